What follows belongs to an exercise in optimizing a design on an open flow for small area; a production flow would make more cautious choices.
Function was checked by simulation only, so behaviour that the tests miss may differ from the original.
Runs are listed by start time; runs that overlapped did not see each other's results, and the first one shown may already differ from the original design.
The series may have gaps, and a smaller design here may also do less where the tests do not look.

`flow/design.v`:
```
function [15:0] get_coef;
input [7:0] index;
case (index)
0: get_coef = 0;
1: get_coef = 0;
2: get_coef = 2;
3: get_coef = 10;
4: get_coef = 18;
5: get_coef = 18;
6: get_coef = -1;
7: get_coef = -39;
8: get_coef = -83;
9: get_coef = -108;
10: get_coef = -85;
11: get_coef = 0;
12: get_coef = 127;
13: get_coef = 249;
14: get_coef = 296;
15: get_coef = 216;
16: get_coef = -1;
17: get_coef = -295;
18: get_coef = -552;
19: get_coef = -635;
20: get_coef = -450;
21: get_coef = 0;
22: get_coef = 587;
23: get_coef = 1085;
24: get_coef = 1240;
25: get_coef = 877;
26: get_coef = -1;
27: get_coef = -1164;
28: get_coef = -2191;
29: get_coef = -2579;
30: get_coef = -1908;
31: get_coef = 0;
32: get_coef = 2973;
33: get_coef = 6502;
34: get_coef = 9846;
35: get_coef = 12241;
36: get_coef = 13110;
37: get_coef = 12241;
38: get_coef = 9846;
39: get_coef = 6502;
40: get_coef = 2973;
41: get_coef = 0;
42: get_coef = -1908;
43: get_coef = -2579;
44: get_coef = -2191;
45: get_coef = -1164;
46: get_coef = -1;
47: get_coef = 877;
48: get_coef = 1240;
49: get_coef = 1085;
50: get_coef = 587;
51: get_coef = 0;
52: get_coef = -450;
53: get_coef = -635;
54: get_coef = -552;
55: get_coef = -295;
56: get_coef = -1;
57: get_coef = 216;
58: get_coef = 296;
59: get_coef = 249;
60: get_coef = 127;
61: get_coef = 0;
62: get_coef = -85;
63: get_coef = -108;
64: get_coef = -83;
65: get_coef = -39;
66: get_coef = -1;
67: get_coef = 18;
68: get_coef = 18;
69: get_coef = 10;
70: get_coef = 2;
71: get_coef = 0;
72: get_coef = 0;
default: get_coef = 0;
endcase
endfunction
module fir_base
#(
	parameter DATA_BITS = 16,
	parameter COEF_BITS = 16,
	parameter EXTEND_BITS = 5,
	parameter OUT_BITS = DATA_BITS + COEF_BITS + EXTEND_BITS
)
(
	input							clk			,
	input							rst			,
	input							en			,
	input	signed [DATA_BITS-1:0]	data_in_A	,
	input	signed [DATA_BITS-1:0]	data_in_B	,
	input	signed [COEF_BITS-1:0]	coef		,
	output	reg						fir_busy	,	 
	output	signed 	[OUT_BITS-1:0]	data_out	,
	output	reg						output_vld	
);
reg signed [DATA_BITS + COEF_BITS - 1:0]	data_mult;
wire signed [DATA_BITS:0]	data_in ;
assign data_in = {data_in_A[DATA_BITS-1], data_in_A} + {data_in_B[DATA_BITS-1], data_in_B};
assign data_out = {{EXTEND_BITS{data_mult[DATA_BITS + COEF_BITS - 1]}},data_mult };
always @(posedge clk or posedge rst) begin
	if (rst) begin
		fir_busy	<=	1'b0;
		data_mult	<= 	0 ;
		output_vld	<=	1'b0;
	end
	else if (en) begin
		data_mult	<=	coef != 0 ? data_in * coef : 0;
		output_vld	<=	1'b1;
	end
	else begin
		data_mult	<=	'd0;
		output_vld	<=	1'b0;
	end
end
endmodule
module fir_inst
#(
	parameter DATA_BITS = 16,	 
	parameter COEF_BITS = 16,	 
	parameter EXTEND_BITS = 5,	 
	parameter FIR_ORDER = 72,	 
	parameter OUT_BITS = DATA_BITS + COEF_BITS + EXTEND_BITS	 
)
(
	input							clk				,
	input							rst				,
	input							data_in_vld		,
	input	signed	[DATA_BITS-1:0]	data_in 		,
	output	reg signed[OUT_BITS-1:0]data_out		,
	output	reg						data_out_vld	
);
 function [15:0] get_coef;
input [7:0] index;
case (index)
0: get_coef = 0;
1: get_coef = 0;
2: get_coef = 2;
3: get_coef = 10;
4: get_coef = 18;
5: get_coef = 18;
6: get_coef = -1;
7: get_coef = -39;
8: get_coef = -83;
9: get_coef = -108;
10: get_coef = -85;
11: get_coef = 0;
12: get_coef = 127;
13: get_coef = 249;
14: get_coef = 296;
15: get_coef = 216;
16: get_coef = -1;
17: get_coef = -295;
18: get_coef = -552;
19: get_coef = -635;
20: get_coef = -450;
21: get_coef = 0;
22: get_coef = 587;
23: get_coef = 1085;
24: get_coef = 1240;
25: get_coef = 877;
26: get_coef = -1;
27: get_coef = -1164;
28: get_coef = -2191;
29: get_coef = -2579;
30: get_coef = -1908;
31: get_coef = 0;
32: get_coef = 2973;
33: get_coef = 6502;
34: get_coef = 9846;
35: get_coef = 12241;
36: get_coef = 13110;
37: get_coef = 12241;
38: get_coef = 9846;
39: get_coef = 6502;
40: get_coef = 2973;
41: get_coef = 0;
42: get_coef = -1908;
43: get_coef = -2579;
44: get_coef = -2191;
45: get_coef = -1164;
46: get_coef = -1;
47: get_coef = 877;
48: get_coef = 1240;
49: get_coef = 1085;
50: get_coef = 587;
51: get_coef = 0;
52: get_coef = -450;
53: get_coef = -635;
54: get_coef = -552;
55: get_coef = -295;
56: get_coef = -1;
57: get_coef = 216;
58: get_coef = 296;
59: get_coef = 249;
60: get_coef = 127;
61: get_coef = 0;
62: get_coef = -85;
63: get_coef = -108;
64: get_coef = -83;
65: get_coef = -39;
66: get_coef = -1;
67: get_coef = 18;
68: get_coef = 18;
69: get_coef = 10;
70: get_coef = 2;
71: get_coef = 0;
72: get_coef = 0;
default: get_coef = 0;
endcase
endfunction
localparam FIR_HALF_ORDER = FIR_ORDER / 2;   
localparam FIR_ADD_ORDER_ONE = (FIR_HALF_ORDER + 3) / 4; 
localparam FIR_ADD_ORDER_TWO = (FIR_ADD_ORDER_ONE + 3) / 4;  
reg signed 	[DATA_BITS-1:0]	data_tmp [FIR_ORDER:0] ;
wire signed [OUT_BITS-1:0]	data_out_tmp [FIR_HALF_ORDER:0] ;
reg signed 	[OUT_BITS-1:0]	dat_out_reg  [FIR_HALF_ORDER+4:0] ; 	 
reg signed [OUT_BITS-1:0]	dat_out_A [FIR_ADD_ORDER_ONE+3:0] ;	 
reg signed [OUT_BITS-1:0]	dat_out_B [FIR_ADD_ORDER_TWO+3:0] ;	 
wire		[FIR_HALF_ORDER:0]	output_vld_tmp;
always @ (posedge clk) begin
	dat_out_reg[FIR_HALF_ORDER+1] = 0;
	dat_out_reg[FIR_HALF_ORDER+2] = 0;
	dat_out_reg[FIR_HALF_ORDER+3] = 0;
	dat_out_reg[FIR_HALF_ORDER+4] = 0;
	dat_out_A[FIR_ADD_ORDER_ONE] = 0;
	dat_out_A[FIR_ADD_ORDER_ONE+1] = 0;
	dat_out_A[FIR_ADD_ORDER_ONE+2] = 0;
	dat_out_A[FIR_ADD_ORDER_ONE+3] = 0;
	dat_out_B[FIR_ADD_ORDER_TWO] = 0;
	dat_out_B[FIR_ADD_ORDER_TWO + 1] = 0;
	dat_out_B[FIR_ADD_ORDER_TWO + 2] = 0;
	dat_out_B[FIR_ADD_ORDER_TWO + 3] = 0;
end
reg vld_tap, vld_reg, vld_A, vld_B;
always @(posedge clk or posedge rst) begin
	if (rst) begin
		vld_tap <= 1'b0;
		vld_reg <= 1'b0;
		vld_A <= 1'b0;
		vld_B <= 1'b0;
		data_out_vld <= 1'b0;
	end
	else begin
		vld_tap <= data_in_vld;
		vld_reg <= &output_vld_tmp[FIR_HALF_ORDER:1];
		vld_A <= vld_reg;
		vld_B <= vld_A;
		data_out_vld <= vld_B;
	end
end
always @(posedge clk or posedge rst) begin
	if (rst) begin
		data_out 	<=	0;
	end
	else if (vld_B) begin
		data_out 	<= dat_out_B[0] + dat_out_B[1] + dat_out_B[2] + dat_out_B[3];
	end
end
always @(posedge clk or posedge rst) begin
	if (rst) begin
		data_tmp[0] <=	0;
		data_tmp[FIR_HALF_ORDER] <= 0;
		data_tmp[FIR_ORDER] <= 0;
	end
	else if (data_in_vld) begin
		data_tmp[0] <=	data_in;
		data_tmp[FIR_HALF_ORDER] <= data_tmp[FIR_HALF_ORDER-1];
		data_tmp[FIR_ORDER]	<=	data_tmp[FIR_ORDER-1];
	end
end
always @(posedge clk or posedge rst) begin
	if (rst) begin
		dat_out_reg[FIR_HALF_ORDER] <= 0;
	end
	else if (output_vld_tmp[FIR_HALF_ORDER]) begin
		dat_out_reg[FIR_HALF_ORDER] <= data_out_tmp[FIR_HALF_ORDER];
	end
end
fir_base 
#(
	.DATA_BITS(DATA_BITS),
	.COEF_BITS(COEF_BITS),
	.EXTEND_BITS(EXTEND_BITS)
	)
fir_inst_FIR_HALF_ORDER(
	.clk		(clk),
	.rst		(rst),
	.en			(vld_tap),
	.data_in_A	(data_tmp[FIR_HALF_ORDER]),
	.data_in_B	(12'd0),
	.coef		(get_coef(FIR_HALF_ORDER)),
	.fir_busy	(),
	.data_out	(data_out_tmp[FIR_HALF_ORDER]),
	.output_vld	(output_vld_tmp[FIR_HALF_ORDER])
);
generate
	genvar j;
	for (j = 1; j < FIR_HALF_ORDER; j = j + 1)
	begin: fir_base
	always @(posedge clk or posedge rst) begin
	if (rst) begin
		data_tmp[j] <=	0;
		data_tmp[FIR_HALF_ORDER + j] <= 0;
	end
	else if (data_in_vld) begin
		data_tmp[j] <=	data_tmp[j-1];
		data_tmp[FIR_HALF_ORDER + j] <= data_tmp[FIR_HALF_ORDER+j-1];
	end
	end
	fir_base
	#(
	.DATA_BITS(DATA_BITS),
	.COEF_BITS(COEF_BITS),
	.EXTEND_BITS(EXTEND_BITS)
	)
	fir_inst_NORMAL
	(
		.clk		(clk),
		.rst		(rst),
		.en			(vld_tap),
		.data_in_A	(data_tmp[j]),
		.data_in_B	(data_tmp[FIR_ORDER-j]),
		.coef		(get_coef(j)),
		.fir_busy	(),
		.data_out	(data_out_tmp[j]),
		.output_vld	(output_vld_tmp[j])
	);
	always @(posedge clk or posedge rst) begin
		if (rst) begin
			dat_out_reg[j] <= 0;
		end
		else if (output_vld_tmp[j]) begin
			dat_out_reg[j] <= data_out_tmp[j];
		end
	end
	if (j <= FIR_ADD_ORDER_ONE)
	begin
		always @(posedge clk or posedge rst) begin
			if (rst) begin
				dat_out_A[j-1] <= 0;
			end
			else begin
				dat_out_A[j-1] <= dat_out_reg[4*j-3] + dat_out_reg[4*j-2] + dat_out_reg[4*j-1] + dat_out_reg[4*j];
			end
		end
	end
	if (j <= FIR_ADD_ORDER_TWO)
	begin
		always @(posedge clk or posedge rst) begin
			if (rst) begin
				dat_out_B[j-1] <= 0;
			end
			else begin
				dat_out_B[j-1] <= dat_out_A[4*j - 4] + dat_out_A[4*j- 3] + dat_out_A[4*j - 2] + dat_out_A[4*j - 1];
			end
		end
	end
end	
endgenerate
endmodule 
```
`flow/run.sh`:
```
#!/bin/bash
# synth_recipe.tcl (not shown) runs the flow's synth.tcl, then flattens the netlist and writes it again
# the make line also repeats each setting of config.mk as NAME=value (left out here)
make -C /OpenROAD-flow-scripts/flow DESIGN_CONFIG=/design/flow/config.mk WORK_HOME=/design/flow/orfs CLKGATE_MAP_FILE= SYNTH_SCRIPT=/design/flow/synth_recipe.tcl finish
```
`flow/config.mk`:
```
export PLATFORM = sky130hd
export DESIGN_NAME = fir_inst
export DESIGN_NICKNAME = fir_inst
export VERILOG_FILES = /design/flow/design.v
export SDC_FILE = /design/flow/constraint.sdc
export NUM_CORES = 4
export LEC_CHECK = 0
export CAP_MARGIN = 20
export CORE_MARGIN = 2
export CORE_UTILIZATION = 40
export SLEW_MARGIN = 20
```
`flow/constraint.sdc`:
```
create_clock -name core_clock -period 9.0 [get_ports {clk}]
set_input_delay 1.8000 -clock core_clock [delete_from_list [all_inputs] [get_ports {clk}]]
set_output_delay 1.8000 -clock core_clock [all_outputs]
set_load 0.01 [all_outputs]
```
==> results of run 1 <==
==> per-layer routing <==
metal  routed length [um]  global-route usage  vias to the layer above
met3                23770             0.02144                      682
li1                     -                   -                    72850
met1               294700              0.2899                    78650
met2               285600              0.3234                     2342
met4                16680             0.04807                        4
met5                   20                   0                        -
==> layout make-up <==
| cell class | instances | area, um^2 |
|---|---|---|
| clock inverters | 184 | 2743 |
| well taps | 8092 | 10120 |
| inverters | 2903 | 10910 |
| repair buffers | 202 | 2079 |
| fillers | 56850 | 341600 |
| flip-flops and latches | 3312 | 82890 |
| clock buffers | 489 | 10390 |
| diodes | 16 | 40.04 |
| multi-input cells | 14930 | 150400 |
==> Yosys cell counts, types with 199 or more instances <==
cell type / instances / area [um^2]
clkbuf_1: 368 / 1381
nand2_1: 654 / 2455
a21o_1: 461 / 3461
o21ai_0: 608 / 3043
inv_1: 2896 / 10870
nor2b_1: 200 / 1251
xor2_1: 472 / 4134
mux2_2: 1906 / 21460
nor2_1: 1160 / 4354
nand3_1: 230 / 1151
fa_1: 2122 / 42480
ha_1: 3006 / 37610
dfrtp_1: 3312 / 82880
xnor2_1: 864 / 7567
o21a_1: 199 / 1494
a21oi_1: 890 / 4454
and2_1: 222 / 1389
nor3_1: 310 / 1551
==> worst reg2reg max path, delay by kind of cell, from the launching register on <==
kind,cells,cell delay [ns]
compound gates,12,3.27
xor+xnor,1,0.47
buf+inv,1,0.07
simple gates,5,0.83
flops,1,0.40
fa+ha+maj,8,3.11
==> metrics by stage <==
step | instances | setup WS (ns) | utilization
final | 30130 | 0.6903 | 0.4411
after global routing | 30110 | 0.02063 | 0.4410
after CTS | 30110 | 0.6115 | 0.4410
after detailed placement | 29440 | 0.7151 | 0.4195
after global placement | 29440 | 0.6950 | 0.4195
after floorplan | 21540 | -38.92 | -
==> logic make-up after synthesis <==
group | after synthesis
fa+ha+maj | 5132
compound gates | 3133
flops | 3312
buf+inv | 3298
other cells | 2
simple gates | 3384
mux | 1937
xor+xnor | 1340
==> how the worst max path moves through the flow <==
stage	from	to	slack (ns)
after floorplan	rst	dat_out_A[0][10]	-38.92
after global placement	data_tmp[29][0]	fir_base[29].fir_inst_NORMAL.data_mult[26]	0.69
after detailed placement	data_tmp[29][0]	fir_base[29].fir_inst_NORMAL.data_mult[26]	0.72
after CTS	data_tmp[29][0]	fir_base[29].fir_inst_NORMAL.data_mult[26]	0.61
after global routing	data_tmp[29][0]	fir_base[29].fir_inst_NORMAL.data_mult[26]	0.02
final	data_tmp[29][0]	fir_base[29].fir_inst_NORMAL.data_mult[26]	0.69
==> notes.md, run 1 <==
area fraction in compound gates after synthesis=0.08373; Die Ht=787.7 um; CTS root buffer=clkbuf_16; CP delay by family, top=compound AO/OA/AOI/OAI gates; Top cell by count, worst path=fa_1; largest family of logic cells by synthesized area=adder cells; critical path endpoint category=flop; area delta synth->final=9.742%; CTS tree=yes; via density per instance=roughly 5; layout cells sized above 1=0.1296; DP Wirelength=499.4 mm; initial antenna violation count=57; Simple-Gate Fraction of Synth Area=0.06571; die area=0.6204 mm^2; pin count of the biggest net entering global routing=roughly 170; # rows=287; sequential fraction of the synthesis area=0.3374; crit path kind=reg -> reg; Core Region=slightly above 0.6 mm^2; Post CTS Setup Buffer Count=0; CP Launch Type=flop; all-layer global routing usage=0.2004; Crit path arrival time=between 9 and 10 ns; Setup-failing EPs final=0; Post-synth EDFFs=0; Hold Slack=about 0.33 ns; Reg2Reg Depth=27; I/O pins=between 50 and 60; Max Buffers Root-to-Sink=4; Crit. path cell count=27; CP Max Fanout=5; first-pass GRT wire length=between 900 and 1000 mm; setup tns final=0 ns; worst hold start=dat_out_A[8][29]; Most used DFF post-synth=dfrtp_1; post-place instance area=~0.26 mm^2; Final nets=26.86k; routed via count=about 150k; port bufs=56; Reg2Reg Setup Slack=~0.69 ns; crit share post-route=0.9233; Design Area, Final=about 0.27 mm^2; Critical Path RT=around 9.8 ns; FF+latch count, synth=3312; min Tclk post-route=approximately 8.3 ns; detailed router's first-iteration violation count=~9.6k; total CTS buffers=about 370; Cell Area, Synth=~0.25 mm^2; TritonRoute pass-1 iters=6; Mean Syn Cell Area=about 11 um^2; Slowest-stage cell, CP=fa_1; # resized after CTS=0; Worst-Margin Slew=1.201 ns; GRT Residual Overflow=0; Max Slew Vio Count=0; final hold violation count=0; clk slew on worst S/H paths=0.07 ns; Synth Instances=roughly 22k; worst path buffer plus inverter count=1; commonest non-fill, non-tap cell in the layout=dfrtp_1; gp weighted congestion=0.8919; H-tree levels=5; Max Cap Viol=0; vias in the first global route=160.8k; ys async rst share=1.000; Hold Crit Depth=0; Starting Density=0.4019; routed len/inst=roughly 20 um; Final ANT Viol Nets=0; Peak Freq=120.3 MHz; multiplexer share of the synthesized area=0.08864; RSZ-0062 raised after global routing=no; Yosys cell types=approximately 110; Post-Synth Adder-Cell Area=0.3262; Worst R2R End=fir_base[29].fir_inst_NORMAL.data_mult[26]; CP max stage delay=0.58 ns; status=timing/DRC/antenna clean; most frequent cells in the layout=dfrtp_1, ha_1, inv_1, fa_1, mux2_2; Yosys Warn Count=10; Hold/Removal Path Class=reg -> reg; Hold Buf Count CTS=0; Synth Area in XOR/XNOR=0.04790; Hold Path End=dat_out_B[2][29]; Post-Route WL=~620 mm; Die W=slightly below 800 um; worst r2r src=data_tmp[29][0]; max reg flops=1136; clock latency on the worst-skew pair=1.04 ns; DRC errors left=0; clk_skew=between 0.09 and 0.1 ns; Rel. slew slack=0.1992; CTS sink count=around 3.3k
Power of run 1 is left out: the tool's default activity adds up to more than one toggle a clock period on the data nets, which glitch-free logic cannot reach.
--- run 2: outline of the changes from run 1 ---
flow/design.v: 362 -> 7042 lines; modules unchanged: 0
  fir_fa: new, 10 lines
  fir_ha: new, 9 lines
  fir_inst: edited, 245 -> 6944 lines, shown in part
  removed: fir_base
==> module fir_fa as of run 2 <==
module fir_fa (
    input  a,
    input  b,
    input  c,
    output s,
    output co
);
assign s  = a ^ b ^ c;
assign co = (a & b) | (c & (a | b));
endmodule
==> module fir_ha as of run 2 <==
module fir_ha (
    input  a,
    input  b,
    output s,
    output co
);
assign s  = a ^ b;
assign co = a & b;
endmodule
==> module fir_inst, changes in run 2, first 77 of 7187 lines <==
@@ -1,245 +1,6944 @@
-module fir_inst
-#(
-	parameter DATA_BITS = 16,	 
-	parameter COEF_BITS = 16,	 
-	parameter EXTEND_BITS = 5,	 
-	parameter FIR_ORDER = 72,	 
-	parameter OUT_BITS = DATA_BITS + COEF_BITS + EXTEND_BITS	 
-)
-(
-	input							clk				,
-	input							rst				,
-	input							data_in_vld		,
-	input	signed	[DATA_BITS-1:0]	data_in 		,
-	output	reg signed[OUT_BITS-1:0]data_out		,
-	output	reg						data_out_vld	
+module fir_inst (
+    input                clk,
+    input                rst,
+    input                data_in_vld,
+    input  signed [15:0] data_in,
+    output wire signed [36:0] data_out,
+    output reg           data_out_vld
 );
- function [15:0] get_coef;
-input [7:0] index;
-case (index)
-0: get_coef = 0;
-1: get_coef = 0;
-2: get_coef = 2;
-3: get_coef = 10;
-4: get_coef = 18;
-5: get_coef = 18;
-6: get_coef = -1;
-7: get_coef = -39;
-8: get_coef = -83;
-9: get_coef = -108;
-10: get_coef = -85;
-11: get_coef = 0;
-12: get_coef = 127;
-13: get_coef = 249;
-14: get_coef = 296;
-15: get_coef = 216;
-16: get_coef = -1;
-17: get_coef = -295;
-18: get_coef = -552;
-19: get_coef = -635;
-20: get_coef = -450;
-21: get_coef = 0;
-22: get_coef = 587;
-23: get_coef = 1085;
-24: get_coef = 1240;
-25: get_coef = 877;
-26: get_coef = -1;
-27: get_coef = -1164;
-28: get_coef = -2191;
-29: get_coef = -2579;
-30: get_coef = -1908;
-31: get_coef = 0;
-32: get_coef = 2973;
-33: get_coef = 6502;
-34: get_coef = 9846;
-35: get_coef = 12241;
-36: get_coef = 13110;
-37: get_coef = 12241;
-38: get_coef = 9846;
-39: get_coef = 6502;
-40: get_coef = 2973;
-41: get_coef = 0;
-42: get_coef = -1908;
-43: get_coef = -2579;
-44: get_coef = -2191;
-45: get_coef = -1164;
-46: get_coef = -1;
-47: get_coef = 877;
-48: get_coef = 1240;
-49: get_coef = 1085;
--- a/flow/config.mk
+++ b/flow/config.mk
@@ -7,5 +7,7 @@
 export LEC_CHECK = 0
 export CAP_MARGIN = 20
 export CORE_MARGIN = 2
-export CORE_UTILIZATION = 40
+export CORE_UTILIZATION = 50
 export SLEW_MARGIN = 20
+export SYNTH_HIERARCHICAL = 1
+export SYNTH_MINIMUM_KEEP_SIZE = 0
==> run 2 against run 1 <==
  * Still clean on timing, DRC and antenna
  * Sequential cell count shrank 1988
  * Clock skew shrank 0.055 ns
  * Sequential share of layout area up 4.8 points
  * Synthesized area down 61%
  * Register-to-register slack got worse by 0.48 ns
  * Count of clock-buffer cells in the layout is 301 lower
  * Critical path depth fell by 11
==> notes.md, run 2 <==
Top reg by flops=x; count leader, synth=fa_1 (was dfrtp_1); die area=0.1964 mm^2 (was 0.6204 mm^2); pin count of the biggest net entering global routing=182 (was 173); gp weighted congestion=1.057 (was 0.8919); all-layer global routing usage=0.4370 (was 0.2004); CP max stage delay=0.62 ns (was 0.58 ns); Critical Path RT=9.70 ns (was 9.83 ns); Hold Buf Count CTS=0 (unchanged); DRC errors left=0 (unchanged); most frequent cells in the layout=fa_1, edfxtp_1, nand2_1, inv_1, buf_4 (was dfrtp_1, ha_1, inv_1, fa_1, mux2_2); worst hold start=r1_n2265 (was dat_out_A[8][29]); crit path kind=reg -> reg (unchanged); clk slew on worst S/H paths=0.06 ns (was 0.07 ns); post-synth top area share=0.5110 (was 0.3374); detailed router's first-iteration violation count=8132 (was 9610); I/O pins=57 (unchanged); Max Slew Vio Count=0 (unchanged); post-place setup slack=0.3005 ns (was 0.7151 ns); clk_skew=0.03537 ns (was 0.09036 ns); min Tclk post-route=8.793 ns (was 8.310 ns); CP delay by family, top=adder cells (was compound AO/OA/AOI/OAI gates); area delta synth->final=10.93% (was 9.742%); Worst R2R End=r1_n7375 (was fir_base[29].fir_inst_NORMAL.data_mult[26]); # resized after CTS=0 (unchanged); Reg2Reg Depth=16 (was 27); CP Max Fanout=12 (was 5); Yosys Warn Count=7 (was 10); Cell Area, Synth=0.09645 mm^2 (was 0.2457 mm^2); via density per instance=6.176 (was 5.129); commonest non-fill, non-tap cell in the layout=fa_1 (was dfrtp_1); Die Ht=443.2 um (was 787.7 um); Final nets=8672 (was 26.86k); critical path endpoint category=flop (unchanged); initial antenna violation count=20 (was 57); Hold Path End=r2_n2265 (was dat_out_B[2][29]); cell accounting for the most synthesized area=fa_1 (was dfrtp_1); H-tree levels=4 (was 5); Slowest-stage cell, CP=inv_1 (was fa_1); worst-path cell chain=nand2_1, inv_1, fa_1, fa_1, fa_1, fa_1, fa_1, fa_1, fa_1, fa_1, fa_1, fa_1, fa_1, fa_1, fa_1, fa_1; Crit path arrival time=9.50 ns (was 9.14 ns); Most used DFF post-synth=edfxtp_1 (was dfrtp_1); sequential fraction of the synthesis area=0.3948 (was 0.3374); vias in the first global route=58.93k (was 160.8k); Hold/Removal Path Class=reg -> reg (unchanged); # rows=161 (was 287); CTS root buffer=clkbuf_16 (unchanged); Final ANT Viol Nets=0 (unchanged); Mean Syn Cell Area=16.78 um^2 (was 11.41 um^2); RSZ-0062 raised after global routing=no (unchanged); Finished Core Util=0.5567 (was 0.4411); Post-synth EDFFs=1120 (was 0); worst r2r src=v[35] (was data_tmp[29][0]); setup slack after layout=0.2071 ns (was 0.6903 ns); final hold violation count=0 (unchanged); setup tns final=0 ns (unchanged); Max Buffers Root-to-Sink=3 (was 4); Reg2Reg Setup Slack=0.21 ns (was 0.69 ns); clock latency on the worst-skew pair=0.85 ns (was 1.04 ns); Max Cap Viol=0 (unchanged); Post CTS Setup Buffer Count=0 (unchanged); Hold Crit Depth=0 (unchanged); ys async rst share=0.05438 (was 1.000); Core Region=0.1922 mm^2 (was 0.6112 mm^2); FF+latch count, synth=1324 (was 3312); GRT Residual Overflow=0 (unchanged); port bufs=56 (unchanged); total CTS buffers=149 (was 368); layout cells sized above 1=0.09100 (was 0.1296); CTS tree=yes (unchanged); Yosys cell types=19 (was 112); Synth Instances=5748 (was 21.54k); CTS sink count=1324 (was 3312); Peak Freq=113.7 MHz (was 120.3 MHz); routed len/inst=47.66 um (was 20.60 um); Setup-failing EPs final=0 (unchanged); Starting Density=0.5019 (was 0.4019); Post-Route WL=417.0 mm (was 620.7 mm); worst path buffer plus inverter count=1 (unchanged); crit share post-route=0.9770 (was 0.9233); CP Launch Type=flop (unchanged); Top cell by count, worst path=fa_1 (unchanged); max reg flops=1120 (was 1136); status=timing/DRC/antenna clean (unchanged); Crit. path cell count=16 (was 27); Die W=443.2 um (was 787.7 um); Rel. slew slack=0.1651 (was 0.1992); Commonest cells post-synth=fa_1, edfxtp_1, nand2_1 (was dfrtp_1, ha_1, inv_1); TritonRoute pass-1 iters=5 (was 6); DP Wirelength=364.9 mm (was 499.4 mm); Worst-Margin Slew=1.239 ns (was 1.201 ns); first-pass GRT wire length=544.4 mm (was 971.8 mm); largest cells by area after synthesis=fa_1, edfxtp_1, nand2_1 (was dfrtp_1, fa_1, ha_1); routed via count=54.04k (was 154.5k)
==> run 2: changes by cell type after synthesis, sizes merged, moves of 1120 or more <==
cell,previous run,this run
dfrtp,3312,72
ha,3006,97
edfxtp,0,1120
mux2,1907,0
inv,2901,512
nor2,1160,0
==> run 2: how the worst max path moves through the flow <==
stage | startpoint | to
4_1_cts | v[35] | r1_n7699
3_3_place_gp | v[35] | r1_n7375
2_1_floorplan | v[26] | r1_n7699
6_report | v[35] | r1_n7375
3_5_place_dp | v[35] | r1_n7699
5_1_grt | v[35] | r1_n7699
==> run 2: final cells by class <==
cell class	count	area (um^2)
diodes	4	10.01
clock buffers	188	4038
clock inverters	89	1142
fillers	15170	85190
inverters	512	1924
multi-input cells	3741	55460
flip-flops and latches	1324	38080
well taps	2526	3161
repair buffers	366	3173
==> run 2: metal layers <==
layer,vias up,wire length (um),share of wire,GRT usage
met2,3817,189600,0.45,0.6587
li1,18860,-,-,-
met4,16,28090,0.067,0.2324
met1,30440,154600,0.37,0.5821
met5,-,129,0.00031,0
met3,902,44680,0.11,0.1252
==> run 2: modules after synthesis, one instance, submodules excluded <==
module | copies in the design | area [um^2] | flip-flops and latches
fir_fa | 2462 | 20.02 | 0
fir_inst | 1 | 46280 | 1324
fir_ha | 71 | 12.51 | 0
==> run 2: metrics by stage <==
stage | cell area (um^2) | cells | hold WS (ns)
6_report | 107000 | 8750 | 0.3254
5_1_grt | 107000 | 8746 | 0.3295
4_1_cts | 107000 | 8746 | 0.3252
3_5_place_dp | 101800 | 8469 | 0.3121
3_3_place_gp | 101800 | 8469 | 0.3112
2_1_floorplan | 96450 | 5748 | 0.3096
==> run 2: logic make-up (layout without fill, tap and decap cells) <==
kind of cell / count (synthesis) / after routing / synth area share
flops: 1324 / 1324 / 0.3948
compound gates: 142 / 142 / 0.009703
simple gates: 1035 / 1035 / 0.04116
other cells: 0 / 4 / 0
fa+ha+maj: 2564 / 2564 / 0.5242
buf+inv: 683 / 1155 / 0.03019
Power of run 2 is left out for the same reason.
## Run 3: large edit since run 2, in outline
flow/design.v: 7042 -> 6406 lines; modules unchanged: 2
  fir_inst: edited, 6944 -> 6308 lines, shown in part
==> module fir_inst, changes in run 3, first 50 of 12661 lines <==
@@ -3,7 +3,7 @@
     input                rst,
     input                data_in_vld,
     input  signed [15:0] data_in,
-    output wire signed [36:0] data_out,
+    output signed [36:0] data_out,
     output reg           data_out_vld
 );
 reg [1119:0] x;
@@ -18,6927 +18,6291 @@
 always @(posedge clk or posedge rst)
     if (rst) begin vld1 <= 1'b0; data_out_vld <= 1'b0; end
     else begin vld1 <= data_in_vld; data_out_vld <= vld1; end
-wire mt_1_0_n = ~(x[16] & m[1]);
-wire mt_1_1_n = ~(x[17] & m[1]);
-wire mt_1_2_n = ~(x[18] & m[1]);
-wire mt_1_3_n = ~(x[19] & m[1]);
-wire mt_1_4_n = ~(x[20] & m[1]);
-wire mt_1_5_n = ~(x[21] & m[1]);
-wire mt_1_6_n = ~(x[22] & m[1]);
-wire mt_1_7_n = ~(x[23] & m[1]);
-wire mt_1_8_n = ~(x[24] & m[1]);
-wire mt_1_9_n = ~(x[25] & m[1]);
-wire mt_1_10_n = ~(x[26] & m[1]);
-wire mt_1_11_n = ~(x[27] & m[1]);
-wire mt_1_12_n = ~(x[28] & m[1]);
-wire mt_1_13_n = ~(x[29] & m[1]);
-wire mt_1_14_n = ~(x[30] & m[1]);
-wire mt_1_15_n = ~(x[31] & m[1]);
-wire mt_69_0_n = ~(x[1104] & m[69]);
-wire mt_69_1_n = ~(x[1105] & m[69]);
-wire mt_69_2_n = ~(x[1106] & m[69]);
-wire mt_69_3_n = ~(x[1107] & m[69]);
-wire mt_69_4_n = ~(x[1108] & m[69]);
-wire mt_69_5_n = ~(x[1109] & m[69]);
-wire mt_69_6_n = ~(x[1110] & m[69]);
-wire mt_69_7_n = ~(x[1111] & m[69]);
-wire mt_69_8_n = ~(x[1112] & m[69]);
-wire mt_69_9_n = ~(x[1113] & m[69]);
-wire mt_69_10_n = ~(x[1114] & m[69]);
-wire mt_69_11_n = ~(x[1115] & m[69]);
-wire mt_69_12_n = ~(x[1116] & m[69]);
-wire mt_69_13_n = ~(x[1117] & m[69]);
-wire mt_69_14_n = ~(x[1118] & m[69]);
-wire mt_69_15_n = ~(x[1119] & m[69]);
+wire mt0_1_0_n = ~(x[16] & m[1]);
+wire mt0_1_1_n = ~(x[17] & m[1]);
+wire mt0_1_2_n = ~(x[18] & m[1]);
+wire mt0_1_3_n = ~(x[19] & m[1]);
+wire mt0_1_4_n = ~(x[20] & m[1]);
--- a/flow/config.mk
+++ b/flow/config.mk
@@ -8,6 +8,8 @@
 export CAP_MARGIN = 20
 export CORE_MARGIN = 2
 export CORE_UTILIZATION = 50
+export CTS_CLUSTER_DIAMETER = 60
+export CTS_CLUSTER_SIZE = 25
 export SLEW_MARGIN = 20
 export SYNTH_HIERARCHICAL = 1
 export SYNTH_MINIMUM_KEEP_SIZE = 0
==> run 3 against run 2 <==
  * Sequential share of layout area is 7.2 points higher
  * Worst hold slack better by 0.0028 ns
  * Critical path type unchanged
  * Core utilization is 0.65 points lower
  * Via count is 13% lower
  * Largest cell class unchanged
  * Critical path depth stayed put
  * Maximum frequency is 5.9% higher
  * Routed wire length is 23% lower
  * Die area is 6.6% lower
  * Synthesized area is 6.7% lower
  * Design area is 8.1% lower
  * First-iteration DRC count is 22% lower
  * Non-clock buffer count is 222 lower
==> notes.md, run 3 <==
ys async rst share=0.04724 (was 0.05438); Final nets=7578 (was 8672); min Tclk post-route=8.304 ns (was 8.793 ns); Commonest cells post-synth=fa_1, edfxtp_1, nand2_1 (unchanged); Die Ht=428.3 um (was 443.2 um); worst-path cell chain=nand2_1, ha_1, ha_1, fa_1, fa_1, fa_1, fa_1, fa_1, fa_1, fa_1, fa_1, fa_1, fa_1, fa_1, fa_1, fa_1 (was nand2_1, inv_1, fa_1, fa_1, fa_1, fa_1, fa_1, fa_1, fa_1, fa_1, fa_1, fa_1, fa_1, fa_1, fa_1, fa_1); CP Max Fanout=19 (was 12); commonest non-fill, non-tap cell in the layout=fa_1 (unchanged); Final ANT Viol Nets=0 (unchanged); largest cells by area after synthesis=fa_1, edfxtp_1, dfxtp_1 (was fa_1, edfxtp_1, nand2_1); Die W=428.3 um (was 443.2 um); routed len/inst=40.42 um (was 47.66 um); layout cells sized above 1=0.06040 (was 0.09100); worst hold start=r1_n4840 (was r1_n2265); Hold Buf Count CTS=0 (unchanged); DRC errors left=0 (unchanged); RSZ-0062 raised after global routing=no (unchanged); H-tree levels=4 (unchanged); count leader, synth=fa_1 (unchanged); Reg2Reg Setup Slack=0.70 ns (was 0.21 ns); Setup-failing EPs final=0 (unchanged); Top cell by count, worst path=fa_1 (unchanged); Hold Crit Depth=0 (unchanged); Design Area, Final=0.09829 mm^2 (was 0.1070 mm^2); worst path buffer plus inverter count=0 (was 1); CP Launch Type=flop (unchanged); # rows=155 (was 161); Post-synth EDFFs=1120 (unchanged); Crit path arrival time=9.01 ns (was 9.50 ns); status=timing/DRC/antenna clean (unchanged); post-synth top area share=0.4183 (was 0.5110); TritonRoute pass-1 iters=6 (was 5); Cell Area, Synth=0.09003 mm^2 (was 0.09645 mm^2); CP max stage delay=0.86 ns (was 0.62 ns); Post-Route WL=319.0 mm (was 417.0 mm); initial antenna violation count=7 (was 20); via density per instance=5.974 (was 6.176); clk slew on worst S/H paths=0.08 ns (was 0.06 ns); routed via count=47.15k (was 54.04k); vias in the first global route=50.18k (was 58.93k); Hold Path End=r2_n4840 (was r2_n2265); crit path kind=reg -> reg (unchanged); CTS root buffer=clkbuf_16 (unchanged); Peak Freq=120.4 MHz (was 113.7 MHz); most frequent cells in the layout=fa_1, edfxtp_1, nand2_1, dfxtp_1, inv_1 (was fa_1, edfxtp_1, nand2_1, inv_1, buf_4); Rel. slew slack=0.1210 (was 0.1651); cell accounting for the most synthesized area=fa_1 (unchanged); port bufs=56 (unchanged); Reg area=0.04208 mm^2 (was 0.03808 mm^2); Finished Core Util=0.5503 (was 0.5567); Mean Syn Cell Area=16.94 um^2 (was 16.78 um^2); Top reg by flops=x (unchanged); clock latency on the worst-skew pair=0.87 ns (was 0.85 ns); Critical Path RT=9.71 ns (was 9.70 ns); setup tns final=0 ns (unchanged); Most used DFF post-synth=edfxtp_1 (unchanged); total CTS buffers=131 (was 149); clk_skew=0.05122 ns (was 0.03537 ns); CTS tree=yes (unchanged); Worst-Margin Slew=1.319 ns (was 1.239 ns); CTS sink count=1524 (was 1324); # resized after CTS=0 (unchanged); Max Slew Vio Count=0 (unchanged); final hold violation count=0 (unchanged); Max Buffers Root-to-Sink=3 (unchanged); setup slack after layout=0.6956 ns (was 0.2071 ns); Core Region=0.1786 mm^2 (was 0.1922 mm^2); area of the multi-input gates=0.04613 mm^2 (was 0.05546 mm^2); worst r2r src=v[9] (was v[35]); Reg2Reg Depth=16 (unchanged); DP Wirelength=276.3 mm (was 364.9 mm); Yosys Warn Count=7 (unchanged); Post CTS Setup Buffer Count=0 (unchanged); die area=0.1835 mm^2 (was 0.1964 mm^2); Worst R2R End=r1_n5538 (was r1_n7375); Yosys cell types=45 (was 19); pin count of the biggest net entering global routing=196 (was 182); gp weighted congestion=1.025 (was 1.057); Starting Density=0.5040 (was 0.5019); Hold/Removal Path Class=reg -> reg (unchanged); detailed router's first-iteration violation count=6372 (was 8132); first-pass GRT wire length=427.2 mm (was 544.4 mm); FILL cells=14.10k (was 15.17k); FF+latch count, synth=1524 (was 1324); I/O pins=57 (unchanged); post-place instance area=0.09345 mm^2 (was 0.1018 mm^2); Slowest-stage cell, CP=dfrtp_1 (was inv_1); crit share post-route=0.9227 (was 0.9770); GRT Residual Overflow=0 (unchanged); CP delay by family, top=adder cells (unchanged); Synth Instances=5314 (was 5748); all-layer global routing usage=0.3565 (was 0.4370); sequential fraction of the synthesis area=0.4674 (was 0.3948); Max Cap Viol=0 (unchanged); max reg flops=1120 (unchanged); critical path endpoint category=flop (unchanged); area delta synth->final=9.176% (was 10.93%); post-place setup slack=0.8422 ns (was 0.3005 ns)
-- run 3: metrics by stage --
step	hold slack, ns	std cells
final	0.3282	7893
after global routing	0.3390	7885
after CTS	0.3360	7885
after detailed placement	0.3153	7641
after global placement	0.3162	7641
after floorplan	0.3096	5314
-- run 3: modules after synthesis (local to each module, per instance) --
| module | cells inside | area (um^2) | copies in the design | flip-flops and latches |
|---|---|---|---|---|
| fir_fa | 1 | 20.02 | 1881 | 0 |
| fir_inst | 3190 | 49330 | 1 | 1524 |
| fir_ha | 1 | 12.51 | 243 | 0 |
-- run 3: cells by family (layout without fill, tap and decap cells) --
group / count (synthesis) / in the layout / synth area share
xor gates and xnor gates: 17 / 17 / 0.001654
DFF: 1524 / 1524 / 0.4674
AOI/OAI and AO/OA: 142 / 142 / 0.01134
adders and majority gates: 2140 / 2140 / 0.4543
and+or+nand+nor: 1053 / 1053 / 0.04498
buffers and inverters: 438 / 654 / 0.02032
other: 0 / 8 / 0
-- run 3: layout make-up --
class / count / area share
repair buffers: 144 / 0.01324
diodes: 8 / 0.0002037
clock inverters: 105 / 0.01514
flip-flops and latches: 1524 / 0.4281
multi-input cells: 3352 / 0.4694
clock buffers: 139 / 0.03376
inverters: 266 / 0.01018
well taps: 2355 / 0.02998
-- run 3: worst max-delay path by stage --
stage               startpoint  endpoint  depth (start not counted)
floorplan                 v[9]  r1_n6130                         18
global placement          v[9]  r1_n5538                         16
detailed placement       v[33]  r1_n4153                         17
CTS                       v[9]  r1_n5538                         16
global route              v[9]  r1_n5538                         16
finish                    v[9]  r1_n5538                         16
-- run 3: metal layers --
| layer | up-vias | share of wire | track usage |
|---|---|---|---|
| met5 | - | 0 | 0 |
| met4 | 0 | 0.031 | 0.1007 |
| met3 | 406 | 0.12 | 0.1173 |
| met2 | 2669 | 0.43 | 0.5098 |
| met1 | 26520 | 0.41 | 0.5265 |
| li1 | 17560 | - | - |
Power of run 3 is left out for the same reason.
--- run 4: outline of the changes from run 3 ---
flow/design.v: 6406 -> 6330 lines; modules unchanged: 2
  fir_inst: edited, 6308 -> 6232 lines, shown in part
==> module fir_inst, changes in run 4, first 38 of 8667 lines <==
@@ -61,17 +61,17 @@
 wire n14, n15;
 fir_fa un13 (.a(mt0_1_4_n), .b(mt0_69_4_n), .c(n12), .s(n14), .co(n15));
 wire n17, n18;
-fir_fa un16 (.a(mt0_1_5_n), .b(mt0_69_5_n), .c(n15), .s(n17), .co(n18));
+fir_ha un16 (.a(mt0_1_5_n), .b(mt0_69_5_n), .s(n17), .co(n18));
 wire n20, n21;
 fir_fa un19 (.a(mt0_1_6_n), .b(mt0_69_6_n), .c(n18), .s(n20), .co(n21));
 wire n23, n24;
 fir_fa un22 (.a(mt0_1_7_n), .b(mt0_69_7_n), .c(n21), .s(n23), .co(n24));
 wire n26, n27;
-fir_ha un25 (.a(mt0_1_8_n), .b(mt0_69_8_n), .s(n26), .co(n27));
+fir_fa un25 (.a(mt0_1_8_n), .b(mt0_69_8_n), .c(n24), .s(n26), .co(n27));
 wire n29, n30;
 fir_fa un28 (.a(mt0_1_9_n), .b(mt0_69_9_n), .c(n27), .s(n29), .co(n30));
 wire n32, n33;
-fir_fa un31 (.a(mt0_1_10_n), .b(mt0_69_10_n), .c(n30), .s(n32), .co(n33));
+fir_ha un31 (.a(mt0_1_10_n), .b(mt0_69_10_n), .s(n32), .co(n33));
 wire n35, n36;
 fir_fa un34 (.a(mt0_1_11_n), .b(mt0_69_11_n), .c(n33), .s(n35), .co(n36));
 wire n38, n39;
@@ -127,17 +127,17 @@
 wire n64, n65;
 fir_fa un63 (.a(mt0_2_4_n), .b(mt0_68_4_n), .c(n62), .s(n64), .co(n65));
 wire n67, n68;
-fir_fa un66 (.a(mt0_2_5_n), .b(mt0_68_5_n), .c(n65), .s(n67), .co(n68));
+fir_ha un66 (.a(mt0_2_5_n), .b(mt0_68_5_n), .s(n67), .co(n68));
 wire n70, n71;
 fir_fa un69 (.a(mt0_2_6_n), .b(mt0_68_6_n), .c(n68), .s(n70), .co(n71));
 wire n73, n74;
 fir_fa un72 (.a(mt0_2_7_n), .b(mt0_68_7_n), .c(n71), .s(n73), .co(n74));
 wire n76, n77;
-fir_ha un75 (.a(mt0_2_8_n), .b(mt0_68_8_n), .s(n76), .co(n77));
+fir_fa un75 (.a(mt0_2_8_n), .b(mt0_68_8_n), .c(n74), .s(n76), .co(n77));
 wire n79, n80;
 fir_fa un78 (.a(mt0_2_9_n), .b(mt0_68_9_n), .c(n77), .s(n79), .co(n80));
 wire n82, n83;
-fir_fa un81 (.a(mt0_2_10_n), .b(mt0_68_10_n), .c(n80), .s(n82), .co(n83));
--- a/flow/config.mk
+++ b/flow/config.mk
@@ -8,8 +8,8 @@
 export CAP_MARGIN = 20
 export CORE_MARGIN = 2
 export CORE_UTILIZATION = 50
-export CTS_CLUSTER_DIAMETER = 60
-export CTS_CLUSTER_SIZE = 25
+export CTS_CLUSTER_DIAMETER = 70
+export CTS_CLUSTER_SIZE = 30
 export SLEW_MARGIN = 20
 export SYNTH_HIERARCHICAL = 1
 export SYNTH_MINIMUM_KEEP_SIZE = 0
==> run 4 against run 3 <==
  * Sequential share of layout area decreased by 0.40 points
  * Synthesized cell count is 1.5% lower
  * Worst setup slack got worse by 0.084 ns
  * Critical path type unchanged
  * Largest cell class unchanged
  * Via count is 1.3% lower
  * Routed wire length grew 0.37%
  * Die area shrank 0.92%
  * Sequential cell count decreased by 55
  * First-iteration DRC count is 3.1% higher
==> notes.md, run 4 <==
status=timing/DRC/antenna clean (unchanged); Max Slew Vio Count=0 (unchanged); GRT Residual Overflow=0 (unchanged); CTS tree=yes (unchanged); Top reg by flops=x (unchanged); port bufs=56 (unchanged); Synth Instances=5236 (was 5314); count leader, synth=fa_1 (unchanged); FF+latch count, synth=1469 (was 1524); Die Ht=426.3 um (was 428.3 um); area of the multi-input gates=0.04671 mm^2 (was 0.04613 mm^2); via density per instance=5.995 (was 5.974); gp weighted congestion=1.053 (was 1.025); Simple-Gate Fraction of Synth Area=0.04565 (was 0.04498); # resized after CTS=0 (unchanged); DP Wirelength=277.3 mm (was 276.3 mm); crit share post-route=0.9320 (was 0.9227); Crit path arrival time=9.06 ns (was 9.01 ns); CP Launch Type=flop (unchanged); all-layer global routing usage=0.3612 (was 0.3565); Critical Path RT=9.67 ns (was 9.71 ns); ys async rst share=0.04901 (was 0.04724); clk_skew=0.04220 ns (was 0.05122 ns); Hold Buf Count CTS=0 (unchanged); initial antenna violation count=16 (was 7); # rows=155 (unchanged); Max Buffers Root-to-Sink=3 (unchanged); area fraction in compound gates after synthesis=0.01155 (was 0.01134); FILL cells=14.11k (was 14.10k); Core Region=0.1778 mm^2 (was 0.1786 mm^2); Yosys Warn Count=7 (unchanged); largest family of logic cells by synthesized area=adder cells (unchanged); sequential fraction of the synthesis area=0.4595 (was 0.4674); detailed router's first-iteration violation count=6569 (was 6372); Commonest cells post-synth=fa_1, edfxtp_1, nand2_1 (unchanged); Post CTS Setup Buffer Count=0 (unchanged); commonest non-fill, non-tap cell in the layout=fa_1 (unchanged); Starting Density=0.5015 (was 0.5040); TritonRoute pass-1 iters=5 (was 6); largest cells by area after synthesis=fa_1, edfxtp_1, dfxtp_1 (unchanged); clock latency on the worst-skew pair=0.80 ns (was 0.87 ns); area delta synth->final=8.336% (was 9.176%); Hold/Removal Path Class=reg -> reg (unchanged); routed via count=46.56k (was 47.15k); clk slew on worst S/H paths=0.09 ns (was 0.08 ns); first-pass GRT wire length=424.9 mm (was 427.2 mm); final hold violation count=0 (unchanged); RSZ-0062 raised after global routing=no (unchanged); Peak Freq=119.2 MHz (was 120.4 MHz); CP Max Fanout=19 (unchanged); setup tns final=0 ns (unchanged); CTS sink count=1469 (was 1524); Cell Area, Synth=0.08919 mm^2 (was 0.09003 mm^2); max reg flops=1120 (unchanged); Rel. slew slack=0.1472 (was 0.1210); Final ANT Viol Nets=0 (unchanged); Post-Synth Adder-Cell Area=0.4646 (was 0.4543); CTS root buffer=clkbuf_16 (unchanged); Finished Core Util=0.5433 (was 0.5503); die area=0.1818 mm^2 (was 0.1835 mm^2); critical path endpoint category=flop (unchanged); min Tclk post-route=8.388 ns (was 8.304 ns); vias in the first global route=48.97k (was 50.18k); Worst-Margin Slew=1.279 ns (was 1.319 ns); I/O pins=57 (unchanged); pin count of the biggest net entering global routing=183 (was 196); H-tree levels=3 (was 4); multiplexer share of the synthesized area=0.0001122 (was 0); total CTS buffers=104 (was 131); crit path kind=reg -> reg (unchanged); most frequent cells in the layout=fa_1, edfxtp_1, nand2_1, ha_1, dfxtp_1 (was fa_1, edfxtp_1, nand2_1, dfxtp_1, inv_1); Synth Area in XOR/XNOR=0.001768 (was 0.001654); Most used DFF post-synth=edfxtp_1 (unchanged); Reg area=0.04098 mm^2 (was 0.04208 mm^2); layout cells sized above 1=0.05235 (was 0.06040); Max Cap Viol=0 (unchanged); Die W=426.3 um (was 428.3 um); Setup-failing EPs final=0 (unchanged); Mean Syn Cell Area=17.03 um^2 (was 16.94 um^2); cell accounting for the most synthesized area=fa_1 (unchanged); Post-Route WL=320.2 mm (was 319.0 mm); routed len/inst=41.24 um (was 40.42 um); DRC errors left=0 (unchanged); Yosys cell types=44 (was 45); Post-synth EDFFs=1120 (unchanged); Final nets=7523 (was 7578); post-synth top area share=0.4200 (was 0.4183)
run 4: logic make-up (layout without fill, tap and decap cells):
logic type	Yosys count	after routing
other	0	4
XOR/XNOR	18	18
AO/OA/AOI/OAI	142	142
AND/OR/NAND/NOR	1053	1053
buffers and inverters	364	534
multiplexers	1	1
adder cells (fa/ha/maj)	2189	2189
flip-flops	1469	1469
run 4: Yosys stat by module (local to each module, per instance):
module | times used | cell area, um^2 | cells inside
fir_fa | 1871 | 20.02 | 1
fir_inst | 1 | 47940 | 3062
fir_ha | 303 | 12.51 | 1
run 4: final timing paths:
path	from	end	slack [ns]	depth (start not counted)
setup / recovery	v[22]	r1_n4477	0.61	15
hold / removal	r1_n4971	r2_n4971	0.33	0
setup reg to reg	v[22]	r1_n4477	0.61	15
hold reg to reg	r1_n4971	r2_n4971	0.33	0
max in group asynchronous	rst	v[11]	6.01	4
min in group asynchronous	rst	data_out_vld	1.50	3
run 4: critical path, cell delays in order (launching register included):
cell and delay [ns]:
dfrtp_1 0.92, nand2_1 0.14, ha_1 0.26, fa_1 0.40
fa_1 0.41, fa_1 0.41, fa_1 1.06, fa_1 0.73
fa_1 0.52, fa_1 0.47, fa_1 0.46, fa_1 0.53
fa_1 0.44, fa_1 0.53, fa_1 0.57, fa_1 0.40
run 4: final cells by class:
class,count,area share
antenna,4,0.0001036
multi-input combinational,3403,0.4834
timing repair buffer,144,0.01373
tap,2355,0.03050
clock inverter,71,0.01102
clock buffer,126,0.02963
inverter,193,0.007511
sequential,1469,0.4241
run 4: layer usage:
layer	vias up	global-route usage	share of wire
li1	17380	-	-
met1	26220	0.5444	0.42
met4	8	0.1171	0.037
met2	2541	0.5180	0.43
met5	-	0	0.00017
met3	405	0.09160	0.10
run 4: stage by stage:
| step | worst slack [ns] | std cells | hold slack, ns | cell area [um^2] |
|---|---|---|---|---|
| after floorplan | 1.570 | 5236 | 0.3096 | 89190 |
| after global placement | 0.7452 | 7564 | 0.3110 | 92680 |
| after detailed placement | 0.7198 | 7564 | 0.3121 | 92680 |
| after CTS | 0.7230 | 7761 | 0.3327 | 96610 |
| after global routing | 0.5805 | 7761 | 0.3448 | 96610 |
| final | 0.6118 | 7765 | 0.3319 | 96620 |
Power of run 4 is left out for the same reason.
## Run 5: large edit since run 4, in outline
flow/design.v: 6330 -> 6293 lines; modules unchanged: 2
  fir_inst: edited, 6232 -> 6195 lines, shown in part
==> module fir_inst as of run 5, first 52 of 6195 lines <==
module fir_inst (
    input                clk,
    input                rst,
    input                data_in_vld,
    input  signed [15:0] data_in,
    output signed [36:0] data_out,
    output reg           data_out_vld
);
reg [1119:0] x;
always @(posedge clk)
    if (data_in_vld) x <= {x[1103:0], data_in};
reg [69:0] v;
always @(posedge clk or posedge rst)
    if (rst) v <= 70'd0;
    else v <= v | ({v[68:0], 1'b1} & {70{data_in_vld}});
wire [69:0] m = v;
reg vld1;
always @(posedge clk or posedge rst)
    if (rst) begin vld1 <= 1'b0; data_out_vld <= 1'b0; end
    else begin vld1 <= data_in_vld; data_out_vld <= vld1; end
wire mt0_1_0_n = ~(x[16] & m[1]);
wire mt0_1_1_n = ~(x[17] & m[1]);
wire mt0_1_2_n = ~(x[18] & m[1]);
wire mt0_1_3_n = ~(x[19] & m[1]);
wire mt0_1_4_n = ~(x[20] & m[1]);
wire mt0_1_5_n = ~(x[21] & m[1]);
wire mt0_1_6_n = ~(x[22] & m[1]);
wire mt0_1_7_n = ~(x[23] & m[1]);
wire mt0_1_8_n = ~(x[24] & m[1]);
wire mt0_1_9_n = ~(x[25] & m[1]);
wire mt0_1_10_n = ~(x[26] & m[1]);
wire mt0_1_11_n = ~(x[27] & m[1]);
wire mt0_1_12_n = ~(x[28] & m[1]);
wire mt0_1_13_n = ~(x[29] & m[1]);
wire mt0_1_14_n = ~(x[30] & m[1]);
wire mt0_1_15_n = ~(x[31] & m[1]);
wire mt0_69_0_n = ~(x[1104] & m[69]);
wire mt0_69_1_n = ~(x[1105] & m[69]);
wire mt0_69_2_n = ~(x[1106] & m[69]);
wire mt0_69_3_n = ~(x[1107] & m[69]);
wire mt0_69_4_n = ~(x[1108] & m[69]);
wire mt0_69_5_n = ~(x[1109] & m[69]);
wire mt0_69_6_n = ~(x[1110] & m[69]);
wire mt0_69_7_n = ~(x[1111] & m[69]);
wire mt0_69_8_n = ~(x[1112] & m[69]);
wire mt0_69_9_n = ~(x[1113] & m[69]);
wire mt0_69_10_n = ~(x[1114] & m[69]);
wire mt0_69_11_n = ~(x[1115] & m[69]);
wire mt0_69_12_n = ~(x[1116] & m[69]);
wire mt0_69_13_n = ~(x[1117] & m[69]);
wire mt0_69_14_n = ~(x[1118] & m[69]);
wire mt0_69_15_n = ~(x[1119] & m[69]);
removed: flow/run.sh
==> flow/flow/run.sh (new file) <==
#!/bin/bash
# The standard layout (standard.sh: standard synthesis, floorplan,
# placement, CTS, routing), with one change: clock tree synthesis does not
# insert dummy loads (the leaf clusters are balanced well enough without
# them).  Everything else, including the synthesis, is the standard flow.
set -euo pipefail
export CTS_ARGS="-sink_clustering_enable -repair_clock_nets -dont_use_dummy_load -sink_clustering_size 30 -sink_clustering_max_diameter 70"
bash standard.sh > standard_flow.log 2>&1
==> flow/standard.sh (new file) <==
#!/bin/bash
# synth_recipe.tcl (not shown) runs the flow's synth.tcl, then flattens the netlist and writes it again
# the make line also repeats each setting of config.mk as NAME=value (left out here)
make -C /OpenROAD-flow-scripts/flow DESIGN_CONFIG=/design/flow/config.mk WORK_HOME=/design/flow/orfs CLKGATE_MAP_FILE= SYNTH_SCRIPT=/design/flow/synth_recipe.tcl "${@:-finish}"
==> run 5 against run 4 <==
  * Worst setup slack improved by 0.012 ns
  * Design area is 1.9% lower
  * Core utilization shrank 0.56 points
  * Via count about the same
  * Worst hold slack got worse by 0.031 ns
  * Routed wire length grew 2.5%
  * Critical endpoint is now r1_n4392
  * Largest cell class unchanged
  * Highest routed layer unchanged
==> notes.md, run 5 <==
Worst-Margin Slew=1.239 ns (was 1.279 ns); post-synth top area share=0.4225 (was 0.4200); CP delay by family, top=adder cells (unchanged); critical path endpoint category=flop (unchanged); Yosys Warn Count=7 (unchanged); final hold violation count=0 (unchanged); layout cells sized above 1=0.03932 (was 0.05235); clock latency on the worst-skew pair=0.79 ns (was 0.80 ns); CTS sink count=1458 (was 1469); CP max stage delay=1.10 ns (was 1.06 ns); # rows=154 (was 155); routed via count=46.60k (was 46.56k); Reg area=0.04076 mm^2 (was 0.04098 mm^2); largest cells by area after synthesis=fa_1, edfxtp_1, dfxtp_1 (unchanged); Rel. slew slack=0.1740 (was 0.1472); via density per instance=6.105 (was 5.995); DP Wirelength=287.4 mm (was 277.3 mm); ys async rst share=0.04938 (was 0.04901); all-layer global routing usage=0.3719 (was 0.3612); Max Buffers Root-to-Sink=3 (unchanged); cell accounting for the most synthesized area=fa_1 (unchanged); Hold/Removal Path Class=reg -> reg (unchanged); largest family of logic cells by synthesized area=adder cells (unchanged); Die W=425.4 um (was 426.3 um); commonest non-fill, non-tap cell in the layout=fa_1 (unchanged); initial antenna violation count=15 (was 16); Top reg by flops=x (unchanged); Final ANT Viol Nets=0 (unchanged); routed len/inst=43.02 um (was 41.24 um); Crit path arrival time=9.02 ns (was 9.06 ns); Post-Route WL=328.3 mm (was 320.2 mm); Mean Syn Cell Area=17.05 um^2 (was 17.03 um^2); CP Launch Type=flop (unchanged); multiplexer share of the synthesized area=0 (was 0.0001122); total CTS buffers=100 (was 104); Synth Area in XOR/XNOR=0.001874 (was 0.001768); area delta synth->final=6.773% (was 8.336%); status=timing/DRC/antenna clean (unchanged); Peak Freq=119.4 MHz (was 119.2 MHz); Starting Density=0.5036 (was 0.5015); Die Ht=425.4 um (was 426.3 um); Simple-Gate Fraction of Synth Area=0.04565 (about the same); crit share post-route=0.9307 (was 0.9320); Post-Synth Adder-Cell Area=0.4655 (was 0.4646); Yosys cell types=34 (was 44); min Tclk post-route=8.376 ns (was 8.388 ns); Core Region=0.1763 mm^2 (was 0.1778 mm^2); FILL cells=14.08k (was 14.11k); port bufs=56 (unchanged); RSZ-0062 raised after global routing=no (unchanged); worst path buffer plus inverter count=0 (unchanged); die area=0.1810 mm^2 (was 0.1818 mm^2); Hold Buf Count CTS=0 (unchanged); area fraction in compound gates after synthesis=0.01081 (was 0.01155); Setup-failing EPs final=0 (unchanged); first-pass GRT wire length=432.4 mm (was 424.9 mm); area of the multi-input gates=0.04651 mm^2 (was 0.04671 mm^2); Commonest cells post-synth=fa_1, edfxtp_1, nand2_1 (unchanged); Max Slew Vio Count=0 (unchanged); Cell Area, Synth=0.08880 mm^2 (was 0.08919 mm^2); Critical Path RT=9.64 ns (was 9.67 ns); FF+latch count, synth=1458 (was 1469); most frequent cells in the layout=fa_1, edfxtp_1, nand2_1, ha_1, dfxtp_1 (unchanged); DRC errors left=0 (unchanged); Slowest-stage cell, CP=fa_1 (unchanged); pin count of the biggest net entering global routing=160 (was 183); sequential fraction of the synthesis area=0.4590 (was 0.4595); crit path kind=reg -> reg (unchanged); I/O pins=57 (unchanged); CP Max Fanout=19 (unchanged); clk_skew=0.09819 ns (was 0.04220 ns); CTS root buffer=clkbuf_16 (unchanged); TritonRoute pass-1 iters=5 (unchanged); Top cell by count, worst path=fa_1 (unchanged); Final nets=7490 (was 7523); gp weighted congestion=1.040 (was 1.053); Synth Instances=5207 (was 5236); Post-synth EDFFs=1120 (unchanged); max reg flops=1120 (unchanged); setup tns final=0 ns (unchanged); Max Cap Viol=0 (unchanged); worst-path cell chain=nand2_1, ha_1, fa_1, fa_1, fa_1, fa_1, fa_1, fa_1, fa_1, fa_1, fa_1, fa_1, fa_1, fa_1, fa_1 (unchanged); # resized after CTS=0 (unchanged); CTS tree=yes (unchanged); Post CTS Setup Buffer Count=0 (unchanged); Most used DFF post-synth=edfxtp_1 (unchanged); vias in the first global route=48.65k (was 48.97k); clk slew on worst S/H paths=0.10 ns (was 0.09 ns); count leader, synth=fa_1 (unchanged); H-tree levels=3 (unchanged); detailed router's first-iteration violation count=6905 (was 6569); GRT Residual Overflow=0 (unchanged)
## run 5: cell types whose count changed after synthesis, sizes merged, moves of 4 or more
cell    before   now
ha         318   305
buf         81    77
dfxtp      277   266
nand4        4     0
inv        193   198
clkbuf      90    94
nand2     1016  1022
## run 5: through the flow
stage / worst slack (ns) / hold WS, ns / util / area, um^2 / cells
global placement: 0.7049 / 0.3138 / 0.5235 / 92300 / 7530
finish: 0.6241 / 0.3013 / 0.5378 / 94810 / 7633
detailed placement: 0.6594 / 0.3121 / 0.5235 / 92300 / 7530
CTS: 0.6708 / 0.3062 / 0.5377 / 94800 / 7630
floorplan: 1.589 / 0.3096 / - / 88800 / 5207
global route: 0.5299 / 0.3195 / 0.5377 / 94800 / 7630
## run 5: final cells by class
cell class                 instances  share of cell area
clock buffer                     100             0.02639
multi-input combinational       3380              0.4906
antenna                            3          0.00007918
sequential                      1458              0.4299
timing repair buffer             154             0.01429
inverter                         198            0.007865
tap                             2340             0.03088
## run 5: per-layer routing
layer	GRT usage	routed length (um)	vias up
li1	-	-	17130
met1	0.5663	139100	26350
met2	0.5277	141000	2696
met3	0.09839	36530	412
met4	0.1134	11450	10
met5	0	227	-
## run 5: cell families (layout without fill, tap and decap cells)
family,count (synthesis),count (layout)
AOI/OAI and AO/OA,132,132
adders and majority gates,2179,2179
other,0,3
DFF,1458,1458
xor gates and xnor gates,19,19
and+or+nand+nor,1050,1050
buffers and inverters,369,452
## run 5: path summary, 6_finish.rpt
check                              start        to  slack [ns]  cells past startpoint
worst max-delay path               v[31]  r1_n4392        0.62                     15
worst min-delay path            r1_n4879  r2_n4879        0.30                      0
worst max register to register     v[31]  r1_n4392        0.62                     15
worst min register to register  r1_n4879  r2_n4879        0.30                      0
max in group asynchronous            rst     v[14]        6.06                      3
min in group asynchronous            rst      vld1        1.43                      2
## run 5: per-module statistics from Yosys, one instance, submodules excluded
| module | area (um^2) | times used |
|---|---|---|
| fir_fa | 20.02 | 1874 |
| fir_ha | 12.51 | 291 |
| fir_inst | 47640 | 1 |
Power of run 5 is left out for the same reason.
==> run 6: too many edits to list; what changed since run 5 <==
flow/design.v: 6293 -> 6268 lines; modules unchanged: 2
  fir_inst: edited, 6195 -> 6170 lines, shown in part
==> module fir_inst, changes in run 6, first 51 of 11476 lines <==
@@ -7,6189 +7,6164 @@
     output reg           data_out_vld
 );
 reg [1119:0] x;
+wire [1119:0] xd;
+assign xd[15:0] = data_in & {16{~rst}};
+genvar g;
+generate for (g = 1; g < 70; g = g + 1) begin : gt
+    if (g % 2) begin : godd
+        assign xd[16*g+15:16*g] = ~(x[16*g-1:16*g-16] & {16{~rst}});
+    end else begin : geven
+        assign xd[16*g+15:16*g] = ~(x[16*g-1:16*g-16] | {16{rst}});
+    end
+end endgenerate
 always @(posedge clk)
-    if (data_in_vld) x <= {x[1103:0], data_in};
-reg [69:0] v;
-always @(posedge clk or posedge rst)
-    if (rst) v <= 70'd0;
-    else v <= v | ({v[68:0], 1'b1} & {70{data_in_vld}});
-wire [69:0] m = v;
+    if (data_in_vld | rst) x <= xd;
 reg vld1;
 always @(posedge clk or posedge rst)
     if (rst) begin vld1 <= 1'b0; data_out_vld <= 1'b0; end
     else begin vld1 <= data_in_vld; data_out_vld <= vld1; end
-wire mt0_1_0_n = ~(x[16] & m[1]);
-wire mt0_1_1_n = ~(x[17] & m[1]);
-wire mt0_1_2_n = ~(x[18] & m[1]);
-wire mt0_1_3_n = ~(x[19] & m[1]);
-wire mt0_1_4_n = ~(x[20] & m[1]);
-wire mt0_1_5_n = ~(x[21] & m[1]);
-wire mt0_1_6_n = ~(x[22] & m[1]);
-wire mt0_1_7_n = ~(x[23] & m[1]);
-wire mt0_1_8_n = ~(x[24] & m[1]);
-wire mt0_1_9_n = ~(x[25] & m[1]);
-wire mt0_1_10_n = ~(x[26] & m[1]);
-wire mt0_1_11_n = ~(x[27] & m[1]);
-wire mt0_1_12_n = ~(x[28] & m[1]);
-wire mt0_1_13_n = ~(x[29] & m[1]);
-wire mt0_1_14_n = ~(x[30] & m[1]);
-wire mt0_1_15_n = ~(x[31] & m[1]);
-wire mt0_69_0_n = ~(x[1104] & m[69]);
-wire mt0_69_1_n = ~(x[1105] & m[69]);
-wire mt0_69_2_n = ~(x[1106] & m[69]);
-wire mt0_69_3_n = ~(x[1107] & m[69]);
-wire mt0_69_4_n = ~(x[1108] & m[69]);
-wire mt0_69_5_n = ~(x[1109] & m[69]);
-wire mt0_69_6_n = ~(x[1110] & m[69]);
-wire mt0_69_7_n = ~(x[1111] & m[69]);
-wire mt0_69_8_n = ~(x[1112] & m[69]);
==> run 6 against run 5 <==
  * Synthesized cell count is 0.29% higher
  * Critical path depth is 3 higher
  * Worst hold slack better by 0.026 ns
==> notes.md, run 6 <==
status=timing/DRC/antenna clean (unchanged); Hold/Removal Path Class=reg -> reg (unchanged); Starting Density=0.5026 (was 0.5036); commonest non-fill, non-tap cell in the layout=fa_1 (unchanged); Hold Buf Count CTS=0 (unchanged); FF+latch count, synth=1372 (was 1458); Final ANT Viol Nets=0 (unchanged); TritonRoute pass-1 iters=6 (was 5); initial antenna violation count=10 (was 15); # resized after CTS=0 (unchanged); Top reg by flops=x (unchanged); worst-path cell chain=ha_1, fa_1, fa_1, fa_1, inv_1, fa_1, fa_1, fa_1, inv_1, fa_1, fa_1, fa_1, fa_1, fa_1, fa_1, fa_1, fa_1, fa_1 (was nand2_1, ha_1, fa_1, fa_1, fa_1, fa_1, fa_1, fa_1, fa_1, fa_1, fa_1, fa_1, fa_1, fa_1, fa_1); port bufs=56 (unchanged); Final nets=7404 (was 7490); Crit path arrival time=9.14 ns (was 9.02 ns); Yosys Warn Count=7 (unchanged); final hold violation count=0 (unchanged); number of placed instances, taps included=7455 (was 7530); Max Cap Viol=0 (unchanged); Hold Crit Depth=0 (unchanged); Max Slew Vio Count=0 (unchanged); Worst-Margin Slew=1.406 ns (was 1.239 ns); H-tree levels=3 (unchanged); clock latency on the worst-skew pair=0.82 ns (was 0.79 ns); DP Wirelength=238.5 mm (was 287.4 mm); total CTS buffers=99 (was 100); most frequent cells in the layout=fa_1, edfxtp_1, nand2_1, nor2_1, ha_1 (was fa_1, edfxtp_1, nand2_1, ha_1, dfxtp_1); count leader, synth=fa_1 (unchanged); die area=0.1756 mm^2 (was 0.1810 mm^2); CTS root buffer=clkbuf_16 (unchanged); CP Max Fanout=2 (was 19); Setup-failing EPs final=0 (unchanged); FILL cells=13.91k (was 14.08k); Peak Freq=117.7 MHz (was 119.4 MHz); detailed router's first-iteration violation count=6220 (was 6905); routed via count=44.24k (was 46.60k); vias in the first global route=46.85k (was 48.65k); post-place setup slack=0.6165 ns (was 0.6594 ns); all-layer global routing usage=0.3282 (was 0.3719); DRC errors left=0 (unchanged); Design Area, Final=0.09157 mm^2 (was 0.09481 mm^2); Critical Path RT=9.64 ns (about the same); cell accounting for the most synthesized area=fa_1 (unchanged); first-pass GRT wire length=379.4 mm (was 432.4 mm); pin count of the biggest net entering global routing=203 (was 160); clk_skew=0.1238 ns (was 0.09819 ns); Crit. path cell count=18 (was 15); Die W=419.0 um (was 425.4 um); CTS tree=yes (unchanged); Die Ht=419.0 um (was 425.4 um); Top cell by count, worst path=fa_1 (unchanged); CP Launch Type=flop (unchanged); I/O pins=57 (unchanged); CP delay by family, top=adder cells (unchanged); Mean Syn Cell Area=16.49 um^2 (was 17.05 um^2); Synth Instances=5222 (was 5207); max reg flops=1120 (unchanged); sequential fraction of the synthesis area=0.4492 (was 0.4590); via density per instance=5.854 (was 6.105); min Tclk post-route=8.498 ns (was 8.376 ns); # rows=152 (was 154); post-synth top area share=0.4205 (was 0.4225); RSZ-0062 raised after global routing=no (unchanged); Post-synth EDFFs=1120 (unchanged); layout cells sized above 1=0.02650 (was 0.03932); Finished Core Util=0.5344 (was 0.5378); Post-Route WL=281.3 mm (was 328.3 mm); Post CTS Setup Buffer Count=0 (unchanged); ys async rst share=0.001458 (was 0.04938); CP max stage delay=0.74 ns (was 1.10 ns); Commonest cells post-synth=fa_1, edfxtp_1, nand2_1 (unchanged); Reg2Reg Depth=18 (was 15); Core Region=0.1714 mm^2 (was 0.1763 mm^2); setup slack after layout=0.5015 ns (was 0.6241 ns); crit path kind=reg -> reg (unchanged); Rel. slew slack=0.06236 (was 0.1740); Max Buffers Root-to-Sink=3 (unchanged); GRT Residual Overflow=0 (unchanged); post-place instance area=0.08906 mm^2 (was 0.09230 mm^2); largest cells by area after synthesis=fa_1, edfxtp_1, dfxtp_1 (unchanged); crit share post-route=0.9443 (was 0.9307); area delta synth->final=6.325% (was 6.773%); gp weighted congestion=1.087 (was 1.040); clk slew on worst S/H paths=0.10 ns (about the same); Yosys cell types=33 (was 34); fin cells=7558 (was 7633); CTS sink count=1372 (was 1458); Most used DFF post-synth=edfxtp_1 (unchanged); worst path buffer plus inverter count=2 (was 0); critical path endpoint category=flop (unchanged); routed len/inst=37.22 um (was 43.02 um); Slowest-stage cell, CP=fa_1 (unchanged); Cell Area, Synth=0.08613 mm^2 (was 0.08880 mm^2)
[run 6: cell types whose count changed after synthesis, sizes merged, moves of 19 or more]
| cell | before | now |
|---|---|---|
| buf | 77 | 145 |
| o21ai | 0 | 27 |
| a21oi | 33 | 0 |
| ha | 305 | 329 |
| a41oi | 26 | 0 |
| a21o | 69 | 30 |
| dfrtp | 72 | 2 |
| nor2b | 1 | 20 |
| fa | 1874 | 1809 |
| clkbuf | 94 | 16 |
| nor2 | 11 | 546 |
| nand2 | 1022 | 567 |
| inv | 198 | 316 |
[run 6: per-stage QoR]
stage / hold slack (ns) / setup TNS [ns]
global route: 0.3416 / 0
floorplan: 0.3096 / -1671.61
CTS: 0.3265 / 0
finish: 0.3277 / 0
detailed placement: 0.3121 / 0
global placement: 0.3116 / 0
[run 6: area by class of cell]
class                      count  area, um^2  share of cell area
multi-input combinational   3373       45380              0.4955
clock buffer                  99        2477             0.02705
tap                         2310        2890             0.03156
sequential                  1372       38690              0.4225
timing repair buffer          85       940.9             0.01027
antenna                        3       7.507          0.00008198
inverter                     316        1194             0.01303
[run 6: cells by family after synthesis]
logic type / Yosys count / share of synthesized area
buffers and inverters: 477 / 0.02397
and+or+nand+nor: 1153 / 0.05165
DFF: 1372 / 0.4492
xor gates and xnor gates: 21 / 0.002136
adders and majority gates: 2139 / 0.4684
AOI/OAI and AO/OA: 60 / 0.004649
[run 6: modules after synthesis (local to each module, per instance)]
module	cells	area [um^2]	copies in the design
fir_ha	1	12.51	314
fir_fa	1	20.02	1809
fir_inst	3099	45980	1
[run 6: final timing paths]
check / to / slack (ns) / startpoint
setup / recovery: r1_n7217 / 0.50 / x[448]
hold / removal: r2_n7646 / 0.33 / r1_n7646
setup reg to reg: r1_n7217 / 0.50 / x[448]
hold reg to reg: r2_n7646 / 0.33 / r1_n7646
max in group asynchronous: vld1 / 7.17 / rst
min in group asynchronous: data_out_vld / 1.35 / rst
[run 6: layer usage]
metal / wire length (um) / global-route usage
met2: 115000 / 0.4396
met1: 122500 / 0.5051
met3: 34920 / 0.1183
met5: 20 / 0
met4: 8853 / 0.09080
Power of run 6 is left out for the same reason.
==> run 7: too many edits to list; what changed since run 6 <==
flow/design.v: 6268 -> 6153 lines; modules unchanged: 2
  fir_inst: edited, 6170 -> 6055 lines, shown in part
==> module fir_inst as of run 7, first 67 of 6055 lines <==
module fir_inst (
    input                clk,
    input                rst,
    input                data_in_vld,
    input  signed [15:0] data_in,
    output signed [36:0] data_out,
    output reg           data_out_vld
);
reg [1119:0] x;
wire [1119:0] xd;
assign xd[15:0] = data_in & {16{~rst}};
genvar g;
generate for (g = 1; g < 70; g = g + 1) begin : gt
    if (g % 2) begin : godd
        assign xd[16*g+15:16*g] = ~(x[16*g-1:16*g-16] & {16{~rst}});
    end else begin : geven
        assign xd[16*g+15:16*g] = ~(x[16*g-1:16*g-16] | {16{rst}});
    end
end endgenerate
always @(posedge clk)
    if (data_in_vld | rst) x <= xd;
reg vld1;
always @(posedge clk or posedge rst)
    if (rst) begin vld1 <= 1'b0; data_out_vld <= 1'b0; end
    else begin vld1 <= data_in_vld; data_out_vld <= vld1; end
wire tp0_1_0 = x[16];
wire tp0_1_1 = x[17];
wire tp0_1_2 = x[18];
wire tp0_1_3 = x[19];
wire tp0_1_4 = x[20];
wire tp0_1_5 = x[21];
wire tp0_1_6 = x[22];
wire tp0_1_7 = x[23];
wire tp0_1_8 = x[24];
wire tp0_1_9 = x[25];
wire tp0_1_10 = x[26];
wire tp0_1_11 = x[27];
wire tp0_1_12 = x[28];
wire tp0_1_13 = x[29];
wire tp0_1_14 = x[30];
wire tp0_1_15 = x[31];
wire tp0_69_0 = x[1104];
wire tp0_69_1 = x[1105];
wire tp0_69_2 = x[1106];
wire tp0_69_3 = x[1107];
wire tp0_69_4 = x[1108];
wire tp0_69_5 = x[1109];
wire tp0_69_6 = x[1110];
wire tp0_69_7 = x[1111];
wire tp0_69_8 = x[1112];
wire tp0_69_9 = x[1113];
wire tp0_69_10 = x[1114];
wire tp0_69_11 = x[1115];
wire tp0_69_12 = x[1116];
wire tp0_69_13 = x[1117];
wire tp0_69_14 = x[1118];
wire tp0_69_15 = x[1119];
wire n1 = ~tp0_1_15;
wire n2 = ~tp0_69_15;
wire tp0_2_0 = x[32];
wire tp0_2_1 = x[33];
wire tp0_2_2 = x[34];
wire tp0_2_3 = x[35];
wire tp0_2_4 = x[36];
wire tp0_2_5 = x[37];
wire tp0_2_6 = x[38];
wire tp0_2_7 = x[39];
==> run 7 against run 6 <==
  * Sequential cell count is 6 higher
  * First-iteration DRC count is 6.3% higher
  * Synthesized area is 0.98% lower
  * Core utilization is 0.094 points higher
  * Routed wire length is 6.7% higher
  * Via count is 0.56% higher
==> notes.md, run 7 <==
Peak Freq=113.3 MHz (was 117.7 MHz); CTS sink count=1378 (was 1372); Simple-Gate Fraction of Synth Area=0.05267 (was 0.05165); Synth Instances=5176 (was 5222); commonest non-fill, non-tap cell in the layout=fa_1 (unchanged); Hold/Removal Path Class=reg -> reg (unchanged); DP Wirelength=256.6 mm (was 238.5 mm); Die W=417.0 um (was 419.0 um); Post-synth EDFFs=1120 (unchanged); Hold Slack=0.2893 ns (was 0.3277 ns); Final ANT Viol Nets=0 (unchanged); DRC errors left=0 (unchanged); Mean Syn Cell Area=16.48 um^2 (was 16.49 um^2); Slowest-stage cell, CP=fa_1 (unchanged); Hold Crit Depth=0 (unchanged); status=timing/DRC/antenna clean (unchanged); Worst-Margin Slew=1.300 ns (was 1.406 ns); vias in the first global route=46.39k (was 46.85k); Top reg by flops=x (unchanged); crit share post-route=0.9803 (was 0.9443); routed len/inst=40.36 um (was 37.22 um); count leader, synth=fa_1 (unchanged); port bufs=56 (unchanged); Synth Area in XOR/XNOR=0.001951 (was 0.002136); Max Slew Vio Count=0 (unchanged); Critical Path RT=9.64 ns (about the same); layout cells sized above 1=0.03011 (was 0.02650); RSZ-0062 raised after global routing=no (unchanged); Rel. slew slack=0.1277 (was 0.06236); Yosys Warn Count=7 (unchanged); worst-path cell chain=ha_1, inv_1, fa_1, fa_1, fa_1, fa_1, fa_1, fa_1, fa_1, fa_1, fa_1, fa_1, fa_1, fa_1, fa_1, fa_1, inv_1, ha_1, inv_1 (was ha_1, fa_1, fa_1, fa_1, inv_1, fa_1, fa_1, fa_1, inv_1, fa_1, fa_1, fa_1, fa_1, fa_1, fa_1, fa_1, fa_1, fa_1); post-synth top area share=0.4235 (was 0.4205); Post-Route WL=300.1 mm (was 281.3 mm); gp weighted congestion=1.043 (was 1.087); min Tclk post-route=8.823 ns (was 8.498 ns); Starting Density=0.5032 (was 0.5026); detailed router's first-iteration violation count=6612 (was 6220); Post-Synth Adder-Cell Area=0.4618 (was 0.4684); sequential fraction of the synthesis area=0.4551 (was 0.4492); Commonest cells post-synth=fa_1, edfxtp_1, nand2_1 (unchanged); Most used DFF post-synth=edfxtp_1 (unchanged); die area=0.1739 mm^2 (was 0.1756 mm^2); Cell Area, Synth=0.08528 mm^2 (was 0.08613 mm^2); GRT Residual Overflow=0 (unchanged); # rows=151 (was 152); Hold Buf Count CTS=0 (unchanged); critical path endpoint category=flop (unchanged); Crit path arrival time=9.46 ns (was 9.14 ns); clk_skew=0.09804 ns (was 0.1238 ns); Top cell by count, worst path=fa_1 (unchanged); initial antenna violation count=18 (was 10); post-place instance area=0.08829 mm^2 (was 0.08906 mm^2); CP Launch Type=flop (unchanged); TritonRoute pass-1 iters=7 (was 6); CP max stage delay=0.83 ns (was 0.74 ns); Final nets=7300 (was 7404); Setup-failing EPs final=0 (unchanged); worst path buffer plus inverter count=3 (was 2); total CTS buffers=97 (was 99); crit path kind=reg -> reg (unchanged); clk slew on worst S/H paths=0.11 ns (was 0.10 ns); Core Region=0.1695 mm^2 (was 0.1714 mm^2); all-layer global routing usage=0.3521 (was 0.3282); CTS tree=yes (unchanged); H-tree levels=3 (unchanged); CP delay by family, top=adder cells (unchanged); Max Cap Viol=0 (unchanged); via density per instance=5.983 (was 5.854); first-pass GRT wire length=398.6 mm (was 379.4 mm); area fraction in compound gates after synthesis=0.002993 (was 0.004649); clock latency on the worst-skew pair=0.80 ns (was 0.82 ns); Yosys cell types=33 (unchanged); CTS root buffer=clkbuf_16 (unchanged); max reg flops=1120 (unchanged); FF+latch count, synth=1378 (was 1372); Post CTS Setup Buffer Count=0 (unchanged); pin count of the biggest net entering global routing=187 (was 203); largest family of logic cells by synthesized area=adder cells (unchanged); ys async rst share=0.001451 (was 0.001458); Max Buffers Root-to-Sink=3 (unchanged); cell accounting for the most synthesized area=fa_1 (unchanged); # resized after CTS=0 (unchanged); CP Max Fanout=3 (was 2); most frequent cells in the layout=fa_1, edfxtp_1, nand2_1, nor2_1, inv_1 (was fa_1, edfxtp_1, nand2_1, nor2_1, ha_1); largest cells by area after synthesis=fa_1, edfxtp_1, dfxtp_1 (unchanged); routed via count=44.49k (was 44.24k); final hold violation count=0 (unchanged); area delta synth->final=6.388% (was 6.325%); Design Area, Final=0.09073 mm^2 (was 0.09157 mm^2); Reg2Reg Depth=19 (was 18); Die Ht=417.0 um (was 419.0 um); Crit. path cell count=19 (was 18); I/O pins=57 (unchanged); multiplexer share of the synthesized area=0 (unchanged)
run 7: per-layer routing:
metal,routed length [um],track usage
met1,133300,0.5630
met2,121500,0.4662
met3,37380,0.1161
met4,7763,0.08039
met5,128,0
run 7: through the flow:
| stage | TNS, ns | setup WS (ns) | instances | utilization |
|---|---|---|---|---|
| after global placement | 0 | 0.3455 | 7335 | 0.5209 |
| after floorplan | -1671.61 | -1.493 | 5176 | - |
| final | 0 | 0.1771 | 7436 | 0.5353 |
| after detailed placement | 0 | 0.3542 | 7335 | 0.5210 |
| after CTS | 0 | 0.2847 | 7432 | 0.5353 |
| after global routing | 0 | 0.1659 | 7434 | 0.5353 |
run 7: final cells by class:
type / instances / area (um^2)
well taps: 2218 / 2775
flip-flops and latches: 1378 / 38810
multi-input cells: 3275 / 44300
clock buffers: 97 / 2427
diodes: 4 / 10.01
inverters: 362 / 1366
fillers: 13770 / 78750
repair buffers: 102 / 1036
run 7: worst register-to-register path, delay by kind of cell, from the launching register on:
kind	cells	cell delay (ns)
adder cells (fa/ha/maj)	16	8.01
flip-flops	1	0.43
buffers and inverters	3	0.24
run 7: kinds of logic after synthesis:
family,after synthesis
AOI/OAI and AO/OA,37
xor gates and xnor gates,19
adders and majority gates,2065
buffers and inverters,523
DFF,1378
and+or+nand+nor,1154
run 7: Yosys stat by module, one instance, submodules excluded:
module | copies in the design | cells inside
fir_inst | 1 | 3129
fir_fa | 1804 | 1
fir_ha | 243 | 1
run 7: final timing paths:
check                               end  slack (ns)      from
max reg2reg                    r1_n8027        0.18    x[624]
max in group asynchronous          vld1        7.19       rst
min in group asynchronous  data_out_vld        1.37       rst
max                            r1_n8027        0.18    x[624]
min                            r2_n7956        0.29  r1_n7956
min reg2reg                    r2_n7956        0.29  r1_n7956
Power of run 7 is left out for the same reason.
==> run 8, diff against run 7 <==
--- a/flow/design.v
+++ b/flow/design.v
@@ -4955,6 +4955,16 @@
 fir_fa un9230 (.a(n9228), .b(n9200), .c(n9203), .s(n9231), .co(n9232));
 wire n9252, n9253;
 fir_fa un9251 (.a(n920), .b(n9229), .c(n9232), .s(n9252), .co(n9253));
+wire r1_tp0_35_13 = ~x[589];
+wire r1_tp0_35_14 = ~x[590];
+wire r1_tp0_35_15 = ~x[591];
+wire r1_n927 = x[591];
+wire r1_n6173 = x[585];
+wire r1_n6174 = x[586];
+wire r1_n6175 = x[587];
+wire r1_n6176 = x[588];
+wire r1_n6177 = x[589];
+wire r1_n6178 = x[590];
 reg r1_n212;
 reg r1_n215;
 reg r1_n218;
@@ -4964,10 +4974,6 @@
 reg r1_n776;
 reg r1_n924;
 reg r1_n926;
-reg r1_tp0_35_13;
-reg r1_tp0_35_14;
-reg r1_tp0_35_15;
-reg r1_n927;
 reg r1_n1220;
 reg r1_n1223;
 reg r1_n1226;
@@ -5051,12 +5057,6 @@
 reg r1_n5981;
 reg r1_n6162;
 reg r1_n6163;
-reg r1_n6173;
-reg r1_n6174;
-reg r1_n6175;
-reg r1_n6176;
-reg r1_n6177;
-reg r1_n6178;
 reg r1_n6273;
 reg r1_n6276;
 reg r1_n6277;
@@ -5181,10 +5181,6 @@
     r1_n776 <= n776;
     r1_n924 <= n924;
     r1_n926 <= n926;
-    r1_tp0_35_13 <= tp0_35_13;
-    r1_tp0_35_14 <= tp0_35_14;
-    r1_tp0_35_15 <= tp0_35_15;
-    r1_n927 <= n927;
     r1_n1220 <= n1220;
     r1_n1223 <= n1223;
     r1_n1226 <= n1226;
@@ -5268,12 +5264,6 @@
     r1_n5981 <= n5981;
     r1_n6162 <= n6162;
     r1_n6163 <= n6163;
-    r1_n6173 <= n6173;
-    r1_n6174 <= n6174;
-    r1_n6175 <= n6175;
-    r1_n6176 <= n6176;
-    r1_n6177 <= n6177;
-    r1_n6178 <= n6178;
     r1_n6273 <= n6273;
     r1_n6276 <= n6276;
     r1_n6277 <= n6277;
--- a/flow/config.mk
+++ b/flow/config.mk
@@ -7,9 +7,10 @@
 export LEC_CHECK = 0
 export CAP_MARGIN = 20
 export CORE_MARGIN = 2
-export CORE_UTILIZATION = 50
+export CORE_UTILIZATION = 62
 export CTS_CLUSTER_DIAMETER = 70
 export CTS_CLUSTER_SIZE = 30
+export PLACE_DENSITY = 0.7
 export SLEW_MARGIN = 20
 export SYNTH_HIERARCHICAL = 1
 export SYNTH_MINIMUM_KEEP_SIZE = 0
==> run 8 against run 7 <==
  * Non-clock buffer count is 8 lower
  * Worst hold slack better by 0.0076 ns
  * Core utilization is 13 points higher
  * Design area is 1.0% lower
  * Die area is 19% lower
  * Critical path depth is 1 lower
  * Cell count is 6.2% lower
==> notes.md, run 8 <==
die area=0.1402 mm^2 (was 0.1739 mm^2); status=timing/DRC/antenna clean (unchanged); all-layer global routing usage=0.4149 (was 0.3521); GRT Residual Overflow=0 (unchanged); Post-synth EDFFs=1120 (unchanged); Hold/Removal Path Class=reg -> reg (unchanged); Final nets=7272 (was 7300); Crit. path cell count=18 (was 19); Reg2Reg Depth=18 (was 19); Die W=374.4 um (was 417.0 um); DRC errors left=0 (unchanged); Hold Buf Count CTS=0 (unchanged); Worst R2R End=r1_n8027 (unchanged); Crit path arrival time=9.36 ns (was 9.46 ns); commonest non-fill, non-tap cell in the layout=fa_1 (unchanged); worst r2r src=x[544] (was x[624]); CP delay by family, top=adder cells (unchanged); Top cell by count, worst path=fa_1 (unchanged); crit share post-route=0.9722 (was 0.9803); clk slew on worst S/H paths=0.09 ns (was 0.11 ns); Commonest cells post-synth=fa_1, edfxtp_1, nand2_1 (unchanged); total CTS buffers=91 (was 97); detailed router's first-iteration violation count=7074 (was 6612); routed len/inst=40.47 um (was 40.36 um); post-synth top area share=0.4246 (was 0.4235); Worst-Margin Slew=1.369 ns (was 1.300 ns); Core Region=0.1358 mm^2 (was 0.1695 mm^2); Max Cap Viol=0 (unchanged); Die Ht=374.4 um (was 417.0 um); Hold Slack=0.2969 ns (was 0.2893 ns); Peak Freq=114.3 MHz (was 113.3 MHz); Hold Crit Depth=0 (unchanged); critical path endpoint category=flop (unchanged); Max Buffers Root-to-Sink=3 (unchanged); worst path buffer plus inverter count=2 (was 3); Mean Syn Cell Area=16.48 um^2 (about the same); initial antenna violation count=11 (was 18); Yosys Warn Count=7 (unchanged); gp weighted congestion=1.092 (was 1.043); sequential fraction of the synthesis area=0.4539 (was 0.4551); TritonRoute pass-1 iters=6 (was 7); Max Slew Vio Count=0 (unchanged); Critical Path RT=9.61 ns (was 9.64 ns); Starting Density=0.6264 (was 0.5032); final hold violation count=0 (unchanged); Setup-failing EPs final=0 (unchanged); Finished Core Util=0.6611 (was 0.5353); worst hold start=r1_n7956 (unchanged); CP max stage delay=1.01 ns (was 0.83 ns); largest cells by area after synthesis=fa_1, edfxtp_1, dfxtp_1 (unchanged); pin count of the biggest net entering global routing=214 (was 187); max reg flops=1120 (unchanged); Most used DFF post-synth=edfxtp_1 (unchanged); Top reg by flops=x (unchanged); CTS tree=yes (unchanged); Post-Route WL=282.2 mm (was 300.1 mm); # resized after CTS=0 (unchanged); DP Wirelength=242.8 mm (was 256.6 mm); clock latency on the worst-skew pair=0.77 ns (was 0.80 ns); CTS sink count=1368 (was 1378); ys async rst share=0.001462 (was 0.001451); Reg2Reg Setup Slack=0.25 ns (was 0.18 ns); worst-path cell chain=ha_1, fa_1, fa_1, fa_1, fa_1, fa_1, fa_1, fa_1, fa_1, fa_1, fa_1, fa_1, fa_1, fa_1, fa_1, inv_1, ha_1, inv_1 (was ha_1, inv_1, fa_1, fa_1, fa_1, fa_1, fa_1, fa_1, fa_1, fa_1, fa_1, fa_1, fa_1, fa_1, fa_1, fa_1, inv_1, ha_1, inv_1); H-tree levels=3 (unchanged); Hold Path End=r2_n7956 (unchanged); Yosys cell types=34 (was 33); I/O pins=57 (unchanged); Synth Instances=5162 (was 5176); cell accounting for the most synthesized area=fa_1 (unchanged); FF+latch count, synth=1368 (was 1378); count leader, synth=fa_1 (unchanged); # rows=135 (was 151); Rel. slew slack=0.08728 (was 0.1277); CTS root buffer=clkbuf_16 (unchanged); CP Launch Type=flop (unchanged); min Tclk post-route=8.750 ns (was 8.823 ns); crit path kind=reg -> reg (unchanged); most frequent cells in the layout=fa_1, edfxtp_1, nand2_1, nor2_1, inv_1 (unchanged); clk_skew=0.1103 ns (was 0.09804 ns); area delta synth->final=5.547% (was 6.388%); FILL cells=9346 (was 13.77k); layout cells sized above 1=0.02757 (was 0.03011); Cell Area, Synth=0.08506 mm^2 (was 0.08528 mm^2); CP Max Fanout=3 (unchanged); RSZ-0062 raised after global routing=no (unchanged); port bufs=56 (unchanged); Final ANT Viol Nets=0 (unchanged); vias in the first global route=46.81k (was 46.39k); routed via count=44.88k (was 44.49k); Post CTS Setup Buffer Count=0 (unchanged); first-pass GRT wire length=381.3 mm (was 398.6 mm); Slowest-stage cell, CP=fa_1 (unchanged); via density per instance=6.437 (was 5.983)
-- run 8: changes by cell type after synthesis --
cell	before	now
dfxtp_1	256	246
inv_1	360	357
a21o_1	18	17
maj3_1	0	1
o21ai_0	15	14
-- run 8: final cells by class --
class	instances	area (um^2)	area share
antenna	5	12.51	0.0001394
clock buffer	91	2277	0.02536
inverter	359	1355	0.01509
multi-input combinational	3274	44300	0.4934
sequential	1368	38610	0.4300
tap	1781	2228	0.02482
timing repair buffer	94	1001	0.01115
-- run 8: modules after synthesis (local to each module, per instance) --
module / cells / cell area (um^2) / flip-flops and latches / times used
fir_fa: 1 / 20.02 / 0 / 1804
fir_ha: 1 / 12.51 / 0 / 243
fir_inst: 3115 / 45910 / 1368 / 1
-- run 8: worst reg2reg max path, stage by stage (launching register included) --
cell and delay [ns]:
edfxtp_1 0.41, ha_1 0.23, fa_1 0.39, fa_1 0.41, fa_1 1.01, fa_1 0.62
fa_1 0.48, fa_1 0.44, fa_1 0.76, fa_1 0.53, fa_1 0.55, fa_1 0.49
fa_1 0.47, fa_1 0.55, fa_1 0.44, fa_1 0.49, inv_1 0.04, ha_1 0.26
inv_1 0.03
-- run 8: stage by stage --
stage	setup WS [ns]	setup TNS, ns	std cells	cell area [um^2]
floorplan	-1.493	-1671.61	5162	85090
detailed placement	0.4008	0	6876	87490
global route	0.1116	0	6967	89770
CTS	0.3505	0	6967	89770
finish	0.2505	0	6972	89780
global placement	0.4074	0	6876	87490
-- run 8: worst max-delay path by stage --
| stage | slack [ns] | endpoint | start |
|---|---|---|---|
| final | 0.25 | r1_n8027 | x[544] |
| after global routing | 0.11 | r1_n8027 | x[544] |
| after CTS | 0.35 | r1_n8027 | x[544] |
| after detailed placement | 0.40 | r1_n8027 | x[544] |
| after global placement | 0.41 | r1_n8027 | x[576] |
| after floorplan | -1.49 | x[0] | rst |
-- run 8: cells by family after synthesis --
group | Yosys count | share of synthesized area
flops | 1368 | 0.4539
xor+xnor | 19 | 0.001956
simple gates | 1154 | 0.05281
compound gates | 35 | 0.002853
buf+inv | 520 | 0.02546
fa+ha+maj | 2066 | 0.4631
-- run 8: routing by layer --
metal,part of all wire,up-vias,global-route usage,wire (um)
met5,0.00018,-,0,50
met4,0.032,8,0.1097,9045
met3,0.17,399,0.1908,46640
met2,0.41,3246,0.5500,115300
met1,0.39,24710,0.6270,111100
li1,-,16520,-,-
Power of run 8 is left out for the same reason.
==> run 9, diff against run 8 <==
==> flow/flow/run.sh (replaced) <==
#!/bin/bash
# The standard layout (standard.sh: standard synthesis, floorplan,
# placement, CTS, routing), with two changes:
#  - clock tree synthesis does not insert dummy loads (the leaf clusters are
#    balanced well enough without them);
#  - the buffer that placement puts on every input and output port is the
#    platform's smallest plain buffer (buf_1) instead of the delay cell that
#    buffer_ports picks by default.
# Everything else, including the synthesis, is the standard flow.
set -euo pipefail
export CTS_ARGS="-sink_clustering_enable -repair_clock_nets -dont_use_dummy_load -sink_clustering_size 30 -sink_clustering_max_diameter 70"
export BUFFER_PORTS_ARGS="-buffer_cell sky130_fd_sc_hd__buf_1"
bash standard.sh > standard_flow.log 2>&1
==> run 9 against run 8 <==
  * Critical path depth grew 1
  * Worst setup slack worse by 0.16 ns
  * Maximum frequency fell by 1.7%
  * Global-route usage up 0.83 points
  * Cell count barely moved
  * Worst hold slack better by 0.0035 ns
  * Die area is the same
  * First-iteration DRC count increased by 4.8%
  * Clock skew up 0.0048 ns
  * Core utilization fell by 0.30 points
  * Critical path type unchanged
  * Critical endpoint unchanged
==> notes.md, run 9 <==
Yosys cell types=34 (unchanged); Reg2Reg Setup Slack=0.1 ns (was 0.25 ns); Critical path origin=x[496] (was x[544]); Post-synth EDFFs=1120 (unchanged); Crit. path cell count=19 (was 18); area delta synth->final=5.072% (was 5.547%); min Tclk post-route=8.905 ns (was 8.750 ns); CP Launch Type=flop (unchanged); most frequent cells in the layout=fa_1, edfxtp_1, nand2_1, nor2_1, inv_1 (unchanged); vias in the first global route=47.51k (was 46.81k); total CTS buffers=89 (was 91); Slowest-stage cell, CP=fa_1 (unchanged); post-synth top area share=0.4246 (unchanged); CTS sink count=1368 (unchanged); worst-path cell chain=ha_1, fa_1, fa_1, fa_1, fa_1, fa_1, fa_1, fa_1, ha_1, fa_1, ha_1, fa_1, fa_1, fa_1, fa_1, fa_1, inv_1, ha_1, inv_1 (was ha_1, fa_1, fa_1, fa_1, fa_1, fa_1, fa_1, fa_1, fa_1, fa_1, fa_1, fa_1, fa_1, fa_1, fa_1, inv_1, ha_1, inv_1); Starting Density=0.6264 (unchanged); Hold Buf Count CTS=0 (unchanged); commonest non-fill, non-tap cell in the layout=fa_1 (unchanged); number of placed instances, taps included=6878 (was 6876); cell accounting for the most synthesized area=fa_1 (unchanged); Yosys Warn Count=7 (unchanged); Critical Path RT=9.60 ns (was 9.61 ns); Hold/Removal Path Class=reg -> reg (unchanged); Core Region=0.1358 mm^2 (unchanged); worst r2r src=x[496] (was x[544]); via density per instance=6.507 (was 6.437); port bufs=56 (unchanged); DRC errors left=0 (unchanged); Max Slew Vio Count=0 (unchanged); Final nets=7273 (was 7272); post-place instance area=0.08713 mm^2 (was 0.08749 mm^2); count leader, synth=fa_1 (unchanged); Hold Slack=0.3004 ns (was 0.2969 ns); crit path kind=reg -> reg (unchanged); # resized after CTS=0 (unchanged); FILL cells=9335 (was 9346); Post-Route WL=287.3 mm (was 282.2 mm); Final ANT Viol Nets=0 (unchanged); Reg2Reg Depth=19 (was 18); GRT Residual Overflow=0 (unchanged); Synth Instances=5162 (unchanged); CTS root buffer=clkbuf_16 (unchanged); crit share post-route=0.9894 (was 0.9722); initial antenna violation count=19 (was 11); Top reg by flops=x (unchanged); Rel. slew slack=0.1589 (was 0.08728); Mean Syn Cell Area=16.48 um^2 (unchanged); status=timing/DRC/antenna clean (unchanged); all-layer global routing usage=0.4232 (was 0.4149); CP Max Fanout=3 (unchanged); routed via count=45.38k (was 44.88k); Max Cap Viol=0 (unchanged); detailed router's first-iteration violation count=7413 (was 7074); final hold violation count=0 (unchanged); clock latency on the worst-skew pair=0.76 ns (was 0.77 ns); largest cells by area after synthesis=fa_1, edfxtp_1, dfxtp_1 (unchanged); Top cell by count, worst path=fa_1 (unchanged); setup tns final=0 ns (unchanged); clk slew on worst S/H paths=0.10 ns (was 0.09 ns); layout cells sized above 1=0.02776 (was 0.02757); I/O pins=57 (unchanged); # rows=135 (unchanged); CP max stage delay=0.82 ns (was 1.01 ns); routed len/inst=41.20 um (was 40.47 um); Worst R2R End=r1_n8027 (unchanged); FF+latch count, synth=1368 (unchanged); worst path buffer plus inverter count=2 (unchanged); Post CTS Setup Buffer Count=0 (unchanged); RSZ-0062 raised after global routing=no (unchanged); TritonRoute pass-1 iters=6 (unchanged); Die W=374.4 um (unchanged); max reg flops=1120 (unchanged); gp weighted congestion=1.073 (was 1.092); H-tree levels=3 (unchanged); DP Wirelength=247.3 mm (was 242.8 mm); sequential fraction of the synthesis area=0.4539 (unchanged); Crit path arrival time=9.50 ns (was 9.36 ns); Worst-Margin Slew=1.249 ns (was 1.369 ns); pin count of the biggest net entering global routing=186 (was 214); first-pass GRT wire length=388.4 mm (was 381.3 mm); CTS tree=yes (unchanged); critical path endpoint category=flop (unchanged); clk_skew=0.1152 ns (was 0.1103 ns); Die Ht=374.4 um (unchanged); Design Area, Final=0.08938 mm^2 (was 0.08978 mm^2); Setup-failing EPs final=0 (unchanged); Peak Freq=112.3 MHz (was 114.3 MHz); ys async rst share=0.001462 (unchanged); Cell Area, Synth=0.08506 mm^2 (unchanged); Most used DFF post-synth=edfxtp_1 (unchanged); Max Buffers Root-to-Sink=3 (unchanged); CP delay by family, top=adder cells (unchanged); crit path capture=r1_n8027 (unchanged); fin cells=6974 (was 6972); die area=0.1402 mm^2 (unchanged); Commonest cells post-synth=fa_1, edfxtp_1, nand2_1 (unchanged)
-- run 9: final cells by class --
cell class,instances,area [um^2],area share
Clock buffer,89,2227,0.02492
Antenna cell,6,15.01,0.0001680
Multi-Input combinational cell,3274,44300,0.4957
Timing Repair Buffer,97,644.4,0.007209
Sequential cell,1368,38610,0.4320
Inverter,359,1355,0.01516
Tap cell,1781,2228,0.02493
-- run 9: through the flow --
stage	util	worst slack (ns)
after global routing	0.6580	0.1145
final	0.6581	0.09504
after floorplan	-	-1.493
after detailed placement	0.6416	0.3774
after CTS	0.6580	0.2565
after global placement	0.6416	0.3852
-- run 9: modules after synthesis (local to each module, per instance) --
module | cells inside | flops+latches | cell area (um^2)
fir_inst | 3115 | 1368 | 45910
fir_fa | 1 | 0 | 20.02
fir_ha | 1 | 0 | 12.51
-- run 9: worst min-delay path by stage --
stage,end,slack (ns),depth (start not counted),start
2_1_floorplan,r2_n7576,0.31,0,r1_n7576
3_3_place_gp,r2_n7611,0.31,0,r1_n7611
3_5_place_dp,r2_n7655,0.31,0,r1_n7655
4_1_cts,r2_n7706,0.30,0,r1_n7706
5_1_grt,r2_n7706,0.30,0,r1_n7706
6_report,r2_n7706,0.30,0,r1_n7706
-- run 9: layer usage --
metal | part of all wire | track usage | vias up
li1 | - | - | 16520
met1 | 0.39 | 0.6410 | 24860
met2 | 0.41 | 0.5596 | 3530
met3 | 0.17 | 0.1915 | 461
met4 | 0.035 | 0.1163 | 16
met5 | 0.00044 | 0 | -
-- run 9: cell families (layout without fill, tap and decap cells) --
family | count (synthesis) | in the layout | synth area share
fa+ha+maj | 2066 | 2066 | 0.4631
flops | 1368 | 1368 | 0.4539
simple gates | 1154 | 1154 | 0.05281
buf+inv | 520 | 545 | 0.02546
compound gates | 35 | 35 | 0.002853
xor+xnor | 19 | 19 | 0.001956
other cells | 0 | 6 | 0
Power of run 9 is left out for the same reason.
==> run 10, diff against run 9 <==
--- a/flow/config.mk
+++ b/flow/config.mk
@@ -7,10 +7,10 @@
 export LEC_CHECK = 0
 export CAP_MARGIN = 20
 export CORE_MARGIN = 2
-export CORE_UTILIZATION = 62
+export CORE_UTILIZATION = 68
 export CTS_CLUSTER_DIAMETER = 70
 export CTS_CLUSTER_SIZE = 30
-export PLACE_DENSITY = 0.7
+export PLACE_DENSITY = 0.76
 export SLEW_MARGIN = 20
 export SYNTH_HIERARCHICAL = 1
 export SYNTH_MINIMUM_KEEP_SIZE = 0
==> run 10 against run 9 <==
  * Still clean on timing, DRC and antenna
  * Synthesized area unchanged
  * Sequential cell count unchanged
  * Non-clock buffer count down 12
  * Critical path depth unchanged
  * Routed wire length down 3.8%
  * Worst hold slack worse by 0.0033 ns
  * Synthesized cell count unchanged
  * Critical path type unchanged
==> notes.md, run 10 <==
all-layer global routing usage=0.4485 (was 0.4232); crit path kind=reg -> reg (unchanged); clock latency on the worst-skew pair=0.78 ns (was 0.76 ns); Yosys cell types=34 (unchanged); Starting Density=0.6862 (was 0.6264); CTS tree=yes (unchanged); clk slew on worst S/H paths=0.10 ns (about the same); commonest non-fill, non-tap cell in the layout=fa_1 (unchanged); min Tclk post-route=8.808 ns (was 8.905 ns); Final ANT Viol Nets=0 (unchanged); Post-Route WL=276.5 mm (was 287.3 mm); Cell Area, Synth=0.08506 mm^2 (unchanged); largest cells by area after synthesis=fa_1, edfxtp_1, dfxtp_1 (unchanged); routed via count=45.34k (was 45.38k); Synth Instances=5162 (unchanged); Die W=357.7 um (was 374.4 um); area delta synth->final=4.679% (was 5.072%); Max Buffers Root-to-Sink=3 (unchanged); FILL cells=7739 (was 9335); crit share post-route=0.9786 (was 0.9894); TritonRoute pass-1 iters=8 (was 6); Crit path arrival time=9.38 ns (was 9.50 ns); port bufs=56 (unchanged); ys async rst share=0.001462 (unchanged); Max Cap Viol=0 (unchanged); layout cells sized above 1=0.02513 (was 0.02776); sequential fraction of the synthesis area=0.4539 (unchanged); I/O pins=57 (unchanged); CP Launch Type=flop (unchanged); Die Ht=357.7 um (was 374.4 um); post-synth top area share=0.4246 (unchanged); Most used DFF post-synth=edfxtp_1 (unchanged); Post CTS Setup Buffer Count=0 (unchanged); Worst-Margin Slew=1.163 ns (was 1.249 ns); Yosys Warn Count=7 (unchanged); Mean Syn Cell Area=16.48 um^2 (unchanged); count leader, synth=fa_1 (unchanged); Commonest cells post-synth=fa_1, edfxtp_1, nand2_1 (unchanged); Post-synth EDFFs=1120 (unchanged); FF+latch count, synth=1368 (unchanged); DRC errors left=0 (unchanged); Critical Path RT=9.57 ns (was 9.60 ns); first-pass GRT wire length=373.0 mm (was 388.4 mm); detailed router's first-iteration violation count=8046 (was 7413); gp weighted congestion=1.121 (was 1.073); # rows=129 (was 135); vias in the first global route=47.41k (was 47.51k); CTS sink count=1368 (unchanged); most frequent cells in the layout=fa_1, edfxtp_1, nand2_1, nor2_1, inv_1 (unchanged); Hold Buf Count CTS=0 (unchanged); Max Slew Vio Count=0 (unchanged); Rel. slew slack=0.2250 (was 0.1589); GRT Residual Overflow=0 (unchanged); via density per instance=6.654 (was 6.507); max reg flops=1120 (unchanged); cell accounting for the most synthesized area=fa_1 (unchanged); Design Area, Final=0.08904 mm^2 (was 0.08938 mm^2); post-place instance area=0.08685 mm^2 (was 0.08713 mm^2); final hold violation count=0 (unchanged); Final nets=7259 (was 7273); DP Wirelength=234.6 mm (was 247.3 mm); Hold/Removal Path Class=reg -> reg (unchanged); critical path endpoint category=flop (unchanged); Top reg by flops=x (unchanged); total CTS buffers=87 (was 89); initial antenna violation count=10 (was 19); RSZ-0062 raised after global routing=no (unchanged); H-tree levels=3 (unchanged); Setup-failing EPs final=0 (unchanged); Peak Freq=113.5 MHz (was 112.3 MHz); pin count of the biggest net entering global routing=193 (was 186); clk_skew=0.09339 ns (was 0.1152 ns); status=timing/DRC/antenna clean (unchanged); # resized after CTS=0 (unchanged); Core Region=0.1240 mm^2 (was 0.1358 mm^2); die area=0.1279 mm^2 (was 0.1402 mm^2); CTS root buffer=clkbuf_16 (unchanged); CP Max Fanout=3 (unchanged); routed len/inst=40.58 um (was 41.20 um)
[run 10: cell count changes in the layout (fill, tap and decap cells not counted), sizes merged]
cell,change
diode,-3
buf,-11
clkbuf,-3
[run 10: per-module statistics from Yosys (local to each module, per instance)]
module / cells / area, um^2 / flops+latches
fir_ha: 1 / 12.51 / 0
fir_inst: 3115 / 45910 / 1368
fir_fa: 1 / 20.02 / 0
[run 10: logic make-up (layout without fill, tap and decap cells)]
kind of cell	after synthesis	in the layout	synth area share
buf+inv	520	531	0.02546
xor+xnor	19	19	0.001956
other cells	0	3	0
compound gates	35	35	0.002853
fa+ha+maj	2066	2066	0.4631
simple gates	1154	1154	0.05281
flops	1368	1368	0.4539
[run 10: cell type report]
type,count,area (um^2),share of cell area
Multi-Input combinational cell,3274,44300,0.4975
Clock buffer,87,2177,0.02445
Sequential cell,1368,38610,0.4336
Inverter,359,1355,0.01522
Tap cell,1637,2048,0.02300
Timing Repair Buffer,85,548.0,0.006155
Antenna cell,3,7.507,0.00008431
[run 10: critical path: stages, from the launching register on]
cell,delay (ns)
edfxtp_1,0.40
ha_1,0.51
fa_1,0.48
fa_1,0.40
fa_1,0.51
fa_1,0.45
fa_1,0.43
fa_1,0.43
fa_1,0.75
ha_1,0.37
fa_1,0.47
ha_1,0.30
fa_1,0.75
fa_1,0.53
fa_1,0.58
fa_1,0.43
fa_1,0.49
inv_1,0.04
ha_1,0.27
inv_1,0.04
[run 10: worst paths after layout]
kind	slack, ns	endpoint	startpoint	cells after the start
setup / recovery	0.19	r1_n8027	x[496]	19
hold / removal	0.30	r2_n7611	r1_n7611	0
setup reg to reg	0.19	r1_n8027	x[496]	19
hold reg to reg	0.30	r2_n7611	r1_n7611	0
max in group asynchronous	6.83	data_out_vld	rst	2
min in group asynchronous	1.68	vld1	rst	2
[run 10: through the flow]
stage,instances,setup WS [ns],utilization,TNS [ns],hold WS [ns]
5_1_grt,6810,0.1499,0.7183,0,0.2948
3_3_place_gp,6723,0.3567,0.7007,0,0.3107
2_1_floorplan,5162,-1.493,-,-1671.61,0.3096
4_1_cts,6810,0.2815,0.7182,0,0.2974
6_report,6813,0.1925,0.7183,0,0.2971
3_5_place_dp,6723,0.3598,0.7007,0,0.3121
[run 10: layer usage]
| metal | routed length, um | vias to the layer above | GRT usage |
|---|---|---|---|
| met5 | 87 | - | 0 |
| met4 | 11550 | 12 | 0.1428 |
| met3 | 52130 | 536 | 0.2421 |
| met2 | 111900 | 3928 | 0.5886 |
| met1 | 100800 | 24380 | 0.6527 |
| li1 | - | 16480 | - |
Power of run 10 is left out for the same reason.
==> run 11, diff against run 10 <==
--- a/flow/design.v
+++ b/flow/design.v
@@ -2270,8 +2270,6 @@
 fir_fa un2662 (.a(n2655), .b(n2660), .c(n2658), .s(n2663), .co(n2664));
 wire n2666, n2667;
 fir_fa un2665 (.a(n2433), .b(n2448), .c(n1856), .s(n2666), .co(n2667));
-wire n2669, n2670;
-fir_fa un2668 (.a(n2661), .b(n2666), .c(n2664), .s(n2669), .co(n2670));
 wire n2672, n2673;
 fir_fa un2671 (.a(tp0_14_15), .b(tp0_56_15), .c(n1859), .s(n2672), .co(n2673));
 wire n2810, n2811;
@@ -2582,8 +2580,6 @@
 fir_fa un3609 (.a(n3602), .b(n3607), .c(n3605), .s(n3610), .co(n3611));
 wire n3613, n3614;
 fir_fa un3612 (.a(n2084), .b(n1613), .c(n3608), .s(n3613), .co(n3614));
-wire n3616, n3617;
-fir_ha un3615 (.a(n3613), .b(n3611), .s(n3616), .co(n3617));
 wire n3619, n3620;
 fir_fa un3618 (.a(n2090), .b(n1619), .c(n3614), .s(n3619), .co(n3620));
 wire n3748, n3749;
@@ -2645,7 +2641,6 @@
 wire n3852 = ~n3799;
 wire n3853 = ~n3805;
 wire n3854 = ~n3800;
-wire n3855 = ~n3811;
 wire n3975, n3976;
 fir_ha un3974 (.a(n476), .b(n3840), .s(n3975), .co(n3976));
 wire n3978, n3979;
@@ -2676,8 +2671,6 @@
 fir_ha un4013 (.a(n4009), .b(n4011), .s(n4014), .co(n4015));
 wire n4017, n4018;
 fir_fa un4016 (.a(n3592), .b(n3851), .c(n4012), .s(n4017), .co(n4018));
-wire n4020, n4021;
-fir_ha un4019 (.a(n4015), .b(n4017), .s(n4020), .co(n4021));
 wire n4179, n4180;
 fir_ha un4178 (.a(n276), .b(n2813), .s(n4179), .co(n4180));
 wire n4182, n4183;
@@ -2923,7 +2916,6 @@
 wire n5005 = ~n4002;
 wire n5006 = ~n4008;
 wire n5007 = ~n4014;
-wire n5008 = ~n4020;
 wire n5134, n5135;
 fir_ha un5133 (.a(n4997), .b(n4410), .s(n5134), .co(n5135));
 wire n5137, n5138;
@@ -3313,8 +3305,6 @@
 fir_fa un6269 (.a(n6170), .b(n4228), .c(n4233), .s(n6270), .co(n6271));
 wire n6273, n6274;
 fir_fa un6272 (.a(n6171), .b(n4239), .c(n6271), .s(n6273), .co(n6274));
-wire n6276, n6277;
-fir_fa un6275 (.a(n6172), .b(n4245), .c(n6274), .s(n6276), .co(n6277));
 wire n6299 = ~n14;
 wire n6301, n6302;
 fir_fa un6300 (.a(tp0_1_0), .b(tp0_69_0), .c(n17), .s(n6301), .co(n6302));
@@ -3785,8 +3775,6 @@
 fir_fa un6991 (.a(n6919), .b(n6986), .c(n5959), .s(n6992), .co(n6993));
 wire n6995, n6996;
 fir_fa un6994 (.a(n3439), .b(n6922), .c(n6989), .s(n6995), .co(n6996));
-wire n6998, n6999;
-fir_fa un6997 (.a(n6925), .b(n6992), .c(n6928), .s(n6998), .co(n6999));
 wire n7005, n7006;
 fir_fa un7004 (.a(n309), .b(n743), .c(n911), .s(n7005), .co(n7006));
 wire n7008, n7009;
@@ -3825,8 +3813,6 @@
 fir_fa un7055 (.a(n6987), .b(n7050), .c(n6153), .s(n7056), .co(n7057));
 wire n7059, n7060;
 fir_fa un7058 (.a(n6990), .b(n5965), .c(n7053), .s(n7059), .co(n7060));
-wire n7062, n7063;
-fir_fa un7061 (.a(n6993), .b(n3445), .c(n7056), .s(n7062), .co(n7063));
 wire n7072, n7073;
 fir_fa un7071 (.a(n259), .b(n7006), .c(n312), .s(n7072), .co(n7073));
 wire n7075, n7076;
@@ -3949,8 +3935,6 @@
 fir_fa un7294 (.a(n7226), .b(n7289), .c(n7292), .s(n7295), .co(n7296));
 wire n7298, n7299;
 fir_fa un7297 (.a(n7229), .b(n1613), .c(n2931), .s(n7298), .co(n7299));
-wire n7301, n7302;
-fir_fa un7300 (.a(n7295), .b(n7232), .c(n5971), .s(n7301), .co(n7302));
 wire n7321, n7322;
 fir_fa un7320 (.a(n462), .b(n564), .c(n168), .s(n7321), .co(n7322));
 wire n7324, n7325;
@@ -4361,8 +4345,6 @@
 fir_fa un8021 (.a(n7951), .b(n8016), .c(n8019), .s(n8022), .co(n8023));
 wire n8025, n8026;
 fir_fa un8024 (.a(n5155), .b(n7954), .c(n8022), .s(n8025), .co(n8026));
-wire n8027 = ~(n7957 ^ n8025);
-wire n8028 = n7957 | n8025;
 wire n8030, n8031;
 fir_fa un8029 (.a(tp0_5_9), .b(tp0_65_9), .c(tp0_15_9), .s(n8030), .co(n8031));
 wire n8033, n8034;
@@ -4407,8 +4389,6 @@
 fir_fa un8089 (.a(n8017), .b(n8081), .c(n8084), .s(n8090), .co(n8091));
 wire n8093, n8094;
 fir_fa un8092 (.a(n8020), .b(n8087), .c(n8090), .s(n8093), .co(n8094));
-wire n8096, n8097;
-fir_fa un8095 (.a(n8023), .b(n5161), .c(n8093), .s(n8096), .co(n8097));
 wire n8102, n8103;
 fir_fa un8101 (.a(tp0_5_10), .b(tp0_65_10), .c(tp0_15_10), .s(n8102), .co(n8103));
 wire n8105, n8106;
@@ -4455,8 +4435,6 @@
 fir_fa un8164 (.a(n6592), .b(n8088), .c(n5155), .s(n8165), .co(n8166));
 wire n8168, n8169;
 fir_fa un8167 (.a(n8159), .b(n8091), .c(n8162), .s(n8168), .co(n8169));
-wire n8171, n8172;
-fir_fa un8170 (.a(n8165), .b(n8094), .c(n8168), .s(n8171), .co(n8172));
 wire n8177, n8178;
 fir_fa un8176 (.a(tp0_5_11), .b(tp0_65_11), .c(tp0_15_11), .s(n8177), .co(n8178));
 wire n8180, n8181;
@@ -4611,8 +4589,6 @@
 fir_fa un8419 (.a(n8325), .b(n8417), .c(n4653), .s(n8420), .co(n8421));
 wire n8423, n8424;
 fir_fa un8422 (.a(n8328), .b(n8331), .c(n6788), .s(n8423), .co(n8424));
-wire n8426, n8427;
-fir_fa un8425 (.a(n8420), .b(n8334), .c(n6789), .s(n8426), .co(n8427));
 wire n8444, n8445;
 fir_fa un8443 (.a(tp0_5_14), .b(tp0_65_14), .c(tp0_15_14), .s(n8444), .co(n8445));
 wire n8447, n8448;
@@ -4709,8 +4685,6 @@
 fir_fa un8601 (.a(n8593), .b(n8508), .c(n8596), .s(n8602), .co(n8603));
 wire n8605, n8606;
 fir_fa un8604 (.a(n8599), .b(n8511), .c(n8602), .s(n8605), .co(n8606));
-wire n8608, n8609;
-fir_fa un8607 (.a(n4665), .b(n8605), .c(n8514), .s(n8608), .co(n8609));
 wire n8629, n8630;
 fir_fa un8628 (.a(n693), .b(n8537), .c(n8540), .s(n8629), .co(n8630));
 wire n8632, n8633;
@@ -4887,8 +4861,6 @@
 fir_fa un8990 (.a(n8935), .b(n3263), .c(n8988), .s(n8991), .co(n8992));
 wire n8994, n8995;
 fir_fa un8993 (.a(n8938), .b(n8991), .c(n4974), .s(n8994), .co(n8995));
-wire n8997, n8998;
-fir_fa un8996 (.a(n8941), .b(n8994), .c(n6273), .s(n8997), .co(n8998));
 wire n9023, n9024;
 fir_fa un9022 (.a(n711), .b(n512), .c(n215), .s(n9023), .co(n9024));
 wire n9026, n9027;
@@ -4947,8 +4919,6 @@
 fir_fa un9198 (.a(n9161), .b(n9196), .c(n9164), .s(n9199), .co(n9200));
 wire n9202, n9203;
 fir_fa un9201 (.a(n9167), .b(n9199), .c(n1077), .s(n9202), .co(n9203));
-wire n9205, n9206;
-fir_fa un9204 (.a(n9170), .b(n9202), .c(n9173), .s(n9205), .co(n9206));
 wire n9228, n9229;
 fir_fa un9227 (.a(n917), .b(n726), .c(n9197), .s(n9228), .co(n9229));
 wire n9231, n9232;
@@ -4959,6 +4929,7 @@
 wire r1_tp0_35_14 = ~x[590];
 wire r1_tp0_35_15 = ~x[591];
 wire r1_n927 = x[591];
+wire r1_n6172 = x[584];
 wire r1_n6173 = x[585];
 wire r1_n6174 = x[586];
 wire r1_n6175 = x[587];
@@ -4990,10 +4961,11 @@
 reg r1_n2096;
 reg r1_n2099;
 reg r1_n2100;
+reg r1_n2661;
 reg r1_n2663;
+reg r1_n2664;
+reg r1_n2666;
 reg r1_n2667;
-reg r1_n2669;
-reg r1_n2670;
 reg r1_n2672;
 reg r1_n2673;
 reg r1_n2930;
@@ -5009,18 +4981,20 @@
 reg r1_n3599;
 reg r1_n3604;
 reg r1_n3610;
-reg r1_n3616;
-reg r1_n3617;
+reg r1_n3611;
+reg r1_n3613;
 reg r1_n3619;
 reg r1_n3620;
 reg r1_n3809;
+reg r1_n3811;
 reg r1_n3812;
 reg r1_n3852;
 reg r1_n3853;
 reg r1_n3854;
-reg r1_n3855;
+reg r1_n4015;
+reg r1_n4017;
 reg r1_n4018;
-reg r1_n4021;
+reg r1_n4245;
 reg r1_n4251;
 reg r1_n4252;
 reg r1_n4254;
@@ -5030,6 +5004,7 @@
 reg r1_n4489;
 reg r1_n4491;
 reg r1_n4492;
+reg r1_n4665;
 reg r1_n4671;
 reg r1_n4677;
 reg r1_n4678;
@@ -5046,7 +5021,7 @@
 reg r1_n4983;
 reg r1_n4984;
 reg r1_n5007;
-reg r1_n5008;
+reg r1_n5161;
 reg r1_n5165;
 reg r1_n5167;
 reg r1_n5168;
@@ -5058,21 +5033,22 @@
 reg r1_n6162;
 reg r1_n6163;
 reg r1_n6273;
-reg r1_n6276;
-reg r1_n6277;
+reg r1_n6274;
+reg r1_n6789;
 reg r1_n6855;
 reg r1_n6859;
 reg r1_n6924;
+reg r1_n6925;
 reg r1_n6927;
+reg r1_n6928;
 reg r1_n6932;
+reg r1_n6992;
+reg r1_n6993;
 reg r1_n6995;
 reg r1_n6996;
-reg r1_n6998;
-reg r1_n6999;
+reg r1_n7056;
 reg r1_n7059;
 reg r1_n7060;
-reg r1_n7062;
-reg r1_n7063;
 reg r1_n7117;
 reg r1_n7118;
 reg r1_n7120;
@@ -5083,14 +5059,14 @@
 reg r1_n7179;
 reg r1_n7180;
 reg r1_n7231;
+reg r1_n7232;
 reg r1_n7234;
 reg r1_n7235;
 reg r1_n7237;
 reg r1_n7238;
+reg r1_n7295;
 reg r1_n7298;
 reg r1_n7299;
-reg r1_n7301;
-reg r1_n7302;
 reg r1_n7354;
 reg r1_n7355;
 reg r1_n7401;
@@ -5117,30 +5093,31 @@
 reg r1_n7822;
 reg r1_n7890;
 reg r1_n7956;
+reg r1_n7957;
+reg r1_n8023;
+reg r1_n8025;
 reg r1_n8026;
-reg r1_n8027;
-reg r1_n8028;
-reg r1_n8096;
-reg r1_n8097;
+reg r1_n8093;
+reg r1_n8094;
+reg r1_n8165;
+reg r1_n8168;
 reg r1_n8169;
-reg r1_n8171;
-reg r1_n8172;
 reg r1_n8246;
 reg r1_n8247;
 reg r1_n8249;
 reg r1_n8250;
+reg r1_n8334;
 reg r1_n8336;
 reg r1_n8337;
 reg r1_n8339;
 reg r1_n8340;
+reg r1_n8420;
 reg r1_n8421;
 reg r1_n8423;
 reg r1_n8424;
-reg r1_n8426;
-reg r1_n8427;
 reg r1_n8513;
-reg r1_n8608;
-reg r1_n8609;
+reg r1_n8514;
+reg r1_n8605;
 reg r1_n8692;
 reg r1_n8693;
 reg r1_n8758;
@@ -5153,21 +5130,22 @@
 reg r1_n8889;
 reg r1_n8892;
 reg r1_n8893;
+reg r1_n8941;
 reg r1_n8943;
 reg r1_n8944;
 reg r1_n8946;
 reg r1_n8947;
+reg r1_n8994;
 reg r1_n8995;
-reg r1_n8997;
-reg r1_n8998;
 reg r1_n9047;
 reg r1_n9048;
 reg r1_n9092;
 reg r1_n9093;
 reg r1_n9131;
+reg r1_n9170;
 reg r1_n9172;
-reg r1_n9205;
-reg r1_n9206;
+reg r1_n9173;
+reg r1_n9202;
 reg r1_n9231;
 reg r1_n9252;
 reg r1_n9253;
@@ -5197,10 +5175,11 @@
     r1_n2096 <= n2096;
     r1_n2099 <= n2099;
     r1_n2100 <= n2100;
+    r1_n2661 <= n2661;
     r1_n2663 <= n2663;
+    r1_n2664 <= n2664;
+    r1_n2666 <= n2666;
     r1_n2667 <= n2667;
-    r1_n2669 <= n2669;
-    r1_n2670 <= n2670;
     r1_n2672 <= n2672;
     r1_n2673 <= n2673;
     r1_n2930 <= n2930;
@@ -5216,18 +5195,20 @@
     r1_n3599 <= n3599;
     r1_n3604 <= n3604;
     r1_n3610 <= n3610;
-    r1_n3616 <= n3616;
-    r1_n3617 <= n3617;
+    r1_n3611 <= n3611;
+    r1_n3613 <= n3613;
     r1_n3619 <= n3619;
     r1_n3620 <= n3620;
     r1_n3809 <= n3809;
+    r1_n3811 <= n3811;
     r1_n3812 <= n3812;
     r1_n3852 <= n3852;
     r1_n3853 <= n3853;
     r1_n3854 <= n3854;
-    r1_n3855 <= n3855;
+    r1_n4015 <= n4015;
+    r1_n4017 <= n4017;
     r1_n4018 <= n4018;
-    r1_n4021 <= n4021;
+    r1_n4245 <= n4245;
     r1_n4251 <= n4251;
     r1_n4252 <= n4252;
     r1_n4254 <= n4254;
@@ -5237,6 +5218,7 @@
     r1_n4489 <= n4489;
     r1_n4491 <= n4491;
     r1_n4492 <= n4492;
+    r1_n4665 <= n4665;
     r1_n4671 <= n4671;
     r1_n4677 <= n4677;
     r1_n4678 <= n4678;
@@ -5253,7 +5235,7 @@
     r1_n4983 <= n4983;
     r1_n4984 <= n4984;
     r1_n5007 <= n5007;
-    r1_n5008 <= n5008;
+    r1_n5161 <= n5161;
     r1_n5165 <= n5165;
     r1_n5167 <= n5167;
     r1_n5168 <= n5168;
@@ -5265,21 +5247,22 @@
     r1_n6162 <= n6162;
     r1_n6163 <= n6163;
     r1_n6273 <= n6273;
-    r1_n6276 <= n6276;
-    r1_n6277 <= n6277;
+    r1_n6274 <= n6274;
+    r1_n6789 <= n6789;
     r1_n6855 <= n6855;
     r1_n6859 <= n6859;
     r1_n6924 <= n6924;
+    r1_n6925 <= n6925;
     r1_n6927 <= n6927;
+    r1_n6928 <= n6928;
     r1_n6932 <= n6932;
+    r1_n6992 <= n6992;
+    r1_n6993 <= n6993;
     r1_n6995 <= n6995;
     r1_n6996 <= n6996;
-    r1_n6998 <= n6998;
-    r1_n6999 <= n6999;
+    r1_n7056 <= n7056;
     r1_n7059 <= n7059;
     r1_n7060 <= n7060;
-    r1_n7062 <= n7062;
-    r1_n7063 <= n7063;
     r1_n7117 <= n7117;
     r1_n7118 <= n7118;
     r1_n7120 <= n7120;
@@ -5290,14 +5273,14 @@
     r1_n7179 <= n7179;
     r1_n7180 <= n7180;
     r1_n7231 <= n7231;
+    r1_n7232 <= n7232;
     r1_n7234 <= n7234;
     r1_n7235 <= n7235;
     r1_n7237 <= n7237;
     r1_n7238 <= n7238;
+    r1_n7295 <= n7295;
     r1_n7298 <= n7298;
     r1_n7299 <= n7299;
-    r1_n7301 <= n7301;
-    r1_n7302 <= n7302;
     r1_n7354 <= n7354;
     r1_n7355 <= n7355;
     r1_n7401 <= n7401;
@@ -5324,30 +5307,31 @@
     r1_n7822 <= n7822;
     r1_n7890 <= n7890;
     r1_n7956 <= n7956;
+    r1_n7957 <= n7957;
+    r1_n8023 <= n8023;
+    r1_n8025 <= n8025;
     r1_n8026 <= n8026;
-    r1_n8027 <= n8027;
-    r1_n8028 <= n8028;
-    r1_n8096 <= n8096;
-    r1_n8097 <= n8097;
+    r1_n8093 <= n8093;
+    r1_n8094 <= n8094;
+    r1_n8165 <= n8165;
+    r1_n8168 <= n8168;
     r1_n8169 <= n8169;
-    r1_n8171 <= n8171;
-    r1_n8172 <= n8172;
     r1_n8246 <= n8246;
     r1_n8247 <= n8247;
     r1_n8249 <= n8249;
     r1_n8250 <= n8250;
+    r1_n8334 <= n8334;
     r1_n8336 <= n8336;
     r1_n8337 <= n8337;
     r1_n8339 <= n8339;
     r1_n8340 <= n8340;
+    r1_n8420 <= n8420;
     r1_n8421 <= n8421;
     r1_n8423 <= n8423;
     r1_n8424 <= n8424;
-    r1_n8426 <= n8426;
-    r1_n8427 <= n8427;
     r1_n8513 <= n8513;
-    r1_n8608 <= n8608;
-    r1_n8609 <= n8609;
+    r1_n8514 <= n8514;
+    r1_n8605 <= n8605;
     r1_n8692 <= n8692;
     r1_n8693 <= n8693;
     r1_n8758 <= n8758;
@@ -5360,35 +5344,40 @@
     r1_n8889 <= n8889;
     r1_n8892 <= n8892;
     r1_n8893 <= n8893;
+    r1_n8941 <= n8941;
     r1_n8943 <= n8943;
     r1_n8944 <= n8944;
     r1_n8946 <= n8946;
     r1_n8947 <= n8947;
+    r1_n8994 <= n8994;
     r1_n8995 <= n8995;
-    r1_n8997 <= n8997;
-    r1_n8998 <= n8998;
     r1_n9047 <= n9047;
     r1_n9048 <= n9048;
     r1_n9092 <= n9092;
     r1_n9093 <= n9093;
     r1_n9131 <= n9131;
+    r1_n9170 <= n9170;
     r1_n9172 <= n9172;
-    r1_n9205 <= n9205;
-    r1_n9206 <= n9206;
+    r1_n9173 <= n9173;
+    r1_n9202 <= n9202;
     r1_n9231 <= n9231;
     r1_n9252 <= n9252;
     r1_n9253 <= n9253;
 end
 wire n1628, n1629;
 fir_fa un1627 (.a(r1_n1623), .b(r1_n1391), .c(r1_n1626), .s(n1628), .co(n1629));
+wire n2669, n2670;
+fir_fa un2668 (.a(r1_n2661), .b(r1_n2666), .c(r1_n2664), .s(n2669), .co(n2670));
 wire n2675, n2676;
-fir_fa un2674 (.a(r1_n2667), .b(r1_n2672), .c(r1_n2670), .s(n2675), .co(n2676));
+fir_fa un2674 (.a(r1_n2667), .b(r1_n2672), .c(n2670), .s(n2675), .co(n2676));
 wire n2678, n2679;
 fir_fa un2677 (.a(r1_n1862), .b(r1_n2673), .c(n2676), .s(n2678), .co(n2679));
 wire n3454, n3455;
 fir_fa un3453 (.a(r1_n3283), .b(r1_n3449), .c(r1_n3452), .s(n3454), .co(n3455));
+wire n3616, n3617;
+fir_ha un3615 (.a(r1_n3613), .b(r1_n3611), .s(n3616), .co(n3617));
 wire n3622, n3623;
-fir_ha un3621 (.a(r1_n3617), .b(r1_n3619), .s(n3622), .co(n3623));
+fir_ha un3621 (.a(r1_n3619), .b(n3617), .s(n3622), .co(n3623));
 wire n3625, n3626;
 fir_fa un3624 (.a(r1_n2096), .b(r1_n1625), .c(r1_n3620), .s(n3625), .co(n3626));
 wire n3628, n3629;
@@ -5408,7 +5397,7 @@
 wire n3817, n3818;
 fir_ha un3816 (.a(r1_n3812), .b(n3814), .s(n3817), .co(n3818));
 wire n3820, n3821;
-fir_fa un3819 (.a(r1_n1223), .b(r1_n2669), .c(n3815), .s(n3820), .co(n3821));
+fir_fa un3819 (.a(r1_n1223), .b(n3815), .c(n2669), .s(n3820), .co(n3821));
 wire n3823, n3824;
 fir_ha un3822 (.a(n3818), .b(n3820), .s(n3823), .co(n3824));
 wire n3826, n3827;
@@ -5421,6 +5410,7 @@
 fir_ha un3834 (.a(n3830), .b(n3832), .s(n3835), .co(n3836));
 wire n3838, n3839;
 fir_fa un3837 (.a(r1_n1863), .b(n2679), .c(n3833), .s(n3838), .co(n3839));
+wire n3855 = ~r1_n3811;
 wire n3856 = ~n3817;
 wire n3857 = ~n3823;
 wire n3858 = ~n3829;
@@ -5428,24 +5418,26 @@
 wire n3860 = ~n3838;
 wire n3861 = ~n3836;
 wire n3862 = ~n3839;
+wire n4020, n4021;
+fir_ha un4019 (.a(r1_n4015), .b(r1_n4017), .s(n4020), .co(n4021));
 wire n4023, n4024;
 fir_fa un4022 (.a(r1_n3598), .b(r1_n3852), .c(r1_n4018), .s(n4023), .co(n4024));
 wire n4026, n4027;
-fir_ha un4025 (.a(r1_n4021), .b(n4023), .s(n4026), .co(n4027));
+fir_ha un4025 (.a(n4021), .b(n4023), .s(n4026), .co(n4027));
 wire n4029, n4030;
 fir_fa un4028 (.a(r1_n3604), .b(r1_n3599), .c(r1_n3854), .s(n4029), .co(n4030));
 wire n4032, n4033;
 fir_fa un4031 (.a(r1_n3853), .b(n4024), .c(n4029), .s(n4032), .co(n4033));
 wire n4035, n4036;
-fir_fa un4034 (.a(r1_n3610), .b(r1_n3855), .c(n4030), .s(n4035), .co(n4036));
+fir_fa un4034 (.a(r1_n3610), .b(n3855), .c(n4030), .s(n4035), .co(n4036));
 wire n4038, n4039;
 fir_ha un4037 (.a(n4033), .b(n4035), .s(n4038), .co(n4039));
 wire n4041, n4042;
-fir_fa un4040 (.a(r1_n3616), .b(n3856), .c(n4036), .s(n4041), .co(n4042));
+fir_fa un4040 (.a(n3616), .b(n3856), .c(n4036), .s(n4041), .co(n4042));
 wire n4044, n4045;
 fir_ha un4043 (.a(n4039), .b(n4041), .s(n4044), .co(n4045));
 wire n4047, n4048;
-fir_fa un4046 (.a(n3622), .b(n3857), .c(n4042), .s(n4047), .co(n4048));
+fir_fa un4046 (.a(n3622), .b(n4042), .c(n3857), .s(n4047), .co(n4048));
 wire n4050, n4051;
 fir_ha un4049 (.a(n4045), .b(n4047), .s(n4050), .co(n4051));
 wire n4053, n4054;
@@ -5459,11 +5451,11 @@
 wire n4065, n4066;
 fir_fa un4064 (.a(n3640), .b(n3635), .c(n3861), .s(n4065), .co(n4066));
 wire n4068, n4069;
-fir_fa un4067 (.a(n3860), .b(n4065), .c(n4060), .s(n4068), .co(n4069));
+fir_fa un4067 (.a(n3860), .b(n4060), .c(n4065), .s(n4068), .co(n4069));
 wire n4071, n4072;
 fir_fa un4070 (.a(n3643), .b(n3862), .c(n4066), .s(n4071), .co(n4072));
 wire n4074, n4075;
-fir_ha un4073 (.a(n4071), .b(n4069), .s(n4074), .co(n4075));
+fir_ha un4073 (.a(n4069), .b(n4071), .s(n4074), .co(n4075));
 wire n4077, n4078;
 fir_fa un4076 (.a(n3644), .b(n4072), .c(n4075), .s(n4077), .co(n4078));
 wire n4257, n4258;
@@ -5504,6 +5496,7 @@
 fir_fa un4991 (.a(r1_n927), .b(n3454), .c(n4990), .s(n4992), .co(n4993));
 wire n4995, n4996;
 fir_ha un4994 (.a(r1_n3284), .b(n3455), .s(n4995), .co(n4996));
+wire n5008 = ~n4020;
 wire n5009 = ~n4026;
 wire n5010 = ~n4032;
 wire n5011 = ~n4027;
@@ -5522,21 +5515,21 @@
 wire n5173, n5174;
 fir_ha un5172 (.a(r1_n5168), .b(n5170), .s(n5173), .co(n5174));
 wire n5176, n5177;
-fir_fa un5175 (.a(r1_n4815), .b(r1_n4810), .c(r1_n5008), .s(n5176), .co(n5177));
+fir_fa un5175 (.a(r1_n4815), .b(r1_n4810), .c(n5008), .s(n5176), .co(n5177));
 wire n5179, n5180;
 fir_ha un5178 (.a(n5171), .b(n5176), .s(n5179), .co(n5180));
 wire n5182, n5183;
-fir_fa un5181 (.a(r1_n4821), .b(n5177), .c(n5180), .s(n5182), .co(n5183));
+fir_fa un5181 (.a(r1_n4821), .b(n5177), .c(n5009), .s(n5182), .co(n5183));
 wire n5185, n5186;
-fir_ha un5184 (.a(n5009), .b(n5182), .s(n5185), .co(n5186));
+fir_ha un5184 (.a(n5180), .b(n5182), .s(n5185), .co(n5186));
 wire n5188, n5189;
 fir_fa un5187 (.a(n4827), .b(n5011), .c(n5010), .s(n5188), .co(n5189));
 wire n5191, n5192;
-fir_fa un5190 (.a(n5183), .b(n5186), .c(n5188), .s(n5191), .co(n5192));
+fir_fa un5190 (.a(n5183), .b(n5188), .c(n5186), .s(n5191), .co(n5192));
 wire n5194, n5195;
 fir_fa un5193 (.a(n4833), .b(n5012), .c(n5189), .s(n5194), .co(n5195));
 wire n5197, n5198;
-fir_ha un5196 (.a(n5192), .b(n5194), .s(n5197), .co(n5198));
+fir_ha un5196 (.a(n5194), .b(n5192), .s(n5197), .co(n5198));
 wire n5200, n5201;
 fir_fa un5199 (.a(n4839), .b(n5013), .c(n5195), .s(n5200), .co(n5201));
 wire n5203, n5204;
@@ -5563,8 +5556,10 @@
 fir_ha un5232 (.a(n5020), .b(n5231), .s(n5233), .co(n5234));
 wire n5236, n5237;
 fir_ha un5235 (.a(n5021), .b(n5234), .s(n5236), .co(n5237));
+wire n6276, n6277;
+fir_fa un6275 (.a(r1_n6172), .b(r1_n4245), .c(r1_n6274), .s(n6276), .co(n6277));
 wire n6279, n6280;
-fir_fa un6278 (.a(r1_n6173), .b(r1_n4251), .c(r1_n6277), .s(n6279), .co(n6280));
+fir_fa un6278 (.a(r1_n6173), .b(r1_n4251), .c(n6277), .s(n6279), .co(n6280));
 wire n6282, n6283;
 fir_fa un6281 (.a(r1_n6174), .b(n4257), .c(n6280), .s(n6282), .co(n6283));
 wire n6285, n6286;
@@ -5580,20 +5575,24 @@
 wire n6930, n6931;
 fir_fa un6929 (.a(r1_n6924), .b(r1_n6855), .c(r1_n6927), .s(n6930), .co(n6931));
 wire n6933 = ~n6930;
+wire n6998, n6999;
+fir_fa un6997 (.a(r1_n6925), .b(r1_n6992), .c(r1_n6928), .s(n6998), .co(n6999));
 wire n7001, n7002;
-fir_fa un7000 (.a(r1_n6995), .b(r1_n6998), .c(n6931), .s(n7001), .co(n7002));
+fir_fa un7000 (.a(r1_n6995), .b(n6931), .c(n6998), .s(n7001), .co(n7002));
 wire n7003 = ~n7001;
+wire n7062, n7063;
+fir_fa un7061 (.a(r1_n6993), .b(r1_n3445), .c(r1_n7056), .s(n7062), .co(n7063));
 wire n7065, n7066;
-fir_fa un7064 (.a(r1_n6996), .b(r1_n7059), .c(r1_n6999), .s(n7065), .co(n7066));
+fir_fa un7064 (.a(r1_n6996), .b(r1_n7059), .c(n6999), .s(n7065), .co(n7066));
 wire n7068, n7069;
-fir_fa un7067 (.a(r1_n7062), .b(n7065), .c(n7002), .s(n7068), .co(n7069));
+fir_fa un7067 (.a(n7062), .b(n7002), .c(n7065), .s(n7068), .co(n7069));
 wire n7070 = ~n7068;
 wire n7123, n7124;
 fir_fa un7122 (.a(r1_n5971), .b(r1_n7117), .c(r1_n7060), .s(n7123), .co(n7124));
 wire n7126, n7127;
-fir_fa un7125 (.a(r1_n3451), .b(r1_n7120), .c(r1_n7063), .s(n7126), .co(n7127));
+fir_fa un7125 (.a(r1_n3451), .b(r1_n7120), .c(n7063), .s(n7126), .co(n7127));
 wire n7129, n7130;
-fir_fa un7128 (.a(n7066), .b(n7123), .c(n7126), .s(n7129), .co(n7130));
+fir_fa un7128 (.a(n7123), .b(n7066), .c(n7126), .s(n7129), .co(n7130));
 wire n7131 = ~n7069;
 wire n7132 = ~n7129;
 wire n7182, n7183;
@@ -5601,11 +5600,11 @@
 wire n7185, n7186;
 fir_fa un7184 (.a(r1_n7118), .b(r1_n7179), .c(r1_n7121), .s(n7185), .co(n7186));
 wire n7188, n7189;
-fir_fa un7187 (.a(r1_n6162), .b(n7124), .c(n7127), .s(n7188), .co(n7189));
+fir_fa un7187 (.a(r1_n6162), .b(n7124), .c(n3454), .s(n7188), .co(n7189));
 wire n7191, n7192;
-fir_fa un7190 (.a(n3454), .b(n7182), .c(n7185), .s(n7191), .co(n7192));
+fir_fa un7190 (.a(n7182), .b(n7185), .c(n7127), .s(n7191), .co(n7192));
 wire n7194, n7195;
-fir_fa un7193 (.a(n7130), .b(n7188), .c(n7191), .s(n7194), .co(n7195));
+fir_fa un7193 (.a(n7188), .b(n7130), .c(n7191), .s(n7194), .co(n7195));
 wire n7196 = ~n7194;
 wire n7240, n7241;
 fir_fa un7239 (.a(r1_n7231), .b(r1_n7177), .c(r1_n5977), .s(n7240), .co(n7241));
@@ -5616,18 +5615,20 @@
 wire n7249, n7250;
 fir_fa un7248 (.a(n7186), .b(n7240), .c(n7243), .s(n7249), .co(n7250));
 wire n7252, n7253;
-fir_fa un7251 (.a(n7189), .b(n7192), .c(n7246), .s(n7252), .co(n7253));
+fir_fa un7251 (.a(n7189), .b(n7246), .c(n7249), .s(n7252), .co(n7253));
 wire n7255, n7256;
-fir_fa un7254 (.a(n7249), .b(n7195), .c(n7252), .s(n7255), .co(n7256));
+fir_fa un7254 (.a(n7192), .b(n7252), .c(n7195), .s(n7255), .co(n7256));
 wire n7257 = ~n7255;
+wire n7301, n7302;
+fir_fa un7300 (.a(r1_n7295), .b(r1_n7232), .c(r1_n5971), .s(n7301), .co(n7302));
 wire n7304, n7305;
 fir_fa un7303 (.a(r1_n2663), .b(r1_n7235), .c(r1_n7298), .s(n7304), .co(n7305));
 wire n7307, n7308;
-fir_fa un7306 (.a(r1_n5980), .b(r1_n7238), .c(r1_n7301), .s(n7307), .co(n7308));
+fir_fa un7306 (.a(r1_n5980), .b(r1_n7238), .c(n7241), .s(n7307), .co(n7308));
 wire n7310, n7311;
-fir_fa un7309 (.a(n7241), .b(n7244), .c(n7304), .s(n7310), .co(n7311));
+fir_fa un7309 (.a(n7244), .b(n7301), .c(n7304), .s(n7310), .co(n7311));
 wire n7313, n7314;
-fir_fa un7312 (.a(n7307), .b(n7247), .c(n7250), .s(n7313), .co(n7314));
+fir_fa un7312 (.a(n7247), .b(n7250), .c(n7307), .s(n7313), .co(n7314));
 wire n7316, n7317;
 fir_fa un7315 (.a(n7310), .b(n7253), .c(n7313), .s(n7316), .co(n7317));
 wire n7318 = ~n7256;
@@ -5635,11 +5636,11 @@
 wire n7357, n7358;
 fir_fa un7356 (.a(r1_n5972), .b(r1_n1619), .c(r1_n7299), .s(n7357), .co(n7358));
 wire n7360, n7361;
-fir_fa un7359 (.a(r1_n5981), .b(r1_n7354), .c(r1_n7302), .s(n7360), .co(n7361));
+fir_fa un7359 (.a(r1_n5981), .b(r1_n7354), .c(n7302), .s(n7360), .co(n7361));
 wire n7363, n7364;
-fir_fa un7362 (.a(r1_n2669), .b(n7305), .c(n7308), .s(n7363), .co(n7364));
+fir_fa un7362 (.a(n7305), .b(n2669), .c(n7357), .s(n7363), .co(n7364));
 wire n7366, n7367;
-fir_fa un7365 (.a(n7357), .b(n7360), .c(n7311), .s(n7366), .co(n7367));
+fir_fa un7365 (.a(n7308), .b(n7311), .c(n7360), .s(n7366), .co(n7367));
 wire n7369, n7370;
 fir_fa un7368 (.a(n7363), .b(n7314), .c(n7366), .s(n7369), .co(n7370));
 wire n7371 = ~n7317;
@@ -5647,9 +5648,9 @@
 wire n7404, n7405;
 fir_fa un7403 (.a(r1_n5977), .b(r1_n7401), .c(r1_n7355), .s(n7404), .co(n7405));
 wire n7407, n7408;
-fir_fa un7406 (.a(r1_n1625), .b(n7358), .c(n7361), .s(n7407), .co(n7408));
+fir_fa un7406 (.a(r1_n1625), .b(n7358), .c(n7404), .s(n7407), .co(n7408));
 wire n7410, n7411;
-fir_fa un7409 (.a(n2675), .b(n7404), .c(n7364), .s(n7410), .co(n7411));
+fir_fa un7409 (.a(n7361), .b(n2675), .c(n7364), .s(n7410), .co(n7411));
 wire n7413, n7414;
 fir_fa un7412 (.a(n7407), .b(n7367), .c(n7410), .s(n7413), .co(n7414));
 wire n7415 = ~n7370;
@@ -5659,9 +5660,9 @@
 wire n7445, n7446;
 fir_fa un7444 (.a(r1_n5980), .b(n7405), .c(n1628), .s(n7445), .co(n7446));
 wire n7448, n7449;
-fir_fa un7447 (.a(n7442), .b(n7408), .c(n2678), .s(n7448), .co(n7449));
+fir_fa un7447 (.a(n7442), .b(n7408), .c(n7445), .s(n7448), .co(n7449));
 wire n7451, n7452;
-fir_fa un7450 (.a(n7445), .b(n7411), .c(n7448), .s(n7451), .co(n7452));
+fir_fa un7450 (.a(n2678), .b(n7411), .c(n7448), .s(n7451), .co(n7452));
 wire n7453 = ~n7414;
 wire n7454 = ~n7451;
 wire n7477, n7478;
@@ -5669,7 +5670,7 @@
 wire n7480, n7481;
 fir_fa un7479 (.a(n1629), .b(n7443), .c(n7477), .s(n7480), .co(n7481));
 wire n7483, n7484;
-fir_fa un7482 (.a(n2679), .b(n7446), .c(n7480), .s(n7483), .co(n7484));
+fir_fa un7482 (.a(n7446), .b(n7480), .c(n2679), .s(n7483), .co(n7484));
 wire n7486, n7487;
 fir_fa un7485 (.a(n7449), .b(n7483), .c(n7452), .s(n7486), .co(n7487));
 wire n7488 = ~n7486;
@@ -5701,26 +5702,34 @@
 fir_fa un7548 (.a(r1_n4680), .b(r1_n4678), .c(n7545), .s(n7549), .co(n7550));
 wire n7551 = ~n7549;
 wire n7553 = ~n7550;
+wire n8027 = ~(r1_n7957 ^ r1_n8025);
+wire n8028 = r1_n7957 | r1_n8025;
+wire n8096, n8097;
+fir_fa un8095 (.a(r1_n8023), .b(r1_n5161), .c(r1_n8093), .s(n8096), .co(n8097));
 wire n8099, n8100;
-fir_fa un8098 (.a(r1_n8026), .b(r1_n8028), .c(r1_n8096), .s(n8099), .co(n8100));
+fir_fa un8098 (.a(r1_n8026), .b(n8028), .c(n8096), .s(n8099), .co(n8100));
+wire n8171, n8172;
+fir_fa un8170 (.a(r1_n8165), .b(r1_n8094), .c(r1_n8168), .s(n8171), .co(n8172));
 wire n8174, n8175;
-fir_fa un8173 (.a(r1_n5167), .b(r1_n8097), .c(r1_n8171), .s(n8174), .co(n8175));
+fir_fa un8173 (.a(r1_n5167), .b(n8097), .c(n8171), .s(n8174), .co(n8175));
 wire n8252, n8253;
 fir_fa un8251 (.a(r1_n8169), .b(r1_n8246), .c(r1_n8249), .s(n8252), .co(n8253));
 wire n8255, n8256;
-fir_fa un8254 (.a(r1_n8172), .b(n8175), .c(n8252), .s(n8255), .co(n8256));
+fir_fa un8254 (.a(n8172), .b(n8252), .c(n5173), .s(n8255), .co(n8256));
 wire n8342, n8343;
 fir_fa un8341 (.a(r1_n8247), .b(r1_n8336), .c(r1_n8250), .s(n8342), .co(n8343));
 wire n8345, n8346;
 fir_fa un8344 (.a(r1_n8339), .b(r1_n5167), .c(n8253), .s(n8345), .co(n8346));
 wire n8348, n8349;
-fir_fa un8347 (.a(n8342), .b(n5174), .c(n5179), .s(n8348), .co(n8349));
+fir_fa un8347 (.a(n8342), .b(n5174), .c(n8345), .s(n8348), .co(n8349));
 wire n8351, n8352;
-fir_fa un8350 (.a(n8256), .b(n8345), .c(n8348), .s(n8351), .co(n8352));
+fir_fa un8350 (.a(n5179), .b(n8256), .c(n8348), .s(n8351), .co(n8352));
+wire n8426, n8427;
+fir_fa un8425 (.a(r1_n8420), .b(r1_n8334), .c(r1_n6789), .s(n8426), .co(n8427));
 wire n8429, n8430;
 fir_fa un8428 (.a(r1_n6273), .b(r1_n8337), .c(r1_n8423), .s(n8429), .co(n8430));
 wire n8432, n8433;
-fir_fa un8431 (.a(r1_n8340), .b(r1_n8426), .c(n8343), .s(n8432), .co(n8433));
+fir_fa un8431 (.a(r1_n8340), .b(n8343), .c(n8426), .s(n8432), .co(n8433));
 wire n8435, n8436;
 fir_fa un8434 (.a(n8429), .b(n5173), .c(n8346), .s(n8435), .co(n8436));
 wire n8438, n8439;
@@ -5730,49 +5739,51 @@
 wire n8516, n8517;
 fir_fa un8515 (.a(r1_n8421), .b(r1_n8513), .c(r1_n8424), .s(n8516), .co(n8517));
 wire n8519, n8520;
-fir_fa un8518 (.a(r1_n6859), .b(r1_n8427), .c(r1_n6276), .s(n8519), .co(n8520));
+fir_fa un8518 (.a(r1_n6859), .b(n8427), .c(n8430), .s(n8519), .co(n8520));
 wire n8522, n8523;
-fir_fa un8521 (.a(n8430), .b(n8516), .c(n8519), .s(n8522), .co(n8523));
+fir_fa un8521 (.a(n6276), .b(n8516), .c(n5174), .s(n8522), .co(n8523));
 wire n8525, n8526;
-fir_fa un8524 (.a(n5174), .b(n5179), .c(n8433), .s(n8525), .co(n8526));
+fir_fa un8524 (.a(n8433), .b(n8519), .c(n5179), .s(n8525), .co(n8526));
 wire n8528, n8529;
 fir_fa un8527 (.a(n8522), .b(n8436), .c(n8525), .s(n8528), .co(n8529));
 wire n8531, n8532;
-fir_fa un8530 (.a(n8439), .b(n8528), .c(n5191), .s(n8531), .co(n8532));
+fir_fa un8530 (.a(n8439), .b(n5191), .c(n8528), .s(n8531), .co(n8532));
 wire n8533 = ~(n8442 ^ n8531);
 wire n8534 = n8442 | n8531;
+wire n8608, n8609;
+fir_fa un8607 (.a(r1_n4665), .b(r1_n8605), .c(r1_n8514), .s(n8608), .co(n8609));
 wire n8611, n8612;
-fir_fa un8610 (.a(r1_n6932), .b(r1_n8608), .c(n8517), .s(n8611), .co(n8612));
+fir_fa un8610 (.a(r1_n6932), .b(n8517), .c(n8608), .s(n8611), .co(n8612));
 wire n8614, n8615;
-fir_fa un8613 (.a(n8520), .b(n6279), .c(n6933), .s(n8614), .co(n8615));
+fir_fa un8613 (.a(n6933), .b(n8520), .c(n6279), .s(n8614), .co(n8615));
 wire n8617, n8618;
-fir_fa un8616 (.a(n8523), .b(n8611), .c(n8614), .s(n8617), .co(n8618));
+fir_fa un8616 (.a(n8611), .b(n8523), .c(n8614), .s(n8617), .co(n8618));
 wire n8620, n8621;
 fir_fa un8619 (.a(n8526), .b(n5185), .c(n8617), .s(n8620), .co(n8621));
 wire n8623, n8624;
-fir_fa un8622 (.a(n8529), .b(n8620), .c(n5197), .s(n8623), .co(n8624));
+fir_fa un8622 (.a(n8529), .b(n5197), .c(n8620), .s(n8623), .co(n8624));
 wire n8626, n8627;
-fir_fa un8625 (.a(n8532), .b(n8623), .c(n8534), .s(n8626), .co(n8627));
+fir_fa un8625 (.a(n8532), .b(n8534), .c(n8623), .s(n8626), .co(n8627));
 wire n8695, n8696;
-fir_fa un8694 (.a(r1_n4671), .b(r1_n8692), .c(r1_n8609), .s(n8695), .co(n8696));
+fir_fa un8694 (.a(r1_n4671), .b(r1_n8692), .c(n8609), .s(n8695), .co(n8696));
 wire n8698, n8699;
-fir_fa un8697 (.a(n8695), .b(n8612), .c(n6282), .s(n8698), .co(n8699));
+fir_fa un8697 (.a(n8612), .b(n8695), .c(n7003), .s(n8698), .co(n8699));
 wire n8701, n8702;
-fir_fa un8700 (.a(n7003), .b(n8615), .c(n8698), .s(n8701), .co(n8702));
+fir_fa un8700 (.a(n6282), .b(n8615), .c(n8698), .s(n8701), .co(n8702));
 wire n8704, n8705;
-fir_fa un8703 (.a(n8618), .b(n8701), .c(n8621), .s(n8704), .co(n8705));
+fir_fa un8703 (.a(n8618), .b(n8701), .c(n5191), .s(n8704), .co(n8705));
 wire n8707, n8708;
-fir_fa un8706 (.a(n5191), .b(n8704), .c(n5203), .s(n8707), .co(n8708));
+fir_fa un8706 (.a(n8621), .b(n8704), .c(n5203), .s(n8707), .co(n8708));
 wire n8710, n8711;
 fir_fa un8709 (.a(n8624), .b(n8707), .c(n8627), .s(n8710), .co(n8711));
 wire n8764, n8765;
 fir_fa un8763 (.a(r1_n8758), .b(r1_n4677), .c(r1_n8693), .s(n8764), .co(n8765));
 wire n8767, n8768;
-fir_fa un8766 (.a(r1_n8761), .b(n8696), .c(n8764), .s(n8767), .co(n8768));
+fir_fa un8766 (.a(r1_n8761), .b(n8764), .c(n8696), .s(n8767), .co(n8768));
 wire n8770, n8771;
-fir_fa un8769 (.a(n8767), .b(n6285), .c(n8699), .s(n8770), .co(n8771));
+fir_fa un8769 (.a(n8767), .b(n7070), .c(n8699), .s(n8770), .co(n8771));
 wire n8773, n8774;
-fir_fa un8772 (.a(n7070), .b(n8702), .c(n8770), .s(n8773), .co(n8774));
+fir_fa un8772 (.a(n6285), .b(n8702), .c(n8770), .s(n8773), .co(n8774));
 wire n8776, n8777;
 fir_fa un8775 (.a(n5197), .b(n8773), .c(n8705), .s(n8776), .co(n8777));
 wire n8779, n8780;
@@ -5784,13 +5795,13 @@
 wire n8835, n8836;
 fir_fa un8834 (.a(r1_n8829), .b(n8765), .c(n8832), .s(n8835), .co(n8836));
 wire n8838, n8839;
-fir_fa un8837 (.a(n8768), .b(n8835), .c(n7132), .s(n8838), .co(n8839));
+fir_fa un8837 (.a(n8835), .b(n8768), .c(n6288), .s(n8838), .co(n8839));
 wire n8841, n8842;
-fir_fa un8840 (.a(n6286), .b(n7131), .c(n6288), .s(n8841), .co(n8842));
+fir_fa un8840 (.a(n7131), .b(n7132), .c(n6286), .s(n8841), .co(n8842));
 wire n8844, n8845;
 fir_fa un8843 (.a(n8838), .b(n8771), .c(n8841), .s(n8844), .co(n8845));
 wire n8847, n8848;
-fir_fa un8846 (.a(n8774), .b(n8844), .c(n5203), .s(n8847), .co(n8848));
+fir_fa un8846 (.a(n8774), .b(n5203), .c(n8844), .s(n8847), .co(n8848));
 wire n8850, n8851;
 fir_fa un8849 (.a(n8777), .b(n5210), .c(n8847), .s(n8850), .co(n8851));
 wire n8853, n8854;
@@ -5800,13 +5811,13 @@
 wire n8898, n8899;
 fir_fa un8897 (.a(r1_n8892), .b(n8833), .c(n8895), .s(n8898), .co(n8899));
 wire n8901, n8902;
-fir_fa un8900 (.a(n8836), .b(n8898), .c(n8839), .s(n8901), .co(n8902));
+fir_fa un8900 (.a(n8836), .b(n8898), .c(n6291), .s(n8901), .co(n8902));
 wire n8904, n8905;
-fir_fa un8903 (.a(n7196), .b(n6291), .c(n8842), .s(n8904), .co(n8905));
+fir_fa un8903 (.a(n8839), .b(n7196), .c(n8842), .s(n8904), .co(n8905));
 wire n8907, n8908;
 fir_fa un8906 (.a(n8901), .b(n8845), .c(n8904), .s(n8907), .co(n8908));
 wire n8910, n8911;
-fir_fa un8909 (.a(n8907), .b(n5209), .c(n8848), .s(n8910), .co(n8911));
+fir_fa un8909 (.a(n5209), .b(n8848), .c(n8907), .s(n8910), .co(n8911));
 wire n8913, n8914;
 fir_fa un8912 (.a(n8851), .b(n8910), .c(n5221), .s(n8913), .co(n8914));
 wire n8949, n8950;
@@ -5814,37 +5825,39 @@
 wire n8952, n8953;
 fir_fa un8951 (.a(r1_n8946), .b(n8896), .c(n8949), .s(n8952), .co(n8953));
 wire n8955, n8956;
-fir_fa un8954 (.a(n8899), .b(n8952), .c(n8902), .s(n8955), .co(n8956));
+fir_fa un8954 (.a(n8899), .b(n8952), .c(n6294), .s(n8955), .co(n8956));
 wire n8958, n8959;
-fir_fa un8957 (.a(n7257), .b(n6294), .c(n8905), .s(n8958), .co(n8959));
+fir_fa un8957 (.a(n8902), .b(n7257), .c(n8955), .s(n8958), .co(n8959));
 wire n8961, n8962;
-fir_fa un8960 (.a(n8955), .b(n8908), .c(n8958), .s(n8961), .co(n8962));
+fir_fa un8960 (.a(n8905), .b(n8958), .c(n5210), .s(n8961), .co(n8962));
 wire n8964, n8965;
-fir_fa un8963 (.a(n5210), .b(n8961), .c(n5215), .s(n8964), .co(n8965));
+fir_fa un8963 (.a(n8908), .b(n5215), .c(n8961), .s(n8964), .co(n8965));
 wire n8967, n8968;
 fir_fa un8966 (.a(n8911), .b(n8964), .c(n8914), .s(n8967), .co(n8968));
+wire n8997, n8998;
+fir_fa un8996 (.a(r1_n8941), .b(r1_n8994), .c(r1_n6273), .s(n8997), .co(n8998));
 wire n9000, n9001;
-fir_fa un8999 (.a(r1_n8944), .b(r1_n8947), .c(r1_n8997), .s(n9000), .co(n9001));
+fir_fa un8999 (.a(r1_n8944), .b(r1_n8947), .c(n8950), .s(n9000), .co(n9001));
 wire n9003, n9004;
-fir_fa un9002 (.a(n8950), .b(n4986), .c(n9000), .s(n9003), .co(n9004));
+fir_fa un9002 (.a(n4986), .b(n8997), .c(n8953), .s(n9003), .co(n9004));
 wire n9006, n9007;
-fir_fa un9005 (.a(n8953), .b(n9003), .c(n7318), .s(n9006), .co(n9007));
+fir_fa un9005 (.a(n9000), .b(n9003), .c(n7319), .s(n9006), .co(n9007));
 wire n9009, n9010;
-fir_fa un9008 (.a(n7319), .b(n6297), .c(n8956), .s(n9009), .co(n9010));
+fir_fa un9008 (.a(n6297), .b(n7318), .c(n9006), .s(n9009), .co(n9010));
 wire n9012, n9013;
-fir_fa un9011 (.a(n9006), .b(n8959), .c(n9009), .s(n9012), .co(n9013));
+fir_fa un9011 (.a(n8956), .b(n9009), .c(n8959), .s(n9012), .co(n9013));
 wire n9015, n9016;
-fir_fa un9014 (.a(n8962), .b(n9012), .c(n5221), .s(n9015), .co(n9016));
+fir_fa un9014 (.a(n9012), .b(n8962), .c(n5221), .s(n9015), .co(n9016));
 wire n9018, n9019;
 fir_fa un9017 (.a(n8965), .b(n9015), .c(n8968), .s(n9018), .co(n9019));
 wire n9020 = ~(n5230 ^ n9018);
 wire n9021 = n5230 | n9018;
 wire n9050, n9051;
-fir_fa un9049 (.a(r1_n8995), .b(r1_n9047), .c(r1_n6276), .s(n9050), .co(n9051));
+fir_fa un9049 (.a(r1_n8995), .b(r1_n9047), .c(n8998), .s(n9050), .co(n9051));
 wire n9053, n9054;
-fir_fa un9052 (.a(r1_n8998), .b(n9001), .c(n9050), .s(n9053), .co(n9054));
+fir_fa un9052 (.a(n6276), .b(n9001), .c(n4989), .s(n9053), .co(n9054));
 wire n9056, n9057;
-fir_fa un9055 (.a(n4989), .b(n9004), .c(n9053), .s(n9056), .co(n9057));
+fir_fa un9055 (.a(n9050), .b(n9004), .c(n9053), .s(n9056), .co(n9057));
 wire n9059, n9060;
 fir_fa un9058 (.a(n9056), .b(n7371), .c(n7372), .s(n9059), .co(n9060));
 wire n9062, n9063;
@@ -5858,9 +5871,9 @@
 wire n9095, n9096;
 fir_fa un9094 (.a(r1_n4980), .b(r1_n9048), .c(r1_n9092), .s(n9095), .co(n9096));
 wire n9098, n9099;
-fir_fa un9097 (.a(n9051), .b(n6279), .c(n9095), .s(n9098), .co(n9099));
+fir_fa un9097 (.a(n9095), .b(n9051), .c(n6279), .s(n9098), .co(n9099));
 wire n9101, n9102;
-fir_fa un9100 (.a(n9054), .b(n9098), .c(n4992), .s(n9101), .co(n9102));
+fir_fa un9100 (.a(n4992), .b(n9054), .c(n9098), .s(n9101), .co(n9102));
 wire n9104, n9105;
 fir_fa un9103 (.a(n9057), .b(n9101), .c(n7415), .s(n9104), .co(n9105));
 wire n9107, n9108;
@@ -5876,9 +5889,9 @@
 wire n9137, n9138;
 fir_fa un9136 (.a(n9096), .b(n9134), .c(n4995), .s(n9137), .co(n9138));
 wire n9140, n9141;
-fir_fa un9139 (.a(n6282), .b(n9099), .c(n9137), .s(n9140), .co(n9141));
+fir_fa un9139 (.a(n9137), .b(n4993), .c(n6282), .s(n9140), .co(n9141));
 wire n9143, n9144;
-fir_fa un9142 (.a(n4993), .b(n9140), .c(n9102), .s(n9143), .co(n9144));
+fir_fa un9142 (.a(n9099), .b(n9102), .c(n9140), .s(n9143), .co(n9144));
 wire n9146, n9147;
 fir_fa un9145 (.a(n7453), .b(n7454), .c(n9143), .s(n9146), .co(n9147));
 wire n9149, n9150;
@@ -5894,23 +5907,25 @@
 wire n9178, n9179;
 fir_fa un9177 (.a(n4996), .b(n9175), .c(n9138), .s(n9178), .co(n9179));
 wire n9181, n9182;
-fir_fa un9180 (.a(n6285), .b(n9141), .c(n9178), .s(n9181), .co(n9182));
+fir_fa un9180 (.a(n9178), .b(n6285), .c(n9141), .s(n9181), .co(n9182));
 wire n9184, n9185;
-fir_fa un9183 (.a(n9181), .b(n9144), .c(n7488), .s(n9184), .co(n9185));
+fir_fa un9183 (.a(n9144), .b(n9181), .c(n7488), .s(n9184), .co(n9185));
 wire n9187, n9188;
 fir_fa un9186 (.a(n9147), .b(n9184), .c(n9150), .s(n9187), .co(n9188));
 wire n9190, n9191;
 fir_fa un9189 (.a(n9187), .b(n5236), .c(n9153), .s(n9190), .co(n9191));
 wire n9193, n9194;
 fir_fa un9192 (.a(n9156), .b(n9190), .c(n9158), .s(n9193), .co(n9194));
+wire n9205, n9206;
+fir_fa un9204 (.a(r1_n9170), .b(r1_n9202), .c(r1_n9173), .s(n9205), .co(n9206));
 wire n9208, n9209;
-fir_fa un9207 (.a(r1_n9205), .b(n4989), .c(n9176), .s(n9208), .co(n9209));
+fir_fa un9207 (.a(n9205), .b(n4989), .c(n9176), .s(n9208), .co(n9209));
 wire n9211, n9212;
-fir_fa un9210 (.a(n6286), .b(n6288), .c(n9208), .s(n9211), .co(n9212));
+fir_fa un9210 (.a(n6288), .b(n9208), .c(n9179), .s(n9211), .co(n9212));
 wire n9214, n9215;
-fir_fa un9213 (.a(n9179), .b(n9211), .c(n7514), .s(n9214), .co(n9215));
+fir_fa un9213 (.a(n6286), .b(n9211), .c(n9182), .s(n9214), .co(n9215));
 wire n9217, n9218;
-fir_fa un9216 (.a(n9182), .b(n7513), .c(n9214), .s(n9217), .co(n9218));
+fir_fa un9216 (.a(n7514), .b(n7513), .c(n9214), .s(n9217), .co(n9218));
 wire n9220, n9221;
 fir_fa un9219 (.a(n9185), .b(n9217), .c(n9188), .s(n9220), .co(n9221));
 wire n9223, n9224;
@@ -5918,11 +5933,11 @@
 wire n9225 = ~(n9223 ^ n9194);
 wire n9226 = n9223 | n9194;
 wire n9234, n9235;
-fir_fa un9233 (.a(r1_n9231), .b(r1_n9206), .c(n4992), .s(n9234), .co(n9235));
+fir_fa un9233 (.a(r1_n9231), .b(n9206), .c(n4992), .s(n9234), .co(n9235));
 wire n9237, n9238;
 fir_fa un9236 (.a(n9209), .b(n7531), .c(n6291), .s(n9237), .co(n9238));
 wire n9240, n9241;
-fir_fa un9239 (.a(n9212), .b(n9234), .c(n7530), .s(n9240), .co(n9241));
+fir_fa un9239 (.a(n9234), .b(n9212), .c(n7530), .s(n9240), .co(n9241));
 wire n9243, n9244;
 fir_fa un9242 (.a(n9237), .b(n9215), .c(n9240), .s(n9243), .co(n9244));
 wire n9246, n9247;
@@ -5934,7 +5949,7 @@
 wire n9261, n9262;
 fir_fa un9260 (.a(n9235), .b(n9258), .c(n6294), .s(n9261), .co(n9262));
 wire n9264, n9265;
-fir_fa un9263 (.a(n9238), .b(n9241), .c(n9261), .s(n9264), .co(n9265));
+fir_fa un9263 (.a(n9238), .b(n9261), .c(n9241), .s(n9264), .co(n9265));
 wire n9267, n9268;
 fir_fa un9266 (.a(n9244), .b(n9264), .c(n9247), .s(n9267), .co(n9268));
 wire n9270, n9271;
@@ -5946,7 +5961,7 @@
 wire n9279, n9280;
 fir_fa un9278 (.a(n6297), .b(n9276), .c(n9262), .s(n9279), .co(n9280));
 wire n9282, n9283;
-fir_fa un9281 (.a(n9265), .b(n9279), .c(n9268), .s(n9282), .co(n9283));
+fir_fa un9281 (.a(n9279), .b(n9265), .c(n9268), .s(n9282), .co(n9283));
 wire n9285, n9286;
 fir_fa un9284 (.a(r1_n926), .b(n9271), .c(n7551), .s(n9285), .co(n9286));
 wire n9288, n9289;
@@ -5959,7 +5974,7 @@
 fir_fa un9296 (.a(n9294), .b(n9289), .c(n9292), .s(n9297), .co(n9298));
 wire n9299 = ~n8174;
 wire n9301, n9302;
-fir_fa un9300 (.a(n5173), .b(n8255), .c(n8174), .s(n9301), .co(n9302));
+fir_fa un9300 (.a(n8175), .b(n8255), .c(n8174), .s(n9301), .co(n9302));
 wire n9303 = ~(n8351 ^ n9302);
 wire n9304 = n8351 | n9302;
 wire n9306, n9307;
@@ -6066,7 +6081,7 @@
     r2_n7822 <= r1_n7822;
     r2_n7890 <= r1_n7890;
     r2_n7956 <= r1_n7956;
-    r2_n8027 <= r1_n8027;
+    r2_n8027 <= n8027;
     r2_n8099 <= n8099;
     r2_n9224 <= n9224;
     r2_n9225 <= n9225;
--- a/flow/config.mk
+++ b/flow/config.mk
@@ -7,10 +7,10 @@
 export LEC_CHECK = 0
 export CAP_MARGIN = 20
 export CORE_MARGIN = 2
-export CORE_UTILIZATION = 68
+export CORE_UTILIZATION = 62
 export CTS_CLUSTER_DIAMETER = 70
 export CTS_CLUSTER_SIZE = 30
-export PLACE_DENSITY = 0.76
+export PLACE_DENSITY = 0.7
 export SLEW_MARGIN = 20
 export SYNTH_HIERARCHICAL = 1
 export SYNTH_MINIMUM_KEEP_SIZE = 0
==> run 11 against run 10 <==
  * First-iteration DRC count fell by 2.6%
  * Sequential share of layout area fell by 0.16 points
  * Die area rose by 9.7%
  * Cell count rose by 2.7%
  * Critical path depth fell by 2
  * Via count barely moved
  * Largest cell class unchanged
==> notes.md, run 11 <==
Die W=374.7 um (was 357.7 um); area delta synth->final=5.269% (was 4.679%); Yosys cell types=34 (unchanged); all-layer global routing usage=0.4193 (was 0.4485); CTS root buffer=clkbuf_16 (unchanged); gp weighted congestion=1.081 (was 1.121); RSZ-0062 raised after global routing=no (unchanged); first-pass GRT wire length=384.8 mm (was 373.0 mm); Commonest cells post-synth=fa_1, edfxtp_1, nand2_1 (unchanged); Final ANT Viol Nets=0 (unchanged); I/O pins=57 (unchanged); Yosys Warn Count=7 (unchanged); initial antenna violation count=10 (unchanged); Max Slew Vio Count=0 (unchanged); Top reg by flops=x (unchanged); commonest non-fill, non-tap cell in the layout=fa_1 (unchanged); status=timing/DRC/antenna clean (unchanged); fin cells=6995 (was 6813); count leader, synth=fa_1 (unchanged); final hold violation count=0 (unchanged); CP Max Fanout=3 (unchanged); total CTS buffers=93 (was 87); Die Ht=374.7 um (was 357.7 um); via density per instance=6.478 (was 6.654); port bufs=56 (unchanged); Peak Freq=117.7 MHz (was 113.5 MHz); Hold Buf Count CTS=0 (unchanged); post-synth top area share=0.4239 (was 0.4246); sequential fraction of the synthesis area=0.4548 (was 0.4539); cell accounting for the most synthesized area=fa_1 (unchanged); critical path endpoint category=flop (unchanged); detailed router's first-iteration violation count=7840 (was 8046); clk slew on worst S/H paths=0.09 ns (was 0.10 ns); Cell Area, Synth=0.08520 mm^2 (was 0.08506 mm^2); Most used DFF post-synth=edfxtp_1 (unchanged); DRC errors left=0 (unchanged); GRT Residual Overflow=0 (unchanged); setup tns final=0 ns (unchanged); number of placed instances, taps included=6896 (was 6723); FF+latch count, synth=1375 (was 1368); Core Region=0.1370 mm^2 (was 0.1240 mm^2); routed len/inst=40.90 um (was 40.58 um); TritonRoute pass-1 iters=5 (was 8); clock latency on the worst-skew pair=0.79 ns (was 0.78 ns); Max Buffers Root-to-Sink=3 (unchanged); post-place instance area=0.08732 mm^2 (was 0.08685 mm^2); Critical Path RT=9.58 ns (was 9.57 ns); crit path kind=reg -> reg (unchanged); Hold/Removal Path Class=reg -> reg (unchanged); CTS sink count=1375 (was 1368); Starting Density=0.6220 (was 0.6862); max reg flops=1120 (unchanged); Setup-failing EPs final=0 (unchanged); Max Cap Viol=0 (unchanged); Synth Instances=5168 (was 5162); Post-Route WL=286.1 mm (was 276.5 mm); layout cells sized above 1=0.02810 (was 0.02513); largest cells by area after synthesis=fa_1, edfxtp_1, dfxtp_1 (unchanged); most frequent cells in the layout=fa_1, edfxtp_1, nand2_1, nor2_1, inv_1 (unchanged); CP Launch Type=flop (unchanged); Rel. slew slack=0.2290 (was 0.2250); ys async rst share=0.001455 (was 0.001462); # rows=136 (was 129); # resized after CTS=0 (unchanged); Design Area, Final=0.08969 mm^2 (was 0.08904 mm^2); DP Wirelength=245.1 mm (was 234.6 mm); pin count of the biggest net entering global routing=205 (was 193); Mean Syn Cell Area=16.49 um^2 (was 16.48 um^2); routed via count=45.31k (was 45.34k); die area=0.1404 mm^2 (was 0.1279 mm^2); crit share post-route=0.9437 (was 0.9786); Final nets=7282 (was 7259); vias in the first global route=46.86k (was 47.41k); clk_skew=0.1297 ns (was 0.09339 ns); Crit path arrival time=9.07 ns (was 9.38 ns); Post-synth EDFFs=1120 (unchanged); Worst-Margin Slew=1.149 ns (was 1.163 ns); Post CTS Setup Buffer Count=0 (unchanged); CTS tree=yes (unchanged); min Tclk post-route=8.493 ns (was 8.808 ns); H-tree levels=3 (unchanged)
[run 11: cell types whose count changed after synthesis]
cell,change
dfxtp_1,+7
buf_1,+1
clkbuf_1,-1
inv_1,-1
[run 11: stage by stage]
stage	hold slack [ns]	worst slack [ns]	util
finish	0.3352	0.5068	0.6548
global route	0.3431	0.4642	0.6547
CTS	0.3331	0.6609	0.6544
detailed placement	0.3146	0.6911	0.6375
global placement	0.3099	0.7411	0.6375
floorplan	0.3096	-1.493	-
[run 11: worst paths after layout]
path,startpoint,endpoint,slack (ns),cells after the start
worst max-delay path,x[496],r1_n8249,0.51,17
min in group asynchronous,rst,data_out_vld,1.51,2
worst min register to register,r1_n7706,r2_n7706,0.34,0
worst max register to register,x[496],r1_n8249,0.51,17
max in group asynchronous,rst,vld1,6.96,2
worst min-delay path,r1_n7706,r2_n7706,0.34,0
[run 11: logic make-up after synthesis]
kind of cell,share of synthesized area
simple gates,0.05272
compound gates,0.002849
flops,0.4548
fa+ha+maj,0.4623
xor+xnor,0.001953
buf+inv,0.02538
[run 11: per-layer routing]
metal  up-vias  global-route usage  wire length, um
li1      16560                   -                -
met1     24980              0.6412           114300
met2      3365              0.5606           117900
met3       411              0.1751            44370
met4         0              0.1131             9459
met5         -                   0                0
[run 11: cell type report]
cell class	instances	area, um^2
inverters	358	1351
fillers	9497	47290
diodes	5	12.51
well taps	1794	2245
clock buffers	93	2327
multi-input cells	3274	44300
flip-flops and latches	1375	38750
repair buffers	96	709.4
[run 11: modules after synthesis, one instance, submodules excluded]
module    area [um^2]  flops+latches  cells inside  times used
fir_inst        46050           1375          3121           1
fir_fa          20.02              0             1        1804
fir_ha          12.51              0             1         243
[run 11: worst max-delay path, cell delays in order (launching register included)]
cell and delay [ns]:
edfxtp_1 0.41, ha_1 0.52, fa_1 0.46, fa_1 0.39, fa_1 0.50, fa_1 0.43, fa_1 0.40, fa_1 0.42
fa_1 0.68, ha_1 0.38, fa_1 0.44, fa_1 0.41, fa_1 0.41, fa_1 0.46, ha_1 0.30, fa_1 0.68
fa_1 0.55, fa_1 0.47
Power of run 11 is left out for the same reason.
==> run 12, diff against run 11 <==
==> flow/design.v: back to that of run 8 <==
--- a/flow/config.mk
+++ b/flow/config.mk
@@ -7,10 +7,10 @@
 export LEC_CHECK = 0
 export CAP_MARGIN = 20
 export CORE_MARGIN = 2
-export CORE_UTILIZATION = 62
+export CORE_UTILIZATION = 75
 export CTS_CLUSTER_DIAMETER = 70
 export CTS_CLUSTER_SIZE = 30
-export PLACE_DENSITY = 0.7
+export PLACE_DENSITY = 0.82
 export SLEW_MARGIN = 20
 export SYNTH_HIERARCHICAL = 1
 export SYNTH_MINIMUM_KEEP_SIZE = 0
==> run 12 against run 11 <==
  * Still clean
  * First-iteration DRC count up 16%
  * Clock skew down 0.043 ns
  * Register-to-register slack worse by 0.21 ns
  * Worst setup slack worse by 0.21 ns
  * Maximum frequency down 2.4%
  * Via count up 6.3%
  * Routed wire length up 0.94%
  * Worst hold slack worse by 0.036 ns
  * Sequential share of layout area up 0.27 points
  * Synthesized area down 0.16%
  * Count of clock-buffer cells in the layout down 14
  * Critical endpoint is now r1_n8097
  * Highest routed layer is now met5
==> notes.md, run 12 <==
via density per instance=7.195 (was 6.478); Core Region=0.1125 mm^2 (was 0.1370 mm^2); Crit path arrival time=9.28 ns (was 9.07 ns); worst path buffer plus inverter count=0 (unchanged); CP Launch Type=flop (unchanged); vias in the first global route=49.90k (was 46.86k); Hold Buf Count CTS=0 (unchanged); I/O pins=57 (unchanged); Rel. slew slack=0.1543 (was 0.2290); TritonRoute pass-1 iters=9 (was 5); GRT Residual Overflow=0 (unchanged); area delta synth->final=4.398% (was 5.269%); Setup-failing EPs final=0 (unchanged); # rows=123 (was 136); min Tclk post-route=8.705 ns (was 8.493 ns); routed len/inst=43.12 um (was 40.90 um); gp weighted congestion=1.122 (was 1.081); port bufs=56 (unchanged); all-layer global routing usage=0.5152 (was 0.4193); max reg flops=1120 (unchanged); CP delay by family, top=adder cells (unchanged); Design Area, Final=0.08881 mm^2 (was 0.08969 mm^2); Worst-Margin Slew=1.255 ns (was 1.149 ns); largest family of logic cells by synthesized area=adder cells (unchanged); clk slew on worst S/H paths=0.11 ns (was 0.09 ns); DP Wirelength=237.9 mm (was 245.1 mm); pin count of the biggest net entering global routing=196 (was 205); Peak Freq=114.9 MHz (was 117.7 MHz); Synth Area in XOR/XNOR=0.001956 (was 0.001953); # resized after CTS=0 (unchanged); sequential fraction of the synthesis area=0.4539 (was 0.4548); FF+latch count, synth=1368 (was 1375); routed via count=48.19k (was 45.31k); Yosys cell types=34 (unchanged); setup tns final=0 ns (unchanged); Final nets=7262 (was 7282); Simple-Gate Fraction of Synth Area=0.05280 (was 0.05272); count leader, synth=fa_1 (unchanged); area fraction in compound gates after synthesis=0.002854 (was 0.002849); crit share post-route=0.9672 (was 0.9437); Cell Area, Synth=0.08506 mm^2 (was 0.08520 mm^2); ys async rst share=0.001462 (was 0.001455); Post CTS Setup Buffer Count=0 (unchanged); Final ANT Viol Nets=0 (unchanged); multiplexer share of the synthesized area=0 (unchanged); post-place instance area=0.08677 mm^2 (was 0.08732 mm^2); Top reg by flops=x (unchanged); DRC errors left=0 (unchanged); Max Buffers Root-to-Sink=3 (unchanged); initial antenna violation count=17 (was 10); Hold/Removal Path Class=reg -> reg (unchanged); worst-path cell chain=ha_1, fa_1, fa_1, fa_1, fa_1, fa_1, fa_1, fa_1, ha_1, fa_1, ha_1, fa_1, fa_1, fa_1, fa_1, fa_1, fa_1 (was ha_1, fa_1, fa_1, fa_1, fa_1, fa_1, fa_1, fa_1, ha_1, fa_1, fa_1, fa_1, fa_1, ha_1, fa_1, fa_1, fa_1); Critical Path RT=9.57 ns (was 9.58 ns); Post-Route WL=288.8 mm (was 286.1 mm); CP max stage delay=0.69 ns (was 0.68 ns); Yosys Warn Count=7 (unchanged); RSZ-0062 raised after global routing=no (unchanged); Mean Syn Cell Area=16.48 um^2 (was 16.49 um^2); post-place setup slack=0.4779 ns (was 0.6911 ns); Slowest-stage cell, CP=fa_1 (unchanged); CTS tree=yes (unchanged); crit path kind=reg -> reg (unchanged); layout cells sized above 1=0.02550 (was 0.02810); CTS root buffer=clkbuf_16 (unchanged); Most used DFF post-synth=edfxtp_1 (unchanged); Die Ht=340.8 um (was 374.7 um); status=timing/DRC/antenna clean (unchanged); commonest non-fill, non-tap cell in the layout=fa_1 (unchanged); die area=0.1161 mm^2 (was 0.1404 mm^2); Top cell by count, worst path=fa_1 (unchanged); Synth Instances=5162 (was 5168); Max Slew Vio Count=0 (unchanged); most frequent cells in the layout=fa_1, edfxtp_1, nand2_1, nor2_1, inv_1 (unchanged); H-tree levels=3 (unchanged); Max Cap Viol=0 (unchanged); critical path endpoint category=flop (unchanged); setup slack after layout=0.2948 ns (was 0.5068 ns); CTS sink count=1368 (was 1375); detailed router's first-iteration violation count=9067 (was 7840); largest cells by area after synthesis=fa_1, edfxtp_1, dfxtp_1 (unchanged); clock latency on the worst-skew pair=0.75 ns (was 0.79 ns); CP Max Fanout=3 (unchanged); final hold violation count=0 (unchanged); Commonest cells post-synth=fa_1, edfxtp_1, nand2_1 (unchanged); cell accounting for the most synthesized area=fa_1 (unchanged); first-pass GRT wire length=390.1 mm (was 384.8 mm); total CTS buffers=79 (was 93); clk_skew=0.08668 ns (was 0.1297 ns); Post-Synth Adder-Cell Area=0.4631 (was 0.4623); Post-synth EDFFs=1120 (unchanged); Starting Density=0.7561 (was 0.6220); Die W=340.8 um (was 374.7 um); post-synth top area share=0.4246 (was 0.4239)
[run 12: path summary, 6_finish.rpt]
path | slack [ns] | end | depth (start not counted) | startpoint
max in group asynchronous | 6.80 | data_out_vld | 2 | rst
hold reg to reg | 0.30 | r2_n7655 | 0 | r1_n7655
setup reg to reg | 0.29 | r1_n8097 | 17 | x[624]
hold / removal | 0.30 | r2_n7655 | 0 | r1_n7655
min in group asynchronous | 1.61 | vld1 | 2 | rst
setup / recovery | 0.29 | r1_n8097 | 17 | x[624]
[run 12: per-module statistics from Yosys, one instance, submodules excluded]
module    flip-flops and latches  cells inside  times used  cell area (um^2)
fir_fa                         0             1        1804             20.02
fir_ha                         0             1         243             12.51
fir_inst                    1368          3115           1             45910
[run 12: area by class of cell]
class | instances | area [um^2]
multi-input cells | 3274 | 44300
flip-flops and latches | 1368 | 38610
fillers | 5445 | 23690
clock buffers | 79 | 1977
well taps | 1500 | 1877
inverters | 359 | 1355
repair buffers | 96 | 639.4
diodes | 21 | 52.55
[run 12: cell families (layout without fill, tap and decap cells)]
kind of cell / count (synthesis) / after routing
AND/OR/NAND/NOR: 1154 / 1154
adder cells (fa/ha/maj): 2066 / 2066
XOR/XNOR: 19 / 19
AO/OA/AOI/OAI: 35 / 35
flip-flops: 1368 / 1368
other: 0 / 21
buffers and inverters: 520 / 534
[run 12: through the flow]
stage	hold WS (ns)	util	std cells
6_report	0.2988	0.7894	6697
5_1_grt	0.2906	0.7890	6681
4_1_cts	0.2901	0.7889	6676
3_5_place_dp	0.3132	0.7713	6597
3_3_place_gp	0.3130	0.7713	6597
2_1_floorplan	0.3096	-	5162
[run 12: routing by layer]
layer / global-route usage / up-vias / wire length [um]
met5: 0.03023 / - / 676
met4: 0.2007 / 30 / 16140
met3: 0.3186 / 1031 / 59120
met2: 0.6956 / 5401 / 119300
met1: 0.6840 / 25220 / 93550
li1: - / 16500 / -
Power of run 12 is left out for the same reason.
==> run 13, diff against run 12 <==
==> flow/design.v: back to that of run 11 <==
--- a/flow/config.mk
+++ b/flow/config.mk
@@ -7,10 +7,10 @@
 export LEC_CHECK = 0
 export CAP_MARGIN = 20
 export CORE_MARGIN = 2
-export CORE_UTILIZATION = 75
+export CORE_UTILIZATION = 72
 export CTS_CLUSTER_DIAMETER = 70
 export CTS_CLUSTER_SIZE = 30
-export PLACE_DENSITY = 0.82
+export PLACE_DENSITY = 0.79
 export SLEW_MARGIN = 20
 export SYNTH_HIERARCHICAL = 1
 export SYNTH_MINIMUM_KEEP_SIZE = 0
==> run 13 against run 12 <==
  * Still clean on timing, DRC and antenna
  * Maximum frequency rose by 1.7%
  * Synthesized cell count increased by 0.12%
  * Design area is 0.39% higher
  * Core utilization shrank 3.2 points
  * Non-clock buffer count fell by 4
  * Largest cell class unchanged
  * Highest routed layer unchanged
==> notes.md, run 13 <==
Core Region=0.1178 mm^2 (was 0.1125 mm^2); Commonest cells post-synth=fa_1, edfxtp_1, nand2_1 (unchanged); GRT Residual Overflow=0 (unchanged); I/O pins=57 (unchanged); clock latency on the worst-skew pair=0.78 ns (was 0.75 ns); total CTS buffers=89 (was 79); clk slew on worst S/H paths=0.10 ns (was 0.11 ns); CTS tree=yes (unchanged); routed via count=47.20k (was 48.19k); ys async rst share=0.001455 (was 0.001462); initial antenna violation count=14 (was 17); area delta synth->final=4.633% (was 4.398%); Max Slew Vio Count=0 (unchanged); setup slack after layout=0.4415 ns (was 0.2948 ns); worst r2r src=x[496] (was x[624]); Post-synth EDFFs=1120 (unchanged); setup tns final=0 ns (unchanged); Max Buffers Root-to-Sink=3 (unchanged); clk_skew=0.1051 ns (was 0.08668 ns); Most used DFF post-synth=edfxtp_1 (unchanged); Mean Syn Cell Area=16.49 um^2 (was 16.48 um^2); worst-path cell chain=ha_1, fa_1, fa_1, fa_1, fa_1, fa_1, fa_1, ha_1, fa_1, fa_1, fa_1, fa_1, fa_1, fa_1, fa_1, fa_1 (was ha_1, fa_1, fa_1, fa_1, fa_1, fa_1, fa_1, fa_1, ha_1, fa_1, ha_1, fa_1, fa_1, fa_1, fa_1, fa_1, fa_1); Reg2Reg Depth=16 (was 17); cell accounting for the most synthesized area=fa_1 (unchanged); detailed router's first-iteration violation count=8577 (was 9067); sequential fraction of the synthesis area=0.4548 (was 0.4539); Hold Buf Count CTS=0 (unchanged); multiplexer share of the synthesized area=0 (unchanged); commonest non-fill, non-tap cell in the layout=fa_1 (unchanged); Reg2Reg Setup Slack=0.44 ns (was 0.29 ns); Cell Area, Synth=0.08520 mm^2 (was 0.08506 mm^2); Yosys cell types=34 (unchanged); Slowest-stage cell, CP=fa_1 (unchanged); first-pass GRT wire length=391.1 mm (was 390.1 mm); met3 routed wirelength=55.33 mm (was 59.12 mm); post-place setup slack=0.6704 ns (was 0.4779 ns); Starting Density=0.7235 (was 0.7561); area fraction in compound gates after synthesis=0.002849 (was 0.002854); Rel. slew slack=0.1909 (was 0.1543); fin cells=6728 (was 6697); Setup-failing EPs final=0 (unchanged); worst hold start=r1_n7706 (was r1_n7655); Worst R2R End=r1_n8692 (was r1_n8097); crit path capture=r1_n8692 (was r1_n8097); CP Launch Type=flop (unchanged); min Tclk post-route=8.559 ns (was 8.705 ns); largest family of logic cells by synthesized area=adder cells (unchanged); largest cells by area after synthesis=fa_1, edfxtp_1, dfxtp_1 (unchanged); routed len/inst=43.12 um (about the same); layout cells sized above 1=0.02641 (was 0.02550); Post-Synth Adder-Cell Area=0.4623 (was 0.4631); pin count of the biggest net entering global routing=195 (was 196); Max Cap Viol=0 (unchanged); TritonRoute pass-1 iters=10 (was 9); status=timing/DRC/antenna clean (unchanged); Top cell by count, worst path=fa_1 (unchanged); RSZ-0062 raised after global routing=no (unchanged); port bufs=56 (unchanged); # resized after CTS=0 (unchanged); count leader, synth=fa_1 (unchanged); critical path endpoint category=flop (unchanged); Peak Freq=116.8 MHz (was 114.9 MHz); post-place instance area=0.08691 mm^2 (was 0.08677 mm^2); via density per instance=7.015 (was 7.195); Synth Instances=5168 (was 5162); CP max stage delay=0.64 ns (was 0.69 ns); Die Ht=348.0 um (was 340.8 um); Hold/Removal Path Class=reg -> reg (unchanged); Top reg by flops=x (unchanged); Post CTS Setup Buffer Count=0 (unchanged); Critical Path RT=9.62 ns (was 9.57 ns); DRT met1 WL=99.60 mm (was 93.55 mm); max reg flops=1120 (unchanged); Synth Area in XOR/XNOR=0.001953 (was 0.001956); all-layer global routing usage=0.4974 (was 0.5152); crit path kind=reg -> reg (unchanged); # rows=126 (was 123); Post-Route WL=290.1 mm (was 288.8 mm); post-synth top area share=0.4239 (was 0.4246); vias in the first global route=49.06k (was 49.90k); Critical path origin=x[496] (was x[624]); Die W=348.0 um (was 340.8 um); CTS root buffer=clkbuf_16 (unchanged); Crit path arrival time=9.18 ns (was 9.28 ns); routed length on met2=120.2 mm (was 119.3 mm); gp weighted congestion=1.103 (was 1.122); final hold violation count=0 (unchanged); Worst-Margin Slew=1.214 ns (was 1.255 ns); Final nets=7274 (was 7262); DRC errors left=0 (unchanged); crit share post-route=0.9509 (was 0.9672); CTS sink count=1375 (was 1368); Design Area, Final=0.08915 mm^2 (was 0.08881 mm^2); die area=0.1211 mm^2 (was 0.1161 mm^2); Simple-Gate Fraction of Synth Area=0.05272 (was 0.05280); H-tree levels=3 (unchanged); FF+latch count, synth=1375 (was 1368); most frequent cells in the layout=fa_1, edfxtp_1, nand2_1, nor2_1, inv_1 (unchanged); number of placed instances, taps included=6635 (was 6597); highest metal used=met5 (unchanged); Final ANT Viol Nets=0 (unchanged); Yosys Warn Count=7 (unchanged); DP Wirelength=243.4 mm (was 237.9 mm); CP Max Fanout=3 (unchanged)
run 13: critical path, delay by kind of cell, from the launching register on:
kind / cells / cell delay, ns
fa+ha+maj: 16 / 8.00
flops: 1 / 0.42
run 13: per-stage QoR:
step | hold WS [ns] | utilization
5_1_grt | 0.3265 | 0.7569
3_5_place_dp | 0.3128 | 0.7380
3_3_place_gp | 0.3124 | 0.7379
4_1_cts | 0.3318 | 0.7569
2_1_floorplan | 0.3096 | -
6_report | 0.3283 | 0.7570
run 13: area by class of cell:
class,count,area [um^2]
well taps,1536,1922
clock buffers,89,2227
fillers,6335,28620
diodes,4,10.01
flip-flops and latches,1375,38750
repair buffers,92,596.8
multi-input cells,3274,44290
inverters,358,1351
run 13: cell families after synthesis:
group                      after synthesis
buffers and inverters                  519
AOI/OAI and AO/OA                       35
and+or+nand+nor                       1154
DFF                                   1375
xor gates and xnor gates                19
adders and majority gates             2066
run 13: routing by layer:
metal | vias to the layer above | track usage
met4 | 18 | 0.1902
li1 | 16520 | -
met2 | 4805 | 0.6726
met1 | 25110 | 0.6964
met5 | - | 0.006403
met3 | 737 | 0.2606
run 13: worst min-delay path by stage:
stage | end | slack, ns | depth (start not counted)
CTS | r2_n7706 | 0.33 | 0
global placement | r2_n7655 | 0.31 | 0
finish | r2_n7706 | 0.33 | 0
detailed placement | r2_n7822 | 0.31 | 0
floorplan | r2_n7576 | 0.31 | 0
global route | r2_n7706 | 0.33 | 0
run 13: per-module statistics from Yosys (local to each module, per instance):
module / cells / flops+latches / area [um^2] / times used
fir_inst: 3121 / 1375 / 46050 / 1
fir_ha: 1 / 0 / 12.51 / 243
fir_fa: 1 / 0 / 20.02 / 1804
Power of run 13 is left out for the same reason.

[what the ideal ports hide]
Ports are ideal in the flow. The routed layouts listed here were re-timed in OpenROAD.
Step 1: set_driving_cell puts a clkbuf_16 on clk and a buf_2 on each other input, an assumption about the parent block.
Step 2, shift: input delay + t, output delay - t, t = (earliest + latest rising clock arrival at the registers) / 2. This alone moves slack from input paths to output paths.
a / b / c = ideal / step 1 / step 2; a / b = the first two.
| run | t, ns | setup WS [ns] | worst register clock-pin slew, ns |
|---|---|---|---|
| run 1 | 1.136 | 0.690 / 0.690 / 0.690 | 0.08 / 0.08 |
| run 2 | 0.942 | 0.207 / 0.207 / 0.207 | 0.07 / 0.07 |
| run 3 | 0.938 | 0.696 / 0.696 / 0.696 | 0.10 / 0.10 |
| run 4 | 0.864 | 0.612 / 0.612 / 0.612 | 0.11 / 0.11 |
| run 5 | 0.848 | 0.624 / 0.624 / 0.624 | 0.11 / 0.11 |
| run 6 | 0.841 | 0.502 / 0.502 / 0.502 | 0.11 / 0.11 |
| run 7 | 0.850 | 0.177 / 0.177 / 0.177 | 0.11 / 0.11 |
| run 8 | 0.797 | 0.250 / 0.250 / 0.250 | 0.11 / 0.11 |
| run 9 | 0.794 | 0.095 / 0.095 / 0.095 | 0.11 / 0.11 |
| run 10 | 0.795 | 0.192 / 0.192 / 0.192 | 0.11 / 0.11 |
| run 11 | 0.817 | 0.507 / 0.507 / 0.507 | 0.11 / 0.11 |
| run 12 | 0.795 | 0.295 / 0.295 / 0.295 | 0.12 / 0.12 |
| run 13 | 0.809 | 0.441 / 0.441 / 0.441 | 0.11 / 0.11 |
After both steps every run listed still meets setup and hold.
